Source: an optimization exercise on an open RTL-to-GDS flow (aim: small area, a short achievable clock period and few clock cycles). Production flows keep margins and buffers that such runs may drop.
Where RTL was checked, it was by simulation tests only, not by an equivalence proof against the original.
Order is by start time. A run may have started before the one above it ended, and the first run may already hold edits.
The series may have gaps, and a smaller design here may also do less where the tests do not look.
The RTL of runs 3 to 12, 15 to 17, 22 and 23 was laid out without a check of its function.

--- flow/design.v ---
module layer1(
input clk,
input reset_n,
input waitrequest,
input readdatavalid,
input [15:0] readdata,
output chipselect,
output [1:0] byteenable,
output reg read_n,
output reg write_n,
output reg [15:0] writedata,
output reg [31:0] address,
input ready,
output reg done
);
	reg [31:0] Adr_Img;
	reg [31:0] Adr_L1;
	reg [31:0] Adr_W1;
   reg [15:0] Data_Img;
	reg signed [15:0] Data_W1;
	reg signed [15:0] Total;
	reg [7:0] state;
	reg [7:0] nextstate;
	reg [15:0] W1_Count;
	reg [15:0] Node_Count;
	localparam IDLE = 0;
	localparam READ_IMG = 1;
	localparam WAIT_IMG = 2;
	localparam ADD = 3;
	localparam WRITE_TO_L1 = 4;
	localparam DONE = 6;
	localparam READ_W1 = 7;
	localparam WAIT_W1 = 8;
	localparam CONT_W1 = 9;
	localparam CONT_L1 = 10;
	localparam Base_Img = 32'd600_000;
	localparam Base_Layer1 = 32'd400_000;
	localparam Base_W1 = 32'd800;
	assign chipselect = 1;
	assign byteenable = 2'b11;
	always @ (posedge clk)
	begin
		state <= nextstate;
		if(reset_n == 0)
		begin
			state <= IDLE;
		end
	end
	always @ (posedge clk)
	begin
		case(state)
			IDLE:
			begin
				W1_Count <= 1;
				Node_Count <= 1;
				Adr_Img <= Base_Img;
				Adr_L1 <= Base_Layer1;
				Adr_W1 <= Base_W1;
				Total <= 0;
			end
			READ_IMG:  
			begin
			end
			WAIT_IMG:  
			begin
				Data_Img <= (readdatavalid) ? readdata : Data_Img;
				Adr_Img <= (readdatavalid) ? Adr_Img + 2 : Adr_Img;
			end
			READ_W1:  
			begin
			end
			WAIT_W1:  
			begin
				Data_W1 <= (readdatavalid) ? readdata : Data_W1;
				Adr_W1 <= (readdatavalid) ? Adr_W1 + 2 : Adr_W1;
			end
			ADD:  
			begin
				Total <= (Data_Img != 0) ? Total + Data_W1 : Total;
			end
			CONT_W1:  
			begin
				W1_Count <= W1_Count + 1;
			end
			WRITE_TO_L1:  
			begin
				Adr_L1 <= (!waitrequest) ? Adr_L1 + 2: Adr_L1;
			end
			CONT_L1:  
			begin
				W1_Count <= 1;
				Total <= 0;
				Adr_Img <= Base_Img;
				Node_Count <= Node_Count + 1;
			end
			DONE:
			begin
			end
		endcase
	end
	always @ (*)
	begin
		read_n = 1;
		write_n = 1;
		address = 0;
		writedata = Total;
		done = 0;
		nextstate = IDLE;
		case(state)
			IDLE:
			begin
				nextstate = (ready) ? READ_IMG : IDLE;
			end
			READ_IMG:
			begin
				read_n = 0;
				write_n = 1;
				address = Adr_Img;
				nextstate = (!waitrequest) ? WAIT_IMG : READ_IMG;
			end
			WAIT_IMG:
			begin
				nextstate = (readdatavalid) ? READ_W1 : WAIT_IMG;
			end
			READ_W1:
			begin
				read_n = 0;
				write_n = 1;
				address = Adr_W1;
				nextstate = (!waitrequest) ? WAIT_W1 : READ_W1;
			end
			WAIT_W1:
			begin
				nextstate = (readdatavalid) ? ADD : WAIT_W1;
			end
			ADD:
			begin
				nextstate = CONT_W1;
			end
			CONT_W1:
			begin
				nextstate = (W1_Count < 784) ? READ_IMG : WRITE_TO_L1;
			end
			WRITE_TO_L1:
			begin
				write_n = 0;
				read_n = 1;
				address = Adr_L1;
				nextstate = (!waitrequest) ? CONT_L1: WRITE_TO_L1;
			end
			CONT_L1:
			begin
				nextstate = (Node_Count < 200) ? READ_IMG : DONE;
			end
			DONE:
			begin
				done = (ready) ? 1 : 0;
				nextstate = (!ready) ? IDLE : DONE;
			end
			default:
			begin
				nextstate = IDLE;
			end
		endcase
	end
endmodule
--- flow/run.sh ---
#!/bin/bash
# synth_recipe.tcl (not shown) runs the flow's synth.tcl, then flattens the netlist and writes it again
# the make line also repeats each setting of config.mk as NAME=value (left out here)
make -C /OpenROAD-flow-scripts/flow DESIGN_CONFIG=/design/flow/config.mk WORK_HOME=/design/flow/orfs CLKGATE_MAP_FILE= SYNTH_SCRIPT=/design/flow/synth_recipe.tcl finish
--- flow/config.mk ---
export PLATFORM = sky130hd
export DESIGN_NAME = layer1
export DESIGN_NICKNAME = layer1
export VERILOG_FILES = /design/flow/design.v
export SDC_FILE = /design/flow/constraint.sdc
export NUM_CORES = 4
export LEC_CHECK = 0
export CAP_MARGIN = 20
export CORE_MARGIN = 2
export CORE_UTILIZATION = 40
export PLACE_DENSITY = 0.6
export SLEW_MARGIN = 20
--- flow/constraint.sdc ---
create_clock -name core_clock -period 5.0 [get_ports {clk}]
set_input_delay 1.0000 -clock core_clock [delete_from_list [all_inputs] [get_ports {clk}]]
set_output_delay 1.0000 -clock core_clock [all_outputs]
set_load 0.01 [all_outputs]
==> results of run 1 <==
-- cells in the mapped netlist, drive strengths merged, types with 3 or more instances --
cell type and n:
a211oi 3, a21o 5, a21oi 36, a222oi 31
and2 10, and3 21, and4 16, buf 9
clkbuf 31, dfxtp 4, edfxtp 173, ha 20
inv 41, mux2 3, nand2 70, nand2b 5
nand3 46, nand3b 4, nand4 37, nor2 120
nor2b 4, nor3 23, nor4 19, o211ai 3
o21a 4, o21ai 27, o311ai 3, or3 23
xnor2 34, xor2 71
-- per-stage QoR --
step	setup WS, ps	util (%)	area (sq um)	hold WS (ps)	std cells
after global placement	1700	44.9	10900	574	1291
after detailed placement	1650	44.9	10900	582	1291
final	1200	47.2	11400	593	1322
after global routing	1050	47.2	11400	621	1322
after floorplan	2130	-	9830	544	927
after CTS	1200	47.2	11400	597	1322
-- final timing paths --
check                startpoint            end  slack, ps  cells after the start
hold reg to reg   Node_Count[0]  Node_Count[0]        590                      1
setup reg to reg      Adr_L1[9]     Adr_L1[31]       2250                      5
hold / removal    Node_Count[0]  Node_Count[0]        590                      1
setup / recovery       state[1]    address[11]       1200                      6
-- layer usage --
| layer | vias to the layer above | GRT usage, % | part of all wire, % |
|---|---|---|---|
| met1 | 3636 | 28.0 | 48 |
| met4 | 0 | 6.17 | 2.1 |
| li1 | 3580 | - | - |
| met3 | 34 | 2.69 | 5.0 |
| met5 | - | 0 | 0 |
| met2 | 199 | 28.8 | 45 |
-- cells by family after synthesis --
family	share of synthesized area, %
AND/OR/NAND/NOR	21.1
flip-flops	53.7
AO/OA/AOI/OAI	9.29
XOR/XNOR	9.36
buffers and inverters	3.25
adder cells (fa/ha/maj)	2.75
multiplexers	0.446
other	0.0765
-- worst max-delay path: cells and delay by family, from the launching register on --
family / cells / cell delay, ps
DFF: 1 / 700
and+or+nand+nor: 2 / 380
buffers and inverters: 3 / 840
AOI/OAI and AO/OA: 1 / 440
-- area by class of cell --
type,count,share of cell area (%)
clock inverters,13,1.02
repair buffers,80,6.80
flip-flops and latches,177,46.2
multi-input cells,669,37.3
well taps,324,3.55
clock buffers,18,3.76
inverters,41,1.35
-- sequential cells by signal, summed over array words and instances (netlist names) --
| signal | cells |
|---|---|
| Total | 16 |
| Node_Count | 16 |
| Adr_L1 | 31 |
| Data_Img | 16 |
| W1_Count | 16 |
| state | 4 |
| Data_W1 | 16 |
| Adr_W1 | 31 |
| Adr_Img | 31 |
==> impl_metrics.ini, run 1 <==
[timing]
fmax_mhz = 263
tightest_slew_ps = 938
fin_crit_sh_pct = 76.0
timing.setup.tns_ps = 0
finClkSkew_ps = 13.8
rsz0062_at_grt = false
hold_viol = 0
min_period_ps = 3800
setup_viol = 0
slew_viol_final = 0
relSlewSlack_pct = 37.3

[cts]
cts_num_sinks = 177
postCtsSetupBuffers = 0
root_buffer = clkbuf_16
clk_latency_ps = 430
post_cts_resized = 0
clock_path_buffers = 2
clk_pin_slew_ps = 60
numCtsBuffers = 17
hold_buffers = 0
cts.htree.levels = 4
cts_tree = done

[floorplan]
ios = 75
num_rows = 57
coreArea_sq_um = 24200
die_w_um = 161
die_y_um = 161
die_area_sq_um = 25800
initial_utilization_pct = 40.6

[grt]
grtUsageTotal_pct = 18.9
grt_pass1_vias = 7070
grt_overflow = 0
grt_first_pass_wirelength_mm = 38.6
grt_max_degree = 39
antenna_found_initial = 0

[hold_path]
hold_class = reg2reg

[run]
drv_cap = 0

[route]
route.vias.total = 7449
firstDrtPassIters = 7
vias_per_cell = 5.63
wirelength_mm = 24.2
wl_per_cell_um = 18.3
drtIter0Drc = 831
ant_nets = 0
drc_errors = 0

[final_layout]
antennaDiodeCount = 0
final_common_cell = edfxtp_1
area_delta_synth_final_pct = 16.2
final_cell_mix = edfxtp_1 (173), nor2_1 (119), xor2_1 (71)
seqCellArea_sq_um = 5280
multi_input_area_sq_um = 4250
layout-drive-gt1-share_pct = 6.01
fillerInstances = 2262
nets = 1028

[yosys]
ys_seq_elements = 177
yosys_most_used_dff = edfxtp_1
ys_types = 60
syn_area_sq_um = 9820
synth_area_leaders = edfxtp_1 (53%), xor2_1 (6.3%), nor2_1 (4.6%)
syn_inst = 925
synth_top_area_cell = edfxtp_1
ys_seq_area_share_pct = 53.7
synth_top_area_share_pct = 52.9
yosys_warnings = 1
async_flop_share_pct = 0
synth_edf_count = 173
postSynthAreaPerCell_sq_um = 10.6

[setup_path]
cp_max_fo = 32
worstSetupPathType = reg2out
cp.required_ps = 4000
cp_cell_sequence = nand2b_1 > nor3_2 > buf_4 > a222oi_1 > inv_1 > clkdlybuf4s50_1
slowest_delay_ps = 700
arrival_ps = 2800
slowest_stage = dfxtp_1
crit_path_end_kind = primary output
cp-start-kind = register

[outcome]
outcome = finished clean

[place]
gp_congestion = 0.860
io_buffers = 70
dp_hpwl_mm = 16.9
Testbench counts, summed over its fixed seeds: cycles 17,811,748.
Power of run 1 is not shown: the default activity estimate is doubtful for this run.
==> inputs of run 2 (changes only) <==
==> flow/design.v (replaced) <==
module layer1(
input clk,
input reset_n,
input waitrequest,
input readdatavalid,
input [15:0] readdata,
output chipselect,
output [1:0] byteenable,
output reg read_n,
output reg write_n,
output reg [15:0] writedata,
output reg [31:0] address,
input ready,
output reg done
);
	localparam K  = 5;           
	localparam KW = 3;           
	localparam M  = 8;           
	localparam MW = 4;           
	localparam [10:0] IC0   = 11'd992;    
	localparam [10:0] ICEND = 11'd1776;   
	localparam [9:0]  WC0   = 10'd320;    
	localparam [9:0]  WCEND = 10'd520;    
	localparam [17:0] WB0   = 18'd400;    
	localparam [17:0] ROW   = 18'd784;    
	assign chipselect = 1'b1;
	assign byteenable = 2'b11;
	reg run;                  
	reg fin;                  
	reg clr;                  
	reg wph;                  
	reg rq_img, rq_wt, rq_wr;
	wire active = rq_img | rq_wt | rq_wr;
	wire acc_ok = active & ~waitrequest;
	reg [10:0] ic;            
	reg [9:0]  wc;            
	reg [17:0] wb;            
	reg [KW-1:0] kk;          
	reg [MW-1:0] ahead;       
	reg [MW-1:0] avail;       
	reg [M-1:0]  mk;          
	reg [7:0] tg;
	reg [3:0] wp, rp;
	reg rdv_q, rtg_q;
	reg [15:0] rd_q;
	reg [15:0] acc [0:K-1];
	wire last_k = (kk == K-1);
	wire zc   = (avail != 0) & ~mk[0];
	wire bc   = rq_wt & last_k & acc_ok;
	wire cons = zc | bc;
	wire img_resp = rdv_q & rtg_q;
	wire wt_resp  = rdv_q & ~rtg_q;
	wire nz = |rd_q;
	wire cons_pre = zc | (rq_wt & last_k);
	wire p_bit    = cons_pre ? mk[1] : mk[0];
	wire p_known  = cons_pre ? (avail > 1) : (avail != 0);
	wire ic_end   = rq_img ? (ic == ICEND - 1) : (ic == ICEND);
	wire [MW:0] ahead_post = ahead + rq_img - cons_pre;
	wire nxt_wt   = (rq_wt & ~last_k) | (p_known & p_bit);
	wire nxt_img  = ~nxt_wt & ~ic_end & (ahead_post < M);
	wire slot = ~active | ~waitrequest;
	wire pass_end = run & ~wph & ~active & (ic == ICEND) & (ahead == 0) &
	                (wp == rp) & ~rdv_q;
	reg [17:0] wb_step;
	always @(*) begin
		if (rq_wt & last_k)
			wb_step = 18'd1 - ROW * (K - 1);
		else if (rq_wt | rq_wr)
			wb_step = ROW;
		else
			wb_step = 18'd1;
	end
	wire wb_en = (rq_wt & acc_ok) | (rq_wr & acc_ok & ~last_k) | (~rq_wt & ~rq_wr & zc);
	integer j;
	always @(posedge clk) begin
		if (!reset_n) begin
			run <= 1'b0;
			fin <= 1'b0;
			clr <= 1'b0;
			wph <= 1'b0;
			rq_img <= 1'b0;
			rq_wt <= 1'b0;
			rq_wr <= 1'b0;
		end else if (!run) begin
			if (fin) begin
				if (!ready) fin <= 1'b0;
			end else if (ready) begin
				run <= 1'b1;
				clr <= 1'b1;
				wph <= 1'b0;
				rq_img <= 1'b1;
			end
		end else begin
			if (clr && wc == WC0 - 1) clr <= 1'b0;
			if (slot) begin
				if (wph) begin
					if (last_k) begin
						wph <= 1'b0;
						rq_wr <= 1'b0;
						if (wc == WCEND - 1) begin
							run <= 1'b0;
							fin <= 1'b1;
						end else begin
							rq_img <= 1'b1;
						end
					end
				end else if (pass_end) begin
					wph <= 1'b1;
					rq_wr <= 1'b1;
				end else begin
					rq_wt <= nxt_wt;
					rq_img <= nxt_img;
				end
			end
		end
	end
	always @(posedge clk) begin
		if (!run) begin
			ic <= IC0;
			wc <= WC0 - K;
			wb <= WB0;
			kk <= 0;
			ahead <= 0;
			avail <= 0;
			wp <= 0;
			rp <= 0;
		end else begin
			if (rq_img & acc_ok)
				ic <= ic + 1'b1;
			else if (wph & acc_ok & last_k)
				ic <= IC0;
			if (clr | (rq_wr & acc_ok))
				wc <= wc + 1'b1;
			if (wb_en)
				wb <= wb + wb_step;
			if ((rq_wt | rq_wr) & acc_ok)
				kk <= last_k ? {KW{1'b0}} : kk + 1'b1;
			ahead <= ahead + (rq_img & acc_ok) - cons;
			avail <= avail + img_resp - cons;
			if (readdatavalid)
				rp <= rp + 1'b1;
			if ((rq_img | rq_wt) & acc_ok)
				wp <= wp + 1'b1;
		end
	end
	always @(posedge clk) begin
		if ((rq_img | rq_wt) & acc_ok)
			tg[wp[2:0]] <= rq_img;
		rdv_q <= readdatavalid & run;
		rtg_q <= tg[rp[2:0]];
		rd_q <= readdata;
		for (j = 0; j < M; j = j + 1) begin
			if (img_resp && (avail - cons) == j)
				mk[j] <= nz;
			else if (cons)
				mk[j] <= (j == M - 1) ? 1'b0 : mk[j + 1];
		end
	end
	always @(posedge clk) begin
		if (wt_resp | clr | (rq_wr & acc_ok)) begin
			for (j = 0; j < K - 1; j = j + 1)
				acc[j] <= acc[j + 1];
			acc[K - 1] <= wt_resp ? acc[0] + rd_q : 16'd0;
		end
	end
	always @(*) begin
		read_n = ~(rq_img | rq_wt);
		write_n = ~rq_wr;
		address = ({32{rq_img}} & {12'd0, 8'h92, ic, 1'b0}) |
		          ({32{rq_wt}}  & {13'd0, wb, 1'b0}) |
		          ({32{rq_wr}}  & {12'd0, 9'hC3, wc, 1'b0});
		writedata = acc[0];
		done = fin & ready;
	end
endmodule
==> run 2 against run 1 <==
  * Clock-buffer cell count is 1 higher
  * Clock skew is 1.4 ps lower
  * Critical path depth is 5 higher
  * Worst hold slack worse by 180 ps
  * Non-clock buffer count is 18 lower
  * Critical endpoint is now mk[5]
==> impl_metrics.ini, run 2 <==
[yosys]
synth_top_area_share_pct = 32.9
syn_area_sq_um = 8770
synth_top_area_cell = edfxtp_1
yosys_warnings = 2
synth_edf_count = 96
synth_area_leaders = edfxtp_1 (33%), dfxtp_1 (19%), ha_1 (7.6%)
syn_inst = 836
postSynthAreaPerCell_sq_um = 10.5
async_flop_share_pct = 0
ys_seq_elements = 179
yosysMostFrequentCell = edfxtp_1
ys_types = 72
ys_seq_area_share_pct = 51.8
synthTopCellsByCount = edfxtp_1 (96), dfxtp_1 (83), nand2_1 (79), nor2_1 (79), ha_1 (53)
yosys_most_used_dff = edfxtp_1

[floorplan]
ios = 75
die_w_um = 152
coreArea_sq_um = 21700
die_y_um = 152
die_area_sq_um = 23100
num_rows = 54
initial_utilization_pct = 40.4

[timing]
fmax_mhz = 275
slew_viol_final = 0
finClkSkew_ps = 12.3
min_period_ps = 3630
setup_viol = 0
timing.setup.tns_ps = 0
relSlewSlack_pct = 30.7
rsz0062_at_grt = false
tightest_slew_ps = 1040
hold_viol = 0
fin_crit_sh_pct = 72.7

[route]
firstDrtPassIters = 5
route.vias.total = 6166
drtIter0Drc = 392
wl_per_cell_um = 15.6
vias_per_cell = 5.23
drc_errors = 0
ant_nets = 0
wirelength_mm = 18.4

[final_layout]
area_delta_synth_final_pct = 15.4
reg_top3 = acc (80), wb (18), rd_q (16)
final_common_cell = edfxtp_1
regMostFlops = acc
antennaDiodeCount = 0
layout-drive-gt1-share_pct = 8.34
final_cell_mix = edfxtp_1 (96), dfxtp_1 (82), nor2_1 (78), nand2_1 (78), clkdlybuf4s50_1 (58)
nets = 963
largest_register_ffs = 80

[setup_path]
worst_r2r_path_depth = 13
critPathTopFamily = buffers and inverters
slowest_stage = a21oi_1
cp.required_ps = 5190
worst-path-stages = 11
cp_max_fo = 12
worstSetupPathType = in2reg
crit_path_end_kind = register
slowest_delay_ps = 530
path_buf_inv = 4
cp-start-kind = input pin
cp_cell_sequence = clkdlybuf4s50_1 > buf_4 > inv_1 > a21oi_1 > inv_1 > ha_1 > ha_1 > a21oi_1 > and3b_1 > nand3_1 > mux2_2
arrival_ps = 3830

[outcome]
outcome = finished clean

[place]
io_buffers = 58
gp_congestion = 0.827
dp_hpwl_mm = 12.4

[cts]
cts.htree.levels = 4
hold_buffers = 0
clk_latency_ps = 440
clock_path_buffers = 2
postCtsSetupBuffers = 0
root_buffer = clkbuf_16
numCtsBuffers = 17
cts_tree = done
post_cts_resized = 0
clk_pin_slew_ps = 80
cts_num_sinks = 179

[grt]
grt_overflow = 0
grt_first_pass_wirelength_mm = 29.9
antenna_found_initial = 0
grt_max_degree = 81
grtUsageTotal_pct = 16.0
grt_pass1_vias = 5858

[run]
drv_cap = 0

[hold_path]
hold_depth = 0
hold_class = reg2reg
==> run 2: cell count changes after synthesis, moves of 16 or more <==
| cell | previous run | this run |
|---|---|---|
| nand4_1 | 36 | 13 |
| dfxtp_1 | 4 | 83 |
| a222oi_1 | 31 | 9 |
| edfxtp_1 | 173 | 96 |
| nor2_1 | 120 | 79 |
| nand3_1 | 46 | 30 |
| ha_1 | 20 | 53 |
| xor2_1 | 71 | 22 |
==> run 2: final cells by class <==
type                            instances  area [sq um]
Fill cell                            1985         11600
Sequential cell                       179          4550
Multi-Input combinational cell        579          3860
Timing Repair Buffer                   62           611
Clock buffer                           19           443
Tap cell                              280           350
Inverter                               47           176
Clock inverter                         13           141
==> run 2: per-layer routing <==
metal | GRT usage (%) | vias to the layer above | share of wire (%)
li1 | - | 3068 | -
met1 | 21.5 | 2936 | 48
met2 | 25.8 | 142 | 47
met3 | 3.28 | 20 | 4.4
met4 | 5.12 | 0 | 1.2
met5 | 0 | - | 0
==> run 2: cell families (layout without fill, tap and decap cells) <==
kind of cell,after synthesis,count (layout),synth area share (%)
xor+xnor,49,49,4.89
buf+inv,92,141,4.92
flops,179,179,51.8
other cells,2,16,0.0856
compound gates,162,162,11.9
mux,20,20,2.75
simple gates,276,276,15.4
fa+ha+maj,56,56,8.24
==> run 2: through the flow <==
step | setup slack [ps] | instance area, sq um | hold slack [ps] | utilization (%) | cells
floorplan | 1290 | 8820 | 400 | - | 850
global placement | 965 | 9540 | 401 | 44.0 | 1147
detailed placement | 892 | 9540 | 405 | 44.0 | 1147
CTS | 1340 | 10100 | 415 | 46.7 | 1179
global route | 1100 | 10100 | 415 | 46.7 | 1179
finish | 1370 | 10100 | 411 | 46.7 | 1179
==> run 2: worst paths after layout <==
kind	slack, ps	start	to
worst max register to register	1400	kk[0]	mk[5]
worst min-delay path	410	acc[2][1]	acc[1][1]
worst min register to register	410	acc[2][1]	acc[1][1]
worst max-delay path	1370	waitrequest	mk[5]
Testbench counts for the RTL of run 2, summed over its fixed seeds: cycles 1,131,662.
Power of run 2 is not shown: the default activity estimate is doubtful for this run.
==> inputs of run 3 (changes only) <==
--- a/flow/design.v
+++ b/flow/design.v
@@ -16,6 +16,6 @@
 	localparam K  = 5;           
 	localparam KW = 3;           
-	localparam M  = 8;           
-	localparam MW = 4;           
+	localparam M  = 7;           
+	localparam MW = 3;           
 	localparam [10:0] IC0   = 11'd992;    
 	localparam [10:0] ICEND = 11'd1776;   
@@ -89,9 +89,12 @@
 				clr <= 1'b1;
 				wph <= 1'b0;
-				rq_img <= 1'b1;
 			end
 		end else begin
-			if (clr && wc == WC0 - 1) clr <= 1'b0;
-			if (slot) begin
+			if (clr) begin
+				if (last_k) begin
+					clr <= 1'b0;
+					rq_img <= 1'b1;
+				end
+			end else if (slot) begin
 				if (wph) begin
 					if (last_k) begin
@@ -118,5 +121,5 @@
 		if (!run) begin
 			ic <= IC0;
-			wc <= WC0 - K;
+			wc <= WC0;
 			wb <= WB0;
 			kk <= 0;
@@ -130,9 +133,9 @@
 			else if (wph & acc_ok & last_k)
 				ic <= IC0;
-			if (clr | (rq_wr & acc_ok))
+			if (rq_wr & acc_ok)
 				wc <= wc + 1'b1;
 			if (wb_en)
 				wb <= wb + wb_step;
-			if ((rq_wt | rq_wr) & acc_ok)
+			if (((rq_wt | rq_wr) & acc_ok) | clr)
 				kk <= last_k ? {KW{1'b0}} : kk + 1'b1;
 			ahead <= ahead + (rq_img & acc_ok) - cons;
--- a/flow/config.mk
+++ b/flow/config.mk
@@ -6,7 +6,9 @@
 export NUM_CORES = 4
 export LEC_CHECK = 0
+export ABC_CLOCK_PERIOD_IN_PS = 2500
 export CAP_MARGIN = 20
 export CORE_MARGIN = 2
 export CORE_UTILIZATION = 40
 export PLACE_DENSITY = 0.6
+export SETUP_SLACK_MARGIN = 2.4
 export SLEW_MARGIN = 20
==> run 3 against run 2 <==
  * Setup slack improved by 1000 ps
  * Critical path type is now reg2reg
  * Still clean on timing, DRC and antenna
  * Final cell count increased by 1.5%
  * Highest routed layer unchanged
  * Fmax increased by 39%
  * Via count increased by 1.8%
  * First-iteration DRC count decreased by 13%
  * Non-clock buffer count increased by 39
  * Synthesized cell count decreased by 1.9%
  * Flip-flop and latch count decreased by 3
  * Critical endpoint is now mk[0]
==> impl_metrics.ini, run 3 <==
[grt]
grt_overflow = 0
grt_pass1_vias = 6101
antenna_found_initial = 0
grtUsageTotal_pct = 17.4
grt_max_degree = 33
grt_first_pass_wirelength_mm = 30.8

[floorplan]
die_w_um = 151
die_area_sq_um = 22800
ios = 75
die_y_um = 151
coreArea_sq_um = 21100
initial_utilization_pct = 40.9
num_rows = 53

[timing]
fin_crit_sh_pct = 52.2
fmax_mhz = 383
hold_ws_ps = 414
setup_viol = 0
finClkSkew_ps = 10.2
rsz0062_at_grt = true
timing.setup.tns_ps = 0
relSlewSlack_pct = 37.6
hold_viol = 0
slew_viol_final = 0
min_period_ps = 2610
tightest_slew_ps = 933

[cts]
numCtsBuffers = 17
clk_pin_slew_ps = 70
root_buffer = clkbuf_16
clock_path_buffers = 2
cts_num_sinks = 176
clk_latency_ps = 440
cts_tree = done
cts.htree.levels = 4
hold_buffers = 0

[setup_path]
worstSetupPathType = reg2reg
regToRegEndpoint = mk[0]
r2r_start = kk[0]
cp-startpoint = kk[0]
crit_path_end_kind = register
cp.required_ps = 5190
arrival_ps = 2800
worst_r2r_path_depth = 13
cp-start-kind = register
rrSetupSlack_ps = 2390
cp_max_fo = 6

[final_layout]
reg_top3 = acc (80), wb (18), rd_q (16)
final_common_cell = edfxtp_1
largest_register_ffs = 80
final_cell_mix = edfxtp_1 (95), nand2_1 (74), dfxtp_1 (74)
stdcell_count = 1197
antennaDiodeCount = 0
regMostFlops = acc
fillerInstances = 1927
final_design_area_no_fill_sq_um = 10700
layout-drive-gt1-share_pct = 18.7
nets = 982
area_delta_synth_final_pct = 23.6

[route]
drc_errors = 0
wl_per_cell_um = 15.9
ant_nets = 0
vias_per_cell = 5.24
route.vias.total = 6276
wirelength_mm = 19.0
firstDrtPassIters = 5
drtIter0Drc = 342

[yosys]
synth_area_leaders = edfxtp_1 (33%), dfxtp_1 (19%), ha_1 (7.0%)
yosys_warnings = 2
ys_seq_area_share_pct = 51.9
ys_seq_elements = 176
synth_top_area_share_pct = 33.1
synth_edf_count = 95
async_flop_share_pct = 0
yosys_most_used_dff = edfxtp_1
ys_types = 71
synth_top_area_cell = edfxtp_1
synthTopCellsByCount = edfxtp_1 (95), dfxtp_1 (81), nand2_1 (78)
syn_area_sq_um = 8630
syn_inst = 820
postSynthAreaPerCell_sq_um = 10.5
yosysMostFrequentCell = edfxtp_1

[outcome]
outcome = finished clean

[place]
gp_congestion = 0.820
dp.cells = 1129
io_buffers = 58
dp_hpwl_mm = 12.5
place_area_sq_um = 9500

[hold_path]
hold_class = reg2reg
hold_depth = 0
min_to = acc[2][2]
hold_path.startpoint = acc[3][2]

[run]
drv_cap = 0
## run 3: critical path: stages (launching register included)
cell	delay, ps
dfxtp_2	330
inv_2	60
ha_4	160
nand2_4	100
a21oi_4	200
o2bb2ai_4	110
a21oi_4	150
inv_2	70
ha_4	180
ha_4	180
xnor2_4	150
a21boi_4	260
nand3_2	120
mux2_4	310
## run 3: cell type report
cell class | count | area [sq um] | share of cell area (%)
flip-flops and latches | 176 | 4490 | 42.1
multi-input cells | 568 | 4150 | 38.9
repair buffers | 101 | 881 | 8.26
clock buffers | 17 | 425 | 3.99
well taps | 275 | 344 | 3.23
clock inverters | 15 | 189 | 1.77
inverters | 45 | 180 | 1.69
## run 3: timing repair
action                     CTS  global route
pin swaps                   22            16
setup buffers               22            13
hold endpoints to repair     0             0
resized for setup           82            46
cloned                       1             0
setup endpoints to repair  140            34
## run 3: kinds of logic after synthesis
logic type                 Yosys count  synth area share [%]
AOI/OAI and AO/OA                  150                  11.8
xor gates and xnor gates            41                  4.16
adders and majority gates           52                  7.89
and+or+nand+nor                    284                  16.0
buffers and inverters               91                  4.90
muxes                               24                  3.23
DFF                                176                  51.9
other                                2                0.0871
## run 3: how the worst max path moves through the flow
stage,to,slack [ps],depth (start not counted)
3_5_place_dp,mk[0],1340,10
6_report,mk[0],2390,13
3_3_place_gp,mk[0],1370,10
4_1_cts,address[5],2310,4
2_1_floorplan,mk[0],2110,10
5_1_grt,mk[3],2270,13
## run 3: stage by stage
| step | worst slack, ps | utilization, % |
|---|---|---|
| final | 2390 | 50.6 |
| after CTS | 2310 | 49.7 |
| after global routing | 2270 | 50.6 |
| after detailed placement | 1340 | 45.1 |
| after floorplan | 2110 | - |
| after global placement | 1370 | 45.1 |
## run 3: layer usage
metal / GRT usage, % / share of wire (%) / vias to the layer above
li1: - / - / 3130
met1: 23.2 / 47 / 2996
met2: 28.5 / 47 / 119
met3: 3.04 / 3.6 / 31
met4: 6.40 / 1.6 / 0
met5: 0 / 0 / -
Power of run 3 is not shown: the default activity estimate is doubtful for this run.
==> inputs of run 4 (changes only) <==
==> flow/design.v (replaced) <==
module layer1(
input clk,
input reset_n,
input waitrequest,
input readdatavalid,
input [15:0] readdata,
output chipselect,
output [1:0] byteenable,
output reg read_n,
output reg write_n,
output reg [15:0] writedata,
output reg [31:0] address,
input ready,
output reg done
);
	localparam K  = 8;           
	localparam KW = 3;           
	localparam M  = 7;           
	localparam MW = 3;           
	localparam [10:0] IC0   = 11'd992;    
	localparam [10:0] ICEND = 11'd1776;   
	localparam [6:0]  Q0    = 7'd40;      
	localparam [6:0]  QEND  = 7'd65;      
	localparam [17:0] WB0   = 18'd400;    
	localparam [17:0] ROW   = 18'd784;    
	assign chipselect = 1'b1;
	assign byteenable = 2'b11;
	reg run;                  
	reg fin;                  
	reg clr;                  
	reg wph;                  
	reg rq_img, rq_wt, rq_wr;
	wire active = rq_img | rq_wt | rq_wr;
	wire stall  = active & waitrequest;
	reg [10:0] ic;            
	reg [6:0]  q;             
	reg [17:0] wb;            
	reg [KW-1:0] kk;          
	reg [MW-1:0] ahead;       
	reg [MW-1:0] avail;       
	reg [M-1:0]  mk;          
	reg [7:0] tg;
	reg [3:0] wp, rp;
	reg rdv_q, rtg_q;
	reg [15:0] rd_q;
	reg [15:0] acc [0:K-1];
	wire last_k = &kk;
	wire zc      = (avail != 0) & ~mk[0];
	wire bt      = rq_wt & last_k;
	wire cons_go = zc | bt;
	wire img_resp = rdv_q & rtg_q;
	wire wt_resp  = rdv_q & ~rtg_q;
	wire nz = |rd_q;
	function [M-1:0] mk_upd;
		input [M-1:0] m;
		input [MW-1:0] av;
		input c;
		input wr;
		input b;
		integer j;
		begin
			for (j = 0; j < M; j = j + 1) begin
				if (wr && av == j + c)
					mk_upd[j] = b;
				else if (c)
					mk_upd[j] = (j == M - 1) ? 1'b0 : m[j + 1];
				else
					mk_upd[j] = m[j];
			end
		end
	endfunction
	wire [M-1:0]  mk_go = mk_upd(mk, avail, cons_go, img_resp, nz);
	wire [M-1:0]  mk_st = mk_upd(mk, avail, zc, img_resp, nz);
	wire [MW-1:0] avail_go = avail + img_resp - cons_go;
	wire [MW-1:0] avail_st = avail + img_resp - zc;
	wire [MW-1:0] ahead_go = ahead + rq_img - cons_go;
	wire [MW-1:0] ahead_st = ahead - zc;
	wire p_bit   = cons_go ? mk[1] : mk[0];
	wire p_known = cons_go ? (avail > 1) : (avail != 0);
	wire ic_end  = rq_img ? (ic == ICEND - 1) : (ic == ICEND);
	wire nxt_wt  = (rq_wt & ~last_k) | (p_known & p_bit);
	wire nxt_img = ~nxt_wt & ~ic_end & (ahead_go != M);
	wire pass_end = run & ~clr & ~wph & ~active & (ic == ICEND) &
	                (ahead == 0) & (wp == rp) & ~rdv_q;
	wire wr_last  = rq_wr & last_k;
	wire job_end  = wr_last & (q == QEND - 1);
	reg [17:0] wb_step;
	always @(*) begin
		if (bt)
			wb_step = 18'd1 - ROW * (K - 1);
		else if (rq_wt | (rq_wr & ~last_k))
			wb_step = ROW;
		else if (zc)
			wb_step = 18'd1;
		else
			wb_step = 18'd0;
	end
	wire [17:0] wb_go = wb + wb_step;
	integer j;
	always @(posedge clk) begin
		if (!reset_n) begin
			run <= 1'b0;
			fin <= 1'b0;
			clr <= 1'b0;
			wph <= 1'b0;
			rq_img <= 1'b0;
			rq_wt <= 1'b0;
			rq_wr <= 1'b0;
		end else if (!run) begin
			if (fin) begin
				if (!ready) fin <= 1'b0;
			end else if (ready) begin
				run <= 1'b1;
				clr <= 1'b1;
				wph <= 1'b0;
			end
		end else if (clr) begin
			if (last_k) begin
				clr <= 1'b0;
				rq_img <= 1'b1;
			end
		end else if (!stall) begin
			if (wph) begin
				if (last_k) begin
					wph <= 1'b0;
					rq_wr <= 1'b0;
					if (job_end) begin
						run <= 1'b0;
						fin <= 1'b1;
					end else begin
						rq_img <= 1'b1;
					end
				end
			end else if (pass_end) begin
				wph <= 1'b1;
				rq_wr <= 1'b1;
			end else begin
				rq_wt <= nxt_wt;
				rq_img <= nxt_img;
			end
		end
	end
	always @(posedge clk) begin
		if (!run) begin
			ic <= IC0;
			q <= Q0;
			wb <= WB0;
			kk <= 0;
			ahead <= 0;
			avail <= 0;
			wp <= 0;
			rp <= 0;
		end else begin
			if (readdatavalid)
				rp <= rp + 1'b1;
			if (stall) begin
				ahead <= ahead_st;
				avail <= avail_st;
				mk <= mk_st;
				if (rq_img)
					wb <= wb_go;
			end else begin
				ahead <= ahead_go;
				avail <= avail_go;
				mk <= mk_go;
				wb <= wb_go;
				if (rq_img)
					ic <= ic + 1'b1;
				else if (wr_last)
					ic <= IC0;
				if (wr_last)
					q <= q + 1'b1;
				if (rq_wt | rq_wr | clr)
					kk <= kk + 1'b1;
				if (rq_img | rq_wt) begin
					wp <= wp + 1'b1;
					tg[wp[2:0]] <= rq_img;
				end
			end
		end
	end
	always @(posedge clk) begin
		rdv_q <= readdatavalid & run;
		rtg_q <= tg[rp[2:0]];
		rd_q <= readdata;
	end
	always @(posedge clk) begin
		if (wt_resp | clr | (rq_wr & ~waitrequest)) begin
			for (j = 0; j < K - 1; j = j + 1)
				acc[j] <= acc[j + 1];
			acc[K - 1] <= wt_resp ? acc[0] + rd_q : 16'd0;
		end
	end
	always @(*) begin
		read_n = ~(rq_img | rq_wt);
		write_n = ~rq_wr;
		address = ({32{rq_img}} & {12'd0, 8'h92, ic, 1'b0}) |
		          ({32{rq_wt}}  & {13'd0, wb, 1'b0}) |
		          ({32{rq_wr}}  & {12'd0, 9'hC3, q, kk, 1'b0});
		writedata = acc[0];
		done = fin & ready;
	end
endmodule
==> run 4 against run 3 <==
  * Still clean on timing, DRC and antenna
  * Critical path depth shrank 9
  * Final cell count up 11%
  * Flip-flop and latch count is 45 higher
==> impl_metrics.ini, run 4 <==
[setup_path]
critPathTopFamily = compound AO/OA/AOI/OAI gates
worst-path-stages = 4
cp-startpoint = rq_img
worstSetupPathType = reg2out
cp-start-kind = register
regToRegEndpoint = rq_img
cp_max_fo = 6
cp_cell_sequence = buf_12 > a222oi_1 > inv_1 > buf_2
arrival_ps = 1720
crit_path_end = address[4]
slowest_delay_ps = 430
slowest_stage = a222oi_1
cp.required_ps = 4000
crit_path_end_kind = primary output
r2r_start = kk[0]
worst_r2r_path_depth = 15
path_buf_inv = 3
rrSetupSlack_ps = 2310

[final_layout]
multi_input_area_sq_um = 4220
final_common_cell = edfxtp_1
reg_top3 = acc (128), wb (18), rd_q (16)
seqCellArea_sq_um = 5880
layout-drive-gt1-share_pct = 19.9
regMostFlops = acc
area_delta_synth_final_pct = 25.7
fillerInstances = 2162
final_cell_mix = edfxtp_1 (143), nor2_1 (85), nand2_1 (73)
nets = 1055
largest_register_ffs = 128
antennaDiodeCount = 0

[grt]
grt_pass1_vias = 6727
grtUsageTotal_pct = 16.4
grt_overflow = 0
grt_max_degree = 47
antenna_found_initial = 0
grt_first_pass_wirelength_mm = 34.8

[cts]
hold_buffers = 0
cts_num_sinks = 221
clk_pin_slew_ps = 60
root_buffer = clkbuf_16
cts_tree = done
clk_latency_ps = 520
numCtsBuffers = 24
clock_path_buffers = 3
cts.htree.levels = 1

[yosys]
ys_seq_area_share_pct = 58.6
synth_top_area_cell = edfxtp_1
postSynthAreaPerCell_sq_um = 11.4
yosysMostFrequentCell = edfxtp_1
synthTopCellsByCount = edfxtp_1 (143), nor2_1 (87), dfxtp_1 (78)
synth_top_area_share_pct = 43.0
ys_seq_elements = 221
ys_types = 71
yosys_most_used_dff = edfxtp_1
syn_inst = 873
yosys_warnings = 2
syn_area_sq_um = 9990
synth_area_leaders = edfxtp_1 (43%), dfxtp_1 (16%), ha_1 (5.8%)
synth_edf_count = 143
async_flop_share_pct = 0

[timing]
worst_slack_ps = 2280
finClkSkew_ps = 9.65
tightest_slew_ps = 843
slew_viol_final = 0
timing.setup.tns_ps = 0
setup_viol = 0
relSlewSlack_pct = 43.8
fmax_mhz = 367
rsz0062_at_grt = true
fin_crit_sh_pct = 54.5
hold_viol = 0
min_period_ps = 2720

[run]
drv_cap = 0

[place]
pre_cts_slack_ps = 1650
io_buffers = 58
dp_hpwl_mm = 13.6
gp_congestion = 0.836

[route]
wl_per_cell_um = 16.7
route.vias.total = 7017
wirelength_mm = 22.2
firstDrtPassIters = 7
ant_nets = 0
drc_errors = 0
vias_per_cell = 5.28
drtIter0Drc = 544

[floorplan]
die_w_um = 162
die_y_um = 162
num_rows = 57
ios = 75
initial_utilization_pct = 41.0
die_area_sq_um = 26300
coreArea_sq_um = 24400

[outcome]
outcome = finished clean

[hold_path]
hold_class = reg2reg
hold_path.startpoint = acc[6][9]
run 4: changes by cell type after synthesis, moves of 9 or more:
cell      before  now
edfxtp_1      95  143
a21oi_1       32   41
nand3_1       35   21
a21o_1        17    7
nor2_1        70   87
o21ai_0       33   42
run 4: worst min path at each step:
stage | cells after the start | end
after floorplan | 0 | acc[0][0]
after global placement | 0 | acc[6][5]
after detailed placement | 0 | acc[0][15]
after CTS | 0 | acc[5][9]
after global routing | 0 | acc[5][9]
final | 0 | acc[5][9]
run 4: routing by layer:
metal	global-route usage [%]	wire length, um
met5	0	0
met4	5.59	557
met3	2.40	1160
met2	26.8	10400
met1	22.6	10100
run 4: cells by family (layout without fill, tap and decap cells):
logic type | count (synthesis) | in the layout | synth area share, %
muxes | 20 | 20 | 2.37
other | 2 | 16 | 0.0752
DFF | 221 | 221 | 58.6
xor gates and xnor gates | 49 | 49 | 4.30
adders and majority gates | 48 | 48 | 6.16
and+or+nand+nor | 283 | 284 | 13.5
buffers and inverters | 88 | 204 | 4.06
AOI/OAI and AO/OA | 162 | 162 | 10.9
run 4: cell type report:
type / count / share of cell area, %
sequential: 221 / 46.8
tap: 324 / 3.23
multi-input combinational: 579 / 33.6
clock inverter: 7 / 0.369
inverter: 39 / 1.26
clock buffer: 37 / 5.41
timing repair buffer: 121 / 9.30
run 4: repair_timing:
item	4_1_cts	5_1_grt
pin swaps	29	33
buffers inserted	43	9
resized for setup	124	47
endpoints found under the setup margin	131	33
gates cloned	5	0
run 4: worst register-to-register path: cells and delay by family, from the launching register on:
kind | cells | cell delay (ps)
adder cells (fa/ha/maj) | 5 | 1200
AND/OR/NAND/NOR | 4 | 480
AO/OA/AOI/OAI | 2 | 370
flip-flops | 1 | 350
buffers and inverters | 4 | 200
run 4: per-stage QoR:
stage | instance area, sq um | cells | hold slack, ps | util [%]
3_5_place_dp | 10900 | 1227 | 405 | 44.7
3_3_place_gp | 10900 | 1227 | 401 | 44.7
4_1_cts | 12300 | 1319 | 413 | 50.4
6_report | 12600 | 1328 | 414 | 51.5
5_1_grt | 12600 | 1328 | 411 | 51.5
2_1_floorplan | 10100 | 887 | 400 | -
Power of run 4 is not shown: the default activity estimate is doubtful for this run.
==> inputs of run 5 (changes only) <==
==> flow/design.v (replaced) <==
module layer1(
input clk,
input reset_n,
input waitrequest,
input readdatavalid,
input [15:0] readdata,
output chipselect,
output [1:0] byteenable,
output reg read_n,
output reg write_n,
output reg [15:0] writedata,
output reg [31:0] address,
input ready,
output reg done
);
	localparam K  = 5;           
	localparam KW = 3;           
	localparam M  = 7;           
	localparam MW = 3;           
	localparam [10:0] IC0   = 11'd992;    
	localparam [10:0] ICEND = 11'd1776;   
	localparam [9:0]  WC0   = 10'd320;    
	localparam [9:0]  WCEND = 10'd520;    
	localparam [17:0] WB0   = 18'd400;    
	localparam [17:0] ROW   = 18'd784;    
	assign chipselect = 1'b1;
	assign byteenable = 2'b11;
	reg run;                  
	reg fin;                  
	reg clr;                  
	reg wph;                  
	reg rq_img, rq_wt, rq_wr;
	wire active = rq_img | rq_wt | rq_wr;
	wire acc_ok = active & ~waitrequest;
	reg [10:0] ic;            
	reg [9:0]  wc;            
	reg [17:0] wb;            
	reg [KW-1:0] kk;          
	reg [MW-1:0] ahead;       
	reg [MW-1:0] avail;       
	reg [M-1:0]  mk;          
	reg [7:0] tg;
	reg [3:0] wp, rp;
	reg rdv_q, rtg_q;
	reg [15:0] rd_q;
	reg [15:0] acc [0:K-1];
	wire last_k = (kk == K-1);
	wire zc   = (avail != 0) & ~mk[0];
	wire bc   = rq_wt & last_k & acc_ok;
	wire cons = zc | bc;
	wire img_resp = rdv_q & rtg_q;
	wire wt_resp  = rdv_q & ~rtg_q;
	wire nz = |rd_q;
	wire cons_pre = zc | (rq_wt & last_k);
	wire p_bit    = cons_pre ? mk[1] : mk[0];
	wire p_known  = cons_pre ? (avail > 1) : (avail != 0);
	wire ic_end   = rq_img ? (ic == ICEND - 1) : (ic == ICEND);
	wire [MW:0] ahead_post = ahead + rq_img - cons_pre;
	wire nxt_wt   = (rq_wt & ~last_k) | (p_known & p_bit);
	wire nxt_img  = ~nxt_wt & ~ic_end & (ahead_post < M);
	wire slot = ~active | ~waitrequest;
	wire pass_end = run & ~wph & ~active & (ic == ICEND) & (ahead == 0) &
	                (wp == rp) & ~rdv_q;
	reg [17:0] wb_step;
	always @(*) begin
		if (rq_wt & last_k)
			wb_step = 18'd1 - ROW * (K - 1);
		else if (rq_wt | rq_wr)
			wb_step = ROW;
		else
			wb_step = 18'd1;
	end
	wire [17:0] wb_sum;
	bkadd #(18) u_wb_add (.a(wb), .b(wb_step), .s(wb_sum));
	wire [15:0] acc_sum;
	bkadd #(16) u_acc_add (.a(acc[0]), .b(rd_q), .s(acc_sum));
	wire wb_en = (rq_wt & acc_ok) | (rq_wr & acc_ok & ~last_k) | (~rq_wt & ~rq_wr & zc);
	integer j;
	always @(posedge clk) begin
		if (!reset_n) begin
			run <= 1'b0;
			fin <= 1'b0;
			clr <= 1'b0;
			wph <= 1'b0;
			rq_img <= 1'b0;
			rq_wt <= 1'b0;
			rq_wr <= 1'b0;
		end else if (!run) begin
			if (fin) begin
				if (!ready) fin <= 1'b0;
			end else if (ready) begin
				run <= 1'b1;
				clr <= 1'b1;
				wph <= 1'b0;
			end
		end else begin
			if (clr) begin
				if (last_k) begin
					clr <= 1'b0;
					rq_img <= 1'b1;
				end
			end else if (slot) begin
				if (wph) begin
					if (last_k) begin
						wph <= 1'b0;
						rq_wr <= 1'b0;
						if (wc == WCEND - 1) begin
							run <= 1'b0;
							fin <= 1'b1;
						end else begin
							rq_img <= 1'b1;
						end
					end
				end else if (pass_end) begin
					wph <= 1'b1;
					rq_wr <= 1'b1;
				end else begin
					rq_wt <= nxt_wt;
					rq_img <= nxt_img;
				end
			end
		end
	end
	always @(posedge clk) begin
		if (!run) begin
			ic <= IC0;
			wc <= WC0;
			wb <= WB0;
			kk <= 0;
			ahead <= 0;
			avail <= 0;
			wp <= 0;
			rp <= 0;
		end else begin
			if (rq_img & acc_ok)
				ic <= ic + 1'b1;
			else if (wph & acc_ok & last_k)
				ic <= IC0;
			if (rq_wr & acc_ok)
				wc <= wc + 1'b1;
			if (wb_en)
				wb <= wb_sum;
			if (((rq_wt | rq_wr) & acc_ok) | clr)
				kk <= last_k ? {KW{1'b0}} : kk + 1'b1;
			ahead <= ahead + (rq_img & acc_ok) - cons;
			avail <= avail + img_resp - cons;
			if (readdatavalid)
				rp <= rp + 1'b1;
			if ((rq_img | rq_wt) & acc_ok)
				wp <= wp + 1'b1;
		end
	end
	always @(posedge clk) begin
		if ((rq_img | rq_wt) & acc_ok)
			tg[wp[2:0]] <= rq_img;
		rdv_q <= readdatavalid & run;
		rtg_q <= tg[rp[2:0]];
		rd_q <= readdata;
		for (j = 0; j < M; j = j + 1) begin
			if (img_resp && (avail - cons) == j)
				mk[j] <= nz;
			else if (cons)
				mk[j] <= (j == M - 1) ? 1'b0 : mk[j + 1];
		end
	end
	always @(posedge clk) begin
		if (wt_resp | clr | (rq_wr & acc_ok)) begin
			for (j = 0; j < K - 1; j = j + 1)
				acc[j] <= acc[j + 1];
			acc[K - 1] <= wt_resp ? acc_sum : 16'd0;
		end
	end
	always @(*) begin
		read_n = ~(rq_img | rq_wt);
		write_n = ~rq_wr;
		address = ({32{rq_img}} & {12'd0, 8'h92, ic, 1'b0}) |
		          ({32{rq_wt}}  & {13'd0, wb, 1'b0}) |
		          ({32{rq_wr}}  & {12'd0, 9'hC3, wc, 1'b0});
		writedata = acc[0];
		done = fin & ready;
	end
endmodule
module bkadd #(parameter N = 16) (
	input  [N-1:0] a,
	input  [N-1:0] b,
	output reg [N-1:0] s
);
	function integer top;
		input integer n;
		begin
			top = 1;
			while (2 * top < n)
				top = top * 2;
		end
	endfunction
	localparam integer D0 = top(N) / 2;
	reg [N-1:0] g, p, t;
	integer d, i;
	always @(*) begin
		g = a & b;
		t = a ^ b;
		p = t;
		for (d = 1; d < N; d = d * 2)
			for (i = 2 * d - 1; i < N; i = i + 2 * d) begin
				g[i] = g[i] | (p[i] & g[i - d]);
				p[i] = p[i] & p[i - d];
			end
		for (d = D0; d >= 1; d = d / 2)
			for (i = 3 * d - 1; i < N; i = i + 2 * d) begin
				g[i] = g[i] | (p[i] & g[i - d]);
				p[i] = p[i] & p[i - d];
			end
		s = t ^ {g[N-2:0], 1'b0};
	end
endmodule
==> run 5 against run 4 <==
  * Synthesized area fell by 16%
  * Synthesized cell count shrank 15%
  * Final cell count down 16%
  * Critical path depth rose by 11
  * Sequential share of layout area is 4.4 points lower
  * Global-route usage increased by 0.56 points
  * Critical path type is now reg2reg
  * Largest cell class unchanged
==> impl_metrics.ini, run 5 <==
[outcome]
outcome = finished clean

[cts]
cts_tree = done
root_buffer = clkbuf_16
clock_path_buffers = 2
cts_num_sinks = 176
hold_buffers = 0
cts.htree.levels = 4
numCtsBuffers = 17
clk_pin_slew_ps = 70
clk_latency_ps = 430

[timing]
rsz0062_at_grt = true
tightest_slew_ps = 1020
slew_viol_final = 0
setup_viol = 0
fmax_mhz = 355
fin_crit_sh_pct = 56.3
min_period_ps = 2820
timing.setup.tns_ps = 0
finClkSkew_ps = 9.63
relSlewSlack_pct = 32.1
hold_viol = 0

[yosys]
ys_types = 69
synthMuxAreaShare_pct = 3.32
postSynthAreaPerCell_sq_um = 11.4
synth_top_family_by_area = simple AND/OR/NAND/NOR gates
synth_compound_area_share_pct = 9.03
synth_edf_count = 95
yosys_most_used_dff = edfxtp_1
syn_area_sq_um = 8440
yosysMostFrequentCell = edfxtp_1
ys_seq_area_share_pct = 53.0
synth_top_area_share_pct = 33.8
ys_seq_elements = 176
synthTopCellsByCount = edfxtp_1 (95), dfxtp_1 (81), nand2_1 (68)
synth_simple_gate_area_share_pct = 14.9
syn_inst = 741
async_flop_share_pct = 0
yosys_warnings = 5
synth_area_leaders = edfxtp_1 (34%), dfxtp_1 (19%), ha_1 (6.8%)
synthAdderAreaFrac_pct = 9.90
synth_top_area_cell = edfxtp_1
synth-xor-area-share_pct = 4.77

[floorplan]
die_w_um = 149
initial_utilization_pct = 40.4
die_area_sq_um = 22300
coreArea_sq_um = 20900
die_y_um = 149
num_rows = 53
ios = 75

[setup_path]
cp_cell_sequence = buf_6 > or2_4 > nand2_4 > inv_4 > ha_4 > a41oi_2 > o31a_1 > o21ai_2 > o2111ai_2 > nand3_2 > ha_4 > or3_4 > a22oi_2 > xor2_1 > and2_1
slowest_delay_ps = 370
cp-start-kind = register
worstSetupPathType = reg2reg
cp.required_ps = 5330
r2r_start = rq_wt
crit_path_end_kind = register
cp_common_cell = ha_4
cp_max_fo = 4
arrival_ps = 3140
slowest_stage = dfxtp_4
cp-startpoint = rq_wt

[grt]
grt_overflow = 0
grt_first_pass_wirelength_mm = 29.5
grtUsageTotal_pct = 17.0
antenna_found_initial = 0
grt_pass1_vias = 5754
grt_max_degree = 81

[final_layout]
layout-drive-gt1-share_pct = 21.1
reg_top3 = acc (80), wb (18), rd_q (16)
regMostFlops = acc
nets = 905
fillerInstances = 1862
multi_input_area_sq_um = 4040
seqCellArea_sq_um = 4490
area_delta_synth_final_pct = 25.3
final_cell_mix = edfxtp_1 (95), dfxtp_1 (75), nand2_1 (64)
final_common_cell = edfxtp_1
largest_register_ffs = 80
antennaDiodeCount = 0

[hold_path]
hold_path.startpoint = acc[1][0]
hold_class = reg2reg

[route]
route.vias.total = 5742
drtIter0Drc = 408
drc_errors = 0
wl_per_cell_um = 16.7
wirelength_mm = 18.6
vias_per_cell = 5.16
ant_nets = 0
firstDrtPassIters = 6

[run]
drv_cap = 0

[place]
dp_hpwl_mm = 12.1
io_buffers = 58
gp_congestion = 0.851
run 5: changes by cell type after synthesis, moves of 7 or more:
cell and delta:
xnor2_1 +8, nor2b_1 +12, xor2_1 -11, nor3_1 -14, nor2_1 -56, o21ai_1 +9
and2_1 +31, o21ai_0 -22, edfxtp_1 -48, nand2_1 -9, a21oi_1 -24, a21boi_1 +7
fa_1 +11
run 5: kinds of logic (layout without fill, tap and decap cells):
kind of cell,count (synthesis),count (layout)
muxes,24,24
DFF,176,176
buffers and inverters,89,171
other,2,16
and+or+nand+nor,238,239
xor gates and xnor gates,46,46
adders and majority gates,59,59
AOI/OAI and AO/OA,107,107
run 5: area by class of cell:
class,count,share of cell area [%]
clock buffer,18,4.06
inverter,43,1.62
clock inverter,14,1.86
timing repair buffer,96,8.59
sequential,176,42.4
tap,275,3.25
multi-input combinational,491,38.2
run 5: path summary, 6_finish.rpt:
check | to | cells past startpoint | slack (ps)
worst min-delay path | acc[0][0] | 0 | 410
worst max register to register | wb[17] | 15 | 2180
worst max-delay path | wb[17] | 15 | 2180
worst min register to register | acc[0][0] | 0 | 410
run 5: stage by stage:
step / utilization [%] / area (sq um) / std cells / hold slack (ps) / setup slack (ps)
after floorplan: - / 8790 / 755 / 400 / 2170
final: 50.6 / 10600 / 1113 / 414 / 2180
after CTS: 49.5 / 10300 / 1098 / 416 / 2100
after detailed placement: 45.2 / 9440 / 1046 / 405 / 1270
after global placement: 45.2 / 9440 / 1046 / 401 / 1350
after global routing: 50.6 / 10600 / 1113 / 421 / 2090
run 5: critical path: cells and delay by family, from the launching register on:
family	cells	cell delay [ps]
AOI/OAI and AO/OA	5	750
adders and majority gates	2	400
xor gates and xnor gates	1	80
and+or+nand+nor	5	950
buffers and inverters	2	160
DFF	1	370
run 5: what timing repair did:
action                     CTS  global route
gates cloned                 1             2
resized for setup           80            41
setup endpoints to repair  161            52
pin swaps                   18            33
setup buffers               19            13
run 5: per-layer routing:
| layer | routed length (um) | track usage, % | vias to the layer above | part of all wire [%] |
|---|---|---|---|---|
| li1 | - | - | 2774 | - |
| met1 | 8520 | 22.1 | 2781 | 46 |
| met2 | 8800 | 27.4 | 154 | 47 |
| met3 | 913 | 4.01 | 33 | 4.9 |
| met4 | 388 | 6.76 | 0 | 2.1 |
| met5 | 0 | 0 | - | 0 |
Power of run 5 is not shown: the default activity estimate is doubtful for this run.
==> inputs of run 6 (changes only) <==
--- a/flow/design.v
+++ b/flow/design.v
@@ -42,6 +42,4 @@
 	reg [7:0] tg;
 	reg [3:0] wp, rp;
-	reg rdv_q, rtg_q;
-	reg [15:0] rd_q;
 	reg [15:0] acc [0:K-1];
 	wire last_k = (kk == K-1);
@@ -49,7 +47,8 @@
 	wire bc   = rq_wt & last_k & acc_ok;
 	wire cons = zc | bc;
-	wire img_resp = rdv_q & rtg_q;
-	wire wt_resp  = rdv_q & ~rtg_q;
-	wire nz = |rd_q;
+	wire rtg      = tg[rp[2:0]];
+	wire img_resp = readdatavalid & rtg;
+	wire wt_resp  = readdatavalid & ~rtg;
+	wire nz = |readdata;
 	wire cons_pre = zc | (rq_wt & last_k);
 	wire p_bit    = cons_pre ? mk[1] : mk[0];
@@ -61,5 +60,5 @@
 	wire slot = ~active | ~waitrequest;
 	wire pass_end = run & ~wph & ~active & (ic == ICEND) & (ahead == 0) &
-	                (wp == rp) & ~rdv_q;
+	                (wp == rp);
 	reg [17:0] wb_step;
 	always @(*) begin
@@ -74,5 +73,5 @@
 	bkadd #(18) u_wb_add (.a(wb), .b(wb_step), .s(wb_sum));
 	wire [15:0] acc_sum;
-	bkadd #(16) u_acc_add (.a(acc[0]), .b(rd_q), .s(acc_sum));
+	bkadd #(16) u_acc_add (.a(acc[0]), .b(readdata), .s(acc_sum));
 	wire wb_en = (rq_wt & acc_ok) | (rq_wr & acc_ok & ~last_k) | (~rq_wt & ~rq_wr & zc);
 	integer j;
@@ -154,7 +153,4 @@
 		if ((rq_img | rq_wt) & acc_ok)
 			tg[wp[2:0]] <= rq_img;
-		rdv_q <= readdatavalid & run;
-		rtg_q <= tg[rp[2:0]];
-		rd_q <= readdata;
 		for (j = 0; j < M; j = j + 1) begin
 			if (img_resp && (avail - cons) == j)
==> run 6 against run 5 <==
  * Still clean
  * First-iteration DRC count is 24% higher
  * Final cell count increased by 0.63%
  * Clock-buffer cell count is the same
==> impl_metrics.ini, run 6 <==
[yosys]
yosysMostFrequentCell = edfxtp_1
async_flop_share_pct = 0
syn_area_sq_um = 7950
synth_edf_count = 95
ys_seq_elements = 158
synth_top_area_cell = edfxtp_1
syn_inst = 728
postSynthAreaPerCell_sq_um = 10.9
synthTopCellsByCount = edfxtp_1 (95), nor2_1 (71), dfxtp_1 (63)
ys_seq_area_share_pct = 51.7
yosys_warnings = 5
synth_area_leaders = edfxtp_1 (36%), dfxtp_1 (16%), ha_1 (7.1%)
synth_top_area_share_pct = 35.9
yosys_most_used_dff = edfxtp_1
ys_types = 63

[place]
dp_hpwl_mm = 12.2
gp_congestion = 0.870
io_buffers = 58

[timing]
rsz0062_at_grt = true
min_period_ps = 2950
slew_viol_final = 0
hold_viol = 0
setup_viol = 0
fin_crit_sh_pct = 59.1
timing.setup.tns_ps = 0
fmax_mhz = 339
finClkSkew_ps = 12.2
tightest_slew_ps = 895
relSlewSlack_pct = 40.1

[cts]
root_buffer = clkbuf_16
cts_num_sinks = 158
numCtsBuffers = 17
cts_tree = done
hold_buffers = 0
clock_path_buffers = 2
cts.htree.levels = 4
clk_pin_slew_ps = 70
clk_latency_ps = 430

[grt]
grtUsageTotal_pct = 17.8
grt_overflow = 0
antenna_found_initial = 0
grt_max_degree = 47
grt_first_pass_wirelength_mm = 30.1
grt_pass1_vias = 5869

[floorplan]
die_area_sq_um = 21000
initial_utilization_pct = 40.8
num_rows = 51
die_y_um = 145
die_w_um = 145
ios = 75
coreArea_sq_um = 19500

[final_layout]
regMostFlops = acc
post-route-util_pct = 52.8
nets = 921
reg_top3 = acc (80), wb (18), ic (11)
antennaDiodeCount = 0
layout-drive-gt1-share_pct = 24.2
final_cell_mix = edfxtp_1 (95), nor2_1 (67), nand2_1 (58)
area_delta_synth_final_pct = 29.3
largest_register_ffs = 80
final_common_cell = edfxtp_1

[setup_path]
rrSetupSlack_ps = 2140
crit_path_end_kind = register
worstSetupPathType = in2reg
cp.required_ps = 5180
cp_max_fo = 3
arrival_ps = 3130
regToRegEndpoint = wb[17]
cp-start-kind = input pin
r2r_start = kk[0]
worst_r2r_path_depth = 16

[hold_path]
hold_depth = 0
min_to = acc[0][2]
hold_class = reg2reg
hold_path.startpoint = acc[1][2]

[route]
vias_per_cell = 5.30
ant_nets = 0
wirelength_mm = 18.8
firstDrtPassIters = 5
route.vias.total = 5933
wl_per_cell_um = 16.8
drc_errors = 0
drtIter0Drc = 504

[run]
drv_cap = 0

[outcome]
outcome = finished clean
[run 6: cell count changes in the layout (fill, tap and decap cells not counted), sizes merged, moves of 6 or more]
| cell | before | now |
|---|---|---|
| a21oi | 17 | 24 |
| dfxtp | 81 | 63 |
| buf | 44 | 76 |
| clkdlybuf4s50 | 36 | 26 |
| a21boi | 7 | 1 |
| and2 | 38 | 7 |
| nor2 | 31 | 71 |
| nor2b | 23 | 6 |
[run 6: worst max path at each step]
stage / startpoint / to / slack, ps / cells past startpoint
floorplan: readdata[0] / acc[4][14] / 1770 / 9
global placement: readdata[0] / acc[4][15] / 1140 / 11
detailed placement: readdata[0] / acc[4][14] / 1080 / 10
CTS: readdata[0] / acc[4][14] / 1930 / 10
global route: kk[0] / wb[17] / 1980 / 16
finish: readdata[0] / acc[4][12] / 2050 / 10
[run 6: what timing repair did]
item / 4_1_cts / 5_1_grt
pin swaps: 43 / 35
buffers inserted: 38 / 20
resized for setup: 121 / 48
gates cloned: 2 / 0
endpoints found under the setup margin: 151 / 82
[run 6: final cells by class]
class                           instances  area, sq um
Clock buffer                           18          429
Tap cell                              265          332
Fill cell                            1693         9190
Sequential cell                       158         4140
Clock inverter                         14          151
Inverter                               49          200
Timing Repair Buffer                  122         1090
Multi-Input combinational cell        494         3940
[run 6: kinds of logic after synthesis]
logic type | share of synthesized area [%]
and+or+nand+nor | 14.3
DFF | 51.7
AOI/OAI and AO/OA | 9.33
buffers and inverters | 5.13
adders and majority gates | 10.4
xor gates and xnor gates | 5.18
muxes | 3.89
other | 0.0945
[run 6: stage by stage]
step                cell area, sq um  std cells  worst slack (ps)  hold slack (ps)
floorplan                       8240        742              1770              400
global placement                8920       1028              1140              402
detailed placement              8920       1028              1080              405
CTS                             9970       1100              1930              413
global route                   10300       1120              1980              417
finish                         10300       1120              2050              413
[run 6: critical path, stage by stage]
cell	delay, ps
buf_8	100
ha_4	150
fa_2	330
a21o_1	160
a21o_1	170
a211o_1	300
a32oi_2	220
nand2b_1	110
fa_2	410
and3_4	170
[run 6: routing by layer]
layer | vias to the layer above | routed length (um) | track usage (%)
met3 | 22 | 920 | 3.58
met1 | 2919 | 8470 | 24.0
met4 | 0 | 247 | 6.34
met5 | - | 0 | 0
met2 | 178 | 9130 | 28.5
li1 | 2814 | - | -
Power of run 6 is not shown: the default activity estimate is doubtful for this run.
==> inputs of run 7 (changes only) <==
--- a/flow/design.v
+++ b/flow/design.v
@@ -39,18 +39,22 @@
 	reg [MW-1:0] ahead;       
 	reg [MW-1:0] avail;       
-	reg [M-1:0]  mk;          
+	reg [M-1:0]  mk;
+	wire [M+1:0] mkx = {mk, 2'b00};
+	wire mk_cur  = mkx[avail + 1];
+	wire mk_nxt  = mkx[avail];
 	reg [7:0] tg;
-	reg [3:0] wp, rp;
+	reg [3:0] nq;             
+	wire [8:0] tgx = {tg, 1'b0};
 	reg [15:0] acc [0:K-1];
 	wire last_k = (kk == K-1);
-	wire zc   = (avail != 0) & ~mk[0];
+	wire zc   = (avail != 0) & ~mk_cur;
 	wire bc   = rq_wt & last_k & acc_ok;
 	wire cons = zc | bc;
-	wire rtg      = tg[rp[2:0]];
+	wire rtg      = tgx[nq];
 	wire img_resp = readdatavalid & rtg;
 	wire wt_resp  = readdatavalid & ~rtg;
 	wire nz = |readdata;
 	wire cons_pre = zc | (rq_wt & last_k);
-	wire p_bit    = cons_pre ? mk[1] : mk[0];
+	wire p_bit    = cons_pre ? mk_nxt : mk_cur;
 	wire p_known  = cons_pre ? (avail > 1) : (avail != 0);
 	wire ic_end   = rq_img ? (ic == ICEND - 1) : (ic == ICEND);
@@ -60,5 +64,5 @@
 	wire slot = ~active | ~waitrequest;
 	wire pass_end = run & ~wph & ~active & (ic == ICEND) & (ahead == 0) &
-	                (wp == rp);
+	                (nq == 0);
 	reg [17:0] wb_step;
 	always @(*) begin
@@ -129,6 +133,5 @@
 			ahead <= 0;
 			avail <= 0;
-			wp <= 0;
-			rp <= 0;
+			nq <= 0;
 		end else begin
 			if (rq_img & acc_ok)
@@ -144,19 +147,12 @@
 			ahead <= ahead + (rq_img & acc_ok) - cons;
 			avail <= avail + img_resp - cons;
-			if (readdatavalid)
-				rp <= rp + 1'b1;
-			if ((rq_img | rq_wt) & acc_ok)
-				wp <= wp + 1'b1;
+			nq <= nq + ((rq_img | rq_wt) & acc_ok) - readdatavalid;
 		end
 	end
 	always @(posedge clk) begin
 		if ((rq_img | rq_wt) & acc_ok)
-			tg[wp[2:0]] <= rq_img;
-		for (j = 0; j < M; j = j + 1) begin
-			if (img_resp && (avail - cons) == j)
-				mk[j] <= nz;
-			else if (cons)
-				mk[j] <= (j == M - 1) ? 1'b0 : mk[j + 1];
-		end
+			tg <= {tg[6:0], rq_img};
+		if (img_resp)
+			mk <= {mk[M-2:0], nz};
 	end
 	always @(posedge clk) begin
==> run 7 against run 6 <==
  * Still clean
  * Via count is 12% lower
  * Fmax increased by 0.81%
  * First-iteration DRC count shrank 38%
  * Non-clock buffer count fell by 31
  * Die area is 3.6% lower
  * Wire length is 11% lower
  * Setup slack gained 24 ps
  * Clock skew is 2.0 ps lower
==> impl_metrics.ini, run 7 <==
[yosys]
async_flop_share_pct = 0
yosys_most_used_dff = edfxtp_1
postSynthAreaPerCell_sq_um = 11.6
ys_seq_elements = 154
syn_inst = 657
ys_seq_area_share_pct = 52.7
synth_top_area_cell = edfxtp_1
ys_types = 69
synth_area_leaders = edfxtp_1 (37%), dfxtp_1 (15%), ha_1 (7.4%)
syn_area_sq_um = 7650
synth_top_area_share_pct = 37.3
synthTopCellsByCount = edfxtp_1 (95), dfxtp_1 (59), inv_1 (57)
yosys_warnings = 5
synth_edf_count = 95
yosysMostFrequentCell = edfxtp_1

[cts]
cts_num_sinks = 154
clk_latency_ps = 430
cts_tree = done
clock_path_buffers = 2
root_buffer = clkbuf_16
cts.htree.levels = 4
clk_pin_slew_ps = 70
numCtsBuffers = 17
hold_buffers = 0

[setup_path]
cp_cell_sequence = buf_12 > or2_4 > buf_12 > ha_1 > a21oi_2 > nor2_2 > or3_4 > a31oi_4 > o31ai_4 > fa_2 > xnor2_2 > a21o_1 > a21oi_2
crit_path_end_kind = register
critPathTopFamily = simple AND/OR/NAND/NOR gates
cp-start-kind = register
worstSetupPathType = reg2reg
arrival_ps = 3220
cp_max_fo = 12
slowest_stage = fa_2
rrSetupSlack_ps = 2070
slowest_delay_ps = 410
path_buf_inv = 2
cp.required_ps = 5290

[floorplan]
initial_utilization_pct = 40.8
coreArea_sq_um = 18800
die_area_sq_um = 20300
die_y_um = 142
ios = 75
num_rows = 50
die_w_um = 142

[final_layout]
layout-drive-gt1-share_pct = 26.2
post-route-util_pct = 51.8
reg_top3 = acc (80), wb (18), ic (11)
nets = 831
antennaDiodeCount = 0
final_cell_mix = edfxtp_1 (95), nor2_1 (52), dfxtp_1 (51)
area_delta_synth_final_pct = 26.9
largest_register_ffs = 80
fillerInstances = 1623
final_design_area_no_fill_sq_um = 9710
regMostFlops = acc
final_common_cell = edfxtp_1

[place]
gp_congestion = 0.875
place_area_sq_um = 8560
dp_hpwl_mm = 11.1
pre_cts_slack_ps = 1320
io_buffers = 58

[timing]
timing.setup.tns_ps = 0
setup_viol = 0
slew_viol_final = 0
relSlewSlack_pct = 47.5
fmax_mhz = 341
rsz0062_at_grt = true
worst_slack_ps = 2070
min_period_ps = 2930
hold_viol = 0
finClkSkew_ps = 10.1
tightest_slew_ps = 784
fin_crit_sh_pct = 58.6

[route]
firstDrtPassIters = 5
wirelength_mm = 16.8
drtIter0Drc = 314
vias_per_cell = 5.25
drc_errors = 0
route.vias.total = 5215
ant_nets = 0
wl_per_cell_um = 16.9

[hold_path]
hold_class = reg2reg

[grt]
antenna_found_initial = 0
grt_max_degree = 41
grt_pass1_vias = 5091
grtUsageTotal_pct = 16.9
grt_overflow = 0
grt_first_pass_wirelength_mm = 26.3

[run]
drv_cap = 0

[outcome]
outcome = finished clean
run 7: what timing repair did:
action                                  in CTS  in global routing
cloned                                       3                  0
buffers inserted                            27                  2
pin swaps                                   53                 33
endpoints found under the setup margin     138                114
resized for setup                          124                 40
run 7: final timing paths:
check / from / to / depth (start not counted)
setup / recovery: rq_wt / wb[17] / 13
hold / removal: acc[2][13] / acc[1][13] / 0
setup reg to reg: rq_wt / wb[17] / 13
hold reg to reg: acc[2][13] / acc[1][13] / 0
run 7: kinds of logic (layout without fill, tap and decap cells):
group	count (synthesis)	after routing	share of synthesized area [%]
multiplexers	17	17	2.57
flip-flops	154	154	52.7
adder cells (fa/ha/maj)	63	63	12.1
AO/OA/AOI/OAI	108	108	10.3
other	2	16	0.0981
AND/OR/NAND/NOR	184	187	12.6
XOR/XNOR	33	33	3.78
buffers and inverters	96	181	5.85
run 7: metrics by stage:
step                      hold WS [ps]  instances
final                              416        993
after global routing               416        993
after CTS                          414        991
after detailed placement           405        930
after global placement             400        930
after floorplan                    400        671
run 7: routing by layer:
layer / global-route usage (%) / up-vias / share of wire [%]
li1: - / 2509 / -
met1: 22.4 / 2562 / 47
met2: 27.2 / 118 / 48
met3: 3.57 / 26 / 3.5
met4: 6.93 / 0 / 2.0
met5: 0 / - / 0
run 7: area by class of cell:
type	count	area, sq um	share of cell area (%)
tap	234	293	3.01
multi-input combinational	424	3760	38.7
sequential	154	4050	41.7
clock buffer	17	425	4.38
timing repair buffer	91	811	8.35
inverter	59	234	2.41
clock inverter	14	141	1.46
Power of run 7 is not shown: the default activity estimate is doubtful for this run.
==> inputs of run 8 (changes only) <==
--- a/flow/design.v
+++ b/flow/design.v
@@ -14,5 +14,5 @@
 output reg done
 );
-	localparam K  = 5;           
+	localparam K  = 8;           
 	localparam KW = 3;           
 	localparam M  = 7;           
@@ -20,6 +20,6 @@
 	localparam [10:0] IC0   = 11'd992;    
 	localparam [10:0] ICEND = 11'd1776;   
-	localparam [9:0]  WC0   = 10'd320;    
-	localparam [9:0]  WCEND = 10'd520;    
+	localparam [6:0]  Q0    = 7'd40;      
+	localparam [6:0]  QEND  = 7'd65;      
 	localparam [17:0] WB0   = 18'd400;    
 	localparam [17:0] ROW   = 18'd784;    
@@ -34,5 +34,5 @@
 	wire acc_ok = active & ~waitrequest;
 	reg [10:0] ic;            
-	reg [9:0]  wc;            
+	reg [6:0]  q;             
 	reg [17:0] wb;            
 	reg [KW-1:0] kk;          
@@ -47,5 +47,5 @@
 	wire [8:0] tgx = {tg, 1'b0};
 	reg [15:0] acc [0:K-1];
-	wire last_k = (kk == K-1);
+	wire last_k = &kk;
 	wire zc   = (avail != 0) & ~mk_cur;
 	wire bc   = rq_wt & last_k & acc_ok;
@@ -74,8 +74,6 @@
 			wb_step = 18'd1;
 	end
-	wire [17:0] wb_sum;
-	bkadd #(18) u_wb_add (.a(wb), .b(wb_step), .s(wb_sum));
-	wire [15:0] acc_sum;
-	bkadd #(16) u_acc_add (.a(acc[0]), .b(readdata), .s(acc_sum));
+	wire [17:0] wb_sum = wb + wb_step;
+	wire [15:0] acc_sum = acc[0] + readdata;
 	wire wb_en = (rq_wt & acc_ok) | (rq_wr & acc_ok & ~last_k) | (~rq_wt & ~rq_wr & zc);
 	integer j;
@@ -108,5 +106,5 @@
 						wph <= 1'b0;
 						rq_wr <= 1'b0;
-						if (wc == WCEND - 1) begin
+						if (q == QEND - 1) begin
 							run <= 1'b0;
 							fin <= 1'b1;
@@ -128,5 +126,5 @@
 		if (!run) begin
 			ic <= IC0;
-			wc <= WC0;
+			q <= Q0;
 			wb <= WB0;
 			kk <= 0;
@@ -139,10 +137,10 @@
 			else if (wph & acc_ok & last_k)
 				ic <= IC0;
-			if (rq_wr & acc_ok)
-				wc <= wc + 1'b1;
+			if (rq_wr & acc_ok & last_k)
+				q <= q + 1'b1;
 			if (wb_en)
 				wb <= wb_sum;
 			if (((rq_wt | rq_wr) & acc_ok) | clr)
-				kk <= last_k ? {KW{1'b0}} : kk + 1'b1;
+				kk <= kk + 1'b1;
 			ahead <= ahead + (rq_img & acc_ok) - cons;
 			avail <= avail + img_resp - cons;
@@ -168,40 +166,7 @@
 		address = ({32{rq_img}} & {12'd0, 8'h92, ic, 1'b0}) |
 		          ({32{rq_wt}}  & {13'd0, wb, 1'b0}) |
-		          ({32{rq_wr}}  & {12'd0, 9'hC3, wc, 1'b0});
+		          ({32{rq_wr}}  & {12'd0, 9'hC3, q, kk, 1'b0});
 		writedata = acc[0];
 		done = fin & ready;
 	end
 endmodule
-module bkadd #(parameter N = 16) (
-	input  [N-1:0] a,
-	input  [N-1:0] b,
-	output reg [N-1:0] s
-);
-	function integer top;
-		input integer n;
-		begin
-			top = 1;
-			while (2 * top < n)
-				top = top * 2;
-		end
-	endfunction
-	localparam integer D0 = top(N) / 2;
-	reg [N-1:0] g, p, t;
-	integer d, i;
-	always @(*) begin
-		g = a & b;
-		t = a ^ b;
-		p = t;
-		for (d = 1; d < N; d = d * 2)
-			for (i = 2 * d - 1; i < N; i = i + 2 * d) begin
-				g[i] = g[i] | (p[i] & g[i - d]);
-				p[i] = p[i] & p[i - d];
-			end
-		for (d = D0; d >= 1; d = d / 2)
-			for (i = 3 * d - 1; i < N; i = i + 2 * d) begin
-				g[i] = g[i] | (p[i] & g[i - d]);
-				p[i] = p[i] & p[i - d];
-			end
-		s = t ^ {g[N-2:0], 1'b0};
-	end
-endmodule
==> run 8 against run 7 <==
  * First-iteration DRC count up 42%
  * Non-clock buffer count is 11 higher
  * Register-to-register slack improved by 200 ps
  * Core utilization shrank 1.1 points
  * Via count is 14% higher
  * Synthesized cell count grew 14%
  * Die area is 17% higher
  * Setup slack better by 200 ps
  * Final cell count increased by 15%
  * Critical endpoint is now rq_img
  * Highest routed layer unchanged
==> impl_metrics.ini, run 8 <==
[yosys]
synth_area_leaders = edfxtp_1 (48%), dfxtp_1 (12%), ha_1 (6.4%)
ys_types = 66
yosysMostFrequentCell = edfxtp_1
synth_edf_count = 143
yosys_warnings = 2
yosys_most_used_dff = edfxtp_1
ys_seq_elements = 199
syn_area_sq_um = 9000
synthTopCellsByCount = edfxtp_1 (143), nand2_1 (60), nor2_1 (57)
synth_top_area_cell = edfxtp_1
synth_top_area_share_pct = 47.7
ys_seq_area_share_pct = 60.2
syn_inst = 749
async_flop_share_pct = 0
postSynthAreaPerCell_sq_um = 12.0

[final_layout]
area_delta_synth_final_pct = 23.6
final_cell_mix = edfxtp_1 (143), nand2_1 (56), nor2_1 (55)
largest_register_ffs = 128
layout-drive-gt1-share_pct = 20.1
reg_top3 = acc (128), wb (18), ic (11)
stdcell_count = 1137
regMostFlops = acc
nets = 916
final_common_cell = edfxtp_1
antennaDiodeCount = 0

[run]
drv_cap = 0

[floorplan]
die_w_um = 154
num_rows = 54
die_area_sq_um = 23700
ios = 75
die_y_um = 154
initial_utilization_pct = 41.0
coreArea_sq_um = 22000

[timing]
fmax_mhz = 367
rsz0062_at_grt = true
finClkSkew_ps = 22.1
hold_viol = 0
min_period_ps = 2720
slew_viol_final = 0
tightest_slew_ps = 545
setup_viol = 0
fin_crit_sh_pct = 54.5
worst_slack_ps = 2280
relSlewSlack_pct = 63.6

[place]
io_buffers = 58
dp.cells = 1066
pre_cts_slack_ps = 1550
dp_hpwl_mm = 12.1
gp_congestion = 0.867

[route]
wirelength_mm = 19.1
drtIter0Drc = 445
vias_per_cell = 5.24
ant_nets = 0
drc_errors = 0
route.vias.total = 5962
wl_per_cell_um = 16.8
firstDrtPassIters = 6

[cts]
cts.htree.levels = 4
cts_tree = done
clock_path_buffers = 2
cts_num_sinks = 199
numCtsBuffers = 17
hold_buffers = 0
root_buffer = clkbuf_16
clk_latency_ps = 440
clk_pin_slew_ps = 80

[hold_path]
hold_class = reg2reg

[setup_path]
cp_max_fo = 3
worstSetupPathType = reg2reg
arrival_ps = 3060
crit_path_end_kind = register
cp.required_ps = 5340
cp-start-kind = register

[grt]
antenna_found_initial = 0
grt_overflow = 0
grt_max_degree = 65
grtUsageTotal_pct = 16.4
grt_pass1_vias = 5597
grt_first_pass_wirelength_mm = 30.5

[outcome]
outcome = finished clean
[run 8: final cells by class]
type                            count  area (sq um)
Clock buffer                       17           425
Clock inverter                     15           179
Fill cell                        1900         10800
Inverter                           57           224
Multi-Input combinational cell    467          3590
Sequential cell                   199          5430
Tap cell                          280           350
Timing Repair Buffer              102           923
[run 8: kinds of logic after synthesis]
kind of cell,Yosys count,share of synthesized area (%)
other cells,2,0.0834
xor+xnor,37,3.60
compound gates,129,10.1
mux,15,2.03
simple gates,219,11.6
flops,199,60.2
buf+inv,97,4.92
fa+ha+maj,51,7.51
[run 8: through the flow]
step	instance area [sq um]	hold WS [ps]	TNS, ps	util [%]
2_1_floorplan	9150	400	-363160	-
3_3_place_gp	9880	401	0	45.0
6_report	11100	416	0	50.7
3_5_place_dp	9880	405	0	45.0
5_1_grt	11100	428	0	50.7
4_1_cts	10900	420	0	49.4
[run 8: layer usage]
metal / part of all wire (%) / routed length, um / track usage [%]
met1: 48 / 9260 / 23.8
met2: 46 / 8840 / 24.6
met4: 1.7 / 332 / 5.83
met3: 3.6 / 692 / 3.02
met5: 0 / 0 / 0
[run 8: worst paths after layout]
check / startpoint / end / cells after the start / slack (ps)
worst max-delay path: mk[3] / rq_img / 10 / 2280
worst min-delay path: acc[7][14] / acc[6][14] / 0 / 420
worst max register to register: mk[3] / rq_img / 10 / 2280
worst min register to register: acc[7][14] / acc[6][14] / 0 / 420
[run 8: critical path, cell delays in order, from the launching register on]
cell	delay [ps]
edfxtp_1	410
mux2_4	280
mux4_2	530
nand2_2	120
ha_4	200
inv_2	60
ha_4	130
fa_2	430
a31oi_1	190
a31oi_1	100
a211oi_1	200
[run 8: timing repair]
action                                  in CTS  in global routing
buffers inserted                            21                 15
pin swaps                                   29                 31
endpoints found under the setup margin     176                 30
resized for setup                          126                 49
gates cloned                                 3                  0
Power of run 8 is not shown: the default activity estimate is doubtful for this run.
==> inputs of run 9 (changes only) <==
--- a/flow/design.v
+++ b/flow/design.v
@@ -51,8 +51,9 @@
 	wire bc   = rq_wt & last_k & acc_ok;
 	wire cons = zc | bc;
-	wire rtg      = tgx[nq];
-	wire img_resp = readdatavalid & rtg;
-	wire wt_resp  = readdatavalid & ~rtg;
-	wire nz = |readdata;
+	reg rdv_q, rtg_q;
+	reg [15:0] rd_q;
+	wire img_resp = rdv_q & rtg_q;
+	wire wt_resp  = rdv_q & ~rtg_q;
+	wire nz = |rd_q;
 	wire cons_pre = zc | (rq_wt & last_k);
 	wire p_bit    = cons_pre ? mk_nxt : mk_cur;
@@ -64,5 +65,5 @@
 	wire slot = ~active | ~waitrequest;
 	wire pass_end = run & ~wph & ~active & (ic == ICEND) & (ahead == 0) &
-	                (nq == 0);
+	                (nq == 0) & ~rdv_q;
 	reg [17:0] wb_step;
 	always @(*) begin
@@ -75,5 +76,5 @@
 	end
 	wire [17:0] wb_sum = wb + wb_step;
-	wire [15:0] acc_sum = acc[0] + readdata;
+	wire [15:0] acc_sum = acc[0] + rd_q;
 	wire wb_en = (rq_wt & acc_ok) | (rq_wr & acc_ok & ~last_k) | (~rq_wt & ~rq_wr & zc);
 	integer j;
@@ -151,4 +152,7 @@
 		if ((rq_img | rq_wt) & acc_ok)
 			tg <= {tg[6:0], rq_img};
+		rdv_q <= readdatavalid & run;
+		rtg_q <= tgx[nq];
+		rd_q <= readdata;
 		if (img_resp)
 			mk <= {mk[M-2:0], nz};
==> run 9 against run 8 <==
  * Critical path depth is 2 higher
  * Largest cell class unchanged
  * Clock skew is 12 ps lower
  * Wire length is 1.3% lower
  * Register-to-register slack hardly changed
  * Global-route usage is 1.4 points lower
  * Cell area is 3.7% higher
  * Synthesized area is 4.6% higher
==> impl_metrics.ini, run 9 <==
[outcome]
outcome = finished clean

[route]
wl_met3_um = 978
firstDrtPassIters = 6
top_layer_used = met4
drc_errors = 0
drtIter0Drc = 509
vias_per_cell = 5.05
m1WireLength_mm = 9.17
ant_nets = 0
routed-wl-met2_mm = 8.32
wl_per_cell_um = 15.7
route.vias.total = 6073
wirelength_mm = 18.9

[timing]
fin_crit_sh_pct = 54.7
finClkSkew_ps = 10.5
tightest_slew_ps = 924
worst_slack_ps = 2270
hold_viol = 0
fmax_mhz = 366
slew_viol_final = 0
min_period_ps = 2730
relSlewSlack_pct = 37.9
rsz0062_at_grt = true
setup_viol = 0

[place]
place_area_sq_um = 10300
dp.cells = 1126
pre_cts_slack_ps = 1400
dp_hpwl_mm = 12.2
gp_congestion = 0.831
io_buffers = 58

[yosys]
ys_types = 69
yosys_warnings = 2
postSynthAreaPerCell_sq_um = 12.2
syn_inst = 769
synth_top_area_cell = edfxtp_1
syn_area_sq_um = 9420
yosys_most_used_dff = edfxtp_1
ys_seq_area_share_pct = 61.3
yosysMostFrequentCell = edfxtp_1
async_flop_share_pct = 0
synthTopCellsByCount = edfxtp_1 (143), dfxtp_1 (74), nor2_1 (62)
synth_top_area_share_pct = 45.6
synth_edf_count = 143
ys_seq_elements = 217
synth_area_leaders = edfxtp_1 (46%), dfxtp_1 (16%), ha_1 (6.1%)

[setup_path]
cp-startpoint = mk[5]
r2r_start = mk[5]
worstSetupPathType = reg2reg
arrival_ps = 3210
cp-start-kind = register
worst_r2r_path_depth = 12
cp.required_ps = 5470
cp_max_fo = 2
crit_path_end_kind = register

[grt]
grt_pass1_vias = 5617
grt_overflow = 0
grt_first_pass_wirelength_mm = 29.5
grtUsageTotal_pct = 15.0
antenna_found_initial = 0
grt_max_degree = 129

[cts]
clock_path_buffers = 3
root_buffer = clkbuf_16
hold_buffers = 0
cts_tree = done
cts_num_sinks = 217
numCtsBuffers = 24
clk_latency_ps = 530
clk_pin_slew_ps = 60
cts.htree.levels = 1

[final_layout]
final_design_area_no_fill_sq_um = 11500
post-route-util_pct = 49.6
stdcell_count = 1203
final_cell_mix = edfxtp_1 (143), dfxtp_1 (68), nor2_1 (60)
largest_register_ffs = 128
regMostFlops = acc
antennaDiodeCount = 0
fillerInstances = 2076
final_common_cell = edfxtp_1
reg_top3 = acc (128), wb (18), rd_q (16)
layout-drive-gt1-share_pct = 15.6
area_delta_synth_final_pct = 22.5
nets = 938

[floorplan]
num_rows = 56
coreArea_sq_um = 23300
initial_utilization_pct = 40.5
die_area_sq_um = 24800
die_y_um = 157
ios = 75
die_w_um = 157

[run]
drv_cap = 0

[hold_path]
hold_class = reg2reg
hold_depth = 0
hold_path.startpoint = acc[6][5]
## run 9: worst paths after layout
kind,to,slack (ps)
worst min register to register,acc[5][5],410
worst max register to register,rq_img,2270
worst min-delay path,acc[5][5],410
worst max-delay path,rq_img,2270
## run 9: timing repair
item / CTS / global route
pin swaps: 22 / 18
cloned: 1 / 0
setup endpoints to repair: 46 / 25
buffers inserted: 20 / 12
gates resized for setup: 97 / 17
## run 9: layer usage
| metal | vias to the layer above | track usage, % |
|---|---|---|
| met3 | 35 | 2.64 |
| met2 | 140 | 22.4 |
| met1 | 2937 | 22.4 |
| met4 | 0 | 4.29 |
| met5 | - | 0 |
| li1 | 2961 | - |
## run 9: cell type report
cell class,instances,area [sq um],share of cell area [%]
clock buffer,28,626,5.42
clock inverter,16,185,1.61
inverter,51,206,1.79
multi-input combinational,476,3470,30.1
sequential,217,5790,50.2
tap,319,399,3.46
timing repair buffer,96,860,7.45
## run 9: worst max-delay path: stages (launching register included)
cell	delay, ps
edfxtp_1	400
mux4_2	480
and2_4	160
or2_4	240
nand2_4	70
ha_4	140
inv_4	30
ha_4	150
fa_2	330
xor2_1	150
and3_4	180
o31ai_1	170
and4b_1	200
## run 9: stage by stage
stage	hold slack [ps]	setup TNS [ps]
6_report	413	0
5_1_grt	417	0
4_1_cts	406	0
3_5_place_dp	405	0
3_3_place_gp	401	0
2_1_floorplan	400	-360010
## run 9: cells by family (layout without fill, tap and decap cells)
| group | after synthesis | count (layout) | synth area share (%) |
|---|---|---|---|
| XOR/XNOR | 36 | 36 | 3.35 |
| adder cells (fa/ha/maj) | 51 | 51 | 7.18 |
| other | 2 | 16 | 0.0798 |
| multiplexers | 12 | 12 | 1.57 |
| buffers and inverters | 90 | 191 | 4.69 |
| AO/OA/AOI/OAI | 141 | 141 | 10.3 |
| AND/OR/NAND/NOR | 220 | 220 | 11.5 |
| flip-flops | 217 | 217 | 61.3 |
Power of run 9 is not shown: the default activity estimate is doubtful for this run.
==> inputs of run 10 (changes only) <==
--- a/flow/design.v
+++ b/flow/design.v
@@ -56,11 +56,13 @@
 	wire wt_resp  = rdv_q & ~rtg_q;
 	wire nz = |rd_q;
-	wire cons_pre = zc | (rq_wt & last_k);
-	wire p_bit    = cons_pre ? mk_nxt : mk_cur;
-	wire p_known  = cons_pre ? (avail > 1) : (avail != 0);
+	wire av1      = (avail != 0);
+	wire av2      = (avail > 1);
+	wire cons_pre = rq_wt ? last_k : (av1 & ~mk_cur);
+	wire nxt_nz   = av2 & mk_nxt;
+	wire nxt_wt   = rq_wt ? (~last_k | nxt_nz) : (av1 & (mk_cur | nxt_nz));
 	wire ic_end   = rq_img ? (ic == ICEND - 1) : (ic == ICEND);
-	wire [MW:0] ahead_post = ahead + rq_img - cons_pre;
-	wire nxt_wt   = (rq_wt & ~last_k) | (p_known & p_bit);
-	wire nxt_img  = ~nxt_wt & ~ic_end & (ahead_post < M);
+	wire ahead_ok = (rq_img & ~cons_pre) ? (ahead < M - 1) :
+	                (~rq_img & cons_pre) ? 1'b1 : (ahead < M);
+	wire nxt_img  = ~nxt_wt & ~ic_end & ahead_ok;
 	wire slot = ~active | ~waitrequest;
 	wire pass_end = run & ~wph & ~active & (ic == ICEND) & (ahead == 0) &
==> run 10 against run 9 <==
  * Synthesized area is 1.6% lower
  * Highest routed layer unchanged
  * Sequential share of layout area is 0.12 points lower
  * Fmax is 0.91% higher
  * Register-to-register slack better by 60 ps
  * Cell area is 0.28% higher
  * Largest cell class unchanged
  * Clock skew is 12 ps higher
  * Critical path type is now reg2out
  * Critical endpoint is now address[3]
  * Flip-flop and latch count stayed put
  * Final cell count is 4.7% lower
  * Core utilization is 1.4 points higher
  * Non-clock buffer count is 1 higher
==> impl_metrics.ini, run 10 <==
[floorplan]
die_w_um = 156
num_rows = 55
coreArea_sq_um = 22700
die_area_sq_um = 24400
ios = 75
die_y_um = 156
initial_utilization_pct = 40.8

[final_layout]
final_cell_mix = edfxtp_1 (143), dfxtp_1 (66), nand2_1 (58)
nets = 906
final_common_cell = edfxtp_1
antennaDiodeCount = 0
largest_register_ffs = 128
multi_input_area_sq_um = 3500
fillerInstances = 1989
seqCellArea_sq_um = 5800
regMostFlops = acc
final_design_area_no_fill_sq_um = 11600
reg_top3 = acc (128), wb (18), rd_q (16)
stdcell_count = 1146
layout-drive-gt1-share_pct = 18.7
area_delta_synth_final_pct = 24.9

[run]
drv_cap = 0

[route]
ant_nets = 0
route.vias.total = 5890
firstDrtPassIters = 5
wl_per_cell_um = 16.3
drc_errors = 0
drtIter0Drc = 441
wirelength_mm = 18.7
vias_per_cell = 5.14

[yosys]
synth_edf_count = 143
ys_seq_area_share_pct = 62.3
syn_area_sq_um = 9270
yosys_warnings = 2
synth_top_area_share_pct = 46.3
synthTopCellsByCount = edfxtp_1 (143), dfxtp_1 (74), nand2_1 (63)
ys_seq_elements = 217
syn_inst = 747
postSynthAreaPerCell_sq_um = 12.4
synth_area_leaders = edfxtp_1 (46%), dfxtp_1 (16%), ha_1 (5.1%)
synth_top_area_cell = edfxtp_1
yosysMostFrequentCell = edfxtp_1
yosys_most_used_dff = edfxtp_1
ys_types = 63
async_flop_share_pct = 0

[hold_path]
min_to = acc[6][10]
hold_class = reg2reg
hold_depth = 0
hold_path.startpoint = acc[7][10]

[timing]
fin_crit_sh_pct = 54.2
relSlewSlack_pct = 52.0
finClkSkew_ps = 22.2
rsz0062_at_grt = true
tightest_slew_ps = 719
setup_viol = 0
timing.setup.tns_ps = 0
hold_ws_ps = 416
hold_viol = 0
min_period_ps = 2710
fmax_mhz = 369
slew_viol_final = 0

[grt]
grt_first_pass_wirelength_mm = 29.4
grt_pass1_vias = 5499
grt_overflow = 0
grt_max_degree = 59
antenna_found_initial = 0
grtUsageTotal_pct = 15.2

[setup_path]
cp.required_ps = 4000
worst_r2r_path_depth = 12
worstSetupPathType = reg2out
r2r_start = avail[0]
crit_path_end_kind = primary output
rrSetupSlack_ps = 2330
cp-start-kind = register
arrival_ps = 1710
regToRegEndpoint = avail[2]
cp_max_fo = 7

[place]
dp.cells = 1067
io_buffers = 58
gp_congestion = 0.808
dp_hpwl_mm = 11.7
place_area_sq_um = 10100

[cts]
cts_num_sinks = 217
numCtsBuffers = 24
clk_pin_slew_ps = 60
cts_tree = done
clock_path_buffers = 3
cts.htree.levels = 1
clk_latency_ps = 520
root_buffer = clkbuf_16

[outcome]
outcome = finished clean
-- run 10: cell count changes after synthesis, moves of 7 or more --
cell / previous run / this run
clkbuf_1: 12 / 21
and2_1: 13 / 33
inv_1: 50 / 41
nor2b_1: 7 / 16
xnor2_1: 13 / 20
a21oi_1: 35 / 28
nor2_1: 62 / 39
ha_1: 46 / 38
-- run 10: kinds of logic (layout without fill, tap and decap cells) --
family | after synthesis | after routing | share of synthesized area [%]
buf+inv | 84 | 183 | 4.28
fa+ha+maj | 43 | 43 | 6.10
other cells | 2 | 16 | 0.0810
flops | 217 | 217 | 62.3
simple gates | 219 | 219 | 11.9
xor+xnor | 38 | 38 | 3.59
mux | 17 | 17 | 2.12
compound gates | 127 | 128 | 9.57
-- run 10: critical path, stage by stage, from the launching register on --
cell,delay (ps)
dfxtp_4,360
buf_12,130
buf_12,120
a222oi_1,360
inv_1,70
buf_2,140
-- run 10: layout make-up --
cell class	count	area share [%]
clock inverters	15	1.75
well taps	285	3.08
inverters	42	1.37
repair buffers	97	7.81
multi-input cells	461	30.3
flip-flops and latches	217	50.1
clock buffers	29	5.62
-- run 10: metrics by stage --
step                util [%]  worst slack [ps]
CTS                     50.0              2290
detailed placement      44.4              1280
finish                  50.9              2290
global placement        44.4              1340
floorplan                  -              2220
global route            50.9              2230
-- run 10: what timing repair did --
| item | in CTS | in global routing |
|---|---|---|
| endpoints found under the hold margin | 0 | 0 |
| setup buffers | 24 | 10 |
| cloned | 1 | 0 |
| pin swaps | 27 | 20 |
| endpoints found under the setup margin | 125 | 110 |
| gates resized for setup | 118 | 31 |
| hold buffers | 0 | 0 |
-- run 10: per-layer routing --
metal	part of all wire [%]	track usage (%)	wire length [um]
met5	0	0	0
met2	44	23.0	8300
met1	49	22.5	9190
met3	4.5	2.44	846
met4	2.1	4.24	402
-- run 10: worst max-delay path by stage --
stage	start	end	slack [ps]
4_1_cts	avail[0]	avail[2]	2290
3_5_place_dp	waitrequest	ahead[2]	1280
2_1_floorplan	avail[0]	ahead[2]	2220
6_report	rq_img	address[3]	2290
3_3_place_gp	waitrequest	ahead[2]	1340
5_1_grt	rq_img	address[2]	2230
Power of run 10 is not shown: the default activity estimate is doubtful for this run.
==> inputs of run 11 (changes only) <==
--- a/flow/design.v
+++ b/flow/design.v
@@ -40,7 +40,6 @@
 	reg [MW-1:0] avail;       
 	reg [M-1:0]  mk;
-	wire [M+1:0] mkx = {mk, 2'b00};
-	wire mk_cur  = mkx[avail + 1];
-	wire mk_nxt  = mkx[avail];
+	wire mk_cur  = mk[0];
+	wire mk_nxt  = mk[1];
 	reg [7:0] tg;
 	reg [3:0] nq;             
@@ -51,10 +50,13 @@
 	wire bc   = rq_wt & last_k & acc_ok;
 	wire cons = zc | bc;
-	reg rdv_q, rtg_q;
-	reg [15:0] rd_q;
-	wire img_resp = rdv_q & rtg_q;
-	wire wt_resp  = rdv_q & ~rtg_q;
-	wire nz = |rd_q;
+	wire rtg      = tgx[nq];
+	wire img_resp = readdatavalid & rtg;
+	wire wt_resp  = readdatavalid & ~rtg;
+	wire nz = |readdata;
 	wire av1      = (avail != 0);
+	wire [MW-1:0] ahead_inc = ahead + 1'b1;
+	wire [MW-1:0] ahead_dec = ahead - 1'b1;
+	wire [MW-1:0] avail_inc = avail + 1'b1;
+	wire [MW-1:0] avail_dec = avail - 1'b1;
 	wire av2      = (avail > 1);
 	wire cons_pre = rq_wt ? last_k : (av1 & ~mk_cur);
@@ -67,5 +69,5 @@
 	wire slot = ~active | ~waitrequest;
 	wire pass_end = run & ~wph & ~active & (ic == ICEND) & (ahead == 0) &
-	                (nq == 0) & ~rdv_q;
+	                (nq == 0);
 	reg [17:0] wb_step;
 	always @(*) begin
@@ -78,5 +80,5 @@
 	end
 	wire [17:0] wb_sum = wb + wb_step;
-	wire [15:0] acc_sum = acc[0] + rd_q;
+	wire [15:0] acc_sum = acc[0] + readdata;
 	wire wb_en = (rq_wt & acc_ok) | (rq_wr & acc_ok & ~last_k) | (~rq_wt & ~rq_wr & zc);
 	integer j;
@@ -146,6 +148,12 @@
 			if (((rq_wt | rq_wr) & acc_ok) | clr)
 				kk <= kk + 1'b1;
-			ahead <= ahead + (rq_img & acc_ok) - cons;
-			avail <= avail + img_resp - cons;
+			if ((rq_img & acc_ok) & ~cons)
+				ahead <= ahead_inc;
+			else if (~(rq_img & acc_ok) & cons)
+				ahead <= ahead_dec;
+			if (img_resp & ~cons)
+				avail <= avail_inc;
+			else if (~img_resp & cons)
+				avail <= avail_dec;
 			nq <= nq + ((rq_img | rq_wt) & acc_ok) - readdatavalid;
 		end
@@ -154,9 +162,11 @@
 		if ((rq_img | rq_wt) & acc_ok)
 			tg <= {tg[6:0], rq_img};
-		rdv_q <= readdatavalid & run;
-		rtg_q <= tgx[nq];
-		rd_q <= readdata;
-		if (img_resp)
-			mk <= {mk[M-2:0], nz};
+		for (j = 0; j < M; j = j + 1) begin
+			if (cons)
+				mk[j] <= (img_resp && avail == j + 1) ? nz :
+				         (j == M - 1) ? 1'b0 : mk[j + 1];
+			else if (img_resp && avail == j)
+				mk[j] <= nz;
+		end
 	end
 	always @(posedge clk) begin
==> run 11 against run 10 <==
  * Still clean
  * Die area about the same
  * Final cell count up 4.4%
  * Core utilization barely moved
  * Wire length grew 5.4%
  * Global-route usage rose by 1.1 points
  * Clock-buffer cell count fell by 12
  * Sequential share of layout area shrank 3.6 points
  * Cell area about the same
  * Register-to-register slack gained 100 ps
  * Largest cell class unchanged
==> impl_metrics.ini, run 11 <==
[floorplan]
num_rows = 55
initial_utilization_pct = 40.8
ios = 75
coreArea_sq_um = 22700
die_area_sq_um = 24400
die_y_um = 156
die_w_um = 156

[yosys]
synth_top_area_share_pct = 44.4
synth_top_area_cell = edfxtp_1
synth_edf_count = 137
synth_area_leaders = edfxtp_1 (44%), dfxtp_1 (13%), ha_1 (5.5%)
synthTopCellsByCount = edfxtp_1 (137), nor2_1 (69), dfxtp_1 (62)
syn_area_sq_um = 9270
postSynthAreaPerCell_sq_um = 11.5
yosysMostFrequentCell = edfxtp_1
yosys_most_used_dff = edfxtp_1
ys_types = 79
yosys_warnings = 2
ys_seq_elements = 199
ys_seq_area_share_pct = 57.8
async_flop_share_pct = 0
syn_inst = 805

[route]
wl_per_cell_um = 16.5
drc_errors = 0
route.vias.total = 6323
vias_per_cell = 5.29
wirelength_mm = 19.7
ant_nets = 0
drtIter0Drc = 476
firstDrtPassIters = 4

[place]
gp_congestion = 0.825
io_buffers = 58
dp_hpwl_mm = 12.3
place_area_sq_um = 10100

[timing]
timing.setup.tns_ps = 0
setup_viol = 0
fmax_mhz = 385
hold_ws_ps = 417
relSlewSlack_pct = 64.4
min_period_ps = 2600
finClkSkew_ps = 12.9
fin_crit_sh_pct = 51.9
hold_viol = 0
tightest_slew_ps = 533
slew_viol_final = 0
rsz0062_at_grt = true

[final_layout]
final_design_area_no_fill_sq_um = 11600
final_common_cell = edfxtp_1
final_cell_mix = edfxtp_1 (137), nor2_1 (66), nand2_1 (57)
largest_register_ffs = 128
nets = 963
antennaDiodeCount = 0
reg_top3 = acc (128), wb (18), ic (11)
post-route-util_pct = 51.0
regMostFlops = acc
layout-drive-gt1-share_pct = 20.1
fillerInstances = 1974
area_delta_synth_final_pct = 24.9

[grt]
grt_overflow = 0
grt_max_degree = 65
grt_first_pass_wirelength_mm = 31.0
antenna_found_initial = 0
grtUsageTotal_pct = 16.3
grt_pass1_vias = 6120

[outcome]
outcome = finished clean

[setup_path]
crit_path_end_kind = primary output
cp-start-kind = register
arrival_ps = 1600
cp.required_ps = 4000
cp_max_fo = 7
worstSetupPathType = reg2out

[cts]
clk_latency_ps = 440
root_buffer = clkbuf_16
numCtsBuffers = 17
cts_tree = done
cts.htree.levels = 4
clk_pin_slew_ps = 80
clock_path_buffers = 2
hold_buffers = 0
cts_num_sinks = 199

[run]
drv_cap = 0

[hold_path]
hold_class = reg2reg
## run 11: changes by cell type in the layout (fill, tap and decap cells not counted), sizes merged, moves of 8 or more
cell           before  now
dlymetal6s2s        0   10
nand4               3   14
o21ai              26   34
clkdlybuf4s50      35   26
buf                51   59
nor2b              16    7
dfxtp              74   62
inv                41   51
nor2               39   69
and2               34   11
a21oi              28   39
## run 11: layout make-up
| class | count | area, sq um | share of cell area [%] |
|---|---|---|---|
| clock inverters | 15 | 236 | 2.04 |
| flip-flops and latches | 199 | 5380 | 46.5 |
| clock buffers | 17 | 425 | 3.67 |
| well taps | 285 | 357 | 3.08 |
| multi-input cells | 523 | 3950 | 34.1 |
| inverters | 46 | 188 | 1.62 |
| repair buffers | 111 | 1040 | 8.98 |
## run 11: path summary, 6_finish.rpt
kind	start	end	slack (ps)	cells past startpoint
worst max-delay path	rq_wt	address[3]	2400	4
worst min-delay path	acc[3][14]	acc[2][14]	420	0
worst max register to register	rq_wt	wb[13]	2430	12
worst min register to register	acc[3][14]	acc[2][14]	420	0
## run 11: logic make-up (layout without fill, tap and decap cells)
kind of cell,after synthesis,after routing,share of synthesized area (%)
AND/OR/NAND/NOR,251,251,13.5
flip-flops,199,199,57.8
AO/OA/AOI/OAI,159,159,12.1
buffers and inverters,97,189,4.93
adder cells (fa/ha/maj),46,46,6.40
XOR/XNOR,28,28,2.65
multiplexers,23,23,2.65
other,2,16,0.0810
## run 11: critical path: stages, from the launching register on
cell and delay, ps:
dfxtp_4 380, buf_4 140, a222oi_1 420, inv_1 80, clkbuf_2 140
## run 11: metrics by stage
step / setup slack, ps / instances
2_1_floorplan: -2830 / 819
3_3_place_gp: 1400 / 1119
3_5_place_dp: 1360 / 1119
4_1_cts: 2300 / 1174
5_1_grt: 2330 / 1196
6_report: 2400 / 1196
## run 11: metal layers
metal / global-route usage, % / share of wire (%) / up-vias
met4: 5.55 / 1.3 / 0
met3: 3.63 / 4.7 / 24
met2: 26.6 / 47 / 159
met1: 21.6 / 47 / 3024
met5: 0 / 0 / -
li1: - / - / 3116
## run 11: what timing repair did
item,in CTS,in global routing
gates resized for setup,102,70
cloned,3,1
endpoints found under the setup margin,178,168
setup buffers,20,21
pin swaps,23,35
Power of run 11 is not shown: the default activity estimate is doubtful for this run.
==> inputs of run 12 (changes only) <==
==> flow/flow/run.sh (new file) <==
#!/bin/bash
# Layout: the standard flow (standard.sh, synthesis included, unchanged)
# with two resizer choices changed: ports get buf_4 buffers instead of the
# smallest buffer cell, and timing repair may change a cell's footprint when
# it resizes it. The whole make output goes to flow.log; ORFS keeps each
# step's own log under orfs/logs/.
set -euo pipefail
sed 's|"\${@:-finish}"|BUFFER_PORTS_ARGS="-buffer_cell sky130_fd_sc_hd__buf_4" MATCH_CELL_FOOTPRINT=0 "${@:-finish}"|' standard.sh > standard_mod.sh
grep -q 'MATCH_CELL_FOOTPRINT=0' standard_mod.sh
bash standard_mod.sh > flow.log 2>&1
==> flow/standard.sh (new file) <==
#!/bin/bash
# synth_recipe.tcl (not shown) runs the flow's synth.tcl, then flattens the netlist and writes it again
# the make line also repeats each setting of config.mk as NAME=value (left out here)
make -C /OpenROAD-flow-scripts/flow DESIGN_CONFIG=/design/flow/config.mk WORK_HOME=/design/flow/orfs CLKGATE_MAP_FILE= SYNTH_SCRIPT=/design/flow/synth_recipe.tcl "${@:-finish}"
removed: flow/run.sh
==> run 12 against run 11 <==
  * Still clean
  * Wire length shrank 2.6%
  * Non-clock buffer count shrank 27
  * Final cell count shrank 2.3%
  * Cell area shrank 5.5%
  * Core utilization is 2.8 points lower
  * Sequential share of layout area is 2.7 points higher
  * Worst hold slack worse by 2.7 ps
  * First-iteration DRC count increased by 18%
  * Critical endpoint is now wb[13]
==> impl_metrics.ini, run 12 <==
[outcome]
outcome = finished clean

[final_layout]
antennaDiodeCount = 0
post-route-util_pct = 48.2
final_common_cell = edfxtp_1
area_delta_synth_final_pct = 18.0
largest_register_ffs = 128
regMostFlops = acc
nets = 936
stdcell_count = 1169
final_cell_mix = edfxtp_1 (137), buf_4 (77), nor2_1 (66)
reg_top3 = acc (128), wb (18), ic (11)
layout-drive-gt1-share_pct = 18.7

[yosys]
yosysMostFrequentCell = edfxtp_1
ys_types = 79
yosys_warnings = 2
yosys_most_used_dff = edfxtp_1
synth_top_area_cell = edfxtp_1
syn_area_sq_um = 9270
ys_seq_area_share_pct = 57.8
postSynthAreaPerCell_sq_um = 11.5
async_flop_share_pct = 0
ys_seq_elements = 199
syn_inst = 805
synth_area_leaders = edfxtp_1 (44%), dfxtp_1 (13%), ha_1 (5.5%)
synth_edf_count = 137
synth_top_area_share_pct = 44.4
synthTopCellsByCount = edfxtp_1 (137), nor2_1 (69), dfxtp_1 (62)

[grt]
antenna_found_initial = 0
grt_max_degree = 57
grt_first_pass_wirelength_mm = 30.1
grtUsageTotal_pct = 15.8
grt_pass1_vias = 5671
grt_overflow = 0

[run]
drv_cap = 0

[floorplan]
die_area_sq_um = 24400
initial_utilization_pct = 40.8
die_w_um = 156
ios = 75
coreArea_sq_um = 22700
die_y_um = 156
num_rows = 55

[setup_path]
slowest_stage = or4_4
worst_r2r_path_depth = 12
cp.required_ps = 5370
rrSetupSlack_ps = 2450
arrival_ps = 2920
cp_max_fo = 5
cp_common_cell = ha_4
cp_cell_sequence = ha_4 > ha_4 > nand2_4 > nand2_4 > inv_2 > ha_4 > a41o_1 > and3_4 > a31o_4 > or4_4 > a31o_1 > a21oi_2
worstSetupPathType = reg2reg
slowest_delay_ps = 420
crit_path_end_kind = register
cp-start-kind = register

[route]
firstDrtPassIters = 6
wirelength_mm = 19.2
route.vias.total = 6250
ant_nets = 0
wl_per_cell_um = 16.5
drtIter0Drc = 564
vias_per_cell = 5.35
drc_errors = 0

[cts]
cts.htree.levels = 4
clk_latency_ps = 440
numCtsBuffers = 17
root_buffer = clkbuf_16
clock_path_buffers = 2
cts_num_sinks = 199
clk_pin_slew_ps = 80
hold_buffers = 0
cts_tree = done

[hold_path]
hold_depth = 0
hold_class = reg2reg

[place]
gp_congestion = 0.815
io_buffers = 58
dp_hpwl_mm = 12.7
pre_cts_slack_ps = 1990
dp.cells = 1118

[timing]
hold_viol = 0
min_period_ps = 2550
fmax_mhz = 392
rsz0062_at_grt = true
worst_slack_ps = 2450
slew_viol_final = 0
fin_crit_sh_pct = 51.0
finClkSkew_ps = 14.6
tightest_slew_ps = 728
relSlewSlack_pct = 51.4
setup_viol = 0
==> run 12: cell types whose count changed in the layout (fill, tap and decap cells not counted), moves of 4 or more <==
cell / before / now
clkdlybuf4s50_1: 26 / 0
ha_1: 19 / 31
a21oi_1: 34 / 38
dlygate4sd2_1: 7 / 0
dlymetal6s2s_1: 10 / 0
buf_2: 8 / 0
dfxtp_1: 51 / 56
ha_4: 19 / 9
clkbuf_2: 6 / 0
buf_4: 43 / 77
dfxtp_2: 7 / 2
==> run 12: logic make-up (layout without fill, tap and decap cells) <==
group	after synthesis	after routing	share of synthesized area, %
AOI/OAI and AO/OA	159	159	12.1
xor gates and xnor gates	28	28	2.65
adders and majority gates	46	46	6.40
buffers and inverters	97	162	4.93
DFF	199	199	57.8
muxes	23	23	2.65
other	2	16	0.0810
and+or+nand+nor	251	251	13.5
==> run 12: final timing paths <==
path,startpoint,to
min reg2reg,acc[4][2],acc[3][2]
min,acc[4][2],acc[3][2]
max,kk[1],wb[13]
max reg2reg,kk[1],wb[13]
==> run 12: critical path: cells and delay by family, from the launching register on <==
family / cells / cell delay [ps]
adders and majority gates: 3 / 540
and+or+nand+nor: 4 / 730
buffers and inverters: 1 / 60
AOI/OAI and AO/OA: 4 / 800
DFF: 1 / 360
==> run 12: per-layer routing <==
metal	global-route usage (%)	wire [um]	vias to the layer above
met1	21.5	9010	2991
met4	4.94	242	0
li1	-	-	3071
met3	3.13	947	16
met5	0	0	-
met2	25.5	9040	172
==> run 12: repair_timing <==
action	CTS	global route
endpoints found under the setup margin	163	131
gates cloned	2	1
endpoints found under the hold margin	0	0
pin swaps	6	11
setup buffers	5	11
gates resized for setup	32	24
==> run 12: metrics by stage <==
| step | hold slack (ps) | instance area [sq um] | setup TNS (ps) |
|---|---|---|---|
| after floorplan | 400 | 9400 | -359190 |
| after global placement | 400 | 9940 | 0 |
| after detailed placement | 405 | 9940 | 0 |
| after CTS | 413 | 10700 | 0 |
| after global routing | 417 | 10900 | 0 |
| final | 414 | 10900 | 0 |
==> run 12: layout make-up <==
type / count / area (sq um)
fillers: 2072 / 11800
clock buffers: 17 / 425
multi-input cells: 523 / 3720
repair buffers: 84 / 699
clock inverters: 15 / 188
inverters: 46 / 178
well taps: 285 / 357
flip-flops and latches: 199 / 5370
Power of run 12 is not shown: the default activity estimate is doubtful for this run.
==> inputs of run 13 (changes only) <==
--- a/flow/design.v
+++ b/flow/design.v
@@ -40,6 +40,7 @@
 	reg [MW-1:0] avail;       
 	reg [M-1:0]  mk;
-	wire mk_cur  = mk[0];
-	wire mk_nxt  = mk[1];
+	wire [M+1:0] mkx = {mk, 2'b00};
+	wire mk_cur  = mkx[avail + 1];
+	wire mk_nxt  = mkx[avail];
 	reg [7:0] tg;
 	reg [3:0] nq;             
@@ -55,8 +56,4 @@
 	wire nz = |readdata;
 	wire av1      = (avail != 0);
-	wire [MW-1:0] ahead_inc = ahead + 1'b1;
-	wire [MW-1:0] ahead_dec = ahead - 1'b1;
-	wire [MW-1:0] avail_inc = avail + 1'b1;
-	wire [MW-1:0] avail_dec = avail - 1'b1;
 	wire av2      = (avail > 1);
 	wire cons_pre = rq_wt ? last_k : (av1 & ~mk_cur);
@@ -148,12 +145,6 @@
 			if (((rq_wt | rq_wr) & acc_ok) | clr)
 				kk <= kk + 1'b1;
-			if ((rq_img & acc_ok) & ~cons)
-				ahead <= ahead_inc;
-			else if (~(rq_img & acc_ok) & cons)
-				ahead <= ahead_dec;
-			if (img_resp & ~cons)
-				avail <= avail_inc;
-			else if (~img_resp & cons)
-				avail <= avail_dec;
+			ahead <= ahead + (rq_img & acc_ok) - cons;
+			avail <= avail + img_resp - cons;
 			nq <= nq + ((rq_img | rq_wt) & acc_ok) - readdatavalid;
 		end
@@ -162,11 +153,6 @@
 		if ((rq_img | rq_wt) & acc_ok)
 			tg <= {tg[6:0], rq_img};
-		for (j = 0; j < M; j = j + 1) begin
-			if (cons)
-				mk[j] <= (img_resp && avail == j + 1) ? nz :
-				         (j == M - 1) ? 1'b0 : mk[j + 1];
-			else if (img_resp && avail == j)
-				mk[j] <= nz;
-		end
+		if (img_resp)
+			mk <= {mk[M-2:0], nz};
 	end
 	always @(posedge clk) begin
==> flow/run.sh (new file) <==
#!/bin/bash
# synth_recipe.tcl (not shown) runs the flow's synth.tcl, then flattens the netlist and writes it again
# the make line also repeats each setting of config.mk as NAME=value (left out here)
make -C /OpenROAD-flow-scripts/flow DESIGN_CONFIG=/design/flow/config.mk WORK_HOME=/design/flow/orfs CLKGATE_MAP_FILE= SYNTH_SCRIPT=/design/flow/synth_recipe.tcl finish
removed: flow/flow/run.sh
removed: flow/standard.sh
==> run 13 against run 12 <==
  * Via count down 7.5%
  * Die area down 4.8%
  * Sequential share of layout area up 0.58 points
  * Global-route usage down 0.46 points
==> impl_metrics.ini, run 13 <==
[final_layout]
nets = 877
reg_top3 = acc (128), wb (18), ic (11)
layout-drive-gt1-share_pct = 18.5
final_common_cell = edfxtp_1
final_cell_mix = edfxtp_1 (143), nor2_1 (74), nand2_1 (60)
regMostFlops = acc
area_delta_synth_final_pct = 24.1
largest_register_ffs = 128
antennaDiodeCount = 0

[yosys]
postSynthAreaPerCell_sq_um = 12.0
ys_seq_elements = 199
yosys_warnings = 2
yosysMostFrequentCell = edfxtp_1
synthTopCellsByCount = edfxtp_1 (143), nor2_1 (76), nand2_1 (64)
synth_top_area_share_pct = 48.7
yosys_most_used_dff = edfxtp_1
ys_types = 69
async_flop_share_pct = 0
synth_top_area_cell = edfxtp_1
ys_seq_area_share_pct = 61.4
syn_inst = 733
synth_edf_count = 143
syn_area_sq_um = 8810
synth_area_leaders = edfxtp_1 (49%), dfxtp_1 (13%), ha_1 (5.4%)

[setup_path]
rrSetupSlack_ps = 2460
crit_path_end_kind = register
worst_r2r_path_depth = 14
worstSetupPathType = in2reg
arrival_ps = 2680
cp_cell_sequence = clkdlybuf4s18_2 > inv_1 > a21oi_2 > nand2_8
slowest_delay_ps = 800
cp_max_fo = 32
cp-start-kind = input pin
regToRegEndpoint = wb[14]
r2r_start = kk[1]
cp.required_ps = 5080
slowest_stage = a21oi_2

[route]
vias_per_cell = 5.22
wl_met3_um = 650
route.vias.total = 5779
wl_per_cell_um = 16.6
m1WireLength_mm = 9.03
firstDrtPassIters = 5
drtIter0Drc = 392
wirelength_mm = 18.4
routed-wl-met2_mm = 8.52
drc_errors = 0
top_layer_used = met4
ant_nets = 0

[hold_path]
hold_path.startpoint = acc[3][1]
min_to = acc[2][1]
hold_depth = 0
hold_class = reg2reg

[timing]
tightest_slew_ps = 1030
timing.setup.tns_ps = 0
slew_viol_final = 0
setup_viol = 0
rsz0062_at_grt = true
finClkSkew_ps = 11.1
min_period_ps = 2600
fmax_mhz = 384
fin_crit_sh_pct = 52.1
relSlewSlack_pct = 31.6
hold_viol = 0

[grt]
grt_pass1_vias = 5337
antenna_found_initial = 0
grt_max_degree = 65
grtUsageTotal_pct = 15.3
grt_first_pass_wirelength_mm = 28.3
grt_overflow = 0

[floorplan]
die_y_um = 152
ios = 75
coreArea_sq_um = 21800
die_area_sq_um = 23200
initial_utilization_pct = 40.5
num_rows = 54
die_w_um = 152

[place]
io_buffers = 58
gp_congestion = 0.812
dp_hpwl_mm = 11.4

[cts]
hold_buffers = 0
clk_latency_ps = 430
cts.htree.levels = 4
clock_path_buffers = 2
numCtsBuffers = 17
cts_num_sinks = 199
clk_pin_slew_ps = 70
cts_tree = done
root_buffer = clkbuf_16

[run]
drv_cap = 0

[outcome]
outcome = finished clean
[run 13: changes by cell type in the layout (fill, tap and decap cells not counted), sizes merged, moves of 7 or more]
| cell | delta |
|---|---|
| xnor2 | +10 |
| or3 | -8 |
| nor2 | +7 |
| clkdlybuf4s50 | +26 |
| dlygate4sd2 | +15 |
| nand4 | -10 |
| a21oi | -10 |
| nand2 | +8 |
| buf | -49 |
[run 13: timing repair]
item,CTS,global route
setup endpoints to repair,183,162
cloned,3,3
gates resized for setup,105,62
buffers inserted,7,12
pin swaps,22,32
[run 13: cell type report]
type / count / area, sq um
Inverter: 45 / 169
Timing Repair Buffer: 84 / 783
Clock buffer: 17 / 425
Sequential cell: 199 / 5440
Multi-Input combinational cell: 467 / 3610
Fill cell: 1914 / 10800
Clock inverter: 15 / 159
Tap cell: 280 / 350
[run 13: worst max-delay path, delay by kind of cell]
kind	cells	cell delay, ps
compound gates	1	800
buf+inv	2	490
simple gates	1	360
[run 13: per-stage QoR]
step / hold slack [ps] / util, % / worst slack [ps] / cell area (sq um) / instances
floorplan: 400 / - / 2230 / 8930 / 747
global placement: 401 / 44.5 / 1490 / 9680 / 1050
detailed placement: 405 / 44.5 / 1470 / 9680 / 1050
CTS: 418 / 48.5 / 2310 / 10500 / 1092
global route: 424 / 50.3 / 2310 / 10900 / 1107
finish: 415 / 50.3 / 2400 / 10900 / 1107
[run 13: worst max path at each step]
stage                start          to  slack, ps
6_report       waitrequest   acc[0][5]       2400
5_1_grt              kk[1]      wb[14]       2310
4_1_cts              nq[1]  acc[1][14]       2310
3_5_place_dp   readdata[0]  acc[7][10]       1470
3_3_place_gp   readdata[1]  acc[7][13]       1490
2_1_floorplan  readdata[0]  acc[7][14]       2230
[run 13: metal layers]
metal,up-vias,GRT usage (%)
met5,-,0
met1,2853,22.4
met3,11,3.27
met4,0,4.37
met2,111,23.2
li1,2804,-
[run 13: kinds of logic (layout without fill, tap and decap cells)]
family                   count (synthesis)  count (layout)  share of synthesized area (%)
flip-flops                             199             199                           61.4
AO/OA/AOI/OAI                          127             128                           10.0
XOR/XNOR                                38              38                           3.78
multiplexers                            18              18                           2.34
AND/OR/NAND/NOR                        221             224                           11.5
other                                    2              16                         0.0852
adder cells (fa/ha/maj)                 43              43                           6.42
buffers and inverters                   85             161                           4.44
Testbench counts for the RTL of run 13, summed over its fixed seeds: cycles 953,835.
Power of run 13 is not shown: the default activity estimate is doubtful for this run.
==> inputs of run 14 (changes only) <==
==> flow/flow/run.sh (new file) <==
#!/bin/bash
# Layout: the standard flow (standard.sh, synthesis included, unchanged)
# with two resizer choices changed: ports get buf_4 buffers instead of the
# smallest buffer cell, and timing repair may change a cell's footprint when
# it resizes it. The whole make output goes to flow.log; ORFS keeps each
# step's own log under orfs/logs/.
set -euo pipefail
sed 's|"\${@:-finish}"|BUFFER_PORTS_ARGS="-buffer_cell sky130_fd_sc_hd__buf_4" MATCH_CELL_FOOTPRINT=0 "${@:-finish}"|' standard.sh > standard_mod.sh
grep -q 'MATCH_CELL_FOOTPRINT=0' standard_mod.sh
bash standard_mod.sh > flow.log 2>&1
==> flow/standard.sh (new file) <==
#!/bin/bash
# synth_recipe.tcl (not shown) runs the flow's synth.tcl, then flattens the netlist and writes it again
# the make line also repeats each setting of config.mk as NAME=value (left out here)
make -C /OpenROAD-flow-scripts/flow DESIGN_CONFIG=/design/flow/config.mk WORK_HOME=/design/flow/orfs CLKGATE_MAP_FILE= SYNTH_SCRIPT=/design/flow/synth_recipe.tcl "${@:-finish}"
removed: flow/run.sh
==> run 14 against run 13 <==
  * Still clean
  * Die area stayed put
  * Clock-buffer cell count stayed put
  * Worst hold slack worse by 7.8 ps
  * Setup slack better by 45 ps
  * Sequential share of layout area is 0.89 points higher
  * Clock skew is 4.2 ps higher
  * First-iteration DRC count is 11% higher
  * Register-to-register slack worse by 20 ps
  * Non-clock buffer count is 5 lower
  * Critical path depth is 7 higher
  * Critical path type is now reg2reg
==> impl_metrics.ini, run 14 <==
[outcome]
outcome = finished clean

[yosys]
synth_area_leaders = edfxtp_1 (49%), dfxtp_1 (13%), ha_1 (5.4%)
synth_top_area_cell = edfxtp_1
yosys_most_used_dff = edfxtp_1
ys_seq_elements = 199
synth-xor-area-share_pct = 3.78
ys_seq_area_share_pct = 61.4
postSynthAreaPerCell_sq_um = 12.0
synth_simple_gate_area_share_pct = 11.5
ys_types = 69
synth_top_area_share_pct = 48.7
synthMuxAreaShare_pct = 2.34
synth_compound_area_share_pct = 10.0
syn_area_sq_um = 8810
synth_top_family_by_area = simple AND/OR/NAND/NOR gates
synth_edf_count = 143
synthAdderAreaFrac_pct = 6.42
synthTopCellsByCount = edfxtp_1 (143), nor2_1 (76), nand2_1 (64)
yosysMostFrequentCell = edfxtp_1
async_flop_share_pct = 0
syn_inst = 733
yosys_warnings = 2

[timing]
tightest_slew_ps = 1060
min_period_ps = 2560
rsz0062_at_grt = true
hold_viol = 0
finClkSkew_ps = 15.3
setup_viol = 0
relSlewSlack_pct = 29.1
fin_crit_sh_pct = 51.2
timing.setup.tns_ps = 0
hold_ws_ps = 407
slew_viol_final = 0
fmax_mhz = 391

[grt]
grt_overflow = 0
grt_max_degree = 65
antenna_found_initial = 0
grt_first_pass_wirelength_mm = 29.4
grtUsageTotal_pct = 16.0
grt_pass1_vias = 5517

[hold_path]
hold_class = reg2reg

[final_layout]
fillerInstances = 1912
regMostFlops = acc
layout-drive-gt1-share_pct = 22.4
nets = 872
final_cell_mix = edfxtp_1 (143), nor2_1 (74), buf_4 (71)
post-route-util_pct = 49.4
final_common_cell = edfxtp_1
reg_top3 = acc (128), wb (18), ic (11)
antennaDiodeCount = 0
largest_register_ffs = 128
area_delta_synth_final_pct = 22.1
stdcell_count = 1102

[floorplan]
ios = 75
initial_utilization_pct = 40.5
die_y_um = 152
coreArea_sq_um = 21800
die_w_um = 152
num_rows = 54
die_area_sq_um = 23200

[route]
drtIter0Drc = 435
wl_per_cell_um = 16.9
firstDrtPassIters = 7
drc_errors = 0
vias_per_cell = 5.24
wirelength_mm = 18.7
ant_nets = 0
route.vias.total = 5772

[cts]
root_buffer = clkbuf_16
cts.htree.levels = 4
cts_num_sinks = 199
cts_tree = done
hold_buffers = 0
numCtsBuffers = 17
clock_path_buffers = 2
clk_latency_ps = 450
clk_pin_slew_ps = 80

[place]
dp_hpwl_mm = 11.8
dp.cells = 1049
io_buffers = 58
gp_congestion = 0.807

[setup_path]
cp.required_ps = 5330
cp-start-kind = register
cp_max_fo = 6
worstSetupPathType = reg2reg
arrival_ps = 2880
crit_path_end_kind = register

[run]
drv_cap = 0
[run 14: cell counts after synthesis]
Identical to the previous run, type by type.
[run 14: cells by family after synthesis]
group,Yosys count
flip-flops,199
XOR/XNOR,38
AND/OR/NAND/NOR,221
adder cells (fa/ha/maj),43
buffers and inverters,85
AO/OA/AOI/OAI,127
multiplexers,18
other,2
[run 14: what timing repair did]
action                                 in CTS  in global routing
pin swaps                                  10                 26
buffers inserted                            4                 11
setup endpoints to repair                 157                161
endpoints found under the hold margin       0                  0
cloned                                      1                  5
resized for setup                          36                 52
[run 14: final timing paths]
check / from / endpoint / slack (ps) / depth (start not counted)
min reg2reg: acc[2][8] / acc[1][8] / 410 / 0
min: acc[2][8] / acc[1][8] / 410 / 0
max: avail[0] / avail[2] / 2440 / 11
max reg2reg: avail[0] / avail[2] / 2440 / 11
[run 14: worst max-delay path, stage by stage, from the launching register on]
cell	delay, ps
dfxtp_4	390
mux4_2	500
and2_4	210
or2_4	270
nand2_4	90
ha_4	200
inv_2	60
ha_4	120
inv_2	30
fa_2	380
xnor2_2	160
nor2_1	50
[run 14: final cells by class]
type | instances | area [sq um] | share of cell area, %
inverter | 45 | 169 | 1.57
timing repair buffer | 79 | 668 | 6.21
tap | 280 | 350 | 3.26
multi-input combinational | 467 | 3520 | 32.7
clock inverter | 15 | 184 | 1.71
clock buffer | 17 | 425 | 3.95
sequential | 199 | 5440 | 50.6
[run 14: metrics by stage]
step / setup slack (ps) / instance area (sq um)
floorplan: 2230 / 8930
global placement: 1850 / 9520
detailed placement: 1800 / 9520
CTS: 2340 / 10300
global route: 2350 / 10800
finish: 2440 / 10800
[run 14: layer usage]
layer / routed length, um / track usage [%]
met1: 8560 / 22.3
met4: 429 / 6.22
met2: 8580 / 23.9
met5: 0 / 0
met3: 1100 / 4.21
Power of run 14 is not shown: the default activity estimate is doubtful for this run.
==> inputs of run 15 (changes only) <==
--- a/flow/design.v
+++ b/flow/design.v
@@ -45,5 +45,6 @@
 	reg [7:0] tg;
 	reg [3:0] nq;             
-	wire [8:0] tgx = {tg, 1'b0};
+	wire [9:0] tgx = {tg, 2'b00};
+	reg rtg;                  
 	reg [15:0] acc [0:K-1];
 	wire last_k = &kk;
@@ -51,5 +52,4 @@
 	wire bc   = rq_wt & last_k & acc_ok;
 	wire cons = zc | bc;
-	wire rtg      = tgx[nq];
 	wire img_resp = readdatavalid & rtg;
 	wire wt_resp  = readdatavalid & ~rtg;
@@ -148,4 +148,8 @@
 			avail <= avail + img_resp - cons;
 			nq <= nq + ((rq_img | rq_wt) & acc_ok) - readdatavalid;
+			if (readdatavalid)
+				rtg <= (nq > 1) ? tgx[nq] : rq_img;
+			else if (nq == 0)
+				rtg <= rq_img;
 		end
 	end
--- a/flow/config.mk
+++ b/flow/config.mk
@@ -11,4 +11,4 @@
 export CORE_UTILIZATION = 40
 export PLACE_DENSITY = 0.6
-export SETUP_SLACK_MARGIN = 2.4
+export SETUP_SLACK_MARGIN = 2.7
 export SLEW_MARGIN = 20
==> run 15 against run 14 <==
  * Via count rose by 5.5%
  * First-iteration DRC count fell by 3.0%
  * Wire length rose by 3.4%
  * Clock-buffer cell count did not move
  * Final cell count rose by 5.0%
  * Fmax rose by 1.0%
==> impl_metrics.ini, run 15 <==
[route]
vias_per_cell = 5.26
route.vias.total = 6088
wirelength_mm = 19.3
firstDrtPassIters = 8
ant_nets = 0
drc_errors = 0
drtIter0Drc = 422
wl_per_cell_um = 16.7

[floorplan]
initial_utilization_pct = 40.6
die_y_um = 155
die_area_sq_um = 24100
die_w_um = 155
coreArea_sq_um = 22500
num_rows = 55
ios = 75

[grt]
grt_pass1_vias = 5716
grt_overflow = 0
grtUsageTotal_pct = 16.3
antenna_found_initial = 0
grt_max_degree = 64
grt_first_pass_wirelength_mm = 30.7

[final_layout]
largest_register_ffs = 128
reg_top3 = acc (128), wb (18), ic (11)
final_cell_mix = edfxtp_1 (144), buf_4 (89), nor2_1 (64)
area_delta_synth_final_pct = 26.1
final_design_area_no_fill_sq_um = 11500
regMostFlops = acc
antennaDiodeCount = 0
layout-drive-gt1-share_pct = 29.6
post-route-util_pct = 51.2
nets = 923
final_common_cell = edfxtp_1

[timing]
finClkSkew_ps = 13.3
rsz0062_at_grt = true
slew_viol_final = 0
fin_crit_sh_pct = 50.6
setup_viol = 0
fmax_mhz = 395
hold_viol = 0
relSlewSlack_pct = 50.8
min_period_ps = 2530
tightest_slew_ps = 738
timing.setup.tns_ps = 0

[cts]
cts_tree = done
clock_path_buffers = 2
cts_num_sinks = 200
cts.htree.levels = 4
numCtsBuffers = 17
hold_buffers = 0
root_buffer = clkbuf_16
clk_latency_ps = 440
clk_pin_slew_ps = 90

[setup_path]
cp-start-kind = register
cp_max_fo = 3
arrival_ps = 2900
worstSetupPathType = reg2reg
cp.required_ps = 5370
crit_path_end_kind = register

[place]
gp_congestion = 0.849
place_area_sq_um = 10000
dp_hpwl_mm = 12.4
io_buffers = 58

[yosys]
synth_edf_count = 144
ys_types = 72
yosysMostFrequentCell = edfxtp_1
syn_inst = 757
syn_area_sq_um = 9130
synthTopCellsByCount = edfxtp_1 (144), nor2_1 (67), dfxtp_1 (56)
postSynthAreaPerCell_sq_um = 12.1
ys_seq_elements = 200
ys_seq_area_share_pct = 59.6
synth_area_leaders = edfxtp_1 (47%), dfxtp_1 (12%), ha_1 (5.3%)
yosys_warnings = 2
synth_top_area_share_pct = 47.3
synth_top_area_cell = edfxtp_1
async_flop_share_pct = 0
yosys_most_used_dff = edfxtp_1

[run]
drv_cap = 0

[outcome]
outcome = finished clean

[hold_path]
hold_class = reg2reg
[run 15: final cells by class]
cell class              count  area [sq um]
fillers                  1936         11000
clock inverters            15           228
inverters                  46           184
clock buffers              17           425
multi-input cells         481          3870
well taps                 285           357
repair buffers            113           982
flip-flops and latches    200          5470
[run 15: cells by family after synthesis]
logic type      after synthesis  synth area share, %
compound gates              126                 9.85
xor+xnor                     34                 3.26
fa+ha+maj                    45                 6.45
buf+inv                      92                 4.74
flops                       200                 59.6
mux                          27                 3.58
other cells                   2               0.0822
simple gates                231                 12.4
[run 15: critical path, cell delays in order, from the launching register on]
cell     delay (ps)
dfxtp_2         360
ha_4            150
ha_4            140
nand2_4          50
nand2_4          70
ha_4            140
ha_4            140
a41o_4          250
a41oi_2         140
or4b_4          520
a21o_1          180
a21oi_2         140
mux2i_1         180
[run 15: layer usage]
metal | vias to the layer above | routed length, um | track usage (%)
li1 | 2945 | - | -
met1 | 2988 | 9350 | 23.4
met2 | 133 | 8870 | 25.2
met3 | 22 | 825 | 2.92
met4 | 0 | 265 | 5.25
met5 | - | 0 | 0
[run 15: worst paths after layout]
check / slack (ps) / depth (start not counted) / endpoint / startpoint
worst max-delay path: 2470 / 12 / wb[14] / kk[0]
worst min-delay path: 410 / 0 / acc[6][0] / acc[7][0]
worst max register to register: 2470 / 12 / wb[14] / kk[0]
worst min register to register: 410 / 0 / acc[6][0] / acc[7][0]
[run 15: repair_timing]
| item | CTS | global route |
|---|---|---|
| resized for setup | 57 | 43 |
| buffers inserted | 33 | 17 |
| gates cloned | 1 | 2 |
| pin swaps | 32 | 30 |
| endpoints found under the setup margin | 121 | 109 |
[run 15: through the flow]
stage / hold slack, ps / instances / worst slack, ps
2_1_floorplan: 400 / 771 / 2390
5_1_grt: 423 / 1157 / 2350
6_report: 415 / 1157 / 2470
4_1_cts: 419 / 1138 / 2470
3_3_place_gp: 400 / 1072 / 2080
3_5_place_dp: 405 / 1072 / 2030
Power of run 15 is not shown: the default activity estimate is doubtful for this run.
==> inputs of run 16 (changes only) <==
--- a/flow/config.mk
+++ b/flow/config.mk
@@ -9,6 +9,6 @@
 export CAP_MARGIN = 20
 export CORE_MARGIN = 2
-export CORE_UTILIZATION = 40
-export PLACE_DENSITY = 0.6
-export SETUP_SLACK_MARGIN = 2.7
+export CORE_UTILIZATION = 55
+export PLACE_DENSITY = 0.7
+export SETUP_SLACK_MARGIN = 2.45
 export SLEW_MARGIN = 20
==> run 16 against run 15 <==
  * Fmax fell by 2.6%
  * Critical path depth fell by 8
  * Final cell count fell by 6.7%
  * Worst hold slack got worse by 2.3 ps
  * Clock skew fell by 0.82 ps
  * Register-to-register slack got worse by 40 ps
  * Synthesized area did not move
  * Wire length fell by 1.2%
  * Sequential share of layout area rose by 2.6 points
  * Critical path type is now reg2out
  * Highest routed layer unchanged
==> impl_metrics.ini, run 16 <==
[floorplan]
coreArea_sq_um = 16400
ios = 75
num_rows = 47
die_w_um = 133
die_y_um = 133
die_area_sq_um = 17700
initial_utilization_pct = 55.7

[cts]
clock_path_buffers = 2
hold_buffers = 0
cts.htree.levels = 4
numCtsBuffers = 17
cts_tree = done
clk_latency_ps = 440
root_buffer = clkbuf_16
cts_num_sinks = 200
clk_pin_slew_ps = 80

[final_layout]
nets = 910
reg_top3 = acc (128), wb (18), ic (11)
regMostFlops = acc
layout-drive-gt1-share_pct = 23.1
antennaDiodeCount = 0
fillerInstances = 1194
post-route-util_pct = 66.5
area_delta_synth_final_pct = 19.5
final_cell_mix = edfxtp_1 (144), buf_4 (96), nor2_1 (67)
final_common_cell = edfxtp_1
largest_register_ffs = 128

[setup_path]
rrSetupSlack_ps = 2430
cp-start-kind = register
crit_path_end_kind = primary output
slowest_stage = dfxtp_4
slowest_delay_ps = 380
cp_max_fo = 6
cp_cell_sequence = buf_2 > buf_4 > a221o_1 > buf_4
worstSetupPathType = reg2out
cp.required_ps = 4000
cp_common_cell = buf_4
arrival_ps = 1600

[yosys]
synth_edf_count = 144
synthTopCellsByCount = edfxtp_1 (144), nor2_1 (67), dfxtp_1 (56)
syn_inst = 757
syn_area_sq_um = 9130
yosys_most_used_dff = edfxtp_1
ys_types = 72
async_flop_share_pct = 0
ys_seq_area_share_pct = 59.6
yosysMostFrequentCell = edfxtp_1
postSynthAreaPerCell_sq_um = 12.1
synth_top_area_cell = edfxtp_1
synth_top_area_share_pct = 47.3
ys_seq_elements = 200
yosys_warnings = 2
synth_area_leaders = edfxtp_1 (47%), dfxtp_1 (12%), ha_1 (5.3%)

[run]
drv_cap = 0

[timing]
worst_slack_ps = 2400
relSlewSlack_pct = 58.0
rsz0062_at_grt = true
finClkSkew_ps = 12.5
min_period_ps = 2600
setup_viol = 0
hold_ws_ps = 412
hold_viol = 0
slew_viol_final = 0
fmax_mhz = 385
tightest_slew_ps = 631
fin_crit_sh_pct = 52.0
timing.setup.tns_ps = 0

[grt]
grt_overflow = 0
grtUsageTotal_pct = 21.5
antenna_found_initial = 0
grt_pass1_vias = 5820
grt_max_degree = 109
grt_first_pass_wirelength_mm = 29.6

[route]
drc_errors = 0
ant_nets = 0
vias_per_cell = 5.73
drtIter0Drc = 481
wirelength_mm = 19.1
firstDrtPassIters = 7
wl_per_cell_um = 17.7
route.vias.total = 6181

[place]
pre_cts_slack_ps = 1830
dp_hpwl_mm = 12.3
gp_congestion = 0.870
io_buffers = 58

[outcome]
outcome = finished clean

[hold_path]
hold_class = reg2reg
==> run 16: cell counts after synthesis <==
No cell type changed its count.
==> run 16: worst max-delay path, delay by kind of cell (launching register included) <==
kind / cells / cell delay, ps
compound gates: 1 / 330
flops: 1 / 380
buf+inv: 3 / 470
==> run 16: per-stage QoR <==
step,cells,instance area [sq um]
2_1_floorplan,771,9320
3_3_place_gp,1005,9770
3_5_place_dp,1005,9770
4_1_cts,1052,10600
5_1_grt,1079,10900
6_report,1079,10900
==> run 16: final cells by class <==
class	count	area, sq um	area share [%]
Timing Repair Buffer	102	800	7.33
Multi-Input combinational cell	479	3580	32.8
Clock buffer	18	429	3.93
Clock inverter	14	180	1.65
Inverter	46	176	1.62
Tap cell	220	275	2.52
Sequential cell	200	5470	50.1
==> run 16: repair_timing <==
item	in CTS	in global routing
pin swaps	7	12
gates resized for setup	22	28
setup endpoints to repair	32	19
setup buffers	15	27
==> run 16: path summary, 6_finish.rpt <==
path	cells after the start	end	from
setup / recovery	4	address[11]	rq_wt
hold / removal	0	acc[2][7]	acc[3][7]
setup reg to reg	12	wb[14]	kk[1]
hold reg to reg	0	acc[2][7]	acc[3][7]
==> run 16: routing by layer <==
| layer | share of wire [%] | vias up | global-route usage (%) |
|---|---|---|---|
| li1 | - | 2918 | - |
| met3 | 6.0 | 28 | 4.75 |
| met4 | 1.4 | 0 | 7.83 |
| met1 | 45 | 3031 | 30.2 |
| met5 | 0 | - | 0 |
| met2 | 47 | 204 | 32.9 |
==> run 16: logic make-up (layout without fill, tap and decap cells) <==
| logic type | count (synthesis) | after routing | share of synthesized area, % |
|---|---|---|---|
| fa+ha+maj | 45 | 45 | 6.45 |
| simple gates | 231 | 231 | 12.4 |
| mux | 27 | 27 | 3.58 |
| buf+inv | 92 | 180 | 4.74 |
| flops | 200 | 200 | 59.6 |
| compound gates | 126 | 126 | 9.85 |
| other cells | 2 | 16 | 0.0822 |
| xor+xnor | 34 | 34 | 3.26 |
Power of run 16 is not shown: the default activity estimate is doubtful for this run.
==> inputs of run 17 (changes only) <==
--- a/flow/config.mk
+++ b/flow/config.mk
@@ -9,6 +9,6 @@
 export CAP_MARGIN = 20
 export CORE_MARGIN = 2
-export CORE_UTILIZATION = 55
-export PLACE_DENSITY = 0.7
-export SETUP_SLACK_MARGIN = 2.45
+export CORE_UTILIZATION = 40
+export PLACE_DENSITY = 0.6
+export SETUP_SLACK_MARGIN = 2.4
 export SLEW_MARGIN = 20
==> run 17 against run 16 <==
  * Wire length is 2.9% lower
  * Core utilization decreased by 18 points
  * First-iteration DRC count fell by 17%
  * Fmax decreased by 1.5%
  * Register-to-register slack got worse by 70 ps
  * Critical endpoint is now wb[17]
  * Critical path depth grew 7
  * Global-route usage shrank 6.1 points
  * Non-clock buffer count down 8
  * Cell area down 0.29%
==> impl_metrics.ini, run 17 <==
[outcome]
outcome = finished clean

[grt]
grt_max_degree = 68
grtUsageTotal_pct = 15.4
grt_pass1_vias = 5408
grt_first_pass_wirelength_mm = 28.9
grt_overflow = 0
antenna_found_initial = 0

[floorplan]
die_w_um = 155
num_rows = 55
die_y_um = 155
initial_utilization_pct = 40.6
die_area_sq_um = 24100
ios = 75
coreArea_sq_um = 22500

[cts]
cts.htree.levels = 4
hold_buffers = 0
root_buffer = clkbuf_16
numCtsBuffers = 17
cts_tree = done
cts_num_sinks = 200
clk_pin_slew_ps = 90
clock_path_buffers = 2
clk_latency_ps = 440

[setup_path]
path_buf_inv = 1
cp-start-kind = register
cp_cell_sequence = ha_4 > ha_4 > nand2_4 > clkinvlp_4 > ha_1 > nand4_1 > o32ai_1 > and3_1 > a211oi_2 > mux2i_1 > mux2i_1
cp.required_ps = 5360
worstSetupPathType = reg2reg
slowest_delay_ps = 380
slowest_stage = ha_1
critPathTopFamily = adder cells
crit_path_end_kind = register
cp_max_fo = 16
arrival_ps = 3000

[yosys]
synth_simple_gate_area_share_pct = 12.4
synth_top_family_by_area = simple AND/OR/NAND/NOR gates
syn_inst = 757
ys_seq_area_share_pct = 59.6
yosysMostFrequentCell = edfxtp_1
synth_compound_area_share_pct = 9.85
synthTopCellsByCount = edfxtp_1 (144), nor2_1 (67), dfxtp_1 (56)
async_flop_share_pct = 0
yosys_warnings = 2
ys_types = 72
synthMuxAreaShare_pct = 3.58
synth_top_area_share_pct = 47.3
synth-xor-area-share_pct = 3.26
synthAdderAreaFrac_pct = 6.45
synth_area_leaders = edfxtp_1 (47%), dfxtp_1 (12%), ha_1 (5.3%)
synth_edf_count = 144
ys_seq_elements = 200
synth_top_area_cell = edfxtp_1
syn_area_sq_um = 9130
postSynthAreaPerCell_sq_um = 12.1
yosys_most_used_dff = edfxtp_1

[final_layout]
antennaDiodeCount = 0
reg_top3 = acc (128), wb (18), ic (11)
area_delta_synth_final_pct = 19.1
largest_register_ffs = 128
regMostFlops = acc
nets = 903
final_cell_mix = edfxtp_1 (144), buf_4 (89), nor2_1 (67)
final_common_cell = edfxtp_1
layout-drive-gt1-share_pct = 21.0

[timing]
slew_viol_final = 0
setup_viol = 0
hold_viol = 0
fin_crit_sh_pct = 52.8
fmax_mhz = 379
tightest_slew_ps = 719
finClkSkew_ps = 14.2
hold_ws_ps = 414
min_period_ps = 2640
timing.setup.tns_ps = 0
rsz0062_at_grt = true
relSlewSlack_pct = 52.1

[place]
dp_hpwl_mm = 12.2
gp_congestion = 0.843
io_buffers = 58

[route]
firstDrtPassIters = 6
route.vias.total = 5921
wirelength_mm = 18.5
drc_errors = 0
vias_per_cell = 5.21
ant_nets = 0
wl_per_cell_um = 16.3
drtIter0Drc = 397

[run]
drv_cap = 0

[hold_path]
hold_class = reg2reg
[run 17: cell counts after synthesis]
Identical to the previous run, type by type.
[run 17: final timing paths]
path | start | to | slack [ps] | cells after the start
hold / removal | acc[2][9] | acc[1][9] | 410 | 0
setup / recovery | kk[0] | wb[17] | 2360 | 11
setup reg to reg | kk[0] | wb[17] | 2360 | 11
hold reg to reg | acc[2][9] | acc[1][9] | 410 | 0
[run 17: layer usage]
layer	GRT usage (%)	share of wire [%]	up-vias
li1	-	-	2910
met1	23.2	51	2877
met2	22.2	44	118
met3	2.84	3.8	16
met4	5.29	1.3	0
met5	0	0	-
[run 17: metrics by stage]
step | area, sq um | setup WS [ps] | instances | utilization (%)
floorplan | 9280 | 2390 | 771 | -
global placement | 9830 | 1860 | 1072 | 43.7
detailed placement | 9830 | 1760 | 1072 | 43.7
CTS | 10700 | 2370 | 1113 | 47.4
global route | 10900 | 2240 | 1137 | 48.4
finish | 10900 | 2360 | 1137 | 48.4
[run 17: final cells by class]
class	count	area, sq um
clock buffers	17	425
repair buffers	94	746
fillers	1999	11600
clock inverters	15	194
well taps	285	357
flip-flops and latches	200	5470
inverters	46	176
multi-input cells	480	3520
[run 17: cells by family (layout without fill, tap and decap cells)]
family,count (synthesis),in the layout
simple gates,231,232
flops,200,200
compound gates,126,126
buf+inv,92,172
fa+ha+maj,45,45
xor+xnor,34,34
mux,27,27
other cells,2,16
[run 17: timing repair]
| item | in CTS | in global routing |
|---|---|---|
| buffers inserted | 9 | 23 |
| pin swaps | 8 | 6 |
| gates cloned | 0 | 1 |
| endpoints found under the setup margin | 31 | 27 |
| gates resized for setup | 28 | 11 |
Power of run 17 is not shown: the default activity estimate is doubtful for this run.
==> inputs of run 18 (changes only) <==
--- a/flow/design.v
+++ b/flow/design.v
@@ -45,6 +45,5 @@
 	reg [7:0] tg;
 	reg [3:0] nq;             
-	wire [9:0] tgx = {tg, 2'b00};
-	reg rtg;                  
+	wire [8:0] tgx = {tg, 1'b0};
 	reg [15:0] acc [0:K-1];
 	wire last_k = &kk;
@@ -52,4 +51,5 @@
 	wire bc   = rq_wt & last_k & acc_ok;
 	wire cons = zc | bc;
+	wire rtg      = tgx[nq];
 	wire img_resp = readdatavalid & rtg;
 	wire wt_resp  = readdatavalid & ~rtg;
@@ -148,8 +148,4 @@
 			avail <= avail + img_resp - cons;
 			nq <= nq + ((rq_img | rq_wt) & acc_ok) - readdatavalid;
-			if (readdatavalid)
-				rtg <= (nq > 1) ? tgx[nq] : rq_img;
-			else if (nq == 0)
-				rtg <= rq_img;
 		end
 	end
--- a/flow/config.mk
+++ b/flow/config.mk
@@ -11,4 +11,4 @@
 export CORE_UTILIZATION = 40
 export PLACE_DENSITY = 0.6
-export SETUP_SLACK_MARGIN = 2.4
+export SETUP_SLACK_MARGIN = 2.5
 export SLEW_MARGIN = 20
==> run 18 against run 17 <==
  * Register-to-register slack better by 180 ps
  * Clock-buffer cell count is the same
  * Fmax increased by 4.5%
  * Sequential share of layout area decreased by 0.66 points
  * Worst hold slack got worse by 1.2 ps
  * Cell area grew 0.84%
  * Global-route usage grew 0.65 points
  * Die area fell by 3.4%
  * Largest cell class unchanged
  * Synthesized area decreased by 3.5%
  * Via count fell by 2.1%
  * Critical endpoint is now address[8]
  * Synthesized cell count fell by 3.2%
  * Still clean on timing, DRC and antenna
==> impl_metrics.ini, run 18 <==
[route]
wirelength_mm = 18.9
firstDrtPassIters = 4
route.vias.total = 5795
drc_errors = 0
wl_per_cell_um = 17.0
vias_per_cell = 5.23
drtIter0Drc = 395
ant_nets = 0

[cts]
cts_num_sinks = 199
hold_buffers = 0
numCtsBuffers = 17
clock_path_buffers = 2
cts.htree.levels = 4
clk_latency_ps = 430
cts_tree = done
root_buffer = clkbuf_16
clk_pin_slew_ps = 80

[hold_path]
hold_path.startpoint = acc[7][11]
hold_class = reg2reg
hold_depth = 0
min_to = acc[6][11]

[floorplan]
ios = 75
die_y_um = 152
num_rows = 54
initial_utilization_pct = 40.5
die_area_sq_um = 23200
die_w_um = 152
coreArea_sq_um = 21800

[yosys]
synthAdderAreaFrac_pct = 6.42
syn_inst = 733
synthMuxAreaShare_pct = 2.34
ys_types = 69
synthTopCellsByCount = edfxtp_1 (143), nor2_1 (76), nand2_1 (64)
yosysMostFrequentCell = edfxtp_1
synth_top_area_cell = edfxtp_1
yosys_warnings = 2
synth_top_family_by_area = simple AND/OR/NAND/NOR gates
postSynthAreaPerCell_sq_um = 12.0
synth_compound_area_share_pct = 10.0
synth_edf_count = 143
synth_top_area_share_pct = 48.7
synth_area_leaders = edfxtp_1 (49%), dfxtp_1 (13%), ha_1 (5.4%)
ys_seq_elements = 199
synth_simple_gate_area_share_pct = 11.5
syn_area_sq_um = 8810
yosys_most_used_dff = edfxtp_1
synth-xor-area-share_pct = 3.78
ys_seq_area_share_pct = 61.4
async_flop_share_pct = 0

[final_layout]
antennaDiodeCount = 0
nets = 879
largest_register_ffs = 128
regMostFlops = acc
area_delta_synth_final_pct = 24.5
final_common_cell = edfxtp_1
reg_top3 = acc (128), wb (18), ic (11)
layout-drive-gt1-share_pct = 24.7
final_cell_mix = edfxtp_1 (143), buf_4 (75), nor2_1 (74)

[setup_path]
cp.required_ps = 4000
cp_max_fo = 14
worstSetupPathType = reg2out
arrival_ps = 1530
slowest_delay_ps = 370
critPathTopFamily = compound AO/OA/AOI/OAI gates
regToRegEndpoint = wb[14]
r2r_start = rq_wt
slowest_stage = a222oi_1
worst_r2r_path_depth = 14
cp-startpoint = rq_wt
path_buf_inv = 3
cp-start-kind = register
rrSetupSlack_ps = 2540
cp_cell_sequence = buf_12 > a222oi_1 > inv_1 > buf_4
crit_path_end_kind = primary output

[grt]
antenna_found_initial = 0
grtUsageTotal_pct = 16.0
grt_overflow = 0
use_met2_pct = 24.0
grt_pass1_vias = 5563
grt_util_met1_pct = 23.5
grt_busiest_layer = met2
use_met3_pct = 2.65
grt_first_pass_wirelength_mm = 29.5
grt_max_degree = 65

[place]
dp_hpwl_mm = 12.0
gp_congestion = 0.837
io_buffers = 58

[timing]
slew_viol_final = 0
relSlewSlack_pct = 23.1
timing.setup.tns_ps = 0
fin_crit_sh_pct = 50.5
fmax_mhz = 396
min_period_ps = 2530
finClkSkew_ps = 14.8
setup_viol = 0
hold_viol = 0
rsz0062_at_grt = true
tightest_slew_ps = 1150

[run]
drv_cap = 0

[outcome]
outcome = finished clean
## run 18: cell types whose count changed after synthesis, moves of 4 or more
cell      change
and3_1        -5
clkbuf_1      -4
mux2i_1       -6
nand2_1      +14
nand2b_1      -8
nand4_1      -10
nor2_1        +9
o21ai_1       +7
xnor2_1       +8
xor2_1        -4
## run 18: how the worst max path moves through the flow
| stage | to | cells past startpoint | slack, ps |
|---|---|---|---|
| final | address[8] | 4 | 2470 |
| after global routing | address[7] | 4 | 2320 |
| after CTS | acc[3][1] | 5 | 2420 |
| after detailed placement | acc[7][10] | 10 | 1890 |
| after global placement | acc[7][8] | 10 | 1970 |
| after floorplan | acc[7][14] | 9 | 2230 |
## run 18: through the flow
stage                     std cells  util [%]  instance area (sq um)  setup slack, ps  hold slack (ps)
after floorplan                 747         -                   8950             2230              400
after global placement         1049      43.8                   9540             1970              401
after detailed placement       1049      43.8                   9540             1890              405
after CTS                      1099      48.9                  10600             2420              410
after global routing           1109      50.4                  11000             2320              417
final                          1109      50.4                  11000             2470              413
## run 18: layer usage
metal  share of wire [%]  vias up
met5                   0        -
met4                 1.9        0
met3                 3.3       24
met2                  45      120
met1                  50     2850
li1                    -     2801
## run 18: cell families (layout without fill, tap and decap cells)
kind of cell    after synthesis  after routing
mux                          18             18
buf+inv                      85            163
compound gates              127            128
xor+xnor                     38             38
fa+ha+maj                    43             43
simple gates                221            224
other cells                   2             16
flops                       199            199
## run 18: area by class of cell
type | count | area, sq um
repair buffers | 86 | 744
clock buffers | 17 | 425
fillers | 1892 | 10800
clock inverters | 15 | 231
inverters | 45 | 176
flip-flops and latches | 199 | 5440
well taps | 280 | 350
multi-input cells | 467 | 3600
## run 18: what timing repair did
action,4_1_cts,5_1_grt
buffers inserted,14,8
gates resized for setup,65,43
endpoints found under the setup margin,172,161
pin swaps,32,30
cloned,4,2
Testbench counts for the RTL of run 18, summed over its fixed seeds: cycles 953,835.
Power of run 18 is not shown: the default activity estimate is doubtful for this run.
==> inputs of run 19 (changes only) <==
--- a/flow/config.mk
+++ b/flow/config.mk
@@ -10,5 +10,6 @@
 export CORE_MARGIN = 2
 export CORE_UTILIZATION = 40
+export CTS_BUF_LIST = sky130_fd_sc_hd__clkbuf_4 sky130_fd_sc_hd__clkbuf_8
 export PLACE_DENSITY = 0.6
-export SETUP_SLACK_MARGIN = 2.5
-export SLEW_MARGIN = 20
+export SETUP_SLACK_MARGIN = 2.4
+export SLEW_MARGIN = 40
==> run 19 against run 18 <==
  * Register-to-register slack got worse by 100 ps
  * First-iteration DRC count decreased by 6.6%
  * Clock-buffer cell count unchanged
  * Fmax decreased by 1.8%
  * Sequential share of layout area increased by 1.7 points
  * Worst hold slack improved by 1.6 ps
  * Synthesized area unchanged
  * Critical path depth unchanged
  * Cell area decreased by 3.4%
  * Critical path type unchanged
==> impl_metrics.ini, run 19 <==
[hold_path]
hold_class = reg2reg
hold_path.startpoint = acc[5][13]

[floorplan]
die_y_um = 152
die_area_sq_um = 23200
ios = 75
initial_utilization_pct = 40.5
num_rows = 54
coreArea_sq_um = 21800
die_w_um = 152

[grt]
grt_first_pass_wirelength_mm = 29.8
antenna_found_initial = 0
grt_overflow = 0
grt_pass1_vias = 5539
grtUsageTotal_pct = 16.1
grt_max_degree = 71

[yosys]
ys_seq_elements = 199
yosysMostFrequentCell = edfxtp_1
async_flop_share_pct = 0
synth_top_area_cell = edfxtp_1
yosys_warnings = 2
ys_seq_area_share_pct = 61.4
syn_area_sq_um = 8810
yosys_most_used_dff = edfxtp_1
synth_area_leaders = edfxtp_1 (49%), dfxtp_1 (13%), ha_1 (5.4%)
synthTopCellsByCount = edfxtp_1 (143), nor2_1 (76), nand2_1 (64)
ys_types = 69
postSynthAreaPerCell_sq_um = 12.0
syn_inst = 733
synth_edf_count = 143
synth_top_area_share_pct = 48.7

[timing]
fin_crit_sh_pct = 51.5
min_period_ps = 2570
slew_viol_final = 0
tightest_slew_ps = 657
rsz0062_at_grt = true
finClkSkew_ps = 21.7
relSlewSlack_pct = 55.8
timing.setup.tns_ps = 0
fmax_mhz = 389
hold_viol = 0
setup_viol = 0

[final_layout]
antennaDiodeCount = 0
final_design_area_no_fill_sq_um = 10600
reg_top3 = acc (128), wb (18), ic (11)
final_cell_mix = edfxtp_1 (143), nor2_1 (74), buf_4 (73)
regMostFlops = acc
final_common_cell = edfxtp_1
largest_register_ffs = 128
area_delta_synth_final_pct = 20.2
nets = 875
layout-drive-gt1-share_pct = 22.8

[cts]
clk_pin_slew_ps = 120
cts_tree = done
clk_latency_ps = 480
numCtsBuffers = 17
root_buffer = clkbuf_8
clock_path_buffers = 2
cts.htree.levels = 4
cts_num_sinks = 199

[setup_path]
cp.required_ps = 4000
r2r_start = mk[5]
cp-startpoint = rq_wt
cp-start-kind = register
arrival_ps = 1570
worstSetupPathType = reg2out
cp_max_fo = 13
crit_path_end_kind = primary output

[place]
place_area_sq_um = 9570
gp_congestion = 0.807
dp_hpwl_mm = 12.0
io_buffers = 58

[route]
firstDrtPassIters = 5
wl_per_cell_um = 16.6
wirelength_mm = 18.4
route.vias.total = 5748
ant_nets = 0
drtIter0Drc = 369
drc_errors = 0
vias_per_cell = 5.20

[run]
drv_cap = 0

[outcome]
outcome = finished clean
run 19: critical path, stage by stage (launching register included):
cell and delay [ps]:
dfxtp_4 370, buf_12 140, a222oi_1 360, inv_1 90
buf_4 150
run 19: final cells by class:
class	instances	area, sq um
clock inverters	15	175
multi-input cells	465	3490
flip-flops and latches	199	5440
fillers	1934	11200
clock buffers	17	234
inverters	45	169
repair buffers	84	737
well taps	280	350
run 19: path summary, 6_finish.rpt:
path,slack [ps],to,cells after the start
worst min-delay path,410,acc[4][13],0
worst max-delay path,2430,address[9],4
worst min register to register,410,acc[4][13],0
worst max register to register,2440,ahead[2],12
run 19: through the flow:
step | hold slack [ps] | setup slack, ps | util [%] | instances
global placement | 400 | 1850 | 43.8 | 1049
CTS | 421 | 2400 | 47.0 | 1095
floorplan | 400 | 2230 | - | 747
detailed placement | 405 | 1880 | 44.0 | 1051
global route | 421 | 2320 | 48.7 | 1105
finish | 415 | 2430 | 48.7 | 1105
run 19: per-layer routing:
layer  GRT usage (%)  vias up  wire length, um
li1                -     2788                -
met1            23.2     2819             8770
met2            24.0      126             8420
met3            4.38       15              913
met4            4.54        0              255
met5               0        -                0
run 19: logic make-up (layout without fill, tap and decap cells):
group,count (synthesis),in the layout,share of synthesized area [%]
buf+inv,85,161,4.44
simple gates,221,223,11.5
fa+ha+maj,43,43,6.42
other cells,2,16,0.0852
xor+xnor,38,38,3.78
mux,18,18,2.34
compound gates,127,127,10.0
flops,199,199,61.4
run 19: repair_timing:
item                       CTS  global route
pin swaps                   11            26
gates resized for setup     37            50
hold buffers                 0             0
buffers inserted             9             9
setup endpoints to repair   96            33
gates cloned                 3             1
Power of run 19 is not shown: the default activity estimate is doubtful for this run.
==> inputs of run 20 (changes only) <==
--- a/flow/config.mk
+++ b/flow/config.mk
@@ -9,7 +9,7 @@
 export CAP_MARGIN = 20
 export CORE_MARGIN = 2
-export CORE_UTILIZATION = 40
+export CORE_UTILIZATION = 55
 export CTS_BUF_LIST = sky130_fd_sc_hd__clkbuf_4 sky130_fd_sc_hd__clkbuf_8
-export PLACE_DENSITY = 0.6
+export PLACE_DENSITY = 0.7
 export SETUP_SLACK_MARGIN = 2.4
 export SLEW_MARGIN = 40
==> run 20 against run 19 <==
  * Sequential share of layout area grew 1.2 points
  * Synthesized area is the same
  * Still clean
  * Clock skew shrank 7.4 ps
  * Setup slack gained 18 ps
==> impl_metrics.ini, run 20 <==
[outcome]
outcome = finished clean

[cts]
clk_pin_slew_ps = 110
cts_tree = done
clk_latency_ps = 470
cts.htree.levels = 4
cts_num_sinks = 199
clock_path_buffers = 2
root_buffer = clkbuf_8
numCtsBuffers = 17
hold_buffers = 0

[yosys]
yosysMostFrequentCell = edfxtp_1
synthTopCellsByCount = edfxtp_1 (143), nor2_1 (76), nand2_1 (64)
synth_top_area_share_pct = 48.7
yosys_most_used_dff = edfxtp_1
yosys_warnings = 2
synth_top_area_cell = edfxtp_1
ys_types = 69
async_flop_share_pct = 0
synth_edf_count = 143
syn_area_sq_um = 8810
postSynthAreaPerCell_sq_um = 12.0
ys_seq_area_share_pct = 61.4
synth_area_leaders = edfxtp_1 (49%), dfxtp_1 (13%), ha_1 (5.4%)
syn_inst = 733
ys_seq_elements = 199

[final_layout]
nets = 867
regMostFlops = acc
reg_top3 = acc (128), wb (18), ic (11)
fillerInstances = 1165
antennaDiodeCount = 0
seqCellArea_sq_um = 5440
area_delta_synth_final_pct = 17.5
final_cell_mix = edfxtp_1 (143), nor2_1 (74), buf_4 (70)
final_common_cell = edfxtp_1
multi_input_area_sq_um = 3470
largest_register_ffs = 128
layout-drive-gt1-share_pct = 21.7

[floorplan]
die_w_um = 131
die_y_um = 131
num_rows = 46
die_area_sq_um = 17100
ios = 75
coreArea_sq_um = 15800
initial_utilization_pct = 55.9

[timing]
min_period_ps = 2560
worst_slack_ps = 2440
tightest_slew_ps = 972
rsz0062_at_grt = true
hold_viol = 0
timing.setup.tns_ps = 0
finClkSkew_ps = 14.2
fin_crit_sh_pct = 51.1
slew_viol_final = 0
relSlewSlack_pct = 35.2
setup_viol = 0
fmax_mhz = 391
hold_ws_ps = 413

[setup_path]
critPathTopFamily = flip-flops
worstSetupPathType = reg2out
path_buf_inv = 3
worst-path-stages = 4
cp-startpoint = rq_wt
cp.required_ps = 4000
crit_path_end_kind = primary output
slowest_delay_ps = 370
r2r_start = avail[0]
cp_cell_sequence = buf_12 > a222oi_1 > inv_1 > buf_4
cp_max_fo = 13
slowest_stage = dfxtp_4
worst_r2r_path_depth = 11
arrival_ps = 1560
cp-start-kind = register

[route]
wirelength_mm = 18.6
ant_nets = 0
drtIter0Drc = 584
vias_per_cell = 5.69
route.vias.total = 5871
firstDrtPassIters = 6
wl_per_cell_um = 18.0
drc_errors = 0

[grt]
grt_first_pass_wirelength_mm = 28.1
antenna_found_initial = 0
grt_pass1_vias = 5486
grt_overflow = 0
grtUsageTotal_pct = 21.7
grt_max_degree = 65

[hold_path]
hold_class = reg2reg
hold_depth = 0
hold_path.startpoint = acc[4][2]

[place]
gp_congestion = 0.851
dp_hpwl_mm = 11.8
pre_cts_slack_ps = 1820
io_buffers = 58

[run]
drv_cap = 0
==> run 20: changes by cell type in the layout (fill, tap and decap cells not counted), moves of 3 or more <==
| cell | previous run | this run |
|---|---|---|
| inv_2 | 5 | 2 |
| nand2_8 | 1 | 4 |
| buf_4 | 73 | 70 |
| clkinv_4 | 1 | 5 |
| buf_6 | 5 | 2 |
| inv_8 | 5 | 2 |
| clkinv_8 | 4 | 1 |
==> run 20: stage by stage <==
stage / util, % / cells / instance area (sq um)
floorplan: - / 747 / 8930
global placement: 59.8 / 984 / 9440
detailed placement: 59.8 / 984 / 9440
CTS: 63.6 / 1022 / 10000
global route: 65.7 / 1032 / 10400
finish: 65.7 / 1032 / 10400
==> run 20: path summary, 6_finish.rpt <==
check               end  slack, ps
min reg2reg   acc[3][2]        410
max reg2reg    avail[2]       2450
max          address[5]       2440
min           acc[3][2]        410
==> run 20: cell type report <==
class | count | area share, %
clock buffers | 18 | 2.33
clock inverters | 13 | 1.40
inverters | 45 | 1.66
multi-input cells | 466 | 33.5
flip-flops and latches | 199 | 52.5
well taps | 216 | 2.61
repair buffers | 75 | 5.92
==> run 20: cell families (layout without fill, tap and decap cells) <==
kind of cell	count (synthesis)	in the layout	synth area share [%]
AND/OR/NAND/NOR	221	224	11.5
flip-flops	199	199	61.4
AO/OA/AOI/OAI	127	127	10.0
buffers and inverters	85	151	4.44
adder cells (fa/ha/maj)	43	43	6.42
XOR/XNOR	38	38	3.78
multiplexers	18	18	2.34
other	2	16	0.0852
==> run 20: per-layer routing <==
| layer | wire, um | GRT usage (%) | vias up |
|---|---|---|---|
| li1 | - | - | 2764 |
| met1 | 8790 | 31.8 | 2897 |
| met2 | 8580 | 32.8 | 189 |
| met3 | 948 | 4.97 | 21 |
| met4 | 244 | 5.94 | 0 |
| met5 | 0 | 0 | - |
==> run 20: repair_timing <==
item | 4_1_cts | 5_1_grt
buffers inserted | 6 | 6
resized for setup | 33 | 45
gates cloned | 1 | 3
pin swaps | 10 | 22
endpoints found under the setup margin | 154 | 158
Power of run 20 is not shown: the default activity estimate is doubtful for this run.
==> inputs of run 21 (changes only) <==
--- a/flow/config.mk
+++ b/flow/config.mk
@@ -9,7 +9,7 @@
 export CAP_MARGIN = 20
 export CORE_MARGIN = 2
-export CORE_UTILIZATION = 55
+export CORE_UTILIZATION = 70
 export CTS_BUF_LIST = sky130_fd_sc_hd__clkbuf_4 sky130_fd_sc_hd__clkbuf_8
-export PLACE_DENSITY = 0.7
+export PLACE_DENSITY = 0.8
 export SETUP_SLACK_MARGIN = 2.4
 export SLEW_MARGIN = 40
==> run 21 against run 20 <==
  * Highest routed layer unchanged
  * Die area decreased by 21%
  * Largest cell class unchanged
  * Clock skew up 6.0 ps
  * Still clean
  * First-iteration DRC count is 11% higher
==> impl_metrics.ini, run 21 <==
[cts]
cts_tree = done
hold_buffers = 0
clock_path_buffers = 2
numCtsBuffers = 17
root_buffer = clkbuf_8
cts_num_sinks = 199
cts.htree.levels = 4
clk_pin_slew_ps = 110
clk_latency_ps = 480

[timing]
timing.setup.tns_ps = 0
tightest_slew_ps = 925
slew_viol_final = 0
fin_crit_sh_pct = 54.3
finClkSkew_ps = 20.2
relSlewSlack_pct = 38.3
rsz0062_at_grt = true
setup_viol = 0
hold_viol = 0
fmax_mhz = 368
min_period_ps = 2710

[final_layout]
area_delta_synth_final_pct = 17.4
reg_top3 = acc (128), wb (18), ic (11)
layout-drive-gt1-share_pct = 22.1
nets = 875
fillerInstances = 598
final_common_cell = edfxtp_1
regMostFlops = acc
antennaDiodeCount = 0
largest_register_ffs = 128
multi_input_area_sq_um = 3430
final_cell_mix = edfxtp_1 (143), nor2_1 (75), buf_4 (72)
seqCellArea_sq_um = 5440

[grt]
grt_max_degree = 65
grt_overflow = 0
grt_pass1_vias = 5588
grt_first_pass_wirelength_mm = 27.6
grtUsageTotal_pct = 27.3
antenna_found_initial = 0

[setup_path]
cp_max_fo = 9
cp.required_ps = 4000
cp-start-kind = register
path_buf_inv = 3
slowest_stage = a222oi_1
cp_cell_sequence = buf_12 > a222oi_1 > inv_1 > buf_6
critPathTopFamily = compound AO/OA/AOI/OAI gates
crit_path_end_kind = primary output
slowest_delay_ps = 470
arrival_ps = 1710
worstSetupPathType = reg2out

[yosys]
yosys_most_used_dff = edfxtp_1
ys_seq_area_share_pct = 61.4
async_flop_share_pct = 0
syn_inst = 733
ys_types = 69
postSynthAreaPerCell_sq_um = 12.0
synthTopCellsByCount = edfxtp_1 (143), nor2_1 (76), nand2_1 (64)
synth_edf_count = 143
synth_area_leaders = edfxtp_1 (49%), dfxtp_1 (13%), ha_1 (5.4%)
synth_top_area_share_pct = 48.7
yosysMostFrequentCell = edfxtp_1
ys_seq_elements = 199
syn_area_sq_um = 8810
synth_top_area_cell = edfxtp_1
yosys_warnings = 2

[route]
firstDrtPassIters = 7
ant_nets = 0
wirelength_mm = 19.1
wl_per_cell_um = 19.2
vias_per_cell = 6.11
drtIter0Drc = 647
drc_errors = 0
route.vias.total = 6065

[floorplan]
die_w_um = 116
num_rows = 40
coreArea_sq_um = 12200
die_y_um = 116
ios = 75
initial_utilization_pct = 72.5
die_area_sq_um = 13500

[place]
dp_hpwl_mm = 11.7
gp_congestion = 0.858
io_buffers = 58

[run]
drv_cap = 0

[hold_path]
hold_class = reg2reg

[outcome]
outcome = finished clean
run 21: cell counts after synthesis:
Identical to the previous run, type by type.
run 21: path summary, 6_finish.rpt:
kind | startpoint | end | slack (ps) | cells after the start
worst min register to register | acc[5][8] | acc[4][8] | 420 | 0
worst min-delay path | acc[5][8] | acc[4][8] | 420 | 0
worst max-delay path | rq_img | address[1] | 2290 | 4
worst max register to register | nq[1] | acc[2][15] | 2390 | 7
run 21: cell families (layout without fill, tap and decap cells):
logic type | count (synthesis) | after routing | share of synthesized area [%]
AND/OR/NAND/NOR | 221 | 224 | 11.5
other | 2 | 16 | 0.0852
AO/OA/AOI/OAI | 127 | 127 | 10.0
XOR/XNOR | 38 | 38 | 3.78
adder cells (fa/ha/maj) | 43 | 43 | 6.42
buffers and inverters | 85 | 160 | 4.44
flip-flops | 199 | 199 | 61.4
multiplexers | 18 | 18 | 2.34
run 21: repair_timing:
action	4_1_cts	5_1_grt
cloned	2	3
endpoints found under the hold margin	0	0
gates resized for setup	38	39
setup buffers	10	9
pin swaps	11	19
endpoints found under the setup margin	152	158
run 21: area by class of cell:
cell class / instances / area share, %
Clock buffer: 18 / 2.33
Timing Repair Buffer: 83 / 6.86
Tap cell: 168 / 2.03
Multi-Input combinational cell: 466 / 33.2
Inverter: 45 / 1.63
Sequential cell: 199 / 52.6
Clock inverter: 14 / 1.34
run 21: stage by stage:
stage / instances / instance area, sq um / utilization [%] / hold WS [ps] / setup slack (ps)
CTS: 980 / 10000 / 82.4 / 416 / 2370
finish: 993 / 10300 / 85.1 / 415 / 2290
global route: 993 / 10300 / 85.1 / 430 / 2210
global placement: 936 / 9380 / 77.1 / 402 / 1950
detailed placement: 936 / 9380 / 77.1 / 405 / 1900
floorplan: 747 / 8930 / - / 400 / 2230
run 21: worst register-to-register path, cell delays in order, from the launching register on:
cell,delay [ps]
dfxtp_4,370
mux2_2,220
nand2_1,60
a21oi_1,230
a31oi_1,90
a21oi_1,230
nand2b_2,620
nand2_4,430
run 21: metal layers:
layer | wire, um | vias up | GRT usage (%)
met3 | 1300 | 38 | 6.28
met4 | 377 | 0 | 8.81
met5 | 0 | - | 0
li1 | - | 2783 | -
met2 | 9600 | 304 | 46.2
met1 | 7800 | 2940 | 35.4
Power of run 21 is not shown: the default activity estimate is doubtful for this run.
==> inputs of run 22 (changes only) <==
--- a/flow/design.v
+++ b/flow/design.v
@@ -135,7 +135,9 @@
 			nq <= 0;
 		end else begin
-			if (rq_img & acc_ok)
+			if (pass_end)
+				ic <= {1'b1, q, 3'b000};
+			else if ((rq_img | (rq_wr & ~last_k)) & acc_ok)
 				ic <= ic + 1'b1;
-			else if (wph & acc_ok & last_k)
+			else if (rq_wr & acc_ok & last_k)
 				ic <= IC0;
 			if (rq_wr & acc_ok & last_k)
@@ -145,6 +147,12 @@
 			if (((rq_wt | rq_wr) & acc_ok) | clr)
 				kk <= kk + 1'b1;
-			ahead <= ahead + (rq_img & acc_ok) - cons;
-			avail <= avail + img_resp - cons;
+			if ((rq_img & acc_ok) & ~cons)
+				ahead <= ahead + 1'b1;
+			else if (~(rq_img & acc_ok) & cons)
+				ahead <= ahead - 1'b1;
+			if (img_resp & ~cons)
+				avail <= avail + 1'b1;
+			else if (~img_resp & cons)
+				avail <= avail - 1'b1;
 			nq <= nq + ((rq_img | rq_wt) & acc_ok) - readdatavalid;
 		end
@@ -166,7 +174,6 @@
 		read_n = ~(rq_img | rq_wt);
 		write_n = ~rq_wr;
-		address = ({32{rq_img}} & {12'd0, 8'h92, ic, 1'b0}) |
-		          ({32{rq_wt}}  & {13'd0, wb, 1'b0}) |
-		          ({32{rq_wr}}  & {12'd0, 9'hC3, q, kk, 1'b0});
+		address = rq_wt ? {13'd0, wb, 1'b0} :
+		          {12'd0, (rq_img ? 8'h92 : 8'h61), ic, 1'b0};
 		writedata = acc[0];
 		done = fin & ready;
--- a/flow/config.mk
+++ b/flow/config.mk
@@ -9,7 +9,7 @@
 export CAP_MARGIN = 20
 export CORE_MARGIN = 2
-export CORE_UTILIZATION = 70
+export CORE_UTILIZATION = 55
 export CTS_BUF_LIST = sky130_fd_sc_hd__clkbuf_4 sky130_fd_sc_hd__clkbuf_8
-export PLACE_DENSITY = 0.8
+export PLACE_DENSITY = 0.7
 export SETUP_SLACK_MARGIN = 2.4
 export SLEW_MARGIN = 40
==> run 22 against run 21 <==
  * Worst hold slack improved by 2.4 ps
  * Cell area rose by 2.0%
  * Fmax rose by 1.3%
  * Die area rose by 28%
  * Sequential share of layout area fell by 1.2 points
  * Via count fell by 6.2%
  * Critical endpoint is now wb[16]
  * Critical path type is now reg2reg
  * Setup slack improved by 36 ps
  * Synthesized area rose by 1.2%
  * Critical path depth rose by 9
  * Clock skew fell by 6.2 ps
  * Clock-buffer cell count fell by 1
  * Global-route usage fell by 6.2 points
==> impl_metrics.ini, run 22 <==
[final_layout]
reg_top3 = acc (128), wb (18), ic (11)
stdcell_count = 1036
antennaDiodeCount = 0
area_delta_synth_final_pct = 18.3
regMostFlops = acc
final_common_cell = edfxtp_1
final_cell_mix = edfxtp_1 (143), buf_4 (80), dfxtp_1 (49)
largest_register_ffs = 128
layout-drive-gt1-share_pct = 24.3
nets = 870

[yosys]
synth_edf_count = 143
syn_inst = 722
ys_types = 62
synthTopCellsByCount = edfxtp_1 (143), dfxtp_1 (56), nand2_1 (48), nor2_1 (48), ha_1 (39)
synth_top_area_cell = edfxtp_1
yosys_most_used_dff = edfxtp_1
yosysMostFrequentCell = edfxtp_1
yosys_warnings = 2
synth_top_area_share_pct = 48.1
syn_area_sq_um = 8920
ys_seq_elements = 199
async_flop_share_pct = 0
postSynthAreaPerCell_sq_um = 12.4
synth_area_leaders = edfxtp_1 (48%), dfxtp_1 (13%), ha_1 (5.5%)
ys_seq_area_share_pct = 60.7

[timing]
fin_crit_sh_pct = 53.6
finClkSkew_ps = 14.1
hold_ws_ps = 418
rsz0062_at_grt = true
hold_viol = 0
fmax_mhz = 373
relSlewSlack_pct = 51.0
setup_viol = 0
min_period_ps = 2680
slew_viol_final = 0
tightest_slew_ps = 725

[outcome]
outcome = finished clean

[grt]
grt_overflow = 0
grt_pass1_vias = 5760
grt_max_degree = 65
antenna_found_initial = 0
grt_first_pass_wirelength_mm = 28.9
grtUsageTotal_pct = 21.1

[route]
wl_per_cell_um = 17.0
drtIter0Drc = 357
ant_nets = 0
vias_per_cell = 5.49
firstDrtPassIters = 5
drc_errors = 0
wirelength_mm = 17.6
route.vias.total = 5687

[floorplan]
ios = 75
num_rows = 46
die_area_sq_um = 17300
coreArea_sq_um = 15900
initial_utilization_pct = 56.2
die_w_um = 131
die_y_um = 131

[cts]
numCtsBuffers = 17
hold_buffers = 0
cts_num_sinks = 199
root_buffer = clkbuf_8
cts_tree = done
clk_latency_ps = 470
cts.htree.levels = 4
clock_path_buffers = 2
clk_pin_slew_ps = 110

[setup_path]
slowest_stage = a311o_1
cp_common_cell = ha_4
critPathTopFamily = adder cells
cp-start-kind = register
slowest_delay_ps = 410
crit_path_end_kind = register
regToRegEndpoint = wb[16]
arrival_ps = 3060
cp_cell_sequence = ha_4 > ha_4 > nand2_2 > nand2_2 > ha_4 > ha_4 > a41oi_2 > nor2_1 > maj3_2 > a311o_1 > mux2i_1 > xnor2_1 > and2_1
r2r_start = kk[1]
cp_max_fo = 3
path_buf_inv = 0
worstSetupPathType = reg2reg
worst_r2r_path_depth = 13
rrSetupSlack_ps = 2320
cp.required_ps = 5380

[hold_path]
min_to = acc[2][8]
hold_depth = 0
hold_path.startpoint = acc[3][8]
hold_class = reg2reg

[place]
dp_hpwl_mm = 11.5
gp_congestion = 0.877
dp.cells = 977
io_buffers = 58

[run]
drv_cap = 0
==> run 22: changes by cell type after synthesis, sizes merged, moves of 4 or more <==
cell	change
inv	-10
a222oi	-9
nor2b	+10
and2	+18
mux2	+12
or3	+6
nand2	-16
nand3	-9
a21boi	+4
nor2	-28
a21oi	+5
==> run 22: layout make-up <==
type	count	area, sq um
inverter	34	130
sequential	199	5430
timing repair buffer	89	751
tap	216	270
fill	1216	5340
multi-input combinational	466	3530
clock inverter	15	205
clock buffer	17	234
==> run 22: worst max-delay path by stage <==
stage	startpoint	to	slack [ps]	depth (start not counted)
3_3_place_gp	avail[2]	ahead[2]	1660	10
4_1_cts	kk[1]	wb[15]	2330	12
2_1_floorplan	waitrequest	acc[0][0]	-2810	2
3_5_place_dp	readdata[0]	acc[7][12]	1720	10
5_1_grt	kk[1]	wb[16]	2210	13
6_report	kk[1]	wb[16]	2320	13
==> run 22: metal layers <==
layer | GRT usage (%) | share of wire [%]
met1 | 28.2 | 46
met3 | 4.82 | 4.5
met4 | 7.85 | 1.9
met2 | 34.0 | 48
met5 | 0 | 0
==> run 22: logic make-up (layout without fill, tap and decap cells) <==
group	after synthesis	in the layout	synth area share (%)
and+or+nand+nor	211	211	12.0
DFF	199	199	60.7
AOI/OAI and AO/OA	126	126	9.40
buffers and inverters	71	155	3.83
adders and majority gates	44	44	6.37
xor gates and xnor gates	41	41	4.03
muxes	28	28	3.60
other	2	16	0.0842
==> run 22: timing repair <==
item | CTS | global route
cloned | 1 | 1
pin swaps | 24 | 19
setup buffers | 17 | 8
endpoints found under the hold margin | 0 | 0
endpoints found under the setup margin | 167 | 150
resized for setup | 42 | 13
==> run 22: metrics by stage <==
stage / util [%] / TNS, ps / instance area (sq um) / setup slack [ps]
floorplan: - / -359280 / 9160 / -2810
global placement: 60.8 / 0 / 9660 / 1660
finish: 66.4 / 0 / 10600 / 2320
detailed placement: 60.9 / 0 / 9670 / 1720
global route: 66.4 / 0 / 10600 / 2210
CTS: 65.6 / 0 / 10400 / 2330
Power of run 22 is not shown: the default activity estimate is doubtful for this run.
==> inputs of run 23 (changes only) <==
--- a/flow/design.v
+++ b/flow/design.v
@@ -147,12 +147,6 @@
 			if (((rq_wt | rq_wr) & acc_ok) | clr)
 				kk <= kk + 1'b1;
-			if ((rq_img & acc_ok) & ~cons)
-				ahead <= ahead + 1'b1;
-			else if (~(rq_img & acc_ok) & cons)
-				ahead <= ahead - 1'b1;
-			if (img_resp & ~cons)
-				avail <= avail + 1'b1;
-			else if (~img_resp & cons)
-				avail <= avail - 1'b1;
+			ahead <= ahead + (rq_img & acc_ok) - cons;
+			avail <= avail + img_resp - cons;
 			nq <= nq + ((rq_img | rq_wt) & acc_ok) - readdatavalid;
 		end
==> run 23 against run 22 <==
  * Still clean
  * Synthesized area increased by 1.7%
  * Via count up 6.8%
  * Critical path depth decreased by 10
  * Final cell count grew 2.3%
  * Global-route usage grew 0.21 points
  * Die area rose by 1.7%
  * Sequential share of layout area shrank 0.82 points
  * Largest cell class unchanged
==> impl_metrics.ini, run 23 <==
[final_layout]
layout-drive-gt1-share_pct = 25.1
nets = 895
reg_top3 = acc (128), wb (18), ic (11)
area_delta_synth_final_pct = 18.3
stdcell_count = 1060
final_common_cell = edfxtp_1
post-route-util_pct = 67.1
final_cell_mix = edfxtp_1 (143), buf_4 (87), nand2_1 (51)
largest_register_ffs = 128
fillerInstances = 1224
regMostFlops = acc
final_design_area_no_fill_sq_um = 10700
antennaDiodeCount = 0

[setup_path]
worst_r2r_path_depth = 12
slowest_delay_ps = 400
critPathTopFamily = flip-flops
worstSetupPathType = reg2out
arrival_ps = 1560
slowest_stage = dfxtp_4
cp_max_fo = 16
cp.required_ps = 4000
cp_cell_sequence = buf_12 > mux2_2 > buf_4
crit_path_end_kind = primary output
worst-path-stages = 3
path_buf_inv = 2
rrSetupSlack_ps = 2440
cp-start-kind = register

[route]
vias_per_cell = 5.73
firstDrtPassIters = 5
drtIter0Drc = 465
drc_errors = 0
wirelength_mm = 18.6
route.vias.total = 6071
wl_per_cell_um = 17.6
ant_nets = 0

[place]
io_buffers = 58
dp_hpwl_mm = 11.9
gp_congestion = 0.851
dp.cells = 996
place_area_sq_um = 9740

[yosys]
yosys_most_used_dff = edfxtp_1
ys_seq_elements = 199
synth_top_area_cell = edfxtp_1
ys_seq_area_share_pct = 59.7
synth_edf_count = 143
synthMuxAreaShare_pct = 2.88
postSynthAreaPerCell_sq_um = 12.2
syn_area_sq_um = 9080
synth_top_family_by_area = simple AND/OR/NAND/NOR gates
synthAdderAreaFrac_pct = 6.38
synth_simple_gate_area_share_pct = 13.5
synthTopCellsByCount = edfxtp_1 (143), nand2_1 (57), dfxtp_1 (56)
synth_compound_area_share_pct = 10.4
synth_area_leaders = edfxtp_1 (47%), dfxtp_1 (12%), ha_1 (5.4%)
yosysMostFrequentCell = edfxtp_1
synth_top_area_share_pct = 47.3
yosys_warnings = 2
async_flop_share_pct = 0
synth-xor-area-share_pct = 3.28
syn_inst = 746
ys_types = 75

[floorplan]
die_y_um = 132
coreArea_sq_um = 16000
ios = 75
num_rows = 46
initial_utilization_pct = 56.7
die_area_sq_um = 17500
die_w_um = 132

[grt]
grt_first_pass_wirelength_mm = 29.5
antenna_found_initial = 0
grt_max_degree = 65
grt_pass1_vias = 5733
grtUsageTotal_pct = 21.3
grt_overflow = 0

[cts]
clock_path_buffers = 2
clk_pin_slew_ps = 120
cts_tree = done
cts.htree.levels = 4
root_buffer = clkbuf_8
clk_latency_ps = 490
numCtsBuffers = 17
cts_num_sinks = 199

[timing]
fmax_mhz = 390
fin_crit_sh_pct = 51.2
tightest_slew_ps = 759
hold_viol = 0
setup_viol = 0
slew_viol_final = 0
relSlewSlack_pct = 49.1
finClkSkew_ps = 14.3
min_period_ps = 2560
rsz0062_at_grt = true

[outcome]
outcome = finished clean

[hold_path]
hold_class = reg2reg
hold_depth = 0

[run]
drv_cap = 0
## run 23: changes by cell type after synthesis, moves of 4 or more
cell,before,now
xnor2_1,26,19
nand2b_1,3,7
nand2_1,48,57
nand3_1,13,17
nor2b_1,16,10
o21ai_0,28,24
o31ai_1,1,6
nor4_1,8,4
a21oi_1,34,38
a21boi_1,0,4
a211oi_1,2,6
## run 23: worst paths after layout
| kind | start | end |
|---|---|---|
| setup / recovery | rq_wt | address[9] |
| hold / removal | acc[5][4] | acc[4][4] |
| setup reg to reg | kk[0] | wb[16] |
| hold reg to reg | acc[5][4] | acc[4][4] |
## run 23: cell type report
cell class / instances / area [sq um] / area share [%]
Sequential cell: 199 / 5440 / 50.6
Multi-Input combinational cell: 489 / 3720 / 34.6
Timing Repair Buffer: 93 / 769 / 7.17
Tap cell: 216 / 270 / 2.52
Clock buffer: 17 / 234 / 2.18
Clock inverter: 15 / 193 / 1.79
Inverter: 31 / 116 / 1.08
## run 23: through the flow
| step | setup TNS [ps] | hold WS (ps) | setup slack, ps |
|---|---|---|---|
| final | 0 | 420 | 2440 |
| after global routing | 0 | 429 | 2380 |
| after CTS | 0 | 417 | 2400 |
| after detailed placement | 0 | 405 | 1700 |
| after global placement | 0 | 401 | 1910 |
| after floorplan | -359240 | 400 | -2810 |
## run 23: cell families after synthesis
group | Yosys count
AND/OR/NAND/NOR | 231
adder cells (fa/ha/maj) | 44
other | 2
AO/OA/AOI/OAI | 142
flip-flops | 199
multiplexers | 22
XOR/XNOR | 34
buffers and inverters | 72
## run 23: metal layers
metal	global-route usage, %	share of wire (%)	vias up
li1	-	-	2873
met3	4.18	4.7	21
met4	6.33	1.3	0
met2	33.3	47	167
met5	0	0	-
met1	30.5	47	3010
## run 23: worst register-to-register path: cells and delay by family (launching register included)
| kind | cells | cell delay, ps |
|---|---|---|
| AO/OA/AOI/OAI | 4 | 810 |
| adder cells (fa/ha/maj) | 4 | 690 |
| flip-flops | 1 | 370 |
| multiplexers | 1 | 140 |
| AND/OR/NAND/NOR | 3 | 480 |
## run 23: repair_timing
action	4_1_cts	5_1_grt
setup buffers	10	19
gates cloned	3	0
pin swaps	7	23
resized for setup	37	39
hold buffers	0	0
setup endpoints to repair	156	121
Power of run 23 is not shown: the default activity estimate is doubtful for this run.
==> inputs of run 24 (changes only) <==
--- a/flow/design.v
+++ b/flow/design.v
@@ -135,9 +135,7 @@
 			nq <= 0;
 		end else begin
-			if (pass_end)
-				ic <= {1'b1, q, 3'b000};
-			else if ((rq_img | (rq_wr & ~last_k)) & acc_ok)
+			if (rq_img & acc_ok)
 				ic <= ic + 1'b1;
-			else if (rq_wr & acc_ok & last_k)
+			else if (wph & acc_ok & last_k)
 				ic <= IC0;
 			if (rq_wr & acc_ok & last_k)
@@ -168,6 +166,7 @@
 		read_n = ~(rq_img | rq_wt);
 		write_n = ~rq_wr;
-		address = rq_wt ? {13'd0, wb, 1'b0} :
-		          {12'd0, (rq_img ? 8'h92 : 8'h61), ic, 1'b0};
+		address = ({32{rq_img}} & {12'd0, 8'h92, ic, 1'b0}) |
+		          ({32{rq_wt}}  & {13'd0, wb, 1'b0}) |
+		          ({32{rq_wr}}  & {12'd0, 9'hC3, q, kk, 1'b0});
 		writedata = acc[0];
 		done = fin & ready;
--- a/flow/config.mk
+++ b/flow/config.mk
@@ -12,4 +12,4 @@
 export CTS_BUF_LIST = sky130_fd_sc_hd__clkbuf_4 sky130_fd_sc_hd__clkbuf_8
 export PLACE_DENSITY = 0.7
-export SETUP_SLACK_MARGIN = 2.4
+export SETUP_SLACK_MARGIN = 2.5
 export SLEW_MARGIN = 40
==> run 24 against run 23 <==
  * Register-to-register slack improved by 110 ps
  * Final cell count fell by 1.0%
  * Worst hold slack improved by 1.7 ps
  * Critical path depth rose by 1
  * Via count fell by 1.6%
  * Core utilization rose by 0.54 points
  * Clock-buffer cell count rose by 1
  * Flip-flop and latch count did not move
  * Global-route usage rose by 1.0 points
  * Fmax fell by 4.1%
  * First-iteration DRC count rose by 38%
==> impl_metrics.ini, run 24 <==
[setup_path]
cp-start-kind = register
cp-startpoint = rq_img
r2r_start = kk[2]
cp_max_fo = 8
rrSetupSlack_ps = 2550
crit_path_end_kind = primary output
worst_r2r_path_depth = 11
arrival_ps = 1670
regToRegEndpoint = avail[1]
cp.required_ps = 4000
worstSetupPathType = reg2out

[yosys]
syn_area_sq_um = 8810
synthAdderAreaFrac_pct = 6.42
syn_inst = 733
async_flop_share_pct = 0
synth_top_family_by_area = simple AND/OR/NAND/NOR gates
synth_edf_count = 143
synthTopCellsByCount = edfxtp_1 (143), nor2_1 (76), nand2_1 (64)
yosys_most_used_dff = edfxtp_1
synthMuxAreaShare_pct = 2.34
synth_simple_gate_area_share_pct = 11.5
synth-xor-area-share_pct = 3.78
synth_compound_area_share_pct = 10.0
postSynthAreaPerCell_sq_um = 12.0
ys_seq_elements = 199
ys_seq_area_share_pct = 61.4
yosys_warnings = 2
synth_area_leaders = edfxtp_1 (49%), dfxtp_1 (13%), ha_1 (5.4%)
synth_top_area_share_pct = 48.7
yosysMostFrequentCell = edfxtp_1
synth_top_area_cell = edfxtp_1
ys_types = 69

[grt]
antenna_found_initial = 0
grt_max_degree = 35
grt_pass1_vias = 5682
grt_overflow = 0
grtUsageTotal_pct = 22.3
grt_first_pass_wirelength_mm = 28.9

[timing]
fmax_mhz = 375
finClkSkew_ps = 14.9
hold_viol = 0
tightest_slew_ps = 997
setup_viol = 0
rsz0062_at_grt = true
relSlewSlack_pct = 33.5
timing.setup.tns_ps = 0
fin_crit_sh_pct = 53.4
slew_viol_final = 0
worst_slack_ps = 2330
min_period_ps = 2670

[hold_path]
hold_depth = 0
hold_class = reg2reg
hold_path.startpoint = acc[2][14]
min_to = acc[1][14]

[run]
drv_cap = 0

[floorplan]
coreArea_sq_um = 15800
die_y_um = 131
die_w_um = 131
ios = 75
die_area_sq_um = 17100
initial_utilization_pct = 55.9
num_rows = 46

[final_layout]
area_delta_synth_final_pct = 21.1
fillerInstances = 1135
final_cell_mix = edfxtp_1 (143), buf_4 (80), nor2_1 (74)
reg_top3 = acc (128), wb (18), ic (11)
antennaDiodeCount = 0
nets = 883
largest_register_ffs = 128
regMostFlops = acc
final_common_cell = edfxtp_1
layout-drive-gt1-share_pct = 24.4

[cts]
clk_latency_ps = 470
cts.htree.levels = 4
cts_tree = done
clock_path_buffers = 2
clk_pin_slew_ps = 100
numCtsBuffers = 17
hold_buffers = 0
cts_num_sinks = 199
root_buffer = clkbuf_8

[place]
gp_congestion = 0.864
io_buffers = 58
dp_hpwl_mm = 11.8
pre_cts_slack_ps = 1880

[route]
drtIter0Drc = 640
route.vias.total = 5974
drc_errors = 0
wirelength_mm = 19.0
wl_per_cell_um = 18.1
firstDrtPassIters = 5
vias_per_cell = 5.69
ant_nets = 0

[outcome]
outcome = finished clean
## run 24: layout make-up
type,instances,area (sq um),area share [%]
clock buffers,18,241,2.26
clock inverters,14,190,1.78
inverters,45,180,1.69
multi-input cells,466,3560,33.4
flip-flops and latches,199,5450,51.0
well taps,216,270,2.53
repair buffers,91,778,7.29
## run 24: worst max-delay path by stage
stage	depth (start not counted)	slack (ps)	to
final	4	2330	address[3]
after global routing	4	2180	address[3]
after CTS	4	2350	address[3]
after detailed placement	5	1880	acc[2][5]
after global placement	10	1910	acc[7][14]
after floorplan	9	2230	acc[7][14]
## run 24: timing repair
action | 4_1_cts | 5_1_grt
gates cloned | 4 | 1
setup endpoints to repair | 175 | 161
buffers inserted | 12 | 15
resized for setup | 62 | 41
endpoints found under the hold margin | 0 | 0
pin swaps | 25 | 32
## run 24: critical path, cell delays in order (launching register included)
cell      delay, ps
dfxtp_4         370
buf_12          130
a222oi_1        450
inv_1           120
buf_6           140
## run 24: kinds of logic (layout without fill, tap and decap cells)
group	after synthesis	in the layout
other	2	16
muxes	18	18
DFF	199	199
xor gates and xnor gates	38	38
buffers and inverters	85	168
AOI/OAI and AO/OA	127	127
adders and majority gates	43	43
and+or+nand+nor	221	224
## run 24: routing by layer
layer | wire, um | global-route usage [%]
met5 | 0 | 0
met4 | 214 | 5.38
met3 | 905 | 4.76
met2 | 9440 | 36.3
met1 | 8480 | 31.1
## run 24: metrics by stage
step                      utilization (%)  hold slack, ps  cell area, sq um  std cells
after floorplan                         -             400              8950        747
after global placement               59.9             403              9450        984
after detailed placement             59.9             405              9450        984
after CTS                            65.3             428             10300       1032
after global routing                 67.7             426             10700       1049
final                                67.7             422             10700       1049
Testbench counts for the RTL of run 24, summed over its fixed seeds: cycles 953,835.
Power of run 24 is not shown: the default activity estimate is doubtful for this run.
==> inputs of run 25 (changes only) <==
--- a/flow/config.mk
+++ b/flow/config.mk
@@ -11,5 +11,6 @@
 export CORE_UTILIZATION = 55
 export CTS_BUF_LIST = sky130_fd_sc_hd__clkbuf_4 sky130_fd_sc_hd__clkbuf_8
+export GPL_TIMING_DRIVEN = 0
 export PLACE_DENSITY = 0.7
-export SETUP_SLACK_MARGIN = 2.5
+export SETUP_SLACK_MARGIN = 2.4
 export SLEW_MARGIN = 40
==> run 25 against run 24 <==
  * Still clean
  * Sequential share of layout area down 0.46 points
  * Synthesized cell count unchanged
  * First-iteration DRC count is 10% lower
  * Register-to-register slack worse by 140 ps
  * Global-route usage up 0.49 points
  * Via count rose by 2.1%
  * Synthesized area is the same
  * Critical path depth up 1
  * Die area unchanged
  * Core utilization grew 0.46 points
  * Critical path type unchanged
==> impl_metrics.ini, run 25 <==
[final_layout]
antennaDiodeCount = 0
final_cell_mix = edfxtp_1 (143), buf_4 (93), nor2_1 (75)
final_common_cell = edfxtp_1
regMostFlops = acc
layout-drive-gt1-share_pct = 25.0
multi_input_area_sq_um = 3480
seqCellArea_sq_um = 5430
area_delta_synth_final_pct = 21.9
reg_top3 = acc (128), wb (18), ic (11)
largest_register_ffs = 128
nets = 914
fillerInstances = 1120
post-route-util_pct = 68.1

[floorplan]
die_w_um = 131
initial_utilization_pct = 55.9
ios = 75
num_rows = 46
die_y_um = 131
coreArea_sq_um = 15800
die_area_sq_um = 17100

[setup_path]
cp_cell_sequence = buf_6 > buf_8 > buf_4 > a221o_1 > buf_4
slowest_delay_ps = 330
path_buf_inv = 4
rrSetupSlack_ps = 2410
worst-path-stages = 5
cp_common_cell = buf_4
regToRegEndpoint = avail[2]
arrival_ps = 1640
slowest_stage = dfxtp_2
cp_max_fo = 9
r2r_start = avail[0]
worstSetupPathType = reg2out
critPathTopFamily = buffers and inverters
cp.required_ps = 4000
cp-startpoint = rq_wr
worst_r2r_path_depth = 12
crit_path_end = address[11]
crit_path_end_kind = primary output
cp-start-kind = register

[grt]
grt_overflow = 0
grt_max_degree = 42
grt_pass1_vias = 5761
antenna_found_initial = 0
grtUsageTotal_pct = 22.8
grt_first_pass_wirelength_mm = 29.6

[cts]
cts_tree = done
clk_pin_slew_ps = 110
cts_num_sinks = 199
clk_latency_ps = 470
cts.htree.levels = 4
clock_path_buffers = 2
root_buffer = clkbuf_8
numCtsBuffers = 17

[route]
wl_per_cell_um = 17.9
route.vias.total = 6101
drc_errors = 0
ant_nets = 0
wirelength_mm = 19.3
vias_per_cell = 5.65
firstDrtPassIters = 5
drtIter0Drc = 576

[timing]
worst_slack_ps = 2360
finClkSkew_ps = 14.1
rsz0062_at_grt = true
min_period_ps = 2640
relSlewSlack_pct = 54.1
fin_crit_sh_pct = 52.9
hold_viol = 0
setup_viol = 0
tightest_slew_ps = 683
timing.setup.tns_ps = 0
slew_viol_final = 0
fmax_mhz = 378

[place]
gp_congestion = 0.887
pre_cts_slack_ps = 1830
dp_hpwl_mm = 12.5
io_buffers = 58

[yosys]
syn_inst = 733
ys_types = 69
ys_seq_elements = 199
synth_edf_count = 143
synth_area_leaders = edfxtp_1 (49%), dfxtp_1 (13%), ha_1 (5.4%)
yosys_warnings = 2
yosysMostFrequentCell = edfxtp_1
yosys_most_used_dff = edfxtp_1
async_flop_share_pct = 0
postSynthAreaPerCell_sq_um = 12.0
synth_top_area_cell = edfxtp_1
synth_top_area_share_pct = 48.7
syn_area_sq_um = 8810
synthTopCellsByCount = edfxtp_1 (143), nor2_1 (76), nand2_1 (64)
ys_seq_area_share_pct = 61.4

[hold_path]
hold_class = reg2reg
hold_path.startpoint = acc[4][2]

[outcome]
outcome = finished clean

[run]
drv_cap = 0
[run 25: cell count changes in the layout (fill, tap and decap cells not counted), moves of 4 or more]
cell      delta
clkbuf_1    +10
inv_6        +6
buf_4       +13
buf_6        +5
dfxtp_4      -4
[run 25: how the worst min path moves through the flow]
stage | endpoint | depth (start not counted)
finish | acc[3][2] | 0
global route | acc[4][1] | 0
CTS | acc[3][2] | 0
detailed placement | acc[1][8] | 0
global placement | acc[4][1] | 0
floorplan | acc[0][0] | 0
[run 25: repair_timing]
action / in CTS / in global routing
hold buffers: 0 / 0
gates cloned: 5 / 1
endpoints found under the setup margin: 173 / 109
resized for setup: 85 / 45
setup buffers: 9 / 11
pin swaps: 13 / 21
[run 25: area by class of cell]
type	instances	area share (%)
buffer	40	2.66
clock buffer	18	2.25
clock inverter	14	1.36
inverter	45	1.65
multi-input combinational	465	32.4
sequential	199	50.6
tap	216	2.52
timing repair buffer	83	6.63
[run 25: cells by family (layout without fill, tap and decap cells)]
family,after synthesis,in the layout,synth area share [%]
compound gates,127,127,10.0
xor+xnor,38,38,3.78
fa+ha+maj,43,43,6.42
buf+inv,85,200,4.44
flops,199,199,61.4
mux,18,18,2.34
other cells,2,16,0.0852
simple gates,221,223,11.5
[run 25: metal layers]
metal | up-vias | wire [um] | track usage, %
met5 | - | 0 | 0
met4 | 0 | 275 | 7.20
met3 | 26 | 1060 | 4.36
met2 | 198 | 9110 | 35.2
met1 | 3011 | 8880 | 33.2
li1 | 2866 | - | -
[run 25: worst register-to-register path: cells and delay by family (launching register included)]
kind	cells	cell delay [ps]
xor+xnor	1	160
buf+inv	3	210
mux	1	500
flops	1	350
fa+ha+maj	3	690
simple gates	4	570
[run 25: per-stage QoR]
| stage | cell area, sq um | instances | hold WS, ps |
|---|---|---|---|
| after global placement | 9640 | 1021 | 400 |
| after detailed placement | 9670 | 1022 | 405 |
| final | 10700 | 1080 | 423 |
| after global routing | 10700 | 1080 | 427 |
| after floorplan | 8930 | 747 | 400 |
| after CTS | 10400 | 1068 | 422 |
Power of run 25 is not shown: the default activity estimate is doubtful for this run.
==> inputs of run 26 (changes only) <==
--- a/flow/config.mk
+++ b/flow/config.mk
@@ -11,6 +11,6 @@
 export CORE_UTILIZATION = 55
 export CTS_BUF_LIST = sky130_fd_sc_hd__clkbuf_4 sky130_fd_sc_hd__clkbuf_8
-export GPL_TIMING_DRIVEN = 0
 export PLACE_DENSITY = 0.7
 export SETUP_SLACK_MARGIN = 2.4
 export SLEW_MARGIN = 40
+export TNS_END_PERCENT = 10
==> run 26 against run 25 <==
  * Still clean on timing, DRC and antenna
  * Global-route usage down 0.96 points
  * Register-to-register slack gained 60 ps
  * Synthesized cell count unchanged
  * Worst hold slack worse by 1.6 ps
  * Via count is 4.4% lower
  * First-iteration DRC count shrank 7.1%
  * Non-clock buffer count fell by 49
  * Cell area decreased by 4.4%
  * Clock skew shrank 1.3 ps
  * Final cell count is 4.4% lower
  * Critical endpoint is now address[2]
  * Highest routed layer unchanged
==> impl_metrics.ini, run 26 <==
[outcome]
outcome = finished clean

[timing]
fin_crit_sh_pct = 51.7
hold_viol = 0
tightest_slew_ps = 1050
relSlewSlack_pct = 30.1
slew_viol_final = 0
fmax_mhz = 387
rsz0062_at_grt = true
timing.setup.tns_ps = 0
setup_viol = 0
min_period_ps = 2590
finClkSkew_ps = 12.7

[floorplan]
num_rows = 46
ios = 75
die_w_um = 131
die_area_sq_um = 17100
die_y_um = 131
coreArea_sq_um = 15800
initial_utilization_pct = 55.9

[final_layout]
final_common_cell = edfxtp_1
nets = 866
largest_register_ffs = 128
layout-drive-gt1-share_pct = 20.0
area_delta_synth_final_pct = 16.5
regMostFlops = acc
reg_top3 = acc (128), wb (18), ic (11)
final_cell_mix = edfxtp_1 (143), nor2_1 (74), buf_4 (70)
fillerInstances = 1226
antennaDiodeCount = 0

[yosys]
synth_area_leaders = edfxtp_1 (49%), dfxtp_1 (13%), ha_1 (5.4%)
yosysMostFrequentCell = edfxtp_1
syn_inst = 733
postSynthAreaPerCell_sq_um = 12.0
yosys_most_used_dff = edfxtp_1
ys_seq_elements = 199
async_flop_share_pct = 0
ys_types = 69
synthTopCellsByCount = edfxtp_1 (143), nor2_1 (76), nand2_1 (64)
synth_edf_count = 143
syn_area_sq_um = 8810
yosys_warnings = 2
synth_top_area_cell = edfxtp_1
synth_top_area_share_pct = 48.7
ys_seq_area_share_pct = 61.4

[place]
io_buffers = 58
gp_congestion = 0.906
dp_hpwl_mm = 12.0

[setup_path]
worstSetupPathType = reg2out
cp-start-kind = register
r2r_start = kk[2]
cp_max_fo = 26
crit_path_end = address[2]
cp.required_ps = 4000
worst_r2r_path_depth = 13
cp-startpoint = rq_img
cp_cell_sequence = buf_12 > a222oi_1 > inv_1 > buf_4
slowest_delay_ps = 370
crit_path_end_kind = primary output
arrival_ps = 1590
regToRegEndpoint = wb[14]
rrSetupSlack_ps = 2470
slowest_stage = a222oi_1

[grt]
grt_max_degree = 65
grtUsageTotal_pct = 21.9
antenna_found_initial = 0
grt_pass1_vias = 5523
grt_overflow = 0
grt_first_pass_wirelength_mm = 28.4

[cts]
clk_pin_slew_ps = 110
root_buffer = clkbuf_8
numCtsBuffers = 17
clk_latency_ps = 470
clock_path_buffers = 2
cts_num_sinks = 199
cts_tree = done
cts.htree.levels = 4

[route]
vias_per_cell = 5.65
drc_errors = 0
route.vias.total = 5833
ant_nets = 0
drtIter0Drc = 535
wl_per_cell_um = 17.8
firstDrtPassIters = 8
wirelength_mm = 18.4

[run]
drv_cap = 0

[hold_path]
hold_class = reg2reg
## run 26: cell types whose count changed in the layout (fill, tap and decap cells not counted), sizes merged
cell / delta
clkbuf: -14
inv: -3
clkinv: +3
nand2: +1
buf: -35
## run 26: routing by layer
layer	vias up	global-route usage, %	share of wire [%]	wire length (um)
met5	-	0	0	0
met4	0	7.38	1.7	320
met3	35	4.48	5.8	1070
met2	203	32.8	46	8500
met1	2831	32.2	46	8480
li1	2764	-	-	-
## run 26: kinds of logic after synthesis
logic type	count (synthesis)	synth area share (%)
flip-flops	199	61.4
AO/OA/AOI/OAI	127	10.0
XOR/XNOR	38	3.78
multiplexers	18	2.34
AND/OR/NAND/NOR	221	11.5
buffers and inverters	85	4.44
adder cells (fa/ha/maj)	43	6.42
other	2	0.0852
## run 26: worst min path at each step
stage               startpoint    endpoint  slack (ps)  depth (start not counted)
floorplan            acc[1][0]   acc[0][0]         400                          0
finish               acc[4][4]   acc[3][4]         420                          0
detailed placement   acc[3][4]   acc[2][4]         400                          0
CTS                 acc[3][13]  acc[2][13]         420                          0
global route         acc[3][0]   acc[2][0]         420                          0
global placement     acc[5][4]   acc[4][4]         400                          0
## run 26: repair_timing
item	CTS	global route
resized for setup	32	35
pin swaps	10	17
hold buffers	0	0
gates cloned	1	2
setup buffers	5	7
endpoints found under the setup margin	161	158
## run 26: layout make-up
class                   count  area (sq um)  share of cell area, %
well taps                 216           270                   2.63
multi-input cells         466          3430                   33.4
clock inverters            14           139                   1.35
inverters                  45           171                   1.67
repair buffers             74           583                   5.68
clock buffers              18           241                   2.35
flip-flops and latches    199          5430                   52.9
## run 26: stage by stage
step                      setup WS [ps]  utilization [%]  instance area (sq um)  cells  hold WS, ps
after global placement             1920             59.7                   9420    984          401
after detailed placement           1820             59.7                   9420    984          405
final                              2410             65.1                  10300   1032          421
after floorplan                    2230                -                   8910    747          400
after CTS                          2360             63.2                   9970   1022          425
after global routing               2320             65.1                  10300   1032          424
## run 26: critical path: cells and delay by family, from the launching register on
kind                   cells  cell delay, ps
DFF                        1             340
AOI/OAI and AO/OA          1             370
buffers and inverters      3             390
Power of run 26 is not shown: the default activity estimate is doubtful for this run.

==> re-timing with driven ports <==
The flow's constraints put no driver on any port. The routed layouts listed below were extracted and timed again, unchanged, in two steps. Step 1 sets driving cells, clkbuf_16 on the clock port and buf_2 on the other inputs (assumed; they add their load-dependent delay and slew). Step 2, shift: input delay + t, output delay - t, t = (earliest + latest rising clock arrival at the registers) / 2. This alone moves slack from input paths to output paths. Slacks: no drivers / after step 1 / after step 2; pairs: no drivers / after step 1.
| run | t, ns | setup slack, ns | clock arrival spread, ns | worst data-port slew with drivers (ns) |
|---|---|---|---|---|
| run 1 | 0.474 | 1.198 / 1.149 / 1.623 | 0.013 / 0.013 | 0.04 |
| run 2 | 0.475 | 1.365 / 1.379 / 0.904 | 0.014 / 0.014 | 0.04 |
| run 3 | 0.477 | 2.391 / 2.391 / 1.937 | 0.010 / 0.011 | 0.04 |
| run 4 | 0.564 | 2.277 / 2.231 / 1.995 | 0.011 / 0.011 | 0.04 |
| run 5 | 0.470 | 2.184 / 2.184 / 2.042 | 0.012 / 0.012 | 0.04 |
| run 6 | 0.464 | 2.047 / 2.048 / 1.584 | 0.012 / 0.012 | 0.06 |
| run 7 | 0.465 | 2.071 / 2.071 / 1.760 | 0.011 / 0.010 | 0.05 |
| run 8 | 0.475 | 2.276 / 2.276 / 1.861 | 0.023 / 0.023 | 0.06 |
| run 9 | 0.573 | 2.266 / 2.266 / 1.926 | 0.012 / 0.012 | 0.04 |
| run 10 | 0.551 | 2.291 / 2.244 / 2.051 | 0.023 / 0.023 | 0.04 |
| run 11 | 0.480 | 2.403 / 2.359 / 2.005 | 0.017 / 0.016 | 0.03 |
| run 12 | 0.472 | 2.448 / 2.425 / 2.062 | 0.015 / 0.016 | 0.03 |
| run 13 | 0.468 | 2.397 / 2.390 / 1.948 | 0.013 / 0.014 | 0.05 |
| run 14 | 0.491 | 2.442 / 2.396 / 2.014 | 0.019 / 0.019 | 0.08 |
| run 15 | 0.477 | 2.469 / 2.465 / 2.174 | 0.015 / 0.015 | 0.06 |
| run 16 | 0.474 | 2.400 / 2.356 / 2.103 | 0.013 / 0.013 | 0.06 |
| run 17 | 0.478 | 2.359 / 2.359 / 2.102 | 0.015 / 0.016 | 0.05 |
| run 18 | 0.470 | 2.473 / 2.432 / 2.053 | 0.017 / 0.017 | 0.05 |
| run 19 | 0.507 | 2.427 / 2.386 / 2.014 | 0.023 / 0.022 | 0.07 |
| run 20 | 0.499 | 2.444 / 2.408 / 2.011 | 0.016 / 0.015 | 0.04 |
| run 21 | 0.508 | 2.286 / 2.251 / 1.962 | 0.021 / 0.021 | 0.05 |
| run 22 | 0.499 | 2.322 / 2.322 / 1.848 | 0.014 / 0.014 | 0.05 |
| run 23 | 0.518 | 2.439 / 2.402 / 1.923 | 0.015 / 0.015 | 0.05 |
| run 24 | 0.504 | 2.330 / 2.292 / 2.046 | 0.018 / 0.018 | 0.06 |
| run 25 | 0.506 | 2.356 / 2.315 / 1.897 | 0.015 / 0.015 | 0.05 |
| run 26 | 0.504 | 2.414 / 2.375 / 1.977 | 0.015 / 0.014 | 0.04 |
After both steps setup and hold are still met in every run listed. The setup slack of run 23, which loses most, moves by -0.037 ns with the drivers and by -0.516 ns with both steps.
